What follows belongs to an exercise in optimizing a design on an open flow for small area; a production flow would make more cautious choices. At most, simulation tests tie the RTL to the original design; equivalence was not proved. The runs stand in the order in which they began. Some may have run side by side, so a run need not build on the results above it, and the first need not be the original design. The series may have gaps, and a smaller design here may also do less where the tests do not look. Function not checked in run 3: the RTL went through the layout flow alone. The flow treats the clock pin as an ideal source, which a real chip does not have. Power is estimated from default activity; no workload was simulated.

--- design/flow/run.sh ---
#!/bin/bash
# synth_recipe.tcl (not shown) runs the flow's synth.tcl, then flattens the netlist and writes it again
# the make line also repeats each setting of config.mk as NAME=value (left out here)
make -C /OpenROAD-flow-scripts/flow DESIGN_CONFIG=/design/flow/config.mk WORK_HOME=/design/flow/orfs CLKGATE_MAP_FILE= SYNTH_SCRIPT=/design/flow/synth_recipe.tcl finish
--- design/flow/constraint.sdc ---
create_clock -name core_clock -period 10.0 [get_ports {clk}]
set_input_delay 2.0000 -clock core_clock [delete_from_list [all_inputs] [get_ports {clk}]]
set_output_delay 2.0000 -clock core_clock [all_outputs]
set_load 0.01 [all_outputs]
--- design/flow/design.v ---
`timescale 1ns / 1ps
module pb_pulse(
    input btn,
    input clk,
    input rst,
    output pbPulse);
 reg [1:0] btnState;
 assign pbPulse = btnState[0] & ~btnState[1];
 always @(posedge clk) begin
    if (rst)
       btnState <= 2'b00;
    else
       btnState <= {btnState[0], btn};
 end
endmodule
`timescale 1ns / 1ps
module signal_decoder(
    input [4:0]SW,
    input [3:0] BTN,
    input clk,
    input rst,
    output reg wu_jiao,
    output reg yi_yuan,
    output reg coin_out,
    output reg coca_cola,
    output reg oolong,
    output reg redtea,
    output reg inquire_coca_cola,
    output reg inquire_oolong,
    output reg inquire_redtea,
    output reg fill_up);
wire BTN0;
wire BTN1;
wire BTN2;
wire BTN3;
wire PBPULSE0;
wire PBPULSE1;
wire PBPULSE2;
wire PBPULSE3;
assign BTN0 = BTN[0];
assign BTN1 = BTN[1];
assign BTN2 = BTN[2];
assign BTN3 = BTN[3];
pb_pulse pp0(.btn(BTN0),
			 .clk(clk),
			 .rst(rst),
			 .pbPulse(PBPULSE0));
pb_pulse pp1(.btn(BTN1),
			 .clk(clk),
			 .rst(rst),
			 .pbPulse(PBPULSE1));
pb_pulse pp2(.btn(BTN2),
			 .clk(clk),
			 .rst(rst),
			 .pbPulse(PBPULSE2));
pb_pulse pp3(.btn(BTN3),
			 .clk(clk),
			 .rst(rst),
			 .pbPulse(PBPULSE3));
always@(*) begin	
	if(SW[0])
		wu_jiao = PBPULSE1;
	else
		wu_jiao = 1'b0;
end
always@(*) begin
	if(SW[0])
		yi_yuan = PBPULSE2;
	else
		yi_yuan = 1'b0;
end
always@(*) begin
	coin_out = PBPULSE3;
end
always@(*) begin
	if(SW[1])
		coca_cola = PBPULSE0;
	else
		coca_cola = 1'b0;
end
always@(*) begin
	if(SW[2])
		oolong = PBPULSE0;
	else
		oolong = 1'b0;
end
always@(*) begin
	if(SW[3])
		redtea = PBPULSE0;
	else
		redtea = 1'b0;
end
always@(*) begin
	if(SW[1])
		inquire_coca_cola = PBPULSE1;
	else
		inquire_coca_cola = 1'b0;
end
always@(*) begin
	if(SW[2])
		inquire_oolong = PBPULSE1;
	else
		inquire_oolong = 1'b0;
end
always@(*) begin
	if(SW[3])
		inquire_redtea = PBPULSE1;
	else
		inquire_redtea = 1'b0;
end
always@(*) begin
	if(SW[4])
		fill_up = PBPULSE0;
	else
		fill_up = 1'b0;
end
endmodule
`timescale 1ns / 1ps
module clk_div(
   input clk,
   input rst,
   input coin_out,
   output tick_50hz,
   output tick_1000hz);
reg [31:0] clk_50_cnt;
reg [14:0] clk_1000_cnt;
reg clk_50hz;
reg clk_1000hz;
assign tick_50hz = !coin_out && clk_50_cnt == 32'd799 && !clk_50hz;
assign tick_1000hz = !coin_out && clk_1000_cnt == 15'd4 && !clk_1000hz;
always@(posedge clk) begin
	if(rst || coin_out)
		clk_50_cnt <= 0;
	else if(clk_50_cnt == 32'd799)
		clk_50_cnt <= 0;
	else
		clk_50_cnt <= clk_50_cnt + 1; 
end
always@(posedge clk) begin
	if(rst || coin_out)
		clk_50hz <= 1'b0;
	else if(clk_50_cnt == 32'd799)
		clk_50hz <= ~clk_50hz;
	else
		clk_50hz <= clk_50hz;
end
always@(posedge clk) begin
	if(rst || coin_out)
		clk_1000_cnt <= 0;
	else if(clk_1000_cnt == 15'd4)
		clk_1000_cnt <= 0;
	else
		clk_1000_cnt <= clk_1000_cnt + 1;
end
always@(posedge clk) begin
	if(rst || coin_out)
		clk_1000hz <= 1'b0;
	else if(clk_1000_cnt == 15'd4)
		clk_1000hz <= ~clk_1000hz;
	else
		clk_1000hz <= clk_1000hz;
end
endmodule
`timescale 1ns / 1ps
module seg7_display(
	input [3:0] NUM,
    output reg[6:0] a_to_g);
always @(*) 
case(NUM)
0:a_to_g=7'b0000001;
1:a_to_g=7'b1001111;
2:a_to_g=7'b0010010;
3:a_to_g=7'b0000110;
4:a_to_g=7'b1001100;
5:a_to_g=7'b0100100;
6:a_to_g=7'b0100000;
7:a_to_g=7'b0001111;
8:a_to_g=7'b0000000;
9:a_to_g=7'b0000100;
'hA: a_to_g=7'b0001000;
'hB: a_to_g=7'b1100000;
'hC: a_to_g=7'b0110001;
'hD: a_to_g=7'b1000010;
'hE: a_to_g=7'b0110000;
'hF: a_to_g=7'b0111000;
default: a_to_g=7'b0000001; 
endcase 
endmodule
`timescale 1ns / 1ps
module control(
    input clk,
    input rst,
    input tick_50hz,
    input tick_1000hz,
    input coin_out,
    input fill_up,
    input wu_jiao,
    input yi_yuan,
    input coca_cola,
    input oolong,
    input redtea,
    input inquire_coca_cola,
    input inquire_oolong,
    input inquire_redtea,
    output reg[3:0] AN,
    output [6:0] a_to_g,
    output reg point);
reg [3:0] xiaoshu;
reg [3:0] ge;
reg [3:0] shi;
reg [3:0] bai;
wire [13:0]money;
reg dis_mode;
assign money = 14'd1000 * bai + 14'd100 * shi + 14'd10 * ge + 14'd1 * bai;
reg [2:0]coca_cola_cnt;
reg [2:0]oolong_cnt;
reg [2:0]redtea_cnt;
always@(posedge clk) begin
	if(rst || fill_up)
		coca_cola_cnt <= 3'd5;
	else if(coca_cola && money >= 14'd20 && coca_cola_cnt > 3'd0)
		coca_cola_cnt <= coca_cola_cnt - 1;
	else
		coca_cola_cnt <= coca_cola_cnt;
end
always@(posedge clk) begin
	if(rst || fill_up)
		oolong_cnt <= 3'd5;
	else if(oolong && money >= 14'd30 && oolong_cnt > 3'd0)
		oolong_cnt <= oolong_cnt - 1;
	else
		oolong_cnt <= oolong_cnt;
end
always@(posedge clk) begin
	if(rst || fill_up)
		redtea_cnt <= 3'd5;
	else if(redtea && money >= 14'd35 && redtea_cnt > 3'd0)
		redtea_cnt <= redtea_cnt - 1;
	else
		redtea_cnt <= redtea_cnt;
end
always@(posedge clk) begin
	if(rst || coin_out)
		xiaoshu <= 4'd0;
	else if(wu_jiao && xiaoshu == 4'd5)
		xiaoshu <= 4'd0;
	else if(wu_jiao && xiaoshu == 4'd0)
		xiaoshu <= 4'd5;
	else if(redtea) begin
		if(money >= 14'd35 && redtea_cnt > 3'd0) begin
			if(ge >= 4'd3 && xiaoshu == 4'd5)
				xiaoshu <= 4'd0;
			else if(xiaoshu != 4'd5)
				xiaoshu <= 4'd5;
		end
		else begin
		end
	end
	else
		xiaoshu <= xiaoshu;
end
always@(posedge clk) begin
	if(rst || coin_out)
		ge <= 4'd0;
	else if(ge == 4'd9 && yi_yuan)
		ge <= 4'd0;
	else if(ge == 4'd9 && xiaoshu == 4'd5 && wu_jiao)
		ge <= 4'd0;
	else if(xiaoshu == 4'd5 && wu_jiao)
		ge <= ge + 4'd1;
	else if(yi_yuan)
		ge <= ge + 4'd1;
	else if(coca_cola) begin
		if(money >= 14'd20 && coca_cola_cnt > 3'd0) begin
			if(ge >= 4'd2)
				ge <= ge - 4'd2;
			else 
				ge <= ge + 4'd8;
		end
		else begin
		end
	end
	else if(oolong) begin
		if(money >= 14'd30 && oolong_cnt > 3'd0) begin
			if(ge >= 4'd3)
				ge <= ge - 4'd3;
			else
				ge <= ge + 4'd7; 
		end
		else begin
		end
	end
	else if(redtea) begin
		if(money >= 14'd35) begin
			if(ge >= 4'd3 && xiaoshu == 4'd5)
				ge <= ge - 4'd3;
			else if(ge >= 4'd4 && xiaoshu == 4'd0)
				ge <= ge - 4'd4;
			else
				ge <= ge + 4'd6;
		end
		else begin
		end
	end
	else
		ge <= ge; 	
end
always@(posedge clk) begin
	if(rst || coin_out)
		shi <= 4'd0;
	else if(shi == 4'd9 && ge == 4'd9 && xiaoshu == 4'd5 && wu_jiao)
		shi <= 4'd0;
	else if(shi == 4'd9 && ge == 4'd9 && yi_yuan)
		shi <= 4'd0;
	else if(ge == 4'd9 && yi_yuan)
		shi <= shi + 4'd1;
	else if(ge == 4'd9 && xiaoshu == 4'd5 && wu_jiao)
		shi <= shi + 4'd1;
	else if(coca_cola) begin
		if(money >= 14'd20 && coca_cola_cnt > 3'd0) begin
			if(shi == 4'd0 && ge <= 4'd1)
				shi <= shi + 4'd9;
			else if(shi >= 4'd1 && ge <= 4'd1)
				shi <= shi - 4'd1;
			else
				shi <= shi;
		end
		else begin
		end
	end
	else if(oolong) begin
		if(money >= 14'd30 && oolong_cnt > 3'd0) begin
			if(shi == 4'd0 && ge <= 4'd2)
				shi <= shi + 4'd9;
			else if(shi >= 4'd1 && ge <= 4'd2)
				shi <= shi - 4'd1;
			else
				shi <= shi;
		end
		else begin
		end
	end
	else if(redtea)begin
		if(money >= 14'd35 && redtea_cnt > 3'd0) begin
			if(shi == 4'd0 && ge <= 4'd2)
				shi <= shi + 4'd9;
			else if(shi == 4'd0 && ge == 4'd3 && xiaoshu == 4'd0)
				shi <= shi + 4'd9;
			else if(shi >= 4'd1 && ge <= 4'd2)
				shi <= shi - 4'd1;
			else if(shi >= 4'd1 && ge == 4'd3 && xiaoshu == 4'd0)
				shi <= shi - 4'd1;
			else 
				shi <= shi;
		end
		else begin
		end
	end
	else
		shi <= shi;
end
always@(posedge clk) begin
	if(rst || coin_out)
		bai <= 4'd0;
	else if(shi == 4'd9 && ge == 4'd9 && xiaoshu == 4'd5 && wu_jiao)
		bai <= bai + 4'd1;
	else if(shi == 4'd9 && ge == 4'd9 && yi_yuan)
		bai <= bai + 4'd1;
	else if(bai == 4'd9 && shi == 4'd9 && ge == 4'd9 && xiaoshu == 4'd5 && wu_jiao)
		bai <= 4'd0;
	else if(bai == 4'd9 && shi == 4'd9 && ge == 4'd9 && yi_yuan)
		bai <= 4'd0;
	else if(coca_cola) begin
		if(money >= 14'd20 && coca_cola_cnt > 3'd0) begin
			if(shi == 4'd0 && ge <= 4'd1)
				bai <= bai - 4'd1;
			else
				bai <= bai;
		end
		else begin
		end
	end
	else if(oolong) begin
		if(money >= 14'd30 && oolong_cnt > 3'd0) begin
			if(shi == 4'd0 && ge <= 4'd2)
				bai <= bai - 4'd1;
			else
				bai <= bai; 
		end
		else begin
		end
	end
	else if(redtea) begin
		if(money >= 14'd35 && redtea_cnt > 3'd0) begin
			if(shi == 4'd0 && ge <= 4'd2)
				bai <= bai - 4'd1;
			else if(shi == 4'd0 && ge == 4'd3 && xiaoshu == 4'd0)
				bai <= bai - 4'd1;
			else
				bai <= bai;
		end
	end
	else
		bai <= bai;
end
reg [31:0]timer1;
always @(posedge clk)begin
	if(rst)
		dis_mode <= 1'b0;
	else if(redtea && redtea_cnt == 3'd0)
		dis_mode <= 1'b1;
	else if(oolong && oolong_cnt == 3'd0)
		dis_mode <= 1'b1;
	else if(coca_cola && coca_cola_cnt == 3'd0)
		dis_mode <= 1'b1;
	else if(dis_mode == 1'b1 && timer1 > 9'd0)
		dis_mode <= 1'b1;
	else
		dis_mode <= 1'b0;
end
always@(posedge clk) begin
	if(rst)
		timer1 <= 32'd0;
	else if(redtea && redtea_cnt == 3'd0)
		timer1 <= 32'd10000;
	else if(oolong && oolong_cnt == 3'd0)
		timer1 <= 32'd10000;
	else if(coca_cola && coca_cola_cnt == 3'd0)
		timer1 <= 32'd10000;
	else if(timer1 == 0)
		timer1 <= timer1;
	else
		timer1 <= timer1 - 1;
end
reg [31:0] timer2;
always@(posedge clk)begin
	if(rst)
		timer2 <= 32'd0;
	else if(coca_cola && money < 14'd20)
		timer2 <= 32'd10000;
	else if(oolong && money < 14'd30)
		timer2 <= 32'd10000;
	else if(redtea && money < 14'd35)
		timer2 <= 32'd10000;
	else if(timer2 == 0)
		timer2 <= timer2;
	else
		timer2 <= timer2 - 1;
end
reg [1:0] mode_flash;
always@(posedge clk)begin
	if(rst)
		mode_flash <= 2'd0;
	else if(coca_cola && money <= 14'd20)
		mode_flash <= 2'd1;
	else if(timer2 > 0 && mode_flash == 2'd1)
		mode_flash <= 2'd1;
	else if(oolong && money <= 14'd30)
		mode_flash <= 2'd2;
	else if(timer2 > 0 && mode_flash == 2'd2)
		mode_flash <= 2'd2;
	else if(redtea && money <= 14'd35)
		mode_flash <= 2'd3;
	else if(timer2 > 0 && mode_flash == 2'd3)
		mode_flash <= 2'd3;
	else
		mode_flash <= 2'd0; 
end
reg [31:0] timer3;
reg [1:0] mode_inquire;
always@(posedge clk)begin
	if(rst)
		timer3 <= 32'd0;
	else if(inquire_coca_cola)
		timer3 <= 32'd10000;
	else if(inquire_oolong)
		timer3 <= 32'd10000;
	else if(inquire_redtea)
		timer3 <= 32'd10000;
	else if(timer3 > 0)
		timer3 <= timer3 - 1;
	else
		timer3 <= 0;
end
always@(posedge clk)begin
	if(rst)
		mode_inquire <= 2'd0;
	else if(inquire_coca_cola)
		mode_inquire <= 2'd1;
	else if(timer3 > 0 && mode_inquire == 2'd1)
		mode_inquire <= 2'd1;
	else if(inquire_oolong)
		mode_inquire <= 2'd2;
	else if(timer3 > 0 && mode_inquire == 2'd2)
		mode_inquire <= 2'd2;
	else if(inquire_redtea)
		mode_inquire <= 2'd3;
	else if(timer3 >0 && mode_inquire == 2'd3)
		mode_inquire <= 2'd3;
	else
		mode_inquire <= 2'd0;
end
reg [1:0]select;
reg [3:0]NUM;
always @(posedge clk)
begin
	if(rst || coin_out)
		select <= 2'd0;
	else if(tick_1000hz)
		select <= select + 1;
end
reg [1:0] select_flash;
always @(posedge clk)
begin
	if(rst || coin_out)
		select_flash <= 2'd0;
	else if(tick_50hz)
		select_flash <= select_flash + 1;
end
always @(*) begin
	if(timer2 > 0) begin
		case(select_flash)
		2'b00:AN = 4'b1110;
		2'b01:AN = 4'b1101;
		2'b10:AN = 4'b1111;
		2'b11:AN = 4'b1111;
		endcase
	end
	else begin
		case(select)
		2'b00:AN = 4'b1110;
		2'b01:AN = 4'b1101;
		2'b10:AN = 4'b1011;
		2'b11:AN = 4'b0111;
		endcase
	end
end
always @(*)
case(select)
2'b01:point = 1'b0;
default:point = 1'b1;
endcase
always @(*) begin
	if(timer1 > 9'd0) begin
		case(select)
		4'b00:NUM = 4'hf;
		4'b01:NUM = 4'hf;
		4'b10:NUM = 4'hf;
		4'b11:NUM = 4'hf;
		endcase	
	end
	else if(timer2 > 9'd0 && mode_flash == 2'd1) begin
			case(select_flash)
			4'b00:NUM = 4'd0;
			4'b01:NUM = 4'd2;
			4'b10:NUM = 4'd0;
			4'b11:NUM = 4'd0;
			endcase
	end
	else if(timer2 > 9'd0 && mode_flash == 2'd2) begin
		case(select_flash)
		4'b00:NUM = 4'd0;
		4'b01:NUM = 4'd3;
		4'b10:NUM = 4'd0;
		4'b11:NUM = 4'd0;
		endcase
	end
	else if(timer2 > 9'd0 && mode_flash == 2'd3) begin
		case(select_flash)
		4'b00:NUM = 4'd5;
		4'b01:NUM = 4'd3;
		4'b10:NUM = 4'd0;
		4'b11:NUM = 4'd0;
		endcase
	end
	else if(timer3 > 9'd0 && mode_inquire == 2'd1) begin
		case(select)
		4'b00:NUM = 4'd0;
		4'b01:NUM = coca_cola_cnt;
		4'b10:NUM = 4'd0;
		4'b11:NUM = 4'd0;
		endcase
	end
	else if(timer3 > 9'd0 && mode_inquire == 2'd2) begin
		case(select)
		4'b00:NUM = 4'd0;
		4'b01:NUM = oolong_cnt;
		4'b10:NUM = 4'd0;
		4'b11:NUM = 4'd0;
		endcase
	end
	else if(timer3 > 9'd0 && mode_inquire == 2'd3) begin
		case(select)
		4'b00:NUM = 4'd0;
		4'b01:NUM = redtea_cnt;
		4'b10:NUM = 4'd0;
		4'b11:NUM = 4'd0;
		endcase
	end
	else begin
		case(select)
		4'b00:NUM = xiaoshu;
		4'b01:NUM = ge;
		4'b10:NUM = shi;
		4'b11:NUM = bai;
		endcase
	end
end
seg7_display seg_d(.NUM(NUM),
			.a_to_g(a_to_g));
endmodule
`timescale 1ns / 1ps
module VendingMachine_top(
    input [3:0] BTN,
    input [4:0]SW,
    input clk,
    input rst,
    output [3:0] AN,
    output [6:0] a_to_g,
    output point);
wire tick_50hz;
wire tick_1000hz;
wire wu_jiao;
wire yi_yuan;
wire coin_out;
wire coca_cola;
wire oolong;
wire redtea;
wire inquire_coca_cola;
wire inquire_oolong;
wire inquire_redtea;
wire fill_up;
signal_decoder s_d(.SW(SW),
				   .BTN(BTN),
				   .coin_out(coin_out),
				   .clk(clk),
				   .rst(rst),
				   .wu_jiao(wu_jiao),
				   .yi_yuan(yi_yuan),
				   .coca_cola(coca_cola),
				   .oolong(oolong),
				   .redtea(redtea),
				   .inquire_coca_cola(inquire_coca_cola),
				   .inquire_oolong(inquire_oolong),
				   .inquire_redtea(inquire_redtea),
				   .fill_up(fill_up));
clk_div c_d(.clk(clk),
			.rst(rst),
			.coin_out(coin_out),
			.tick_50hz(tick_50hz),
			.tick_1000hz(tick_1000hz));
control cl(.clk(clk),
		   .rst(rst),
		   .tick_50hz(tick_50hz),
		   .tick_1000hz(tick_1000hz),
		   .coin_out(coin_out),
		   .fill_up(fill_up),
		   .wu_jiao(wu_jiao),
		   .yi_yuan(yi_yuan),
		   .coca_cola(coca_cola),
		   .oolong(oolong),
		   .redtea(redtea),
		   .inquire_coca_cola(inquire_coca_cola),
		   .inquire_oolong(inquire_oolong),
		   .inquire_redtea(inquire_redtea),
		   .AN(AN),
		   .a_to_g(a_to_g),
		   .point(point));
endmodule
--- design/flow/config.mk ---
export PLATFORM = sky130hd
export DESIGN_NAME = VendingMachine_top
export DESIGN_NICKNAME = VendingMachine_top
export VERILOG_FILES = /design/flow/design.v
export SDC_FILE = /design/flow/constraint.sdc
export NUM_CORES = 4
export LEC_CHECK = 0
export CAP_MARGIN = 20
export CORE_MARGIN = 2
export CORE_UTILIZATION = 40
export SLEW_MARGIN = 20
==> impl_summary.log, run 1 <==
[metrics] average via count per standard cell: 5.26
[metrics] post-CTS sizing: 0
[metrics] static power due to leakage: 4.98 nW
[metrics] Nets: 1,462
[metrics] worst clock skew: 0.0155 ns
[metrics] width of the die: 172 um
[metrics] Power Internal: 2.42 mW
[metrics] buffers from clock root to sink, at most: 2
[metrics] area taken by flip-flops and latches: 3660 um2
[metrics] most instantiated flip-flop cell in the synthesis netlist: dfxtp_1
[metrics] slack of the worst reg-to-reg path: 3.73 ns
[metrics] weighted congestion reported at the end of routability-driven placement: 0.855
[metrics] register bit count reported by yosys: 183
[metrics] total track usage: 0.170
[metrics] Die Y: 172 um
[metrics] clock root buffer master: clkbuf_16
[metrics] Final Core Density: 0.447
[metrics] synth warn: 5
[metrics] number of levels in the clock H-tree: 4
[metrics] drt total wl: 24,300 um
[metrics] required time of the critical path: 8.00 ns
[metrics] element type at the critical path end: primary output
[metrics] ANT nets after route: 0
[metrics] core box area: 27,800 um2
[metrics] I/O Buffers: 22
[metrics] final period utilization: 0.659
[metrics] largest fanout of any net on the critical path: 11
[metrics] tightest slew margin relative to the limit: 0.332
[metrics] WL/cell: 14.1 um
[metrics] clock input transition at the sequential cells of the worst setup and hold paths: 0.08 ns
[metrics] vias in the first global route: 8,559
[metrics] Worst-Skew Late Latency: 0.44 ns
[metrics] power density over the cells: 363 nW/um2
[metrics] postcts setup bufs: 0
[metrics] gate count of the mapped netlist: 1,332
[metrics] unrepaired setup endpoints after global routing: false
[metrics] clock share of power: 0.152
[metrics] total area of multi-input combinational cells: 7160 um2
[metrics] post-synth net total: 1,457
[metrics] share of the yosys chip area belonging to registers: 0.324
[metrics] share of flip-flops with an asynchronous set or reset after synthesis: 0
[metrics] number of violations of the max-capacitance limit: 0
[metrics] Filler Cells Inserted: 2,761
[metrics] outcome: timing/DRC/antenna clean
[metrics] worst path arrival time: 4.59 ns
[metrics] DRC viols: 0
[metrics] Total Negative Setup Slacks: 0 ns
[metrics] final number of max-transition violations: 0
[metrics] path type of the worst setup path: reg2out
[metrics] # hold bufs at CTS: 0
[metrics] Max IR drop VDD: 0.173 mV
[metrics] Final HPWL DP: 17,900 um
[metrics] post-synthesis cell type count: 95
[metrics] switching power total: 2.09 mW
[metrics] Reg power frac: 0.254
[metrics] switching share of power: 0.464
[metrics] clock tree from TritonCTS: done
[metrics] most frequent cells in the layout: dfxtp_1 (183), nor2_1 (180), nand2_1 (103)
[metrics] Die Outline Area: 29,600 um2
[metrics] startpoint type of the worst setup path: flip-flop
[metrics] Area growth, synth to finish: 10.0%
[metrics] first-pass GRT wire length: 41,100 um
[metrics] worst-margin pin slew: 1.00 ns
[metrics] clock sink count: 183
[metrics] final global-route overflow total: 0
[metrics] DR iter-0 viols: 535
[metrics] DR vias: 9,086
[metrics] pin count of the biggest net entering global routing: 35
[metrics] Final Critical Period: 6.59 ns
[metrics] Final Hold Vio Count: 0
[metrics] initial standard-cell utilization of the core: 0.406
[metrics] netlist area before placement: 11,300 um2
[metrics] antenna cells: 0
[metrics] f_max: 152 MHz
[metrics] combinational fraction of design power: 0.594
[metrics] cts bufs inserted: 17
[metrics] number of primary I/O pins: 23
[metrics] Post-synth EDFFs: 0
[metrics] fraction of final layout cells sized beyond drive strength 1: 0.0593
[metrics] post-synthesis average cell area: 8.48 um2
[metrics] number of antenna violations at the first check in global routing: 0
[metrics] most common cell after layout, fill and taps aside: dfxtp_1
[metrics] first-pass detailed-route iteration total: 4
[metrics] worst hold-check path type: reg2reg
[metrics] num rows: 61
[metrics] PnR Total Power: 4.52 mW
[metrics] final setup violation count: 0
## cell usage after synthesis, drive strengths merged (27+ instances only)
| cell | n | area share |
|---|---|---|
| dfxtp | 183 | 0.32 |
| nor2 | 181 | 0.060 |
| nand2 | 105 | 0.035 |
| ha | 97 | 0.11 |
| a21oi | 82 | 0.037 |
| xnor2 | 73 | 0.057 |
| inv | 67 | 0.022 |
| xor2 | 57 | 0.044 |
| o21ai | 50 | 0.022 |
| nand3 | 49 | 0.023 |
| nor3 | 36 | 0.018 |
| nor4 | 30 | 0.018 |
| clkbuf | 28 | 0.011 |
| or3 | 27 | 0.016 |
## power groups by stage
stage	combinational, mW	clock (mW)	sequential (mW)
final	2.68	0.688	1.15
after global routing	3.04	0.736	1.18
after CTS	2.68	0.706	1.14
after detailed placement	2.65	0	1.16
after global placement	2.63	0	1.15
after floorplan	2.18	0	1.09
## metrics by stage
stage	hold WS [ns]	instance area [um2]	std cells	worst slack, ns
finish	0.466	12400	1728	3.41
floorplan	0.430	11300	1332	4.73
global placement	0.443	11800	1694	3.88
detailed placement	0.449	11800	1694	3.73
global route	0.490	12400	1728	3.01
CTS	0.468	12400	1726	3.37
## registers in the layout, summed over array words and instances (netlist names), 3 cells and up
signal and count:
c_d.clk_50_cnt 32, cl.timer1 32, cl.timer2 32, cl.timer3 32
c_d.clk_1000_cnt 15, cl.bai 4, cl.ge 4, cl.shi 4
cl.coca_cola_cnt 3, cl.oolong_cnt 3, cl.redtea_cnt 3
## final timing paths
check | endpoint | start | depth (start not counted)
worst max-delay path | a_to_g[3] | cl.timer2[4]$_SDFFE_PP0P_ | 13
worst min-delay path | c_d.clk_1000_cnt[0]$_SDFF_PP0_ | c_d.clk_1000_cnt[0]$_SDFF_PP0_ | 1
worst max register to register | cl.timer2[12]$_SDFFE_PP0P_ | cl.bai[1]$_SDFFE_PP0P_ | 19
worst min register to register | c_d.clk_1000_cnt[0]$_SDFF_PP0_ | c_d.clk_1000_cnt[0]$_SDFF_PP0_ | 1
## worst max-delay path, cell delays in order (launching register included)
cell,delay [ns]
dfxtp_1,0.35
or4_1,0.57
nor4_2,0.31
nand3_1,0.26
or2_1,0.46
nand2_1,0.21
o221ai_1,0.23
nor2_1,0.33
inv_1,0.12
ha_1,0.26
mux2_1,0.30
o22ai_1,0.14
a21oi_1,0.11
clkdlybuf4s50_1,0.51
## per-layer routing
layer,up-vias,GRT usage,part of all wire
met5,-,0,0
met2,107,0.281,0.46
met3,23,0.0279,0.028
met1,4280,0.232,0.50
met4,0,0.0442,0.012
li1,4676,-,-
## kinds of logic after synthesis
| kind of cell | share of synthesized area |
|---|---|
| simple gates | 0.245 |
| compound gates | 0.138 |
| flops | 0.324 |
| xor+xnor | 0.103 |
| fa+ha+maj | 0.138 |
| buf+inv | 0.0414 |
| mux | 0.0111 |
## area by class of cell
class,instances,area share
clock buffers,18,0.0345
clock inverters,14,0.0146
inverters,67,0.0202
multi-input cells,1042,0.576
flip-flops and latches,183,0.295
well taps,378,0.0381
repair buffers,26,0.0214
==> run 2: changes to the inputs <==
==> design/flow/design.v (replaced) <==
`timescale 1ns / 1ps
module VendingMachine_top(
    input [3:0] BTN,
    input [4:0] SW,
    input clk,
    input rst,
    output reg [3:0] AN,
    output reg [6:0] a_to_g,
    output point);
reg [3:0] s0, p;
always @(posedge clk) begin
	if (rst) begin
		s0 <= 4'd0;
		p  <= 4'd0;
	end else begin
		s0 <= BTN;
		p  <= BTN & ~s0;
	end
end
wire wj = p[1] & SW[0];
wire yy = p[2] & SW[0];
wire co = p[3];
wire cc = p[0] & SW[1];
wire ol = p[0] & SW[2];
wire rt = p[0] & SW[3];
wire fill = p[0] & SW[4];
wire iqc = p[1] & SW[1];
wire iqo = p[1] & SW[2];
wire iqr = p[1] & SW[3];
reg [2:0] c5;
reg c2;
reg [1:0] sel;
reg [5:0] u;
reg [1:0] sf;
wire e5 = (c5 == 3'd4);
always @(posedge clk) begin
	if (rst || co) begin
		c5 <= 3'd0;
		c2 <= 1'b0;
		sel <= 2'd0;
		u <= 6'd20;
		sf <= 2'd0;
	end else begin
		c5 <= e5 ? 3'd0 : c5 + 3'd1;
		if (e5) begin
			c2 <= ~c2;
			if (!c2)
				sel <= sel + 2'd1;
			if (c2 && sel == 2'd0) begin
				u <= (u == 6'd39) ? 6'd0 : u + 6'd1;
				if (u == 6'd39)
					sf <= sf + 2'd1;
			end
		end
	end
end
reg x;             
reg [3:0] ge, shi, bai;
reg [2:0] nc, no, nr;
wire hi   = (shi != 4'd0) || (bai != 4'd0);
wire ge2  = ge >= 4'd2;
wire ge3  = ge >= 4'd3;
wire ge4  = ge >= 4'd4;
wire m20  = hi || ge2;     
wire m30  = hi || ge3;     
wire m35  = hi || ge4;     
wire okc  = m20 && nc != 3'd0;
wire oko  = m30 && no != 3'd0;
wire okr  = m35 && nr != 3'd0;
wire ge9  = ge == 4'd9;
wire shi9 = shi == 4'd9;
wire inc  = yy || (x && wj);
wire dec_shi = cc ? (okc && ge <= 4'd1) :
               ol ? (oko && ge <= 4'd2) :
               rt ? (okr && (ge <= 4'd2 || (ge == 4'd3 && !x))) : 1'b0;
always @(posedge clk) begin
	if (rst || co)
		x <= 1'b0;
	else if (wj)
		x <= ~x;
	else if (rt && okr)
		x <= ~x || !ge3;
end
always @(posedge clk) begin
	if (rst || co)
		ge <= 4'd0;
	else if (inc)
		ge <= ge9 ? 4'd0 : ge + 4'd1;
	else if (cc) begin
		if (okc) ge <= ge2 ? ge - 4'd2 : ge + 4'd8;
	end else if (ol) begin
		if (oko) ge <= ge3 ? ge - 4'd3 : ge + 4'd7;
	end else if (rt) begin
		if (m35) begin
			if (ge3 && x) ge <= ge - 4'd3;
			else if (ge4 && !x) ge <= ge - 4'd4;
			else ge <= ge + 4'd6;
		end
	end
end
always @(posedge clk) begin
	if (rst || co)
		shi <= 4'd0;
	else if (inc && ge9)
		shi <= shi9 ? 4'd0 : shi + 4'd1;
	else if (dec_shi)
		shi <= (shi == 4'd0) ? 4'd9 : shi - 4'd1;
end
always @(posedge clk) begin
	if (rst || co)
		bai <= 4'd0;
	else if (inc && ge9 && shi9)
		bai <= bai + 4'd1;
	else if (dec_shi && shi == 4'd0)
		bai <= bai - 4'd1;
end
always @(posedge clk) begin
	if (rst || fill) begin
		nc <= 3'd5;
		no <= 3'd5;
		nr <= 3'd5;
	end else begin
		if (cc && okc) nc <= nc - 3'd1;
		if (ol && oko) no <= no - 3'd1;
		if (rt && okr) nr <= nr - 3'd1;
	end
end
reg [13:0] t1, t2, t3;
wire a1 = t1 != 14'd0;
wire a2 = t2 != 14'd0;
wire a3 = t3 != 14'd0;
wire ld1 = (cc && nc == 3'd0) || (ol && no == 3'd0) || (rt && nr == 3'd0);
wire ld2 = (cc && !m20) || (ol && !m30) || (rt && !m35);
wire ld3 = iqc || iqo || iqr;
always @(posedge clk) begin
	if (rst) t1 <= 14'd0;
	else if (ld1) t1 <= 14'd10000;
	else if (a1) t1 <= t1 - 14'd1;
end
always @(posedge clk) begin
	if (rst) t2 <= 14'd0;
	else if (ld2) t2 <= 14'd10000;
	else if (a2) t2 <= t2 - 14'd1;
end
always @(posedge clk) begin
	if (rst) t3 <= 14'd0;
	else if (ld3) t3 <= 14'd10000;
	else if (a3) t3 <= t3 - 14'd1;
end
wire le20 = !hi && ge <= 4'd2;
wire le30 = !hi && ge <= 4'd3;
reg [1:0] mf, mi;
always @(posedge clk) begin
	if (rst) mf <= 2'd0;
	else if (cc && le20) mf <= 2'd1;
	else if (a2 && mf == 2'd1) mf <= 2'd1;
	else if (ol && le30) mf <= 2'd2;
	else if (a2 && mf == 2'd2) mf <= 2'd2;
	else if (rt && le30) mf <= 2'd3;
	else if (a2 && mf == 2'd3) mf <= 2'd3;
	else mf <= 2'd0;
end
always @(posedge clk) begin
	if (rst) mi <= 2'd0;
	else if (iqc) mi <= 2'd1;
	else if (a3 && mi == 2'd1) mi <= 2'd1;
	else if (iqo) mi <= 2'd2;
	else if (a3 && mi == 2'd2) mi <= 2'd2;
	else if (iqr) mi <= 2'd3;
	else if (a3 && mi == 2'd3) mi <= 2'd3;
	else mi <= 2'd0;
end
assign point = ~(sel == 2'd1);
always @(*) begin
	if (a2)
		case (sf)
		2'd0: AN = 4'b1110;
		2'd1: AN = 4'b1101;
		default: AN = 4'b1111;
		endcase
	else
		case (sel)
		2'd0: AN = 4'b1110;
		2'd1: AN = 4'b1101;
		2'd2: AN = 4'b1011;
		default: AN = 4'b0111;
		endcase
end
reg [3:0] num;
always @(*) begin
	if (a1)
		num = 4'hf;
	else if (a2) begin
		if (sf == 2'd1) num = (mf == 2'd1) ? 4'd2 : 4'd3;
		else if (sf == 2'd0 && mf == 2'd3) num = 4'd5;
		else num = 4'd0;
	end else if (a3) begin
		if (sel == 2'd1) num = (mi == 2'd1) ? {1'b0, nc} : (mi == 2'd2) ? {1'b0, no} : {1'b0, nr};
		else num = 4'd0;
	end else
		case (sel)
		2'd0: num = x ? 4'd5 : 4'd0;
		2'd1: num = ge;
		2'd2: num = shi;
		default: num = bai;
		endcase
end
always @(*)
	case (num)
	4'h0: a_to_g = 7'b0000001;
	4'h1: a_to_g = 7'b1001111;
	4'h2: a_to_g = 7'b0010010;
	4'h3: a_to_g = 7'b0000110;
	4'h4: a_to_g = 7'b1001100;
	4'h5: a_to_g = 7'b0100100;
	4'h6: a_to_g = 7'b0100000;
	4'h7: a_to_g = 7'b0001111;
	4'h8: a_to_g = 7'b0000000;
	4'h9: a_to_g = 7'b0000100;
	4'hA: a_to_g = 7'b0001000;
	4'hB: a_to_g = 7'b1100000;
	4'hC: a_to_g = 7'b0110001;
	4'hD: a_to_g = 7'b1000010;
	4'hE: a_to_g = 7'b0110000;
	default: a_to_g = 7'b0111000;
	endcase
endmodule
==> run 2 against run 1 <==
Against the previous run:
- first-iteration DRC count down 30%
- maximum frequency up 6.8%
- synthesized area down 51%
- design area down 50%
- cell count down 50%
- still clean on timing, DRC and antenna
- largest power group unchanged
- non-clock buffer count down 3
- flip-flop and latch count down 93
- highest routed layer unchanged
- critical endpoint is now a_to_g[5]
==> impl_summary.log, run 2 <==
[metrics] power density over the cells: 259 nW/um2
[metrics] Worst R2R Path Depth: 9
[metrics] postcts setup bufs: 0
[metrics] drt total wl: 13,200 um
[metrics] worst clock skew: 0.00673 ns
[metrics] gate count of the mapped netlist: 678
[metrics] number of violations of the max-capacitance limit: 0
[metrics] num rows: 42
[metrics] leading post-synthesis cells by cell area: dfxtp_1 (33%), ha_1 (9.3%), xnor2_1 (6.0%)
[metrics] slack of the worst reg-to-reg path: 6.72 ns
[metrics] Filler Cells Inserted: 1,284
[metrics] largest fanout of any net on the critical path: 14
[metrics] top post-synthesis cells by count: dfxtp_1 (90), nor2_1 (82), nand2_1 (56)
[metrics] buffers from clock root to sink, at most: 2
[metrics] final global-route overflow total: 0
[metrics] Worst setup startpoint: t3[4]$_SDFFE_PP0P_
[metrics] Final HPWL DP: 9720 um
[metrics] Area growth, synth to finish: 11.7%
[metrics] number of primary I/O pins: 23
[metrics] first-pass detailed-route iteration total: 5
[metrics] share of the yosys chip area belonging to registers: 0.326
[metrics] number of levels in the clock H-tree: 3
[metrics] cts bufs inserted: 9
[metrics] final worst setup slack: 3.83 ns
[metrics] Worst Hold Depth: 1
[metrics] Worst-Skew Late Latency: 0.36 ns
[metrics] post-synthesis cell type count: 67
[metrics] path type of the worst setup path: reg2out
[metrics] Die Outline Area: 14,800 um2
[metrics] clock tree from TritonCTS: done
[metrics] cell type with the largest total area after synthesis: dfxtp_1
[metrics] final number of max-transition violations: 0
[metrics] average via count per standard cell: 5.52
[metrics] startpoint type of the worst setup path: flip-flop
[metrics] static power due to leakage: 2.39 nW
[metrics] # hold bufs at CTS: 0
[metrics] Final Hold Vio Count: 0
[metrics] DRC viols: 0
[metrics] clock root buffer master: clkbuf_16
[metrics] DR vias: 4,773
[metrics] core box area: 13,300 um2
[metrics] I/O Buffers: 22
[metrics] unrepaired setup endpoints after global routing: false
[metrics] clock input transition at the sequential cells of the worst setup and hold paths: 0.07 ns
[metrics] cell with the most instances after synthesis: dfxtp_1
[metrics] area fraction of the dominant cell type after synthesis: 0.326
[metrics] WL/cell: 15.2 um
[metrics] number of antenna violations at the first check in global routing: 0
[metrics] Die Y: 122 um
[metrics] final setup violation count: 0
[metrics] register bit count reported by yosys: 90
[metrics] element type at the critical path end: primary output
[metrics] post-CTS sizing: 0
[metrics] share of flip-flops with an asynchronous set or reset after synthesis: 0
[metrics] most common cell after layout, fill and taps aside: dfxtp_1
[metrics] DR iter-0 viols: 373
[metrics] width of the die: 122 um
[metrics] netlist area before placement: 5530 um2
[metrics] biggest registers after layout: t1 x14, t2 x14, t3 x14
[metrics] Nets: 736
[metrics] f_max: 162 MHz
[metrics] outcome: timing/DRC/antenna clean
[metrics] post-synth net total: 731
[metrics] ANT nets after route: 0
[metrics] post-synthesis average cell area: 8.15 um2
[metrics] first-pass GRT wire length: 22,300 um
[metrics] initial standard-cell utilization of the core: 0.414
[metrics] Post-synth EDFFs: 0
[metrics] antenna cells: 0
[metrics] clock sink count: 90
[metrics] total track usage: 0.187
[metrics] Worst Hold Launch: s0[1]$_SDFF_PP0_
[metrics] vias in the first global route: 4,635
[metrics] worst-margin pin slew: 0.879 ns
[metrics] weighted congestion reported at the end of routability-driven placement: 0.867
[metrics] synth warn: 1
[metrics] required time of the critical path: 8.00 ns
[metrics] final period utilization: 0.617
[metrics] startpoint of the worst-slack reg-to-reg timing path: ge[2]$_SDFFE_PP0P_
[metrics] worst path arrival time: 4.17 ns
[metrics] Total Negative Setup Slacks: 0 ns
[metrics] Final Critical Period: 6.17 ns
[metrics] Max IR drop VDD: 0.109 mV
[metrics] most instantiated flip-flop cell in the synthesis netlist: dfxtp_1
[metrics] Worst R2R End: bai[3]$_SDFFE_PP0P_
[metrics] fraction of final layout cells sized beyond drive strength 1: 0.0451
[metrics] pin count of the biggest net entering global routing: 31
[metrics] most frequent cells in the layout: dfxtp_1 (90), nor2_1 (82), nand2_1 (56)
[metrics] pre-CTS WS: 4.20 ns
[metrics] tightest slew margin relative to the limit: 0.412
[metrics] Hold Path Sink: p[1]$_SDFF_PP0_
[metrics] worst hold-check path type: reg2reg
run 2: changes by cell type after synthesis, sizes merged, moves of 16 or more:
cell,delta
nor3,-25
nor2,-98
inv,-28
xnor2,-35
ha,-56
dfxtp,-93
nor4,-18
a21oi,-30
nand3,-32
o21ai,-21
fa,-16
or3,-22
nand2,-49
xor2,-37
run 2: worst max-delay path by stage:
stage | endpoint | slack (ns) | cells after the start
floorplan | a_to_g[5] | 5.05 | 13
global placement | a_to_g[5] | 4.30 | 12
detailed placement | a_to_g[5] | 4.20 | 12
CTS | a_to_g[5] | 3.81 | 12
global route | a_to_g[5] | 3.61 | 14
finish | a_to_g[5] | 3.83 | 12
run 2: critical path, cell delays in order, from the launching register on:
cell and delay (ns):
dfxtp_1 0.35, or4_1 0.68, or4b_4 0.70, a221o_1 0.32, o311a_1 0.14, a21o_1 0.17, nand2_1 0.13, inv_1 0.12
ha_1 0.32, nor2_1 0.10, nand2_1 0.06, o311ai_1 0.12, clkdlybuf4s50_1 0.61
run 2: stage by stage:
stage	utilization	hold WS (ns)	instance area, um2	power, mW	cells
after global placement	0.438	0.372	5840	1.21	848
final	0.462	0.385	6170	1.60	864
after global routing	0.462	0.393	6170	1.72	864
after floorplan	-	0.367	5530	1.05	678
after detailed placement	0.438	0.377	5840	1.23	848
after CTS	0.462	0.387	6170	1.61	864
run 2: per-layer routing:
| layer | GRT usage | vias up | share of wire |
|---|---|---|---|
| met4 | 0.0740 | 0 | 0.017 |
| met2 | 0.309 | 94 | 0.48 |
| li1 | - | 2393 | - |
| met1 | 0.239 | 2272 | 0.47 |
| met5 | 0 | - | 0 |
| met3 | 0.0393 | 14 | 0.034 |
run 2: cell families (layout without fill, tap and decap cells):
group,Yosys count,count (layout),share of synthesized area
buffers and inverters,68,78,0.0498
adder cells (fa/ha/maj),42,42,0.0965
multiplexers,10,10,0.0186
AO/OA/AOI/OAI,153,153,0.184
AND/OR/NAND/NOR,257,257,0.233
flip-flops,90,90,0.326
XOR/XNOR,58,58,0.0919
run 2: layout make-up:
type	count	area, um2	share of cell area
Inverter	39	146	0.0237
Tap cell	176	220	0.0357
Timing Repair Buffer	23	228	0.0369
Sequential cell	90	1800	0.292
Clock inverter	7	103	0.0166
Multi-Input combinational cell	520	3450	0.559
Clock buffer	9	225	0.0365
run 2: where the power goes:
group | internal, mW | switching [mW] | total, mW
Clock | 0.221 | 0.151 | 0.372
Combinational | 0.326 | 0.395 | 0.721
Sequential | 0.434 | 0.0724 | 0.506
Total | 0.981 | 0.618 | 1.60
==> run 3: changes to the inputs <==
--- a/design/flow/design.v
+++ b/design/flow/design.v
@@ -125,27 +125,31 @@
 		if (rt && okr) nr <= nr - 3'd1;
 	end
 end
+localparam [13:0] TSTART = 14'h1d8a;
 reg [13:0] t1, t2, t3;
-wire a1 = t1 != 14'd0;
-wire a2 = t2 != 14'd0;
-wire a3 = t3 != 14'd0;
+wire z1 = t1[12:0] == 13'd0;
+wire z2 = t2[12:0] == 13'd0;
+wire z3 = t3[12:0] == 13'd0;
+wire a1 = !z1 || t1[13];
+wire a2 = !z2 || t2[13];
+wire a3 = !z3 || t3[13];
 wire ld1 = (cc && nc == 3'd0) || (ol && no == 3'd0) || (rt && nr == 3'd0);
 wire ld2 = (cc && !m20) || (ol && !m30) || (rt && !m35);
 wire ld3 = iqc || iqo || iqr;
 always @(posedge clk) begin
 	if (rst) t1 <= 14'd0;
-	else if (ld1) t1 <= 14'd10000;
-	else if (a1) t1 <= t1 - 14'd1;
+	else if (ld1) t1 <= TSTART;
+	else t1 <= {t1[12:0], (t1[13] ^ t1[0]) & !z1};
 end
 always @(posedge clk) begin
 	if (rst) t2 <= 14'd0;
-	else if (ld2) t2 <= 14'd10000;
-	else if (a2) t2 <= t2 - 14'd1;
+	else if (ld2) t2 <= TSTART;
+	else t2 <= {t2[12:0], (t2[13] ^ t2[0]) & !z2};
 end
 always @(posedge clk) begin
 	if (rst) t3 <= 14'd0;
-	else if (ld3) t3 <= 14'd10000;
-	else if (a3) t3 <= t3 - 14'd1;
+	else if (ld3) t3 <= TSTART;
+	else t3 <= {t3[12:0], (t3[13] ^ t3[0]) & !z3};
 end
 wire le20 = !hi && ge <= 4'd2;
 wire le30 = !hi && ge <= 4'd3;
==> design/flow/flow/run.sh (new file) <==
#!/bin/bash
# Own layout flow: standard ORFS steps, with an area-oriented synthesis
# (no adder extraction, ABC deepsyn + area mapping), minimum-size port
# buffers and a small clock tree without dummy loads.
set -euo pipefail
HERE=$(pwd)
export MY_ABC_SCRIPT=$HERE/flow/abc_area.script

# Synthesis: the standard script, with extract_fa and the ABC script swapped.
bash standard.sh SYNTH_SCRIPT=$HERE/flow/my_synth.tcl synth > synth.log 2>&1

# Rest of the flow.
bash standard.sh \
  BUFFER_PORTS_ARGS="-buffer_cell sky130_fd_sc_hd__buf_1" \
  CTS_ARGS="-buf_list sky130_fd_sc_hd__clkbuf_8 -root_buf sky130_fd_sc_hd__clkbuf_8 -sink_clustering_enable -sink_clustering_size 30 -sink_clustering_max_diameter 60 -dont_use_dummy_load -repair_clock_nets" \
  finish > layout.log 2>&1
==> design/flow/flow/abc_area.script (new file) <==
strash
&get -n
&st
&deepsyn -T 60
&nf -a
&put
topo
stime -c
==> design/flow/flow/my_synth.tcl (new file) <==
proc synth {args} { yosys synth -nofsm -noshare {*}$args }
proc extract_fa {args} { puts "own synthesis: extract_fa skipped" }
proc abc {args} {
  set i [lsearch -exact $args -script]
  if { $i >= 0 } { lset args [expr {$i + 1}] $::env(MY_ABC_SCRIPT) }
  puts "own synthesis: abc $args"
  yosys abc {*}$args
}
source $::env(SCRIPTS_DIR)/synth.tcl
# left out here: clear keep_hierarchy, flatten, clean up, hide names made inside functions, write 1_2_yosys.v
==> design/flow/standard.sh (new file) <==
#!/bin/bash
# synth_recipe.tcl (not shown) runs the flow's synth.tcl, then flattens the netlist and writes it again
# the make line also repeats each setting of config.mk as NAME=value (left out here)
make -C /OpenROAD-flow-scripts/flow DESIGN_CONFIG=/design/flow/config.mk WORK_HOME=/design/flow/orfs CLKGATE_MAP_FILE= SYNTH_SCRIPT=/design/flow/synth_recipe.tcl "${@:-finish}"
removed: design/flow/run.sh
==> run 3 against run 2 <==
Against the previous run:
- via count down 31%
- design area down 32%
- critical path depth down 2
- cell count down 29%
- clock skew up 0.028 ns
- synthesized area down 31%
- critical path type unchanged
- largest cell class unchanged
- largest power group is now sequential cells
- highest routed layer unchanged
==> impl_summary.log, run 3 <==
[metrics] outcome: timing/DRC/antenna clean
[metrics] share of flip-flops with an asynchronous set or reset after synthesis: 0
[metrics] Reg power frac: 0.584
[metrics] Total Negative Setup Slacks: 0 ns
[metrics] initial standard-cell utilization of the core: 0.413
[metrics] buffer and inverter count on the worst path: 1
[metrics] leading post-synthesis cells by cell area: dfxtp_1 (47%), nor2_1 (6.8%), a21oi_1 (4.7%)
[metrics] weighted congestion reported at the end of routability-driven placement: 0.889
[metrics] post-CTS sizing: 0
[metrics] WL/cell: 14.1 um
[metrics] Worst R2R End: shi[2]$_SDFFE_PP0P_
[metrics] Worst R2R Path Depth: 9
[metrics] Worst Hold Depth: 1
[metrics] top post-synthesis cells by count: dfxtp_1 (90), nor2_1 (69), a21oi_1 (36)
[metrics] largest fanout of any net on the critical path: 5
[metrics] total track usage: 0.175
[metrics] clock root buffer master: clkbuf_8
[metrics] cell with the most instances after synthesis: dfxtp_1
[metrics] switching share of power: 0.268
[metrics] final period utilization: 0.556
[metrics] num rows: 35
[metrics] fraction of final layout cells sized beyond drive strength 1: 0.0248
[metrics] biggest registers after layout: t1 x14, t2 x14, t3 x14
[metrics] antenna cells: 0
[metrics] startpoint type of the worst setup path: flip-flop
[metrics] cell area reported after detailed placement: 4100 um2
[metrics] Global Route met3 Usage: 0.0356
[metrics] path type of the worst setup path: reg2out
[metrics] delay contributed by the slowest stage of the critical path: 0.53 ns
[metrics] filler-free cell count of the finished design: 612
[metrics] Post-synth EDFFs: 0
[metrics] number of violations of the max-capacitance limit: 0
[metrics] ANT nets after route: 0
[metrics] static power due to leakage: 1.56 nW
[metrics] number of primary I/O pins: 23
[metrics] first-pass detailed-route iteration total: 7
[metrics] number of levels in the clock H-tree: 3
[metrics] Nets: 496
[metrics] share of the yosys chip area belonging to registers: 0.470
[metrics] Worst setup startpoint: t3[1]$_SDFF_PP0_
[metrics] Final Core Density: 0.455
[metrics] unrepaired setup endpoints after global routing: false
[metrics] post-synthesis cell type count: 52
[metrics] worst hold-check path type: reg2reg
[metrics] post-synth net total: 460
[metrics] combinational fraction of design power: 0.132
[metrics] Final Hold Vio Count: 0
[metrics] final setup violation count: 0
[metrics] met1 track demand over resource: 0.246
[metrics] gate count of the mapped netlist: 449
[metrics] pin count of the biggest net entering global routing: 37
[metrics] total instance count after detailed placement: 603
[metrics] Die Y: 102 um
[metrics] Power Internal: 0.486 mW
[metrics] worst clock skew: 0.0348 ns
[metrics] postcts setup bufs: 0
[metrics] cts bufs inserted: 9
[metrics] core box area: 9280 um2
[metrics] most common cell after layout, fill and taps aside: dfxtp_1
[metrics] Worst Hold Launch: s0[3]$_SDFF_PP0_
[metrics] first-pass GRT wire length: 14,400 um
[metrics] drt total wl: 8600 um
[metrics] fraction of met2 tracks used by global routing: 0.272
[metrics] Final Critical Period: 5.56 ns
[metrics] clock tree from TritonCTS: done
[metrics] width of the die: 102 um
[metrics] most frequent cells in the layout: dfxtp_1 (90), nor2_1 (69), a21oi_1 (36)
[metrics] netlist area before placement: 3830 um2
[metrics] Die Outline Area: 10,400 um2
[metrics] # hold bufs at CTS: 0
[metrics] DRC viols: 0
[metrics] cell-by-cell trace of the critical path: nor4_1 > and4_1 > nor4b_1 > a32oi_1 > and3_1 > or3_1 > a21boi_0 > o31ai_1 > a21oi_1 > buf_1
[metrics] worst-margin pin slew: 0.741 ns
[metrics] area taken by flip-flops and latches: 1800 um2
[metrics] worst path arrival time: 3.56 ns
[metrics] Filler Cells Inserted: 957
[metrics] vias in the first global route: 3,009
[metrics] most instantiated flip-flop cell in the synthesis netlist: dfxtp_1
[metrics] family with the most delay on the worst path: simple AND/OR/NAND/NOR gates
[metrics] buffers from clock root to sink, at most: 2
[metrics] synth warn: 1
[metrics] required time of the critical path: 8.00 ns
[metrics] Area growth, synth to finish: 10.2%
[metrics] post-synthesis average cell area: 8.54 um2
[metrics] clock share of power: 0.283
[metrics] clock sink count: 90
[metrics] Worst-Skew Late Latency: 0.35 ns
[metrics] DR iter-0 viols: 178
[metrics] final global-route overflow total: 0
[metrics] Top Usage Layer GRT: met2
[metrics] area fraction of the dominant cell type after synthesis: 0.470
[metrics] Max stage delay cell, worst path: nor4b_1
[metrics] DR vias: 3,306
[metrics] cell type with the largest total area after synthesis: dfxtp_1
[metrics] switching power total: 0.178 mW
[metrics] average via count per standard cell: 5.40
[metrics] clock input transition at the sequential cells of the worst setup and hold paths: 0.09 ns
[metrics] f_max: 180 MHz
[metrics] total non-filler cell area in the finished layout: 4230 um2
[metrics] Hold Path Sink: p[3]$_SDFF_PP0_
[metrics] element type at the critical path end: primary output
[metrics] power density over the cells: 157 nW/um2
[metrics] Max IR drop VDD: 0.0800 mV
[metrics] register bit count reported by yosys: 90
[metrics] tightest slew margin relative to the limit: 0.493
[metrics] slack of the worst reg-to-reg path: 6.72 ns
[metrics] final number of max-transition violations: 0
[metrics] total area of multi-input combinational cells: 1970 um2
[metrics] Final HPWL DP: 6300 um
[metrics] startpoint of the worst-slack reg-to-reg timing path: shi[3]$_SDFFE_PP0P_
[metrics] I/O Buffers: 22
[metrics] number of antenna violations at the first check in global routing: 0
-- run 3: cell count changes after synthesis, moves of 18 or more --
cell,before,now
xnor2_1,38,4
ha_1,41,0
nand2_1,56,31
clkinv_1,0,18
inv_1,38,0
and2_0,0,24
clkbuf_1,25,0
-- run 3: layout make-up --
class                           count  share of cell area
Tap cell                          129              0.0382
Sequential cell                    90               0.426
Clock buffer                        9              0.0293
Multi-Input combinational cell    341               0.465
Inverter                           18              0.0160
Timing Repair Buffer               25              0.0249
-- run 3: per-stage QoR --
step	setup WS, ns	hold WS, ns	power (mW)
floorplan	4.71	0.367	0.455
global placement	4.96	0.372	0.482
detailed placement	4.85	0.375	0.483
CTS	4.43	0.384	0.671
global route	4.11	0.399	0.699
finish	4.44	0.380	0.663
-- run 3: cells by family after synthesis --
| logic type | synth area share |
|---|---|
| xor+xnor | 0.0183 |
| mux | 0.00294 |
| buf+inv | 0.0176 |
| flops | 0.470 |
| simple gates | 0.267 |
| compound gates | 0.224 |
-- run 3: worst max path at each step --
stage / end / slack [ns] / cells after the start
after global routing: a_to_g[2] / 4.11 / 10
after CTS: a_to_g[2] / 4.43 / 10
final: a_to_g[2] / 4.44 / 10
after global placement: a_to_g[2] / 4.96 / 11
after floorplan: a_to_g[2] / 4.71 / 9
after detailed placement: a_to_g[2] / 4.85 / 10
-- run 3: layer usage --
metal / share of wire / wire length, um
met1: 0.49 / 4260
met2: 0.45 / 3860
met5: 0 / 0
met4: 0.0097 / 83
met3: 0.046 / 395
-- run 3: power by group through the flow --
stage,logic (mW),registers (mW),clock network [mW]
after global routing,0.0994,0.390,0.210
after detailed placement,0.0873,0.395,0
final,0.0877,0.387,0.188
after global placement,0.0866,0.395,0
after CTS,0.0877,0.387,0.196
after floorplan,0.0640,0.391,0
==> run 4: changes to the inputs <==
==> design/flow/design.v (replaced) <==
`timescale 1ns / 1ps
module VendingMachine_top(
    input [3:0] BTN,
    input [4:0] SW,
    input clk,
    input rst,
    output [3:0] AN,
    output [6:0] a_to_g,
    output point);
reg [3:0] s0, p;
always @(posedge clk) begin
	if (rst) begin
		s0 <= 4'd0;
		p  <= 4'd0;
	end else begin
		s0 <= BTN;
		p  <= BTN & ~s0;
	end
end
wire wj = p[1] & SW[0];
wire yy = p[2] & SW[0];
wire co = p[3];
wire cc = p[0] & SW[1];
wire ol = p[0] & SW[2];
wire rt = p[0] & SW[3];
wire fill = p[0] & SW[4];
wire iqc = p[1] & SW[1];
wire iqo = p[1] & SW[2];
wire iqr = p[1] & SW[3];
wire rc = rst | co;
reg [2:0] c5;
reg c2;
reg [1:0] sel;
reg [5:0] u;
reg [1:0] sf;
wire e5 = c5[2];                        
wire eu = e5 & c2 & (sel == 2'd0);      
wire [6:0] u1 = {1'b0, u} + 7'd1;
wire uw = u1[6];                        
always @(posedge clk) begin
	if (rc) begin
		c5 <= 3'd0;
		c2 <= 1'b0;
		sel <= 2'd0;
		u <= 6'd44;
		sf <= 2'd0;
	end else begin
		c5 <= {c5[1] & c5[0], c5[1] ^ c5[0], ~c5[0] & ~c5[2]};
		if (e5) begin
			c2 <= ~c2;
			if (!c2)
				sel <= sel + 2'd1;
		end
		if (eu) begin
			u <= {u1[5], u1[4] | uw, u1[3] | uw, u1[2:0]};
			if (uw)
				sf <= sf + 2'd1;
		end
	end
end
reg x;             
reg [3:0] ge, shi, bai;
reg [2:0] nc, no, nr;
wire shi0 = shi == 4'd0;
wire hi   = !shi0 || (bai != 4'd0);
wire ge2  = ge[3] | ge[2] | ge[1];
wire ge3  = ge[3] | ge[2] | (ge[1] & ge[0]);
wire ge4  = ge[3] | ge[2];
wire ge9  = ge[3] & ge[0];
wire shi9 = shi[3] & shi[0];
wire eq3  = !ge[3] & !ge[2] & ge[1] & ge[0];
wire m20  = hi || ge2;     
wire m30  = hi || ge3;     
wire m35  = hi || ge4;     
wire hc   = nc != 3'd0;
wire ho   = no != 3'd0;
wire hr   = nr != 3'd0;
wire okc  = m20 && hc;
wire oko  = m30 && ho;
wire okr  = m35 && hr;
wire inc  = yy || (x && wj);
wire dec_shi = cc ? (hi && hc && !ge2) :
               ol ? (hi && ho && !ge3) :
               rt ? (hi && hr && (!ge3 || (eq3 && !x))) : 1'b0;
always @(posedge clk) begin
	if (rc)
		x <= 1'b0;
	else if (wj)
		x <= ~x;
	else if (rt && okr)
		x <= ~x || !ge3;
end
wire [1:0] dsel = cc ? 2'd0 : ol ? 2'd1 : (x && ge3) ? 2'd1 : 2'd2;
wire [3:0] damt = {1'b0, dsel == 2'd2, dsel != 2'd2, dsel == 2'd1};
wire [4:0] gsub = {1'b0, ge} - {1'b0, damt};
wire [3:0] gdec = gsub[4] ? gsub[3:0] + 4'd10 : gsub[3:0];
wire gdo = cc ? okc : ol ? oko : rt ? m35 : 1'b0;
always @(posedge clk) begin
	if (rc)
		ge <= 4'd0;
	else if (inc)
		ge <= ge9 ? 4'd0 : ge + 4'd1;
	else if (gdo)
		ge <= gdec;
end
always @(posedge clk) begin
	if (rc)
		shi <= 4'd0;
	else if (inc && ge9)
		shi <= shi9 ? 4'd0 : shi + 4'd1;
	else if (dec_shi)
		shi <= shi0 ? 4'd9 : shi - 4'd1;
end
always @(posedge clk) begin
	if (rc)
		bai <= 4'd0;
	else if (inc && ge9 && shi9)
		bai <= bai + 4'd1;
	else if (dec_shi && shi0)
		bai <= bai - 4'd1;
end
always @(posedge clk) begin
	if (rst || fill) begin
		nc <= 3'd5;
		no <= 3'd5;
		nr <= 3'd5;
	end else begin
		if (cc && okc) nc <= nc - 3'd1;
		if (ol && oko) no <= no - 3'd1;
		if (rt && okr) nr <= nr - 3'd1;
	end
end
localparam [13:0] TSTART = 14'h1d8a;
reg [13:0] t1, t2, t3;
wire z1 = t1[12:0] == 13'd0;
wire z2 = t2[12:0] == 13'd0;
wire z3 = t3[12:0] == 13'd0;
wire a1 = !z1 || t1[13];
wire a2 = !z2 || t2[13];
wire a3 = !z3 || t3[13];
wire ld1 = (cc && !hc) || (ol && !ho) || (rt && !hr);
wire ld2 = (cc && !m20) || (ol && !m30) || (rt && !m35);
wire ld3 = iqc || iqo || iqr;
always @(posedge clk) begin
	if (rst) t1 <= 14'd0;
	else if (ld1) t1 <= TSTART;
	else t1 <= {t1[12:0], (t1[13] ^ t1[0]) & !z1};
end
always @(posedge clk) begin
	if (rst) t2 <= 14'd0;
	else if (ld2) t2 <= TSTART;
	else t2 <= {t2[12:0], (t2[13] ^ t2[0]) & !z2};
end
always @(posedge clk) begin
	if (rst) t3 <= 14'd0;
	else if (ld3) t3 <= TSTART;
	else t3 <= {t3[12:0], (t3[13] ^ t3[0]) & !z3};
end
wire le20 = !hi && !ge3;                 
wire le30 = !hi && !ge4;                 
reg [1:0] mf, mi;
always @(posedge clk) begin
	if (cc && le20) mf <= 2'd1;
	else if (a2 && mf == 2'd1) mf <= 2'd1;
	else if (ol && le30) mf <= 2'd2;
	else if (a2 && mf == 2'd2) mf <= 2'd2;
	else if (rt && le30) mf <= 2'd3;
	else if (a2) mf <= mf;
	else mf <= 2'd3;
end
always @(posedge clk) begin
	if (iqc) mi <= 2'd1;
	else if (a3 && mi == 2'd1) mi <= 2'd1;
	else if (iqo) mi <= 2'd2;
	else if (a3 && mi == 2'd2) mi <= 2'd2;
	else if (iqr) mi <= 2'd3;
	else if (a3) mi <= mi;
	else mi <= 2'd3;
end
assign point = ~(sel == 2'd1);
assign AN = a2 ? {2'b11, sf != 2'd1, sf != 2'd0} : ~(4'd1 << sel);
reg [3:0] num;
always @(*) begin
	if (a1)
		num = 4'hf;
	else if (a2) begin
		if (sf == 2'd1) num = (mf == 2'd1) ? 4'd2 : 4'd3;
		else if (sf == 2'd0 && mf == 2'd3) num = 4'd5;
		else num = 4'd0;
	end else if (a3) begin
		if (sel == 2'd1) num = {1'b0, mi[1] ? (mi[0] ? nr : no) : nc};
		else num = 4'd0;
	end else
		case (sel)
		2'd0: num = {1'b0, x, 1'b0, x};
		2'd1: num = ge;
		2'd2: num = shi;
		default: num = bai;
		endcase
end
reg [6:0] seg;
always @(*)
	case (num)
	4'h0: seg = 7'b0000001;
	4'h1: seg = 7'b1001111;
	4'h2: seg = 7'b0010010;
	4'h3: seg = 7'b0000110;
	4'h4: seg = 7'b1001100;
	4'h5: seg = 7'b0100100;
	4'h6: seg = 7'b0100000;
	4'h7: seg = 7'b0001111;
	4'h8: seg = 7'b0000000;
	4'h9: seg = 7'b0000100;
	4'hA: seg = 7'b0001000;
	4'hB: seg = 7'b1100000;
	4'hC: seg = 7'b0110001;
	4'hD: seg = 7'b1000010;
	4'hE: seg = 7'b0110000;
	default: seg = 7'b0111000;
	endcase
assign a_to_g = seg;
endmodule
==> run 4 against run 3 <==
Against the previous run:
- total power is 6.3% higher
- worst setup slack got worse by 0.48 ns
- non-clock buffer count fell by 1
- largest power group unchanged
- cell count is 0.49% lower
- design area is 0.41% lower
==> impl_summary.log, run 4 <==
[metrics] Final HPWL DP: 6230 um
[metrics] Worst-Skew Late Latency: 0.37 ns
[metrics] Total Negative Setup Slacks: 0 ns
[metrics] number of primary I/O pins: 23
[metrics] Worst R2R Path Depth: 9
[metrics] final setup violation count: 0
[metrics] width of the die: 102 um
[metrics] num rows: 35
[metrics] f_max: 165 MHz
[metrics] biggest registers after layout: t1 x14, t2 x14, t3 x14
[metrics] gate count of the mapped netlist: 447
[metrics] fraction of final layout cells sized beyond drive strength 1: 0.0229
[metrics] Final Hold Vio Count: 0
[metrics] Hold Path Sink: p[3]$_SDFF_PP0_
[metrics] most frequent cells in the layout: dfxtp_1 (90), nor2_1 (46), a21oi_1 (44)
[metrics] Most common cell on crit path: nor4_1
[metrics] vias in the first global route: 3,123
[metrics] Max IR drop VDD: 0.0645 mV
[metrics] DR vias: 3,266
[metrics] first-pass GRT wire length: 14,200 um
[metrics] register bit count reported by yosys: 90
[metrics] Final Core Density: 0.455
[metrics] pin count of the biggest net entering global routing: 33
[metrics] Filler Cells Inserted: 956
[metrics] DRC viols: 0
[metrics] worst-margin pin slew: 0.842 ns
[metrics] post-synthesis average cell area: 8.56 um2
[metrics] total track usage: 0.175
[metrics] post-CTS sizing: 0
[metrics] weighted congestion reported at the end of routability-driven placement: 0.856
[metrics] I/O Buffers: 22
[metrics] Area growth, synth to finish: 10.0%
[metrics] post-synthesis cell type count: 47
[metrics] number of violations of the max-capacitance limit: 0
[metrics] clock tree from TritonCTS: done
[metrics] cell with the most instances after synthesis: dfxtp_1
[metrics] share of flip-flops with an asynchronous set or reset after synthesis: 0
[metrics] outcome: timing/DRC/antenna clean
[metrics] cell-by-cell trace of the critical path: nor4_1 > nand4_1 > nor4_1 > a32oi_1 > a211oi_1 > a311oi_1 > a311o_1 > o211ai_1 > o211a_1 > buf_1
[metrics] worst path arrival time: 4.04 ns
[metrics] WL/cell: 13.9 um
[metrics] drt total wl: 8460 um
[metrics] clock root buffer master: clkbuf_8
[metrics] final period utilization: 0.604
[metrics] clock sink count: 90
[metrics] Worst Hold Launch: s0[3]$_SDFF_PP0_
[metrics] core box area: 9240 um2
[metrics] netlist area before placement: 3820 um2
[metrics] antenna cells: 0
[metrics] buffers from clock root to sink, at most: 2
[metrics] area fraction of the dominant cell type after synthesis: 0.471
[metrics] path type of the worst setup path: reg2out
[metrics] Post-synth EDFFs: 0
[metrics] # hold bufs at CTS: 0
[metrics] Worst Hold Depth: 1
[metrics] first-pass detailed-route iteration total: 4
[metrics] DR iter-0 viols: 172
[metrics] delay contributed by the slowest stage of the critical path: 0.73 ns
[metrics] static power due to leakage: 1.54 nW
[metrics] final global-route overflow total: 0
[metrics] worst clock skew: 0.0257 ns
[metrics] unrepaired setup endpoints after global routing: false
[metrics] Worst R2R End: ge[3]$_SDFFE_PP0P_
[metrics] largest fanout of any net on the critical path: 6
[metrics] Die Outline Area: 10,400 um2
[metrics] cts bufs inserted: 9
[metrics] share of the yosys chip area belonging to registers: 0.471
[metrics] number of levels in the clock H-tree: 3
[metrics] postcts setup bufs: 0
[metrics] top post-synthesis cells by count: dfxtp_1 (90), nor2_1 (46), a21oi_1 (44)
[metrics] ANT nets after route: 0
[metrics] initial standard-cell utilization of the core: 0.414
[metrics] tightest slew margin relative to the limit: 0.437
[metrics] Die Y: 102 um
[metrics] startpoint of the worst-slack reg-to-reg timing path: shi[1]$_SDFFE_PP0P_
[metrics] final number of max-transition violations: 0
[metrics] element type at the critical path end: primary output
[metrics] Nets: 493
[metrics] most common cell after layout, fill and taps aside: dfxtp_1
[metrics] hold slack: 0.388 ns
[metrics] Max stage delay cell, worst path: nor4_1
[metrics] slack of the worst reg-to-reg path: 6.93 ns
[metrics] synth warn: 1
[metrics] required time of the critical path: 8.00 ns
[metrics] average via count per standard cell: 5.36
[metrics] Final Critical Period: 6.04 ns
[metrics] Worst setup startpoint: t3[3]$_SDFF_PP0_
[metrics] clock input transition at the sequential cells of the worst setup and hold paths: 0.08 ns
[metrics] post-synth net total: 458
[metrics] number of antenna violations at the first check in global routing: 0
[metrics] startpoint type of the worst setup path: flip-flop
[metrics] most instantiated flip-flop cell in the synthesis netlist: dfxtp_1
[metrics] leading post-synthesis cells by cell area: dfxtp_1 (47%), a21oi_1 (5.8%), nor2_1 (4.5%)
[metrics] cell type with the largest total area after synthesis: dfxtp_1
[metrics] worst hold-check path type: reg2reg
[metrics] power density over the cells: 167 nW/um2
==> run 4: cell type report <==
class	instances	area, um2	share of cell area
tap	129	161	0.0384
sequential	90	1800	0.428
clock buffer	9	124	0.0294
inverter	27	101	0.0241
timing repair buffer	24	97.6	0.0232
multi-input combinational	330	1920	0.457
==> run 4: worst max-delay path by stage <==
stage,to,slack [ns],depth (start not counted)
final,a_to_g[4],3.96,10
after global routing,a_to_g[4],3.60,10
after CTS,a_to_g[4],3.97,10
after detailed placement,a_to_g[4],4.38,10
after global placement,a_to_g[4],4.61,10
after floorplan,a_to_g[4],5.02,9
==> run 4: per-layer routing <==
layer	global-route usage	part of all wire	vias to the layer above
met4	0.0863	0.012	0
met3	0.0345	0.038	10
met1	0.221	0.49	1508
met5	0	0	-
met2	0.284	0.46	52
li1	-	-	1696
==> run 4: stage by stage <==
stage                     cells  power [mW]  cell area, um2  setup slack [ns]
after global routing        609       0.745            4210              3.60
after CTS                   609       0.712            4210              3.97
after detailed placement    600       0.521            4080              4.38
after floorplan             447       0.482            3820              5.02
final                       609       0.705            4210              3.96
after global placement      600       0.518            4080              4.61
==> run 4: logic make-up (layout without fill, tap and decap cells) <==
kind of cell	count (synthesis)	in the layout	synth area share
compound gates	132	132	0.227
simple gates	190	190	0.256
buf+inv	27	60	0.0265
mux	1	1	0.00262
fa+ha+maj	1	1	0.00262
xor+xnor	6	6	0.0137
flops	90	90	0.471
==> run 4: where the power goes <==
part / internal (mW) / leakage (nW) / switching (mW) / total, mW
sequential: 0.374 / 0.732 / 0.0162 / 0.390
clock: 0.0807 / 0.0647 / 0.111 / 0.191
combinational: 0.0473 / 0.740 / 0.0761 / 0.123
==> run 4: critical path, delay by kind of cell, from the launching register on <==
family / cells / cell delay, ns
compound gates: 6 / 1.82
buf+inv: 1 / 0.15
flops: 1 / 0.31
simple gates: 3 / 1.39
==> run 5: changes to the inputs <==
==> design/flow/flow/run.sh (replaced) <==
#!/bin/bash
# Own layout flow: the standard ORFS steps (standard.sh), with
#  - an area-oriented synthesis: the standard synthesis script with Yosys's
#    extract_fa skipped and ABC run as &deepsyn + area-oriented &nf for
#    several seeds, keeping the smallest netlist (flow/my_synth.tcl);
#    registers come out as in the standard synthesis;
#  - minimum-size port buffers (buf_1) instead of clkdlybuf4s50_1;
#  - a clock tree of clkbuf_8 cells without dummy loads (the denser
#    placement of config.mk keeps its wires short).
# Each step's full output goes to a log file in this folder.
set -euo pipefail
HERE=$(pwd)
export MY_ABC_DIR=$HERE/abc
export MY_ABC_SEEDS="1 2 3 4 5 6 7 8"
export MY_ABC_TIME=20
mkdir -p "$MY_ABC_DIR"

bash standard.sh SYNTH_SCRIPT=$HERE/flow/my_synth.tcl synth > synth.log 2>&1

bash standard.sh \
  BUFFER_PORTS_ARGS="-buffer_cell sky130_fd_sc_hd__buf_1" \
  CTS_ARGS="-buf_list sky130_fd_sc_hd__clkbuf_8 -root_buf sky130_fd_sc_hd__clkbuf_8 -sink_clustering_enable -dont_use_dummy_load -repair_clock_nets" \
  finish > layout.log 2>&1
==> design/flow/flow/my_synth.tcl (replaced) <==
# Standard synthesis script (synth_recipe.tcl), with two changes for area:
# Yosys's extract_fa is skipped, and ABC maps with an area script
# (&deepsyn, then area-oriented &nf) run for several random seeds, keeping
# the smallest result. Registers are untouched (ABC only maps logic).
proc synth {args} { yosys synth -nofsm -noshare {*}$args }
proc extract_fa {args} { puts "own synthesis: extract_fa skipped" }
proc abc {args} {
  set i [lsearch -exact $args -script]
  set lib [lindex $args [expr {[lsearch -exact $args -liberty] + 1}]]
  yosys design -save pre_abc
  set best 1e18
  set bestseed -1
  foreach seed $::env(MY_ABC_SEEDS) {
    yosys design -load pre_abc
    set path $::env(MY_ABC_DIR)/abc_seed$seed.script
    set f [open $path w]
    puts $f "strash\n&get -n\n&st\n&deepsyn -T $::env(MY_ABC_TIME) -S $seed\n&nf -a\n&put\ntopo\nstime -c"
    close $f
    lset args [expr {$i + 1}] $path
    yosys abc {*}$args
    set s [tee -q -s result.string stat -liberty $lib]
    regexp {Chip area for module[^:]*: ([0-9.]+)} $s -> area
    puts "own synthesis: seed $seed area $area"
    if { $area < $best } {
      set best $area
      set bestseed $seed
      yosys design -save best_abc
    }
  }
  yosys design -load best_abc
  puts "own synthesis: kept seed $bestseed area $best"
}
source $::env(SCRIPTS_DIR)/synth.tcl
# left out here: clear keep_hierarchy, flatten, clean up, hide names made inside functions, write 1_2_yosys.v
--- a/design/flow/config.mk
+++ b/design/flow/config.mk
@@ -7,5 +7,6 @@
 export LEC_CHECK = 0
 export CAP_MARGIN = 20
 export CORE_MARGIN = 2
-export CORE_UTILIZATION = 40
+export CORE_UTILIZATION = 70
+export PLACE_DENSITY = 0.8
 export SLEW_MARGIN = 20
removed: design/flow/flow/abc_area.script
==> run 5 against run 4 <==
Against the previous run:
- sequential share of layout area is 1.7 points higher
- largest cell class unchanged
- clock skew is 0.0077 ns lower
- clock-buffer cell count stayed put
- register-to-register slack better by 0.31 ns
- synthesized area is 2.1% lower
==> impl_summary.log, run 5 <==
[metrics] outcome: timing/DRC/antenna clean
[metrics] synth warn: 1
[metrics] largest fanout of any net on the critical path: 10
[metrics] startpoint of the worst-slack reg-to-reg timing path: ge[1]$_SDFFE_PP0P_
[metrics] post-synthesis average cell area: 8.37 um2
[metrics] average via count per standard cell: 6.01
[metrics] biggest registers after layout: t1 x14, t2 x14, t3 x14
[metrics] vias in the first global route: 3,191
[metrics] Final Critical Period: 5.70 ns
[metrics] final number of max-transition violations: 0
[metrics] Die Y: 77.1 um
[metrics] Nets: 492
[metrics] buffers from clock root to sink, at most: 2
[metrics] delay contributed by the slowest stage of the critical path: 0.65 ns
[metrics] ANT nets after route: 0
[metrics] first-pass GRT wire length: 14,000 um
[metrics] f_max: 175 MHz
[metrics] cell with the most instances after synthesis: dfxtp_1
[metrics] Filler Cells Inserted: 377
[metrics] final worst setup slack: 4.30 ns
[metrics] tightest slew margin relative to the limit: 0.462
[metrics] hold slack: 0.392 ns
[metrics] cell type with the largest total area after synthesis: dfxtp_1
[metrics] pin count of the biggest net entering global routing: 35
[metrics] Worst-Skew Late Latency: 0.35 ns
[metrics] post-synth net total: 458
[metrics] worst hold-check path type: reg2reg
[metrics] first-pass detailed-route iteration total: 7
[metrics] number of primary I/O pins: 23
[metrics] static power due to leakage: 1.55 nW
[metrics] most instantiated flip-flop cell in the synthesis netlist: dfxtp_1
[metrics] final setup violation count: 0
[metrics] Worst Hold Depth: 1
[metrics] register bit count reported by yosys: 90
[metrics] number of violations of the max-capacitance limit: 0
[metrics] DR iter-0 viols: 223
[metrics] area fraction of the dominant cell type after synthesis: 0.481
[metrics] cts bufs inserted: 9
[metrics] element type at the critical path end: primary output
[metrics] slack of the worst reg-to-reg path: 7.24 ns
[metrics] Final Core Density: 0.787
[metrics] width of the die: 77.1 um
[metrics] Post-synth EDFFs: 0
[metrics] Area growth, synth to finish: 8.05%
[metrics] Final Hold Vio Count: 0
[metrics] gate count of the mapped netlist: 447
[metrics] clock sink count: 90
[metrics] top post-synthesis cells by count: dfxtp_1 (90), nor2_1 (75), nand2_1 (37)
[metrics] most frequent cells in the layout: dfxtp_1 (90), nor2_1 (75), nand2_1 (37)
[metrics] clock tree from TritonCTS: done
[metrics] total track usage: 0.290
[metrics] pre-CTS WS: 4.75 ns
[metrics] antenna cells: 0
[metrics] cell-by-cell trace of the critical path: nor2b_1 > clkinv_1 > nor3_1 > nand3b_1 > o2111ai_1 > xor2_1 > o32ai_1 > o22ai_1 > a211oi_1 > buf_1
[metrics] Worst R2R Path Depth: 9
[metrics] share of flip-flops with an asynchronous set or reset after synthesis: 0
[metrics] DR vias: 3,298
[metrics] Max IR drop VDD: 0.137 mV
[metrics] I/O Buffers: 22
[metrics] WL/cell: 14.6 um
[metrics] core box area: 5140 um2
[metrics] fraction of final layout cells sized beyond drive strength 1: 0.0209
[metrics] num rows: 26
[metrics] netlist area before placement: 3740 um2
[metrics] weighted congestion reported at the end of routability-driven placement: 0.920
[metrics] path type of the worst setup path: reg2out
[metrics] worst path arrival time: 3.70 ns
[metrics] Worst Hold Launch: s0[0]$_SDFF_PP0_
[metrics] power density over the cells: 190 nW/um2
[metrics] final period utilization: 0.570
[metrics] most common cell after layout, fill and taps aside: dfxtp_1
[metrics] final global-route overflow total: 0
[metrics] worst-margin pin slew: 0.800 ns
[metrics] required time of the critical path: 8.00 ns
[metrics] drt total wl: 8040 um
[metrics] Total Negative Setup Slacks: 0 ns
[metrics] Hold Path Sink: p[0]$_SDFF_PP0_
[metrics] share of the yosys chip area belonging to registers: 0.481
[metrics] Final HPWL DP: 5870 um
[metrics] Max stage delay cell, worst path: nor3_1
[metrics] number of antenna violations at the first check in global routing: 0
[metrics] post-CTS sizing: 0
[metrics] Die Outline Area: 5950 um2
[metrics] clock input transition at the sequential cells of the worst setup and hold paths: 0.08 ns
[metrics] # hold bufs at CTS: 0
[metrics] Worst R2R End: bai[3]$_SDFFE_PP0P_
[metrics] clock root buffer master: clkbuf_8
[metrics] startpoint type of the worst setup path: flip-flop
[metrics] worst clock skew: 0.0180 ns
[metrics] number of levels in the clock H-tree: 3
[metrics] postcts setup bufs: 0
[metrics] leading post-synthesis cells by cell area: dfxtp_1 (48%), nor2_1 (7.5%), a21oi_1 (4.3%)
[metrics] post-synthesis cell type count: 46
[metrics] unrepaired setup endpoints after global routing: false
[metrics] DRC viols: 0
[metrics] initial standard-cell utilization of the core: 0.728
-- run 5: final cells by class --
| type | count | area, um2 | share of cell area |
|---|---|---|---|
| well taps | 70 | 87.6 | 0.0217 |
| inverters | 22 | 82.6 | 0.0204 |
| repair buffers | 23 | 90.1 | 0.0223 |
| clock buffers | 9 | 124 | 0.0306 |
| multi-input cells | 335 | 1860 | 0.460 |
| flip-flops and latches | 90 | 1800 | 0.445 |
-- run 5: worst max-delay path by stage --
stage,start,cells past startpoint,to
floorplan,sel[0]$_SDFFE_PP0P_,9,a_to_g[2]
CTS,sel[0]$_SDFFE_PP0P_,10,a_to_g[2]
global route,sel[0]$_SDFFE_PP0P_,10,a_to_g[4]
finish,sel[0]$_SDFFE_PP0P_,10,a_to_g[2]
detailed placement,sel[0]$_SDFFE_PP0P_,10,a_to_g[2]
global placement,sel[0]$_SDFFE_PP0P_,10,a_to_g[2]
-- run 5: where the power goes --
part | total (mW) | leakage (nW) | switching, mW | internal (mW)
clock | 0.188 | 0.0647 | 0.107 | 0.0807
combinational | 0.185 | 0.755 | 0.115 | 0.0698
sequential | 0.396 | 0.732 | 0.0176 | 0.378
total | 0.769 | 1.55 | 0.240 | 0.529
-- run 5: kinds of logic after synthesis --
kind of cell / after synthesis / synth area share
simple gates: 224 / 0.296
mux: 1 / 0.00301
fa+ha+maj: 1 / 0.00267
compound gates: 97 / 0.166
flops: 90 / 0.481
buf+inv: 22 / 0.0221
xor+xnor: 12 / 0.0281
-- run 5: worst max-delay path, delay by kind of cell, from the launching register on --
kind            cells  cell delay, ns
flops               1            0.48
compound gates      4            1.11
xor+xnor            1            0.19
buf+inv             2            0.39
simple gates        3            1.20
-- run 5: layer usage --
metal  GRT usage  vias up  part of all wire
li1            -     1638                 -
met1       0.339     1521              0.42
met2       0.505      109              0.49
met3      0.0682       30             0.054
met4       0.125        0             0.032
met5           0        -                 0
-- run 5: stage by stage --
step	total power, mW	instances	instance area (um2)
floorplan	0.533	447	3740
global placement	0.579	540	3920
detailed placement	0.585	540	3920
CTS	0.765	549	4050
global route	0.804	549	4050
finish	0.769	549	4050
==> run 6: changes to the inputs <==
==> design/flow/flow/run.sh (replaced) <==
#!/bin/bash
# Own layout flow: the standard ORFS steps (standard.sh), with
#  - an area-oriented synthesis: the standard synthesis script with Yosys's
#    extract_fa skipped and ABC run as &deepsyn + the area mapper amap for
#    several seeds, keeping the smallest netlist (flow/my_synth.tcl);
#    registers come out as in the standard synthesis;
#  - minimum-size port buffers (buf_1) instead of clkdlybuf4s50_1;
#  - CTS's clock tree without dummy loads, its leaf buffers then sized
#    down to what keeps the register clock slew at most 105 ps
#    (flow/post_cts.tcl).
# Each step's full output goes to a log file in this folder.
set -euo pipefail
HERE=$(pwd)
export MY_ABC_DIR=$HERE/abc
export MY_ABC_SEEDS="1 2 3 4 5 6 7 8"
export MY_ABC_TIME=20
mkdir -p "$MY_ABC_DIR"

bash standard.sh SYNTH_SCRIPT=$HERE/flow/my_synth.tcl synth > synth.log 2>&1

export MY_CLK_PORT=clk
export MY_CLK_ROOT_CELL=sky130_fd_sc_hd__clkbuf_8
export MY_CLK_LEAF_CELLS="sky130_fd_sc_hd__clkbuf_2 sky130_fd_sc_hd__clkbuf_4 sky130_fd_sc_hd__clkbuf_8 sky130_fd_sc_hd__clkbuf_16"
export MY_CLK_SLEW_NS=0.105
bash standard.sh \
  BUFFER_PORTS_ARGS="-buffer_cell sky130_fd_sc_hd__buf_1" \
  CTS_ARGS="-buf_list sky130_fd_sc_hd__clkbuf_8 -root_buf sky130_fd_sc_hd__clkbuf_8 -sink_clustering_enable -dont_use_dummy_load" \
  POST_CTS_TCL=$HERE/flow/post_cts.tcl \
  finish > layout.log 2>&1
--- a/design/flow/flow/my_synth.tcl
+++ b/design/flow/flow/my_synth.tcl
@@ -1,6 +1,6 @@
 # Standard synthesis script (synth_recipe.tcl), with two changes for area:
 # Yosys's extract_fa is skipped, and ABC maps with an area script
-# (&deepsyn, then area-oriented &nf) run for several random seeds, keeping
+# (&deepsyn, then the area mapper amap) run for several random seeds, keeping
 # the smallest result. Registers are untouched (ABC only maps logic).
 proc synth {args} { yosys synth -nofsm -noshare {*}$args }
 proc extract_fa {args} { puts "own synthesis: extract_fa skipped" }
@@ -14,7 +14,7 @@
     yosys design -load pre_abc
     set path $::env(MY_ABC_DIR)/abc_seed$seed.script
     set f [open $path w]
-    puts $f "strash\n&get -n\n&st\n&deepsyn -T $::env(MY_ABC_TIME) -S $seed\n&nf -a\n&put\ntopo\nstime -c"
+    puts $f "strash\n&get -n\n&st\n&deepsyn -T $::env(MY_ABC_TIME) -S $seed\n&dch -f\n&put\namap\ntopo\nstime -c"
     close $f
     lset args [expr {$i + 1}] $path
     yosys abc {*}$args
==> design/flow/flow/post_cts.tcl (new file) <==
# Resize the clock buffers that CTS built (a root buffer and leaf buffers
# of at most 15 registers each). Every leaf starts at the smallest size in
# MY_CLK_LEAF_CELLS and is stepped up until the estimated slew at each of
# its register clock pins is at most MY_CLK_SLEW_NS. The tree's shape and
# every register's path (two buffers) are unchanged.
set block [ord::get_db_block]
set db [ord::get_db]
set sizes $::env(MY_CLK_LEAF_CELLS)
set target $::env(MY_CLK_SLEW_NS)
proc out_net { inst } {
  foreach it [$inst getITerms] {
    if { [$it getIoType] == "OUTPUT" } { return [$it getNet] }
  }
  return ""
}
set root [$block findInst "clkbuf_0_$::env(MY_CLK_PORT)"]
$root swapMaster [$db findMaster $::env(MY_CLK_ROOT_CELL)]
set leaves {}
foreach it [[out_net $root] getITerms] {
  set inst [$it getInst]
  if { $inst == $root } { continue }
  if { [string match "sky130_fd_sc_hd__clkbuf_*" [[$inst getMaster] getName]] } {
    lappend leaves $inst
    set level([$inst getName]) 0
    $inst swapMaster [$db findMaster [lindex $sizes 0]]
  }
}
set_propagated_clock [all_clocks]
for { set iter 0 } { $iter < [llength $sizes] } { incr iter } {
  estimate_parasitics -placement
  set changed 0
  foreach inst $leaves {
    set name [$inst getName]
    set mx 0
    foreach p [get_pins -of_objects [get_nets [[out_net $inst] getName]] -filter "direction==input"] {
      set s [get_property $p slew_max]
      if { $s > $mx } { set mx $s }
    }
    puts "post_cts: iter $iter leaf $name [[$inst getMaster] getName] max slew $mx"
    if { $mx > $target && $level($name) < [llength $sizes] - 1 } {
      incr level($name)
      $inst swapMaster [$db findMaster [lindex $sizes $level($name)]]
      set changed 1
    }
  }
  if { !$changed } { break }
}
set_placement_padding -global -left 0 -right 0
detailed_placement
estimate_parasitics -placement
repair_timing -hold
detailed_placement
check_placement -verbose
report_clock_skew
==> run 6 against run 5 <==
Against the previous run:
- highest routed layer unchanged
- clock power is about 10% lower
- global-route usage is 1.3 points lower
- total power is 28% higher
- critical endpoint unchanged
- utilization is 1.5 points lower
- still clean on timing, DRC and antenna
- critical path depth is 6 higher
- maximum frequency is 15% lower
==> impl_summary.log, run 6 <==
[metrics] antenna cells: 0
[metrics] worst hold-check path type: reg2reg
[metrics] Post-synth EDFFs: 0
[metrics] DRC viols: 0
[metrics] power density over the cells: 251 nW/um2
[metrics] combinational fraction of design power: 0.384
[metrics] unrepaired setup endpoints after global routing: false
[metrics] path type of the worst setup path: reg2out
[metrics] cell area reported after detailed placement: 3820 um2
[metrics] initial standard-cell utilization of the core: 0.718
[metrics] I/O Buffers: 22
[metrics] largest fanout of any net on the critical path: 7
[metrics] cell type with the largest total area after synthesis: dfxtp_1
[metrics] Max stage delay cell, worst path: a2111oi_0
[metrics] cell-by-cell trace of the critical path: nor4_1 > nand4_1 > nor2_1 > clkinv_1 > nand2_1 > nor2_1 > a2111oi_0 > clkinv_1 > nor2_1 > nor2_1 > or3_1 > o21ai_0 > o32ai_1 > a32o_1 > nor2_1 > buf_1
[metrics] pin count of the biggest net entering global routing: 35
[metrics] Total Negative Setup Slacks: 0 ns
[metrics] number of antenna violations at the first check in global routing: 0
[metrics] Nets: 512
[metrics] startpoint of the worst-slack reg-to-reg timing path: shi[2]$_SDFFE_PP0P_
[metrics] total non-filler cell area in the finished layout: 3920 um2
[metrics] f_max: 150 MHz
[metrics] Worst Hold Launch: s0[2]$_SDFF_PP0_
[metrics] worst-margin pin slew: 1.09 ns
[metrics] first-pass GRT wire length: 13,000 um
[metrics] startpoint type of the worst setup path: flip-flop
[metrics] DR iter-0 viols: 241
[metrics] simple-gate portion of the synthesized area: 0.285
[metrics] outcome: timing/DRC/antenna clean
[metrics] worst clock skew: 0.0312 ns
[metrics] tightest slew margin relative to the limit: 0.254
[metrics] adder-cell share of the synthesized area: 0
[metrics] switching power total: 0.390 mW
[metrics] Die Outline Area: 5800 um2
[metrics] xor and xnor area share after synthesis: 0
[metrics] Die Y: 76.1 um
[metrics] number of violations of the max-capacitance limit: 0
[metrics] most frequent cells in the layout: nor2_1 (123), dfxtp_1 (90), clkinv_1 (54)
[metrics] biggest registers after layout: t1 x14, t2 x14, t3 x14
[metrics] most instantiated flip-flop cell in the synthesis netlist: dfxtp_1
[metrics] worst path arrival time: 4.69 ns
[metrics] Final HPWL DP: 5760 um
[metrics] synth warn: 1
[metrics] Worst setup startpoint: t2[8]$_SDFF_PP0_
[metrics] register bit count reported by yosys: 90
[metrics] fraction of final layout cells sized beyond drive strength 1: 0.0200
[metrics] switching share of power: 0.396
[metrics] leading post-synthesis cells by cell area: dfxtp_1 (49%), nor2_1 (13%), clkinv_1 (5.6%)
[metrics] Final Hold Vio Count: 0
[metrics] Worst-Skew Late Latency: 0.36 ns
[metrics] gate count of the mapped netlist: 467
[metrics] ANT nets after route: 0
[metrics] clock sink count: 90
[metrics] delay contributed by the slowest stage of the critical path: 0.95 ns
[metrics] required time of the critical path: 8.00 ns
[metrics] static power due to leakage: 1.46 nW
[metrics] buffer and inverter count on the worst path: 3
[metrics] clock input transition at the sequential cells of the worst setup and hold paths: 0.10 ns
[metrics] combinational family with the most area after synthesis: simple AND/OR/NAND/NOR gates
[metrics] clock share of power: 0.172
[metrics] cell with the most instances after synthesis: nor2_1
[metrics] WL/cell: 13.5 um
[metrics] final period utilization: 0.669
[metrics] Reg power frac: 0.444
[metrics] family with the most delay on the worst path: simple AND/OR/NAND/NOR gates
[metrics] top post-synthesis cells by count: nor2_1 (123), dfxtp_1 (90), clkinv_1 (54)
[metrics] core box area: 5070 um2
[metrics] weighted congestion reported at the end of routability-driven placement: 0.866
[metrics] netlist area before placement: 3640 um2
[metrics] complex-gate fraction of the synthesized area: 0.165
[metrics] number of primary I/O pins: 23
[metrics] Power Internal: 0.595 mW
[metrics] DR vias: 3,313
[metrics] post-synthesis cell type count: 34
[metrics] share of synthesized area spent on multiplexers: 0
[metrics] post-synthesis average cell area: 7.80 um2
[metrics] Max IR drop VDD: 0.132 mV
[metrics] share of the yosys chip area belonging to registers: 0.495
[metrics] num rows: 26
[metrics] first-pass detailed-route iteration total: 5
[metrics] most common cell after layout, fill and taps aside: nor2_1
[metrics] Final Critical Period: 6.69 ns
[metrics] average via count per standard cell: 5.82
[metrics] vias in the first global route: 3,010
[metrics] area fraction of the dominant cell type after synthesis: 0.495
[metrics] final number of max-transition violations: 0
[metrics] clock tree from TritonCTS: done
[metrics] Area growth, synth to finish: 7.59%
[metrics] post-synth net total: 478
[metrics] share of flip-flops with an asynchronous set or reset after synthesis: 0
[metrics] final setup violation count: 0
[metrics] Most common cell on crit path: nor2_1
[metrics] final global-route overflow total: 0
[metrics] width of the die: 76.1 um
[metrics] element type at the critical path end: primary output
[metrics] drt total wl: 7690 um
[metrics] total track usage: 0.277
[run 6: changes by cell type in the layout (fill, tap and decap cells not counted), moves of 6 or more]
cell	delta
a21oi_1	-20
and2_0	-21
clkinv_1	+32
nand2_1	-6
nand4_1	-6
nor2_1	+48
nor2b_1	+11
nor3_1	+6
o21ai_0	+12
xnor2_1	-6
xor2_1	-6
[run 6: stage by stage]
step	instances	setup WS [ns]	util	total power, mW	hold WS (ns)
2_1_floorplan	467	4.30	-	0.713	0.367
3_3_place_gp	560	4.10	0.753	0.797	0.370
3_5_place_dp	560	3.82	0.753	0.814	0.373
5_1_grt	569	2.93	0.772	1.05	0.358
6_report	569	3.31	0.772	0.985	0.353
[run 6: path summary, 6_finish.rpt]
kind	end	cells past startpoint	slack, ns
setup / recovery	a_to_g[2]	16	3.31
hold / removal	p[2]$_SDFF_PP0_	1	0.35
setup reg to reg	bai[3]$_SDFFE_PP0P_	14	6.66
hold reg to reg	p[2]$_SDFF_PP0_	1	0.35
[run 6: power by group through the flow]
stage / Combinational, mW / Clock (mW) / Sequential (mW)
finish: 0.378 / 0.169 / 0.438
floorplan: 0.280 / 0 / 0.433
global placement: 0.357 / 0 / 0.440
global route: 0.422 / 0.183 / 0.442
detailed placement: 0.370 / 0 / 0.444
[run 6: metal layers]
metal	share of wire	track usage
met5	0	0
met4	0.025	0.122
met3	0.059	0.0486
met2	0.47	0.469
met1	0.45	0.350
[run 6: cell type report]
type / count / area, um2
Clock buffer: 9 / 98.8
Timing Repair Buffer: 23 / 90.1
Inverter: 54 / 203
Tap cell: 70 / 87.6
Fill cell: 374 / 1150
Multi-Input combinational cell: 323 / 1640
Sequential cell: 90 / 1800
[run 6: logic make-up after synthesis]
kind of cell           count (synthesis)
buffers and inverters                 54
flip-flops                            90
AND/OR/NAND/NOR                      232
AO/OA/AOI/OAI                         91
==> run 7: changes to the inputs <==
--- a/design/flow/flow/run.sh
+++ b/design/flow/flow/run.sh
@@ -13,7 +13,7 @@
 HERE=$(pwd)
 export MY_ABC_DIR=$HERE/abc
 export MY_ABC_SEEDS="1 2 3 4 5 6 7 8"
-export MY_ABC_TIME=20
+export MY_ABC_TIME=30
 mkdir -p "$MY_ABC_DIR"
 
 bash standard.sh SYNTH_SCRIPT=$HERE/flow/my_synth.tcl synth > synth.log 2>&1
--- a/design/flow/flow/my_synth.tcl
+++ b/design/flow/flow/my_synth.tcl
@@ -14,7 +14,7 @@
     yosys design -load pre_abc
     set path $::env(MY_ABC_DIR)/abc_seed$seed.script
     set f [open $path w]
-    puts $f "strash\n&get -n\n&st\n&deepsyn -T $::env(MY_ABC_TIME) -S $seed\n&dch -f\n&put\namap\ntopo\nstime -c"
+    puts $f "strash\n&get -n\n&st\n&deepsyn -T $::env(MY_ABC_TIME) -S $seed\n&dch -f\n&put\namap -F 4\ntopo\nstime -c"
     close $f
     lset args [expr {$i + 1}] $path
     yosys abc {*}$args
==> run 7 against run 6 <==
Against the previous run:
- still clean on timing, DRC and antenna
- combinational power grew 4%
- clock skew rose by 0.0024 ns
- clock power is essentially flat
- synthesized area shrank 1.1%
- first-iteration DRC count grew 5.0%
- critical path depth is 1 lower
- utilization shrank 0.17 points
- register-to-register slack improved by 0.34 ns
- flip-flop and latch count is the same
- via count is 0.24% higher
- largest power group unchanged
==> impl_summary.log, run 7 <==
[metrics] power density over the cells: 257 nW/um2
[metrics] share of synthesized area spent on multiplexers: 0
[metrics] gate count of the mapped netlist: 458
[metrics] adder-cell share of the synthesized area: 0
[metrics] leading post-synthesis cells by cell area: dfxtp_1 (50%), nor2_1 (13%), clkinv_1 (5.6%)
[metrics] Die Outline Area: 5740 um2
[metrics] Max stage delay cell, worst path: nor2_1
[metrics] worst-margin pin slew: 0.832 ns
[metrics] share of flip-flops with an asynchronous set or reset after synthesis: 0
[metrics] PnR Total Power: 0.998 mW
[metrics] total non-filler cell area in the finished layout: 3890 um2
[metrics] average via count per standard cell: 5.93
[metrics] combinational family with the most area after synthesis: simple AND/OR/NAND/NOR gates
[metrics] Die Y: 75.8 um
[metrics] worst hold-check path type: reg2reg
[metrics] worst path arrival time: 4.15 ns
[metrics] drt total wl: 7750 um
[metrics] filler-free cell count of the finished design: 560
[metrics] total instance count after detailed placement: 551
[metrics] largest fanout of any net on the critical path: 7
[metrics] required time of the critical path: 8.00 ns
[metrics] startpoint of the worst-slack reg-to-reg timing path: shi[3]$_SDFFE_PP0P_
[metrics] Worst Hold Depth: 1
[metrics] final global-route overflow total: 0
[metrics] final number of max-transition violations: 0
[metrics] Area growth, synth to finish: 7.85%
[metrics] initial standard-cell utilization of the core: 0.715
[metrics] synth warn: 1
[metrics] cell type with the largest total area after synthesis: dfxtp_1
[metrics] startpoint type of the worst setup path: flip-flop
[metrics] Total Negative Setup Slacks: 0 ns
[metrics] simple-gate portion of the synthesized area: 0.274
[metrics] Final Hold Vio Count: 0
[metrics] vias in the first global route: 2,882
[metrics] number of antenna violations at the first check in global routing: 0
[metrics] number of primary I/O pins: 23
[metrics] I/O Buffers: 22
[metrics] number of violations of the max-capacitance limit: 0
[metrics] register bit count reported by yosys: 90
[metrics] element type at the critical path end: primary output
[metrics] area taken by flip-flops and latches: 1800 um2
[metrics] Final Critical Period: 6.15 ns
[metrics] static power due to leakage: 1.39 nW
[metrics] worst clock skew: 0.0335 ns
[metrics] delay contributed by the slowest stage of the critical path: 0.40 ns
[metrics] first-pass GRT wire length: 12,200 um
[metrics] top post-synthesis cells by count: nor2_1 (124), dfxtp_1 (90), clkinv_1 (54)
[metrics] total area of multi-input combinational cells: 1600 um2
[metrics] post-synth net total: 469
[metrics] Worst R2R Path Depth: 16
[metrics] total track usage: 0.280
[metrics] Hold Path Sink: p[3]$_SDFF_PP0_
[metrics] complex-gate fraction of the synthesized area: 0.170
[metrics] DR iter-0 viols: 253
[metrics] clock input transition at the sequential cells of the worst setup and hold paths: 0.08 ns
[metrics] Worst R2R End: bai[3]$_SDFFE_PP0P_
[metrics] outcome: timing/DRC/antenna clean
[metrics] f_max: 163 MHz
[metrics] family with the most delay on the worst path: simple AND/OR/NAND/NOR gates
[metrics] area fraction of the dominant cell type after synthesis: 0.500
[metrics] tightest slew margin relative to the limit: 0.439
[metrics] xor and xnor area share after synthesis: 0
[metrics] final setup violation count: 0
[metrics] path type of the worst setup path: reg2out
[metrics] Post-synth EDFFs: 0
[metrics] width of the die: 75.8 um
[metrics] biggest registers after layout: t1 x14, t2 x14, t3 x14
[metrics] Max IR drop VDD: 0.157 mV
[metrics] cell with the most instances after synthesis: nor2_1
[metrics] Worst Hold Launch: s0[3]$_SDFF_PP0_
[metrics] DRC viols: 0
[metrics] most instantiated flip-flop cell in the synthesis netlist: dfxtp_1
[metrics] unrepaired setup endpoints after global routing: false
[metrics] Worst-Skew Late Latency: 0.36 ns
[metrics] Most common cell on crit path: nor2_1
[metrics] Final HPWL DP: 5750 um
[metrics] buffer and inverter count on the worst path: 3
[metrics] Filler Cells Inserted: 394
[metrics] first-pass detailed-route iteration total: 5
[metrics] share of the yosys chip area belonging to registers: 0.500
[metrics] clock tree from TritonCTS: done
[metrics] pin count of the biggest net entering global routing: 35
[metrics] fraction of final layout cells sized beyond drive strength 1: 0.0204
[metrics] most frequent cells in the layout: nor2_1 (124), dfxtp_1 (90), clkinv_1 (54)
[metrics] WL/cell: 13.8 um
[metrics] cell area reported after detailed placement: 3780 um2
[metrics] DR vias: 3,321
[metrics] most common cell after layout, fill and taps aside: nor2_1
[metrics] ANT nets after route: 0
[metrics] core box area: 5040 um2
[metrics] clock sink count: 90
[metrics] hold slack: 0.386 ns
[metrics] antenna cells: 0
[metrics] netlist area before placement: 3600 um2
[metrics] num rows: 26
[metrics] post-synthesis cell type count: 35
[metrics] Nets: 503
[metrics] cell-by-cell trace of the critical path: nor4_1 > nand4_1 > nor2_1 > clkinv_1 > nor2_1 > nand3_1 > o221ai_1 > clkinv_1 > nor2_1 > nor2_1 > o31ai_1 > o22ai_1 > a32o_1 > nor2_1 > buf_1
[metrics] slack of the worst reg-to-reg path: 7.00 ns
[metrics] weighted congestion reported at the end of routability-driven placement: 0.913
[metrics] post-synthesis average cell area: 7.87 um2
[metrics] final period utilization: 0.615
[run 7: cell count changes in the layout (fill, tap and decap cells not counted), moves of 5 or more]
cell      change
nand2_1       -9
a21oi_1       +7
a211oi_1      -6
a31oi_1       -5
o221ai_1      +5
[run 7: through the flow]
stage | worst slack, ns | utilization
2_1_floorplan | 4.71 | -
3_3_place_gp | 4.69 | 0.750
3_5_place_dp | 4.37 | 0.750
5_1_grt | 3.42 | 0.771
6_report | 3.85 | 0.771
[run 7: worst register-to-register path, stage by stage (launching register included)]
cell and delay, ns:
dfxtp_1 0.40, clkinv_1 0.14, nand4_1 0.13, nor4b_1 0.09, nand2_1 0.14, nand3_1 0.17, nor2_1 0.21, a21oi_1 0.09
nor4_1 0.42, clkinv_1 0.18, nor2_1 0.20, o22ai_1 0.13, clkinv_1 0.07, o221ai_1 0.14, nor2_1 0.15, o21ai_0 0.10
a21oi_1 0.15
[run 7: metal layers]
layer / vias to the layer above / track usage / part of all wire
li1: 1645 / - / -
met1: 1528 / 0.348 / 0.44
met2: 112 / 0.464 / 0.47
met3: 36 / 0.0582 / 0.050
met4: 0 / 0.135 / 0.033
met5: - / 0 / 0
[run 7: logic make-up after synthesis]
| group | Yosys count |
|---|---|
| AND/OR/NAND/NOR | 222 |
| AO/OA/AOI/OAI | 92 |
| flip-flops | 90 |
| buffers and inverters | 54 |
[run 7: final cells by class]
| type | instances | area share |
|---|---|---|
| inverter | 54 | 0.0522 |
| sequential | 90 | 0.464 |
| multi-input combinational | 314 | 0.411 |
| clock buffer | 9 | 0.0270 |
| timing repair buffer | 23 | 0.0232 |
| tap | 70 | 0.0225 |
[run 7: report_power, final]
group	internal (mW)	switching (mW)
sequential	0.402	0.0320
clock	0.0681	0.104
combinational	0.133	0.259
total	0.603	0.395
[run 7: worst max-delay path by stage]
stage	startpoint	endpoint	slack, ns	depth (start not counted)
2_1_floorplan	t2[8]$_SDFF_PP0_	a_to_g[2]	4.71	14
3_3_place_gp	t2[8]$_SDFF_PP0_	a_to_g[2]	4.69	15
3_5_place_dp	t2[8]$_SDFF_PP0_	a_to_g[2]	4.37	15
5_1_grt	t2[12]$_SDFF_PP0_	a_to_g[2]	3.42	15
6_report	t2[12]$_SDFF_PP0_	a_to_g[2]	3.85	15
==> run 8: changes to the inputs <==
--- a/design/flow/flow/run.sh
+++ b/design/flow/flow/run.sh
@@ -2,8 +2,8 @@
 # Own layout flow: the standard ORFS steps (standard.sh), with
 #  - an area-oriented synthesis: the standard synthesis script with Yosys's
 #    extract_fa skipped and ABC run as &deepsyn + the area mapper amap for
-#    several seeds, keeping the smallest netlist (flow/my_synth.tcl);
-#    registers come out as in the standard synthesis;
+#    12 seeds (4 at a time), keeping the smallest netlist
+#    (flow/my_synth.tcl); registers come out as in the standard synthesis;
 #  - minimum-size port buffers (buf_1) instead of clkdlybuf4s50_1;
 #  - CTS's clock tree without dummy loads, its leaf buffers then sized
 #    down to what keeps the register clock slew at most 105 ps
@@ -12,8 +12,9 @@
 set -euo pipefail
 HERE=$(pwd)
 export MY_ABC_DIR=$HERE/abc
-export MY_ABC_SEEDS="1 2 3 4 5 6 7 8"
-export MY_ABC_TIME=30
+export MY_ABC_SEEDS="1 2 3 4 5 6 7 8 9 10 11 12"
+export MY_ABC_TIME=40
+export MY_ABC_PAR=4
 mkdir -p "$MY_ABC_DIR"
 
 bash standard.sh SYNTH_SCRIPT=$HERE/flow/my_synth.tcl synth > synth.log 2>&1
==> design/flow/flow/my_synth.tcl (replaced) <==
# Standard synthesis script (synth_recipe.tcl), with two changes for area:
# Yosys's extract_fa is skipped, and ABC maps with an area script
# (&deepsyn, then the area mapper amap). The ABC runs for several random
# seeds go in parallel on the same extracted logic; the smallest mapped
# netlist is then read back through Yosys's abc pass. Registers are
# untouched (ABC only maps the logic between them).
proc synth {args} { yosys synth -nofsm -noshare {*}$args }
proc extract_fa {args} { puts "own synthesis: extract_fa skipped" }
proc abc {args} {
  set dir $::env(MY_ABC_DIR)
  set i [lsearch -exact $args -script]
  set abcbin [file join [file dirname [info nameofexecutable]] yosys-abc]
  if { ![file executable $abcbin] } { set abcbin yosys-abc }
  yosys design -save pre_abc
  # 1. Let the abc pass write out the logic (input.blif) and its script.
  set f [open $dir/dump.script w]
  puts $f "strash"
  close $f
  lset args [expr {$i + 1}] $dir/dump.script
  file mkdir $dir/dump
  set old [pwd]
  cd $dir/dump
  yosys abc -nocleanup {*}$args
  cd $old
  set tmp [lindex [glob -directory $dir/dump -type d _tmp_yosys-abc-*] 0]
  set hdr {}
  set f [open $tmp/abc.script r]
  foreach line [split [read $f] "\n"] {
    if { [regexp {^(read_lib|read_constr) } $line] } { lappend hdr $line }
  }
  close $f
  yosys design -load pre_abc
  # 2. Map with each seed, in parallel batches.
  set jobs {}
  foreach seed $::env(MY_ABC_SEEDS) {
    set f [open $dir/seed$seed.script w]
    puts $f "read_blif $tmp/input.blif"
    foreach line $hdr { puts $f $line }
    puts $f "strash\n&get -n\n&st\n&deepsyn -T $::env(MY_ABC_TIME) -S $seed\n&dch -f\n&put\namap -F 4\ntopo\nwrite_blif $dir/seed$seed.blif\nstime"
    close $f
    lappend jobs "$abcbin -f $dir/seed$seed.script > $dir/seed$seed.log 2>&1"
  }
  set par $::env(MY_ABC_PAR)
  for { set k 0 } { $k < [llength $jobs] } { incr k $par } {
    set batch [lrange $jobs $k [expr {$k + $par - 1}]]
    exec sh -c "[join $batch { & }] & wait"
  }
  # 3. Keep the smallest.
  set best 1e18
  set bestseed -1
  foreach seed $::env(MY_ABC_SEEDS) {
    set f [open $dir/seed$seed.log r]
    set log [read $f]
    close $f
    if { [regexp {Area =\s*([0-9.]+)} [regsub -all {\x1b\[[0-9;]*m} $log ""] -> area] && [file exists $dir/seed$seed.blif] } {
      puts "own synthesis: seed $seed area $area"
      if { $area < $best } {
        set best $area
        set bestseed $seed
      }
    }
  }
  if { $bestseed < 0 } { error "own synthesis: no ABC run finished" }
  puts "own synthesis: kept seed $bestseed (logic area $best)"
  # 4. Read the chosen netlist back through the abc pass.
  set f [open $dir/final.script w]
  puts $f "read_blif $dir/seed$bestseed.blif"
  close $f
  lset args [expr {$i + 1}] $dir/final.script
  yosys abc {*}$args
}
source $::env(SCRIPTS_DIR)/synth.tcl
# left out here: clear keep_hierarchy, flatten, clean up, hide names made inside functions, write 1_2_yosys.v
==> run 8 against run 7 <==
Against the previous run:
- maximum frequency unchanged
- worst setup slack unchanged
- flip-flop and latch count unchanged
- critical path type unchanged
- highest routed layer unchanged
==> impl_summary.log, run 8 <==
[metrics] most instantiated flip-flop cell in the synthesis netlist: dfxtp_1
[metrics] first-pass GRT wire length: 12,200 um
[metrics] combinational fraction of design power: 0.393
[metrics] most frequent cells in the layout: nor2_1 (124), dfxtp_1 (90), clkinv_1 (54)
[metrics] gate count of the mapped netlist: 458
[metrics] width of the die: 75.8 um
[metrics] DR iter-0 viols: 253
[metrics] antenna cells: 0
[metrics] number of antenna violations at the first check in global routing: 0
[metrics] post-synthesis average cell area: 7.87 um2
[metrics] post-synth net total: 469
[metrics] num rows: 26
[metrics] initial standard-cell utilization of the core: 0.715
[metrics] cell type with the largest total area after synthesis: dfxtp_1
[metrics] startpoint type of the worst setup path: flip-flop
[metrics] top post-synthesis cells by count: nor2_1 (124), dfxtp_1 (90), clkinv_1 (54)
[metrics] Power Internal: 0.603 mW
[metrics] total track usage: 0.280
[metrics] drt total wl: 7750 um
[metrics] required time of the critical path: 8.00 ns
[metrics] element type at the critical path end: primary output
[metrics] leading post-synthesis cells by cell area: dfxtp_1 (50%), nor2_1 (13%), clkinv_1 (5.6%)
[metrics] outcome: timing/DRC/antenna clean
[metrics] Die Y: 75.8 um
[metrics] Max IR drop VDD: 0.157 mV
[metrics] share of the yosys chip area belonging to registers: 0.500
[metrics] WL/cell: 13.8 um
[metrics] static power due to leakage: 1.39 nW
[metrics] vias in the first global route: 2,882
[metrics] Post-synth EDFFs: 0
[metrics] worst hold-check path type: reg2reg
[metrics] share of flip-flops with an asynchronous set or reset after synthesis: 0
[metrics] post-synthesis cell type count: 35
[metrics] netlist area before placement: 3600 um2
[metrics] Nets: 503
[metrics] DR vias: 3,321
[metrics] fraction of final layout cells sized beyond drive strength 1: 0.0204
[metrics] path type of the worst setup path: reg2out
[metrics] Worst Hold Depth: 1
[metrics] Worst-Skew Late Latency: 0.36 ns
[metrics] f_max: 163 MHz
[metrics] Reg power frac: 0.435
[metrics] Worst R2R Path Depth: 16
[metrics] synth warn: 1
[metrics] Final HPWL DP: 5750 um
[metrics] Final Hold Vio Count: 0
[metrics] pin count of the biggest net entering global routing: 35
[metrics] switching power total: 0.395 mW
[metrics] worst-margin pin slew: 0.832 ns
[metrics] Final Critical Period: 6.15 ns
[metrics] power density over the cells: 257 nW/um2
[metrics] final setup violation count: 0
[metrics] clock tree from TritonCTS: done
[metrics] cell with the most instances after synthesis: nor2_1
[metrics] register bit count reported by yosys: 90
[metrics] hold slack: 0.386 ns
[metrics] clock sink count: 90
[metrics] area fraction of the dominant cell type after synthesis: 0.500
[metrics] ANT nets after route: 0
[metrics] Die Outline Area: 5740 um2
[metrics] final period utilization: 0.615
[metrics] weighted congestion reported at the end of routability-driven placement: 0.913
[metrics] clock input transition at the sequential cells of the worst setup and hold paths: 0.08 ns
[metrics] core box area: 5040 um2
[metrics] switching share of power: 0.396
[metrics] biggest registers after layout: t1 x14, t2 x14, t3 x14
[metrics] number of primary I/O pins: 23
[metrics] number of violations of the max-capacitance limit: 0
[metrics] final number of max-transition violations: 0
[metrics] I/O Buffers: 22
[metrics] final global-route overflow total: 0
[metrics] largest fanout of any net on the critical path: 7
[metrics] tightest slew margin relative to the limit: 0.439
[metrics] average via count per standard cell: 5.93
[metrics] most common cell after layout, fill and taps aside: nor2_1
[metrics] clock share of power: 0.172
[metrics] Total Negative Setup Slacks: 0 ns
[metrics] unrepaired setup endpoints after global routing: false
[metrics] DRC viols: 0
[metrics] worst path arrival time: 4.15 ns
[metrics] Area growth, synth to finish: 7.85%
[metrics] worst clock skew: 0.0335 ns
[metrics] first-pass detailed-route iteration total: 5
[run 8: cell counts after synthesis]
No cell type changed its count.
[run 8: per-layer routing]
| metal | share of wire | GRT usage |
|---|---|---|
| met5 | 0 | 0 |
| met4 | 0.033 | 0.135 |
| met3 | 0.050 | 0.0582 |
| met2 | 0.47 | 0.464 |
| met1 | 0.44 | 0.348 |
[run 8: final timing paths]
kind | start | to | slack, ns
worst min register to register | s0[3]$_SDFF_PP0_ | p[3]$_SDFF_PP0_ | 0.39
worst max register to register | shi[3]$_SDFFE_PP0P_ | bai[3]$_SDFFE_PP0P_ | 7.00
worst min-delay path | s0[3]$_SDFF_PP0_ | p[3]$_SDFF_PP0_ | 0.39
worst max-delay path | t2[12]$_SDFF_PP0_ | a_to_g[2] | 3.85
[run 8: cell type report]
cell class | count | area, um2
Timing Repair Buffer | 23 | 90.1
Fill cell | 394 | 1160
Multi-Input combinational cell | 314 | 1600
Clock buffer | 9 | 105
Sequential cell | 90 | 1800
Tap cell | 70 | 87.6
Inverter | 54 | 203
[run 8: per-stage QoR]
stage | cell area, um2 | std cells | setup WS [ns] | utilization | power, mW
floorplan | 3600 | 458 | 4.71 | - | 0.723
global placement | 3780 | 551 | 4.69 | 0.750 | 0.809
detailed placement | 3780 | 551 | 4.37 | 0.750 | 0.824
global route | 3890 | 560 | 3.42 | 0.771 | 1.07
finish | 3890 | 560 | 3.85 | 0.771 | 0.998
[run 8: critical path: stages (launching register included)]
cell and delay, ns:
dfxtp_1 0.32, nor4_1 0.29, nand4_1 0.16, nor2_1 0.40, clkinv_1 0.19, nor2_1 0.31
nand3_1 0.20, o221ai_1 0.33, clkinv_1 0.21, nor2_1 0.23, nor2_1 0.09, o31ai_1 0.31
o22ai_1 0.17, a32o_1 0.33, nor2_1 0.09, buf_1 0.15
[run 8: cell families after synthesis]
group | share of synthesized area
buf+inv | 0.0562
flops | 0.500
simple gates | 0.274
compound gates | 0.170
[run 8: power by group through the flow]
stage | combinational [mW] | clock, mW | sequential (mW)
after floorplan | 0.290 | 0 | 0.433
after global placement | 0.371 | 0 | 0.438
after detailed placement | 0.383 | 0 | 0.441
after global routing | 0.444 | 0.188 | 0.439
final | 0.393 | 0.172 | 0.434
==> run 9: changes to the inputs <==
--- a/design/flow/flow/run.sh
+++ b/design/flow/flow/run.sh
@@ -5,9 +5,9 @@
 #    12 seeds (4 at a time), keeping the smallest netlist
 #    (flow/my_synth.tcl); registers come out as in the standard synthesis;
 #  - minimum-size port buffers (buf_1) instead of clkdlybuf4s50_1;
-#  - CTS's clock tree without dummy loads, its leaf buffers then sized
-#    down to what keeps the register clock slew at most 105 ps
-#    (flow/post_cts.tcl).
+#  - CTS's clock tree without dummy loads, its leaves then evened out,
+#    centred on their registers and sized down to what keeps the
+#    estimated register clock slew at most 114 ps (flow/post_cts.tcl).
 # Each step's full output goes to a log file in this folder.
 set -euo pipefail
 HERE=$(pwd)
@@ -22,7 +22,7 @@
 export MY_CLK_PORT=clk
 export MY_CLK_ROOT_CELL=sky130_fd_sc_hd__clkbuf_8
 export MY_CLK_LEAF_CELLS="sky130_fd_sc_hd__clkbuf_2 sky130_fd_sc_hd__clkbuf_4 sky130_fd_sc_hd__clkbuf_8 sky130_fd_sc_hd__clkbuf_16"
-export MY_CLK_SLEW_NS=0.105
+export MY_CLK_SLEW_NS=0.114
 bash standard.sh \
   BUFFER_PORTS_ARGS="-buffer_cell sky130_fd_sc_hd__buf_1" \
   CTS_ARGS="-buf_list sky130_fd_sc_hd__clkbuf_8 -root_buf sky130_fd_sc_hd__clkbuf_8 -sink_clustering_enable -dont_use_dummy_load" \
==> design/flow/flow/post_cts.tcl (replaced) <==
# Rework the clock tree that CTS built (a root buffer and leaf buffers of
# at most 15 registers each), keeping its shape (every register is clocked
# through exactly two buffers):
#  1. even out the leaves: registers move from leaves above
#     ceil(registers / leaves) to the nearest leaf below it;
#  2. move each leaf buffer to the centre of its registers;
#  3. size each leaf to the smallest of MY_CLK_LEAF_CELLS that keeps the
#     estimated slew at its register clock pins at most MY_CLK_SLEW_NS.
set block [ord::get_db_block]
set db [ord::get_db]
set sizes $::env(MY_CLK_LEAF_CELLS)
set target $::env(MY_CLK_SLEW_NS)
proc out_net { inst } {
  foreach it [$inst getITerms] {
    if { [$it getIoType] == "OUTPUT" } { return [$it getNet] }
  }
  return ""
}
proc sinks_of { inst } {
  set l {}
  foreach it [[out_net $inst] getITerms] {
    if { [$it getInst] != $inst } { lappend l $it }
  }
  return $l
}
proc center { inst } {
  set b [$inst getBBox]
  return [list [expr {([$b xMin] + [$b xMax]) / 2}] [expr {([$b yMin] + [$b yMax]) / 2}]]
}
proc dist { a b } {
  return [expr {abs([lindex $a 0] - [lindex $b 0]) + abs([lindex $a 1] - [lindex $b 1])}]
}
set root [$block findInst "clkbuf_0_$::env(MY_CLK_PORT)"]
$root swapMaster [$db findMaster $::env(MY_CLK_ROOT_CELL)]
set leaves {}
foreach it [[out_net $root] getITerms] {
  set inst [$it getInst]
  if { $inst == $root } { continue }
  if { [string match "sky130_fd_sc_hd__clkbuf_*" [[$inst getMaster] getName]] } {
    lappend leaves $inst
  }
}
set nsinks 0
foreach l $leaves { incr nsinks [llength [sinks_of $l]] }
set cap [expr {($nsinks + [llength $leaves] - 1) / [llength $leaves]}]
puts "post_cts: [llength $leaves] leaves, $nsinks registers, at most $cap per leaf"
# 1. even out
for { set guard 0 } { $guard < 200 } { incr guard } {
  set moved 0
  foreach l $leaves {
    set s [sinks_of $l]
    if { [llength $s] <= $cap } { continue }
    # the register of this leaf that is closest to another leaf with room
    set best ""
    set bestd 1e18
    foreach it $s {
      set p [center [$it getInst]]
      foreach m $leaves {
        if { $m == $l || [llength [sinks_of $m]] >= $cap } { continue }
        set d [expr {[dist $p [center $m]] - [dist $p [center $l]]}]
        if { $d < $bestd } {
          set bestd $d
          set best [list $it $m]
        }
      }
    }
    if { $best == "" } { continue }
    set it [lindex $best 0]
    $it disconnect
    $it connect [out_net [lindex $best 1]]
    set moved 1
  }
  if { !$moved } { break }
}
# 2. centre the leaves on their registers
foreach l $leaves {
  set sx 0
  set sy 0
  set s [sinks_of $l]
  foreach it $s {
    set p [center [$it getInst]]
    set sx [expr {$sx + [lindex $p 0]}]
    set sy [expr {$sy + [lindex $p 1]}]
  }
  set n [llength $s]
  if { $n > 0 } {
    $l setLocation [expr {$sx / $n}] [expr {$sy / $n}]
  }
}
# 3. size the leaves
foreach l $leaves {
  set level([$l getName]) 0
  $l swapMaster [$db findMaster [lindex $sizes 0]]
}
set_placement_padding -global -left 0 -right 0
detailed_placement
set_propagated_clock [all_clocks]
for { set iter 0 } { $iter < [llength $sizes] } { incr iter } {
  estimate_parasitics -placement
  set changed 0
  foreach inst $leaves {
    set name [$inst getName]
    set mx 0
    foreach p [get_pins -of_objects [get_nets [[out_net $inst] getName]] -filter "direction==input"] {
      set s [get_property $p slew_max]
      if { $s > $mx } { set mx $s }
    }
    puts "post_cts: iter $iter leaf $name [[$inst getMaster] getName] fanout [llength [sinks_of $inst]] max slew $mx"
    if { $mx > $target && $level($name) < [llength $sizes] - 1 } {
      incr level($name)
      $inst swapMaster [$db findMaster [lindex $sizes $level($name)]]
      set changed 1
    }
  }
  if { !$changed } { break }
  detailed_placement
}
estimate_parasitics -placement
repair_timing -hold
detailed_placement
check_placement -verbose
report_clock_skew
==> run 9 against run 8 <==
Against the previous run:
- clock skew increased by 0.0028 ns
- worst setup slack worse by 0.098 ns
- clock-buffer cell count unchanged
- combinational power barely moved
- sequential share of layout area is the same
- clock power up 3%
- non-clock buffer count unchanged
- utilization did not move
- critical endpoint unchanged
==> impl_summary.log, run 9 <==
[metrics] worst-margin pin slew: 0.817 ns
[metrics] DRC viols: 0
[metrics] number of logic stages on the critical path including buffering: 15
[metrics] initial standard-cell utilization of the core: 0.715
[metrics] final period utilization: 0.625
[metrics] clock input transition at the sequential cells of the worst setup and hold paths: 0.11 ns
[metrics] DR iter-0 viols: 245
[metrics] I/O Buffers: 22
[metrics] startpoint type of the worst setup path: flip-flop
[metrics] element type at the critical path end: primary output
[metrics] WL/cell: 14.4 um
[metrics] most common cell after layout, fill and taps aside: nor2_1
[metrics] Worst-Skew Late Latency: 0.37 ns
[metrics] width of the die: 75.8 um
[metrics] total track usage: 0.290
[metrics] cell type with the largest total area after synthesis: dfxtp_1
[metrics] register bit count reported by yosys: 90
[metrics] most instantiated flip-flop cell in the synthesis netlist: dfxtp_1
[metrics] pre-CTS WS: 4.37 ns
[metrics] Post-synth EDFFs: 0
[metrics] gate count of the mapped netlist: 458
[metrics] final worst setup slack: 3.75 ns
[metrics] tightest slew margin relative to the limit: 0.450
[metrics] drt total wl: 8090 um
[metrics] Worst R2R Path Depth: 16
[metrics] total non-filler cell area in the finished layout: 3890 um2
[metrics] post-synthesis average cell area: 7.87 um2
[metrics] synth warn: 1
[metrics] top post-synthesis cells by count: nor2_1 (124), dfxtp_1 (90), clkinv_1 (54)
[metrics] Final HPWL DP: 5750 um
[metrics] Max IR drop VDD: 0.149 mV
[metrics] DR vias: 3,329
[metrics] share of the yosys chip area belonging to registers: 0.500
[metrics] post-synthesis cell type count: 35
[metrics] Total Negative Setup Slacks: 0 ns
[metrics] total area of multi-input combinational cells: 1600 um2
[metrics] power density over the cells: 259 nW/um2
[metrics] area fraction of the dominant cell type after synthesis: 0.500
[metrics] Nets: 503
[metrics] fraction of met2 tracks used by global routing: 0.480
[metrics] antenna cells: 0
[metrics] post-synth net total: 469
[metrics] static power due to leakage: 1.39 nW
[metrics] share of flip-flops with an asynchronous set or reset after synthesis: 0
[metrics] Max stage delay cell, worst path: nor2_1
[metrics] core box area: 5040 um2
[metrics] number of antenna violations at the first check in global routing: 0
[metrics] cell with the most instances after synthesis: nor2_1
[metrics] Filler Cells Inserted: 382
[metrics] buffer and inverter count on the worst path: 3
[metrics] clock tree from TritonCTS: done
[metrics] total instance count after detailed placement: 551
[metrics] final number of max-transition violations: 0
[metrics] final setup violation count: 0
[metrics] number of violations of the max-capacitance limit: 0
[metrics] fraction of final layout cells sized beyond drive strength 1: 0.0204
[metrics] unrepaired setup endpoints after global routing: false
[metrics] vias in the first global route: 2,916
[metrics] netlist area before placement: 3600 um2
[metrics] outcome: timing/DRC/antenna clean
[metrics] path type of the worst setup path: reg2out
[metrics] Final Core Density: 0.771
[metrics] Global Route met3 Usage: 0.0569
[metrics] number of primary I/O pins: 23
[metrics] f_max: 160 MHz
[metrics] worst hold-check path type: reg2reg
[metrics] worst path arrival time: 4.25 ns
[metrics] biggest registers after layout: t1 x14, t2 x14, t3 x14
[metrics] required time of the critical path: 8.00 ns
[metrics] average via count per standard cell: 5.94
[metrics] weighted congestion reported at the end of routability-driven placement: 0.913
[metrics] cell-by-cell trace of the critical path: nor4_1 > nand4_1 > nor2_1 > clkinv_1 > nor2_1 > nand3_1 > o221ai_1 > clkinv_1 > nor2_1 > nor2_1 > o31ai_1 > o22ai_1 > a32o_1 > nor2_1 > buf_1
[metrics] worst clock skew: 0.0364 ns
[metrics] first-pass GRT wire length: 12,600 um
[metrics] filler-free cell count of the finished design: 560
[metrics] first-pass detailed-route iteration total: 6
[metrics] Die Outline Area: 5740 um2
[metrics] Most common cell on crit path: nor2_1
[metrics] Worst Hold Depth: 1
[metrics] pin count of the biggest net entering global routing: 35
[metrics] num rows: 26
[metrics] Die Y: 75.8 um
[metrics] family with the most delay on the worst path: simple AND/OR/NAND/NOR gates
[metrics] final global-route overflow total: 0
[metrics] ANT nets after route: 0
[metrics] leading post-synthesis cells by cell area: dfxtp_1 (50%), nor2_1 (13%), clkinv_1 (5.6%)
[metrics] clock sink count: 90
[metrics] Final Hold Vio Count: 0
[metrics] met1 track demand over resource: 0.356
[metrics] Area growth, synth to finish: 7.85%
[metrics] cell area reported after detailed placement: 3780 um2
[metrics] most frequent cells in the layout: nor2_1 (124), dfxtp_1 (90), clkinv_1 (54)
[metrics] area taken by flip-flops and latches: 1800 um2
[metrics] largest fanout of any net on the critical path: 7
[metrics] delay contributed by the slowest stage of the critical path: 0.40 ns
[metrics] Top Usage Layer GRT: met2
[metrics] Final Critical Period: 6.25 ns
[run 9: layer usage]
| layer | vias up | wire length, um |
|---|---|---|
| met5 | - | 0 |
| met4 | 0 | 253 |
| met3 | 37 | 452 |
| met2 | 130 | 3820 |
| met1 | 1517 | 3570 |
| li1 | 1645 | - |
[run 9: logic make-up after synthesis]
| kind of cell | count (synthesis) | share of synthesized area |
|---|---|---|
| buf+inv | 54 | 0.0562 |
| simple gates | 222 | 0.274 |
| compound gates | 92 | 0.170 |
| flops | 90 | 0.500 |
[run 9: area by class of cell]
type | instances | share of cell area
multi-input cells | 314 | 0.411
flip-flops and latches | 90 | 0.464
inverters | 54 | 0.0522
repair buffers | 23 | 0.0232
well taps | 70 | 0.0225
clock buffers | 9 | 0.0270
[run 9: where the power goes]
group          internal (mW)  leakage (nW)  total (mW)  switching, mW
combinational          0.133         0.603       0.396          0.263
sequential             0.402         0.732       0.434         0.0320
clock                 0.0681        0.0569       0.178          0.110
total                  0.603          1.39        1.01          0.405
[run 9: path summary, 6_finish.rpt]
path,startpoint,to,slack [ns]
setup / recovery,t2[8]$_SDFF_PP0_,a_to_g[2],3.75
setup reg to reg,shi[1]$_SDFFE_PP0P_,bai[3]$_SDFFE_PP0P_,7.00
hold / removal,s0[3]$_SDFF_PP0_,p[3]$_SDFF_PP0_,0.39
hold reg to reg,s0[3]$_SDFF_PP0_,p[3]$_SDFF_PP0_,0.39
[run 9: worst reg2reg max path, stage by stage (launching register included)]
cell and delay, ns:
dfxtp_1 0.41, clkinv_1 0.12, nand4_1 0.13, nor4b_1 0.09
nand2_1 0.14, nand3_1 0.17, nor2_1 0.21, a21oi_1 0.09
nor4_1 0.44, clkinv_1 0.20, nor2_1 0.20, o22ai_1 0.12
clkinv_1 0.07, o221ai_1 0.15, nor2_1 0.16, o21ai_0 0.09
a21oi_1 0.15
[run 9: stage by stage]
step                hold slack [ns]  power, mW
floorplan                     0.367      0.723
global placement              0.371      0.809
detailed placement            0.373      0.824
global route                  0.403       1.07
finish                        0.387       1.01
==> run 10: changes to the inputs <==
--- a/design/flow/flow/run.sh
+++ b/design/flow/flow/run.sh
@@ -5,9 +5,9 @@
 #    12 seeds (4 at a time), keeping the smallest netlist
 #    (flow/my_synth.tcl); registers come out as in the standard synthesis;
 #  - minimum-size port buffers (buf_1) instead of clkdlybuf4s50_1;
-#  - CTS's clock tree without dummy loads, its leaves then evened out,
-#    centred on their registers and sized down to what keeps the
-#    estimated register clock slew at most 114 ps (flow/post_cts.tcl).
+#  - CTS's clock tree without dummy loads, its leaf buffers then sized
+#    down to what keeps the register clock slew at most 105 ps
+#    (flow/post_cts.tcl).
 # Each step's full output goes to a log file in this folder.
 set -euo pipefail
 HERE=$(pwd)
@@ -22,7 +22,7 @@
 export MY_CLK_PORT=clk
 export MY_CLK_ROOT_CELL=sky130_fd_sc_hd__clkbuf_8
 export MY_CLK_LEAF_CELLS="sky130_fd_sc_hd__clkbuf_2 sky130_fd_sc_hd__clkbuf_4 sky130_fd_sc_hd__clkbuf_8 sky130_fd_sc_hd__clkbuf_16"
-export MY_CLK_SLEW_NS=0.114
+export MY_CLK_SLEW_NS=0.105
 bash standard.sh \
   BUFFER_PORTS_ARGS="-buffer_cell sky130_fd_sc_hd__buf_1" \
   CTS_ARGS="-buf_list sky130_fd_sc_hd__clkbuf_8 -root_buf sky130_fd_sc_hd__clkbuf_8 -sink_clustering_enable -dont_use_dummy_load" \
==> design/flow/flow/post_cts.tcl (replaced) <==
# Resize the clock buffers that CTS built (a root buffer and leaf buffers
# of at most 15 registers each). Every leaf starts at the smallest size in
# MY_CLK_LEAF_CELLS and is stepped up until the estimated slew at each of
# its register clock pins is at most MY_CLK_SLEW_NS. The tree's shape and
# every register's path (two buffers) are unchanged.
set block [ord::get_db_block]
set db [ord::get_db]
set sizes $::env(MY_CLK_LEAF_CELLS)
set target $::env(MY_CLK_SLEW_NS)
proc out_net { inst } {
  foreach it [$inst getITerms] {
    if { [$it getIoType] == "OUTPUT" } { return [$it getNet] }
  }
  return ""
}
set root [$block findInst "clkbuf_0_$::env(MY_CLK_PORT)"]
$root swapMaster [$db findMaster $::env(MY_CLK_ROOT_CELL)]
set leaves {}
foreach it [[out_net $root] getITerms] {
  set inst [$it getInst]
  if { $inst == $root } { continue }
  if { [string match "sky130_fd_sc_hd__clkbuf_*" [[$inst getMaster] getName]] } {
    lappend leaves $inst
    set level([$inst getName]) 0
    $inst swapMaster [$db findMaster [lindex $sizes 0]]
  }
}
set_propagated_clock [all_clocks]
for { set iter 0 } { $iter < [llength $sizes] } { incr iter } {
  estimate_parasitics -placement
  set changed 0
  foreach inst $leaves {
    set name [$inst getName]
    set mx 0
    foreach p [get_pins -of_objects [get_nets [[out_net $inst] getName]] -filter "direction==input"] {
      set s [get_property $p slew_max]
      if { $s > $mx } { set mx $s }
    }
    puts "post_cts: iter $iter leaf $name [[$inst getMaster] getName] max slew $mx"
    if { $mx > $target && $level($name) < [llength $sizes] - 1 } {
      incr level($name)
      $inst swapMaster [$db findMaster [lindex $sizes $level($name)]]
      set changed 1
    }
  }
  if { !$changed } { break }
}
set_placement_padding -global -left 0 -right 0
detailed_placement
estimate_parasitics -placement
repair_timing -hold
detailed_placement
check_placement -verbose
report_clock_skew
--- a/design/flow/config.mk
+++ b/design/flow/config.mk
@@ -7,6 +7,6 @@
 export LEC_CHECK = 0
 export CAP_MARGIN = 20
 export CORE_MARGIN = 2
-export CORE_UTILIZATION = 70
-export PLACE_DENSITY = 0.8
+export CORE_UTILIZATION = 60
+export PLACE_DENSITY = 0.7
 export SLEW_MARGIN = 20
==> run 10 against run 9 <==
Against the previous run:
- still clean on timing, DRC and antenna
- design area increased by 0.32%
- combinational power decreased by 2%
- sequential power about the same
- largest power group unchanged
==> impl_summary.log, run 10 <==
[metrics] simple-gate portion of the synthesized area: 0.274
[metrics] leading post-synthesis cells by cell area: dfxtp_1 (50%), nor2_1 (13%), clkinv_1 (5.6%)
[metrics] Max IR drop VDD: 0.141 mV
[metrics] DR vias: 3,225
[metrics] outcome: timing/DRC/antenna clean
[metrics] register bit count reported by yosys: 90
[metrics] Die Outline Area: 6640 um2
[metrics] Most common cell on crit path: nor2_1
[metrics] share of the yosys chip area belonging to registers: 0.500
[metrics] WL/cell: 13.5 um
[metrics] post-synthesis cell type count: 35
[metrics] netlist area before placement: 3600 um2
[metrics] Nets: 503
[metrics] complex-gate fraction of the synthesized area: 0.170
[metrics] cell-by-cell trace of the critical path: nor4_1 > nand4_1 > nor2_1 > clkinv_1 > nor2_1 > nand3_1 > o221ai_1 > clkinv_1 > nor2_1 > nor2_1 > o31ai_1 > o22ai_1 > a32o_1 > nor2_1 > buf_1
[metrics] share of flip-flops with an asynchronous set or reset after synthesis: 0
[metrics] Final HPWL DP: 5830 um
[metrics] I/O Buffers: 22
[metrics] delay contributed by the slowest stage of the critical path: 0.42 ns
[metrics] area fraction of the dominant cell type after synthesis: 0.500
[metrics] Filler Cells Inserted: 511
[metrics] Post-synth EDFFs: 0
[metrics] average via count per standard cell: 5.71
[metrics] buffer and inverter count on the worst path: 3
[metrics] Worst Hold Depth: 1
[metrics] family with the most delay on the worst path: simple AND/OR/NAND/NOR gates
[metrics] DRC viols: 0
[metrics] most frequent cells in the layout: nor2_1 (124), dfxtp_1 (90), clkinv_1 (54)
[metrics] clock sink count: 90
[metrics] path type of the worst setup path: reg2out
[metrics] Worst-Skew Late Latency: 0.35 ns
[metrics] top post-synthesis cells by count: nor2_1 (124), dfxtp_1 (90), clkinv_1 (54)
[metrics] Total Negative Setup Slacks: 0 ns
[metrics] post-synth net total: 469
[metrics] tightest slew margin relative to the limit: 0.406
[metrics] most common cell after layout, fill and taps aside: nor2_1
[metrics] weighted congestion reported at the end of routability-driven placement: 0.899
[metrics] worst clock skew: 0.0282 ns
[metrics] static power due to leakage: 1.40 nW
[metrics] f_max: 166 MHz
[metrics] number of violations of the max-capacitance limit: 0
[metrics] drt total wl: 7620 um
[metrics] combinational family with the most area after synthesis: simple AND/OR/NAND/NOR gates
[metrics] width of the die: 81.5 um
[metrics] most instantiated flip-flop cell in the synthesis netlist: dfxtp_1
[metrics] element type at the critical path end: primary output
[metrics] first-pass GRT wire length: 12,500 um
[metrics] cell with the most instances after synthesis: nor2_1
[metrics] final setup violation count: 0
[metrics] worst hold-check path type: reg2reg
[metrics] final number of max-transition violations: 0
[metrics] antenna cells: 0
[metrics] synth warn: 1
[metrics] total track usage: 0.244
[metrics] worst path arrival time: 4.02 ns
[metrics] adder-cell share of the synthesized area: 0
[metrics] pin count of the biggest net entering global routing: 35
[metrics] total area of multi-input combinational cells: 1600 um2
[metrics] number of primary I/O pins: 23
[metrics] required time of the critical path: 8.00 ns
[metrics] core box area: 5850 um2
[metrics] Final Critical Period: 6.02 ns
[metrics] DR iter-0 viols: 183
[metrics] share of synthesized area spent on multiplexers: 0
[metrics] num rows: 28
[metrics] startpoint type of the worst setup path: flip-flop
[metrics] area taken by flip-flops and latches: 1800 um2
[metrics] Max stage delay cell, worst path: o221ai_1
[metrics] first-pass detailed-route iteration total: 8
[metrics] final global-route overflow total: 0
[metrics] Die Y: 81.5 um
[metrics] Final Core Density: 0.666
[metrics] unrepaired setup endpoints after global routing: false
[metrics] xor and xnor area share after synthesis: 0
[metrics] cell type with the largest total area after synthesis: dfxtp_1
[metrics] power density over the cells: 257 nW/um2
[metrics] final period utilization: 0.602
[metrics] Worst R2R Path Depth: 16
[metrics] gate count of the mapped netlist: 458
[metrics] initial standard-cell utilization of the core: 0.616
[metrics] biggest registers after layout: t1 x14, t2 x14, t3 x14
[metrics] fraction of final layout cells sized beyond drive strength 1: 0.0204
[metrics] number of antenna violations at the first check in global routing: 0
[metrics] number of logic stages on the critical path including buffering: 15
[metrics] largest fanout of any net on the critical path: 7
[metrics] vias in the first global route: 2,949
[metrics] Area growth, synth to finish: 8.19%
[metrics] Final Hold Vio Count: 0
[metrics] clock input transition at the sequential cells of the worst setup and hold paths: 0.09 ns
[metrics] worst-margin pin slew: 0.882 ns
[metrics] ANT nets after route: 0
[metrics] post-synthesis average cell area: 7.87 um2
[metrics] clock tree from TritonCTS: done
run 10: cell families after synthesis:
kind of cell           after synthesis
flip-flops                          90
AO/OA/AOI/OAI                       92
AND/OR/NAND/NOR                    222
buffers and inverters               54
run 10: report_power, final:
| part | switching, mW | total (mW) | internal (mW) | leakage, nW |
|---|---|---|---|---|
| registers | 0.0310 | 0.433 | 0.402 | 0.732 |
| clock network | 0.106 | 0.178 | 0.0724 | 0.0595 |
| logic | 0.256 | 0.390 | 0.133 | 0.603 |
run 10: area by class of cell:
class,count,area share
sequential,90,0.462
multi-input combinational,314,0.410
inverter,54,0.0520
clock buffer,9,0.0286
tap,75,0.0241
timing repair buffer,23,0.0231
run 10: through the flow:
stage / setup slack, ns / cells / hold WS (ns) / total power, mW / cell area [um2]
6_report: 3.98 / 565 / 0.367 / 1.00 / 3900
3_5_place_dp: 4.46 / 556 / 0.378 / 0.823 / 3790
5_1_grt: 3.53 / 565 / 0.388 / 1.08 / 3900
2_1_floorplan: 4.71 / 458 / 0.367 / 0.723 / 3600
3_3_place_gp: 4.67 / 556 / 0.369 / 0.813 / 3790
run 10: path summary, 6_finish.rpt:
check | startpoint | end | slack (ns)
worst max-delay path | t2[8]$_SDFF_PP0_ | a_to_g[2] | 3.98
worst min-delay path | s0[2]$_SDFF_PP0_ | p[2]$_SDFF_PP0_ | 0.37
worst max register to register | shi[0]$_SDFFE_PP0P_ | bai[3]$_SDFFE_PP0P_ | 6.88
worst min register to register | s0[2]$_SDFF_PP0_ | p[2]$_SDFF_PP0_ | 0.37
run 10: metal layers:
| layer | track usage | up-vias | wire [um] |
|---|---|---|---|
| met5 | 0 | - | 0 |
| li1 | - | 1641 | - |
| met4 | 0.100 | 0 | 108 |
| met3 | 0.0440 | 13 | 415 |
| met2 | 0.430 | 95 | 3630 |
| met1 | 0.293 | 1476 | 3470 |
==> run 11: changes to the inputs <==
--- a/design/flow/config.mk
+++ b/design/flow/config.mk
@@ -7,6 +7,6 @@
 export LEC_CHECK = 0
 export CAP_MARGIN = 20
 export CORE_MARGIN = 2
-export CORE_UTILIZATION = 60
-export PLACE_DENSITY = 0.7
+export CORE_UTILIZATION = 78
+export PLACE_DENSITY = 0.86
 export SLEW_MARGIN = 20
==> run 11 against run 10 <==
Against the previous run:
- still clean on timing, DRC and antenna
- sequential power rose by 1%
- wire length rose by 15%
- via count rose by 8.2%
- first-iteration DRC count rose by 130%
- combinational power rose by 5.4%
- cell count fell by 4.1%
- die area fell by 22%
- maximum frequency fell by 3.7%
- critical path depth did not move
- hold slack improved by 0.026 ns
- worst setup slack got worse by 0.23 ns
==> impl_summary.log, run 11 <==
[metrics] outcome: timing/DRC/antenna clean
[metrics] clock share of power: 0.170
[metrics] final global-route overflow total: 0
[metrics] Filler Cells Inserted: 235
[metrics] DR iter-0 viols: 425
[metrics] Most common cell on crit path: nor2_1
[metrics] num rows: 24
[metrics] pin count of the biggest net entering global routing: 35
[metrics] Final Hold Vio Count: 0
[metrics] DR vias: 3,491
[metrics] gate count of the mapped netlist: 458
[metrics] average via count per standard cell: 6.44
[metrics] Worst setup startpoint: t2[10]$_SDFF_PP0_
[metrics] biggest registers after layout: t1 x14, t2 x14, t3 x14
[metrics] total track usage: 0.367
[metrics] element type at the critical path end: primary output
[metrics] combinational fraction of design power: 0.401
[metrics] drt total wl: 8790 um
[metrics] cell-by-cell trace of the critical path: nor4_1 > nand4_1 > nor2_1 > clkinv_1 > nor2_1 > nand3_1 > o221ai_1 > clkinv_1 > nor2_1 > nor2_1 > o31ai_1 > o22ai_1 > a32o_1 > nor2_1 > buf_1
[metrics] cell with the most instances after synthesis: nor2_1
[metrics] initial standard-cell utilization of the core: 0.816
[metrics] total instance count after detailed placement: 533
[metrics] post-synthesis average cell area: 7.87 um2
[metrics] worst clock skew: 0.0325 ns
[metrics] number of violations of the max-capacitance limit: 0
[metrics] switching share of power: 0.410
[metrics] Die Outline Area: 5180 um2
[metrics] DRC viols: 0
[metrics] PnR Total Power: 1.02 mW
[metrics] static power due to leakage: 1.39 nW
[metrics] number of primary I/O pins: 23
[metrics] width of the die: 72.0 um
[metrics] Area growth, synth to finish: 7.22%
[metrics] Worst-Skew Late Latency: 0.36 ns
[metrics] core box area: 4410 um2
[metrics] final worst setup slack: 3.75 ns
[metrics] top post-synthesis cells by count: nor2_1 (124), dfxtp_1 (90), clkinv_1 (54)
[metrics] clock input transition at the sequential cells of the worst setup and hold paths: 0.10 ns
[metrics] share of flip-flops with an asynchronous set or reset after synthesis: 0
[metrics] slack of the worst reg-to-reg path: 6.84 ns
[metrics] tightest slew margin relative to the limit: 0.433
[metrics] Worst R2R Path Depth: 16
[metrics] post-synthesis cell type count: 35
[metrics] Max IR drop VDD: 0.222 mV
[metrics] worst hold-check path type: reg2reg
[metrics] family with the most delay on the worst path: simple AND/OR/NAND/NOR gates
[metrics] most instantiated flip-flop cell in the synthesis netlist: dfxtp_1
[metrics] weighted congestion reported at the end of routability-driven placement: 0.966
[metrics] startpoint type of the worst setup path: flip-flop
[metrics] unrepaired setup endpoints after global routing: false
[metrics] worst-margin pin slew: 0.841 ns
[metrics] first-pass detailed-route iteration total: 6
[metrics] final setup violation count: 0
[metrics] clock sink count: 90
[metrics] most frequent cells in the layout: nor2_1 (124), dfxtp_1 (90), clkinv_1 (54)
[metrics] most common cell after layout, fill and taps aside: nor2_1
[metrics] worst path arrival time: 4.25 ns
[metrics] required time of the critical path: 8.00 ns
[metrics] Final HPWL DP: 6060 um
[metrics] Max stage delay cell, worst path: nor2_1
[metrics] Total Negative Setup Slacks: 0 ns
[metrics] number of antenna violations at the first check in global routing: 0
[metrics] antenna cells: 0
[metrics] synth warn: 1
[metrics] largest fanout of any net on the critical path: 7
[metrics] Die Y: 72.0 um
[metrics] Reg power frac: 0.429
[metrics] ANT nets after route: 0
[metrics] Critical path destination: a_to_g[2]
[metrics] filler-free cell count of the finished design: 542
[metrics] switching power total: 0.420 mW
[metrics] area fraction of the dominant cell type after synthesis: 0.500
[metrics] total non-filler cell area in the finished layout: 3860 um2
[metrics] Final Critical Period: 6.25 ns
[metrics] Nets: 503
[metrics] Post-synth EDFFs: 0
[metrics] vias in the first global route: 3,306
[metrics] f_max: 160 MHz
[metrics] WL/cell: 16.2 um
[metrics] post-synth net total: 469
[metrics] buffer and inverter count on the worst path: 3
[metrics] I/O Buffers: 22
[metrics] hold slack: 0.393 ns
[metrics] fraction of final layout cells sized beyond drive strength 1: 0.0204
[metrics] Final Core Density: 0.875
[metrics] cell type with the largest total area after synthesis: dfxtp_1
[metrics] register bit count reported by yosys: 90
[metrics] startpoint of the worst-slack reg-to-reg timing path: shi[0]$_SDFFE_PP0P_
[metrics] leading post-synthesis cells by cell area: dfxtp_1 (50%), nor2_1 (13%), clkinv_1 (5.6%)
[metrics] clock tree from TritonCTS: done
[metrics] delay contributed by the slowest stage of the critical path: 0.46 ns
[metrics] final period utilization: 0.625
[metrics] first-pass GRT wire length: 14,800 um
[metrics] netlist area before placement: 3600 um2
[metrics] share of the yosys chip area belonging to registers: 0.500
[metrics] final number of max-transition violations: 0
[metrics] Power Internal: 0.604 mW
[metrics] power density over the cells: 265 nW/um2
[metrics] cell area reported after detailed placement: 3760 um2
[metrics] pre-CTS WS: 4.31 ns
[metrics] path type of the worst setup path: reg2out
[metrics] Worst R2R End: bai[3]$_SDFFE_PP0P_
[metrics] number of logic stages on the critical path including buffering: 15
## run 11: worst min path at each step
stage / from / endpoint / slack, ns / cells past startpoint
5_1_grt: s0[1]$_SDFF_PP0_ / p[1]$_SDFF_PP0_ / 0.40 / 1
2_1_floorplan: s0[0]$_SDFF_PP0_ / p[0]$_SDFF_PP0_ / 0.37 / 1
3_3_place_gp: s0[3]$_SDFF_PP0_ / p[3]$_SDFF_PP0_ / 0.37 / 1
3_5_place_dp: s0[3]$_SDFF_PP0_ / p[3]$_SDFF_PP0_ / 0.38 / 1
6_report: s0[1]$_SDFF_PP0_ / p[1]$_SDFF_PP0_ / 0.39 / 1
## run 11: cell type report
| class | count | area [um2] | share of cell area |
|---|---|---|---|
| clock buffer | 9 | 105 | 0.0272 |
| timing repair buffer | 23 | 90.1 | 0.0233 |
| inverter | 54 | 203 | 0.0525 |
| sequential | 90 | 1800 | 0.466 |
| tap | 52 | 65.1 | 0.0168 |
| multi-input combinational | 314 | 1600 | 0.414 |
## run 11: power groups by stage
stage	Clock [mW]	Combinational (mW)	Sequential, mW
detailed placement	0	0.390	0.442
global placement	0	0.372	0.438
floorplan	0	0.290	0.433
global route	0.190	0.458	0.442
finish	0.174	0.411	0.439
## run 11: kinds of logic after synthesis
| logic type | after synthesis | share of synthesized area |
|---|---|---|
| AND/OR/NAND/NOR | 222 | 0.274 |
| AO/OA/AOI/OAI | 92 | 0.170 |
| flip-flops | 90 | 0.500 |
| buffers and inverters | 54 | 0.0562 |
## run 11: layer usage
metal	up-vias	track usage	routed length, um
met2	203	0.613	4130
met3	57	0.110	714
met4	0	0.161	356
met5	-	0	0
met1	1587	0.440	3580
li1	1644	-	-
==> run 12: changes to the inputs <==
--- a/design/flow/flow/my_synth.tcl
+++ b/design/flow/flow/my_synth.tcl
@@ -36,7 +36,7 @@
     set f [open $dir/seed$seed.script w]
     puts $f "read_blif $tmp/input.blif"
     foreach line $hdr { puts $f $line }
-    puts $f "strash\n&get -n\n&st\n&deepsyn -T $::env(MY_ABC_TIME) -S $seed\n&dch -f\n&put\namap -F 4\ntopo\nwrite_blif $dir/seed$seed.blif\nstime"
+    puts $f "strash\n&get -n\n&st\n&deepsyn -T $::env(MY_ABC_TIME) -S $seed\n&dch -f\n&put\namap -F 4 -A 16\ntopo\nwrite_blif $dir/seed$seed.blif\nstime"
     close $f
     lappend jobs "$abcbin -f $dir/seed$seed.script > $dir/seed$seed.log 2>&1"
   }
--- a/design/flow/config.mk
+++ b/design/flow/config.mk
@@ -7,6 +7,6 @@
 export LEC_CHECK = 0
 export CAP_MARGIN = 20
 export CORE_MARGIN = 2
-export CORE_UTILIZATION = 78
-export PLACE_DENSITY = 0.86
+export CORE_UTILIZATION = 70
+export PLACE_DENSITY = 0.8
 export SLEW_MARGIN = 20
==> run 12 against run 11 <==
Against the previous run:
- clock-buffer cell count unchanged
- clock power about the same
- flip-flop and latch count unchanged
- critical path type unchanged
- global-route usage decreased by 8.3 points
- non-clock buffer count did not move
- wire length fell by 11%
==> impl_summary.log, run 12 <==
[metrics] outcome: timing/DRC/antenna clean
[metrics] number of antenna violations at the first check in global routing: 0
[metrics] path type of the worst setup path: reg2out
[metrics] f_max: 165 MHz
[metrics] post-synthesis average cell area: 7.89 um2
[metrics] startpoint type of the worst setup path: flip-flop
[metrics] Max IR drop VDD: 0.144 mV
[metrics] first-pass GRT wire length: 12,100 um
[metrics] Final HPWL DP: 5890 um
[metrics] Filler Cells Inserted: 385
[metrics] DR vias: 3,301
[metrics] gate count of the mapped netlist: 456
[metrics] Worst-Skew Late Latency: 0.36 ns
[metrics] post-synthesis cell type count: 35
[metrics] cell-by-cell trace of the critical path: nor4_1 > nand4_1 > nor2_1 > clkinv_1 > nor2_1 > nand3_1 > o221ai_1 > nand2_1 > o21ai_0 > nand4_1 > o31ai_1 > o22ai_1 > a32o_1 > nor2_1 > buf_1
[metrics] final global-route overflow total: 0
[metrics] initial standard-cell utilization of the core: 0.713
[metrics] delay contributed by the slowest stage of the critical path: 0.47 ns
[metrics] family with the most delay on the worst path: simple AND/OR/NAND/NOR gates
[metrics] leading post-synthesis cells by cell area: dfxtp_1 (50%), nor2_1 (13%), clkinv_1 (5.5%)
[metrics] Post-synth EDFFs: 0
[metrics] weighted congestion reported at the end of routability-driven placement: 0.923
[metrics] total track usage: 0.284
[metrics] DR iter-0 viols: 371
[metrics] fraction of final layout cells sized beyond drive strength 1: 0.0205
[metrics] most frequent cells in the layout: nor2_1 (122), dfxtp_1 (90), clkinv_1 (53)
[metrics] total non-filler cell area in the finished layout: 3880 um2
[metrics] final number of max-transition violations: 0
[metrics] post-synth net total: 467
[metrics] clock sink count: 90
[metrics] total area of multi-input combinational cells: 1600 um2
[metrics] static power due to leakage: 1.39 nW
[metrics] top post-synthesis cells by count: nor2_1 (122), dfxtp_1 (90), clkinv_1 (53)
[metrics] ANT nets after route: 0
[metrics] core box area: 5040 um2
[metrics] synth warn: 1
[metrics] clock tree from TritonCTS: done
[metrics] share of the yosys chip area belonging to registers: 0.501
[metrics] power density over the cells: 257 nW/um2
[metrics] drt total wl: 7780 um
[metrics] area fraction of the dominant cell type after synthesis: 0.501
[metrics] width of the die: 75.7 um
[metrics] vias in the first global route: 2,822
[metrics] tightest slew margin relative to the limit: 0.366
[metrics] most common cell after layout, fill and taps aside: nor2_1
[metrics] Max stage delay cell, worst path: nor2_1
[metrics] Final Core Density: 0.769
[metrics] Final Hold Vio Count: 0
[metrics] largest fanout of any net on the critical path: 7
[metrics] final worst setup slack: 3.93 ns
[metrics] Most common cell on crit path: nor2_1
[metrics] WL/cell: 13.9 um
[metrics] antenna cells: 0
[metrics] pin count of the biggest net entering global routing: 35
[metrics] average via count per standard cell: 5.92
[metrics] Die Outline Area: 5730 um2
[metrics] biggest registers after layout: t1 x14, t2 x14, t3 x14
[metrics] DRC viols: 0
[metrics] buffer and inverter count on the worst path: 2
[metrics] required time of the critical path: 8.00 ns
[metrics] most instantiated flip-flop cell in the synthesis netlist: dfxtp_1
[metrics] area taken by flip-flops and latches: 1800 um2
[metrics] unrepaired setup endpoints after global routing: false
[metrics] PnR Total Power: 0.998 mW
[metrics] cell with the most instances after synthesis: nor2_1
[metrics] pre-CTS WS: 4.43 ns
[metrics] final setup violation count: 0
[metrics] final period utilization: 0.607
[metrics] cell type with the largest total area after synthesis: dfxtp_1
[metrics] cell area reported after detailed placement: 3770 um2
[metrics] Die Y: 75.7 um
[metrics] Total Negative Setup Slacks: 0 ns
[metrics] worst-margin pin slew: 0.941 ns
[metrics] num rows: 26
[metrics] I/O Buffers: 22
[metrics] worst clock skew: 0.0281 ns
[metrics] Nets: 501
[metrics] number of violations of the max-capacitance limit: 0
[metrics] worst path arrival time: 4.07 ns
[metrics] worst hold-check path type: reg2reg
[metrics] Final Critical Period: 6.07 ns
[metrics] register bit count reported by yosys: 90
[metrics] clock input transition at the sequential cells of the worst setup and hold paths: 0.09 ns
[metrics] element type at the critical path end: primary output
[metrics] number of primary I/O pins: 23
[metrics] first-pass detailed-route iteration total: 5
[metrics] Area growth, synth to finish: 7.86%
[metrics] netlist area before placement: 3600 um2
[metrics] share of flip-flops with an asynchronous set or reset after synthesis: 0
run 12: cell types whose count changed after synthesis, sizes merged:
cell and delta:
clkinv -1, o22ai +1, o221ai -1, nor2 -2, a211oi +1
run 12: cell type report:
cell class / count / area share
Clock buffer: 9 / 0.0271
Inverter: 53 / 0.0513
Multi-Input combinational cell: 313 / 0.411
Sequential cell: 90 / 0.464
Tap cell: 70 / 0.0226
Timing Repair Buffer: 23 / 0.0232
run 12: through the flow:
step / instances / hold slack, ns
3_5_place_dp: 549 / 0.381
2_1_floorplan: 456 / 0.367
3_3_place_gp: 549 / 0.371
6_report: 558 / 0.393
5_1_grt: 558 / 0.404
run 12: routing by layer:
metal | up-vias | global-route usage | wire length (um) | part of all wire
li1 | 1647 | - | - | -
met1 | 1509 | 0.360 | 3420 | 0.44
met2 | 128 | 0.467 | 3680 | 0.47
met3 | 17 | 0.0569 | 531 | 0.068
met4 | 0 | 0.131 | 151 | 0.019
met5 | - | 0 | 0 | 0
run 12: path summary, 6_finish.rpt:
kind	endpoint	from	slack, ns	cells past startpoint
setup / recovery	a_to_g[2]	t2[10]$_SDFF_PP0_	3.93	15
hold / removal	p[3]$_SDFF_PP0_	s0[3]$_SDFF_PP0_	0.39	1
setup reg to reg	bai[3]$_SDFFE_PP0P_	shi[3]$_SDFFE_PP0P_	6.74	16
hold reg to reg	p[3]$_SDFF_PP0_	s0[3]$_SDFF_PP0_	0.39	1
run 12: cells by family (layout without fill, tap and decap cells):
family | Yosys count | count (layout) | share of synthesized area
simple gates | 220 | 220 | 0.272
compound gates | 93 | 93 | 0.172
flops | 90 | 90 | 0.501
buf+inv | 53 | 85 | 0.0553
run 12: worst reg2reg max path: stages, from the launching register on:
cell and delay [ns]:
dfxtp_1 0.41, clkinv_1 0.14, nand4_1 0.13, nor4b_1 0.10
nand2_1 0.14, nand3_1 0.21, nor2_1 0.29, a21oi_1 0.10
nor4_1 0.54, clkinv_1 0.19, nor2_1 0.20, o22ai_1 0.12
clkinv_1 0.08, o221ai_1 0.16, nor2_1 0.16, o21ai_0 0.09
a21oi_1 0.13
run 12: report_power, final:
| part | internal (mW) | switching, mW | total, mW |
|---|---|---|---|
| registers | 0.402 | 0.0311 | 0.433 |
| logic | 0.132 | 0.261 | 0.393 |
| clock network | 0.0681 | 0.104 | 0.172 |
| total | 0.602 | 0.396 | 0.998 |
==> run 13: changes to the inputs <==
--- a/design/flow/flow/run.sh
+++ b/design/flow/flow/run.sh
@@ -5,7 +5,8 @@
 #    12 seeds (4 at a time), keeping the smallest netlist
 #    (flow/my_synth.tcl); registers come out as in the standard synthesis;
 #  - minimum-size port buffers (buf_1) instead of clkdlybuf4s50_1;
-#  - CTS's clock tree without dummy loads, its leaf buffers then sized
+#  - CTS's clock tree without dummy loads, with a clkbuf_4 root; its leaf
+#    buffers are then sized
 #    down to what keeps the register clock slew at most 105 ps
 #    (flow/post_cts.tcl).
 # Each step's full output goes to a log file in this folder.
@@ -20,7 +21,7 @@
 bash standard.sh SYNTH_SCRIPT=$HERE/flow/my_synth.tcl synth > synth.log 2>&1
 
 export MY_CLK_PORT=clk
-export MY_CLK_ROOT_CELL=sky130_fd_sc_hd__clkbuf_8
+export MY_CLK_ROOT_CELL=sky130_fd_sc_hd__clkbuf_4
 export MY_CLK_LEAF_CELLS="sky130_fd_sc_hd__clkbuf_2 sky130_fd_sc_hd__clkbuf_4 sky130_fd_sc_hd__clkbuf_8 sky130_fd_sc_hd__clkbuf_16"
 export MY_CLK_SLEW_NS=0.105
 bash standard.sh \
==> run 13 against run 12 <==
Against the previous run:
- cell count did not move
- hold slack hardly changed
- highest routed layer unchanged
- largest cell class unchanged
- clock power decreased by 3%
- critical endpoint unchanged
- worst setup slack got worse by 0.10 ns
- register-to-register slack about the same
- clock-buffer cell count is the same
- flip-flop and latch count is the same
==> impl_summary.log, run 13 <==
[metrics] DRC viols: 0
[metrics] register bit count reported by yosys: 90
[metrics] delay contributed by the slowest stage of the critical path: 0.48 ns
[metrics] antenna cells: 0
[metrics] slack of the worst reg-to-reg path: 6.74 ns
[metrics] startpoint type of the worst setup path: flip-flop
[metrics] first-pass GRT wire length: 12,100 um
[metrics] fraction of met2 tracks used by global routing: 0.467
[metrics] post-synthesis average cell area: 7.89 um2
[metrics] family with the most delay on the worst path: simple AND/OR/NAND/NOR gates
[metrics] pre-CTS WS: 4.43 ns
[metrics] unrepaired setup endpoints after global routing: false
[metrics] drt total wl: 7820 um
[metrics] total non-filler cell area in the finished layout: 3870 um2
[metrics] synth warn: 1
[metrics] Nets: 501
[metrics] Filler Cells Inserted: 386
[metrics] Final HPWL DP: 5890 um
[metrics] Global Route met3 Usage: 0.0569
[metrics] vias in the first global route: 2,822
[metrics] f_max: 162 MHz
[metrics] Worst R2R End: bai[3]$_SDFFE_PP0P_
[metrics] switching power total: 0.400 mW
[metrics] post-synth net total: 467
[metrics] most frequent cells in the layout: nor2_1 (122), dfxtp_1 (90), clkinv_1 (53)
[metrics] area fraction of the dominant cell type after synthesis: 0.501
[metrics] final period utilization: 0.617
[metrics] total area of multi-input combinational cells: 1600 um2
[metrics] initial standard-cell utilization of the core: 0.713
[metrics] final worst setup slack: 3.83 ns
[metrics] switching share of power: 0.401
[metrics] Worst Hold Depth: 1
[metrics] first-pass detailed-route iteration total: 6
[metrics] average via count per standard cell: 5.96
[metrics] clock sink count: 90
[metrics] I/O Buffers: 22
[metrics] worst-margin pin slew: 0.934 ns
[metrics] clock input transition at the sequential cells of the worst setup and hold paths: 0.09 ns
[metrics] Power Internal: 0.597 mW
[metrics] final global-route overflow total: 0
[metrics] met1 track demand over resource: 0.360
[metrics] combinational fraction of design power: 0.398
[metrics] width of the die: 75.7 um
[metrics] share of the yosys chip area belonging to registers: 0.501
[metrics] Worst-Skew Late Latency: 0.43 ns
[metrics] biggest registers after layout: t1 x14, t2 x14, t3 x14
[metrics] Worst R2R Path Depth: 16
[metrics] WL/cell: 14.0 um
[metrics] Most common cell on crit path: nor2_1
[metrics] weighted congestion reported at the end of routability-driven placement: 0.923
[metrics] hold slack: 0.393 ns
[metrics] startpoint of the worst-slack reg-to-reg timing path: shi[3]$_SDFFE_PP0P_
[metrics] number of antenna violations at the first check in global routing: 0
[metrics] power density over the cells: 257 nW/um2
[metrics] most common cell after layout, fill and taps aside: nor2_1
[metrics] final setup violation count: 0
[metrics] tightest slew margin relative to the limit: 0.371
[metrics] Worst Hold Launch: s0[3]$_SDFF_PP0_
[metrics] area taken by flip-flops and latches: 1800 um2
[metrics] most instantiated flip-flop cell in the synthesis netlist: dfxtp_1
[metrics] final number of max-transition violations: 0
[metrics] Die Outline Area: 5730 um2
[metrics] outcome: timing/DRC/antenna clean
[metrics] number of violations of the max-capacitance limit: 0
[metrics] largest fanout of any net on the critical path: 7
[metrics] number of primary I/O pins: 23
[metrics] clock tree from TritonCTS: done
[metrics] post-synthesis cell type count: 35
[metrics] pin count of the biggest net entering global routing: 35
[metrics] fraction of final layout cells sized beyond drive strength 1: 0.0205
[metrics] worst hold-check path type: reg2reg
[metrics] DR vias: 3,324
[metrics] Top Usage Layer GRT: met2
[metrics] PnR Total Power: 0.996 mW
[metrics] clock share of power: 0.167
[metrics] Die Y: 75.7 um
[metrics] share of flip-flops with an asynchronous set or reset after synthesis: 0
[metrics] Max stage delay cell, worst path: nor2_1
[metrics] Post-synth EDFFs: 0
[metrics] ANT nets after route: 0
[metrics] cell-by-cell trace of the critical path: nor4_1 > nand4_1 > nor2_1 > clkinv_1 > nor2_1 > nand3_1 > o221ai_1 > nand2_1 > o21ai_0 > nand4_1 > o31ai_1 > o22ai_1 > a32o_1 > nor2_1 > buf_1
[metrics] Area growth, synth to finish: 7.69%
[metrics] top post-synthesis cells by count: nor2_1 (122), dfxtp_1 (90), clkinv_1 (53)
[metrics] DR iter-0 viols: 360
[metrics] Final Critical Period: 6.17 ns
[metrics] core box area: 5040 um2
[metrics] worst clock skew: 0.0260 ns
[metrics] buffer and inverter count on the worst path: 2
[metrics] cell area reported after detailed placement: 3770 um2
[metrics] element type at the critical path end: primary output
[metrics] Reg power frac: 0.434
[metrics] leading post-synthesis cells by cell area: dfxtp_1 (50%), nor2_1 (13%), clkinv_1 (5.5%)
[metrics] gate count of the mapped netlist: 456
[metrics] netlist area before placement: 3600 um2
[metrics] worst path arrival time: 4.17 ns
[metrics] num rows: 26
[metrics] cell type with the largest total area after synthesis: dfxtp_1
[metrics] Max IR drop VDD: 0.144 mV
[metrics] required time of the critical path: 8.00 ns
[metrics] cell with the most instances after synthesis: nor2_1
[metrics] Hold Path Sink: p[3]$_SDFF_PP0_
[metrics] Final Hold Vio Count: 0
[metrics] Total Negative Setup Slacks: 0 ns
[metrics] static power due to leakage: 1.39 nW
[metrics] total track usage: 0.284
[metrics] path type of the worst setup path: reg2out
run 13: cell count changes in the layout (fill, tap and decap cells not counted):
cell / delta
clkbuf_4: +1
clkbuf_8: -1
run 13: worst max-delay path by stage:
stage | startpoint | end | slack (ns) | cells past startpoint
6_report | t2[10]$_SDFF_PP0_ | a_to_g[2] | 3.83 | 15
5_1_grt | t2[10]$_SDFF_PP0_ | a_to_g[2] | 3.49 | 15
3_5_place_dp | t2[10]$_SDFF_PP0_ | a_to_g[2] | 4.43 | 15
3_3_place_gp | t2[8]$_SDFF_PP0_ | a_to_g[2] | 4.75 | 15
2_1_floorplan | t2[8]$_SDFF_PP0_ | a_to_g[2] | 4.82 | 14
run 13: kinds of logic (layout without fill, tap and decap cells):
group / after synthesis / after routing / share of synthesized area
compound gates: 93 / 93 / 0.172
buf+inv: 53 / 85 / 0.0553
flops: 90 / 90 / 0.501
simple gates: 220 / 220 / 0.272
run 13: area by class of cell:
class	count	area share
repair buffers	23	0.0233
inverters	53	0.0514
flip-flops and latches	90	0.465
clock buffers	9	0.0255
multi-input cells	313	0.412
well taps	70	0.0226
run 13: per-stage QoR:
step / utilization / cells
final: 0.768 / 558
after floorplan: - / 456
after global placement: 0.749 / 549
after detailed placement: 0.749 / 549
after global routing: 0.768 / 558
run 13: power groups by stage:
stage / combinational (mW) / clock, mW / sequential [mW]
floorplan: 0.286 / 0 / 0.433
global placement: 0.370 / 0 / 0.438
detailed placement: 0.382 / 0 / 0.441
global route: 0.440 / 0.182 / 0.438
finish: 0.397 / 0.167 / 0.433
run 13: metal layers:
metal	routed length [um]	vias to the layer above	share of wire
met1	3480	1529	0.44
met3	490	17	0.063
met4	145	0	0.019
met5	0	-	0
li1	-	1644	-
met2	3710	134	0.47
==> run 14: changes to the inputs <==
--- a/design/flow/config.mk
+++ b/design/flow/config.mk
@@ -8,5 +8,6 @@
 export CAP_MARGIN = 20
 export CORE_MARGIN = 2
 export CORE_UTILIZATION = 70
+export GPL_TIMING_DRIVEN = 0
 export PLACE_DENSITY = 0.8
 export SLEW_MARGIN = 20
==> run 14 against run 13 <==
Against the previous run:
- register-to-register slack improved by 0.09 ns
- first-iteration DRC count shrank 31%
- largest power group unchanged
- maximum frequency up 0.11%
- design area stayed put
- global-route usage is 1.6 points lower
- critical endpoint unchanged
- clock power rose by 5%
- combinational power down 3%
- critical path depth is the same
==> impl_summary.log, run 14 <==
[metrics] outcome: timing/DRC/antenna clean
[metrics] Filler Cells Inserted: 375
[metrics] number of primary I/O pins: 23
[metrics] Die Y: 75.7 um
[metrics] DRC viols: 0
[metrics] Worst-Skew Late Latency: 0.44 ns
[metrics] total non-filler cell area in the finished layout: 3870 um2
[metrics] number of antenna violations at the first check in global routing: 0
[metrics] worst hold-check path type: reg2reg
[metrics] WL/cell: 13.6 um
[metrics] clock tree from TritonCTS: done
[metrics] cell type with the largest total area after synthesis: dfxtp_1
[metrics] startpoint type of the worst setup path: flip-flop
[metrics] drt total wl: 7580 um
[metrics] gate count of the mapped netlist: 456
[metrics] Area growth, synth to finish: 7.69%
[metrics] DR vias: 3,275
[metrics] vias in the first global route: 2,662
[metrics] worst-margin pin slew: 0.940 ns
[metrics] final global-route overflow total: 0
[metrics] Hold Path Sink: p[3]$_SDFF_PP0_
[metrics] slack of the worst reg-to-reg path: 6.83 ns
[metrics] Max IR drop VDD: 0.184 mV
[metrics] synth warn: 1
[metrics] Final Critical Period: 6.16 ns
[metrics] Final Hold Vio Count: 0
[metrics] pin count of the biggest net entering global routing: 35
[metrics] area fraction of the dominant cell type after synthesis: 0.501
[metrics] Final HPWL DP: 5570 um
[metrics] first-pass detailed-route iteration total: 5
[metrics] weighted congestion reported at the end of routability-driven placement: 0.939
[metrics] most instantiated flip-flop cell in the synthesis netlist: dfxtp_1
[metrics] startpoint of the worst-slack reg-to-reg timing path: shi[1]$_SDFFE_PP0P_
[metrics] first-pass GRT wire length: 11,500 um
[metrics] Post-synth EDFFs: 0
[metrics] biggest registers after layout: t1 x14, t2 x14, t3 x14
[metrics] largest fanout of any net on the critical path: 7
[metrics] tightest slew margin relative to the limit: 0.367
[metrics] fraction of final layout cells sized beyond drive strength 1: 0.0205
[metrics] number of violations of the max-capacitance limit: 0
[metrics] required time of the critical path: 8.00 ns
[metrics] final setup violation count: 0
[metrics] PnR Total Power: 0.996 mW
[metrics] share of flip-flops with an asynchronous set or reset after synthesis: 0
[metrics] netlist area before placement: 3600 um2
[metrics] final period utilization: 0.616
[metrics] power density over the cells: 257 nW/um2
[metrics] path type of the worst setup path: reg2out
[metrics] Worst R2R Path Depth: 16
[metrics] Final Core Density: 0.768
[metrics] worst path arrival time: 4.16 ns
[metrics] num rows: 26
[metrics] cell area reported after detailed placement: 3770 um2
[metrics] core box area: 5040 um2
[metrics] Die Outline Area: 5730 um2
[metrics] f_max: 162 MHz
[metrics] I/O Buffers: 22
[metrics] clock input transition at the sequential cells of the worst setup and hold paths: 0.09 ns
[metrics] antenna cells: 0
[metrics] most frequent cells in the layout: nor2_1 (122), dfxtp_1 (90), clkinv_1 (53)
[metrics] final number of max-transition violations: 0
[metrics] top post-synthesis cells by count: nor2_1 (122), dfxtp_1 (90), clkinv_1 (53)
[metrics] worst clock skew: 0.0322 ns
[metrics] static power due to leakage: 1.39 nW
[metrics] Worst R2R End: bai[3]$_SDFFE_PP0P_
[metrics] Nets: 500
[metrics] Worst Hold Launch: s0[3]$_SDFF_PP0_
[metrics] Total Negative Setup Slacks: 0 ns
[metrics] post-synthesis cell type count: 35
[metrics] total area of multi-input combinational cells: 1600 um2
[metrics] clock sink count: 90
[metrics] Worst Hold Depth: 1
[metrics] unrepaired setup endpoints after global routing: false
[metrics] ANT nets after route: 0
[metrics] leading post-synthesis cells by cell area: dfxtp_1 (50%), nor2_1 (13%), clkinv_1 (5.5%)
[metrics] total track usage: 0.268
[metrics] width of the die: 75.7 um
[metrics] area taken by flip-flops and latches: 1800 um2
[metrics] register bit count reported by yosys: 90
[metrics] post-synthesis average cell area: 7.89 um2
[metrics] share of the yosys chip area belonging to registers: 0.501
[metrics] most common cell after layout, fill and taps aside: nor2_1
[metrics] cell with the most instances after synthesis: nor2_1
[metrics] DR iter-0 viols: 248
[metrics] element type at the critical path end: primary output
[metrics] post-synth net total: 467
[metrics] initial standard-cell utilization of the core: 0.713
[metrics] Worst setup startpoint: t2[10]$_SDFF_PP0_
[metrics] average via count per standard cell: 5.88
-- run 14: worst max path at each step --
stage	to	slack, ns	depth (start not counted)
floorplan	a_to_g[2]	4.82	14
global placement	a_to_g[2]	4.45	15
detailed placement	a_to_g[2]	4.37	15
global route	a_to_g[2]	3.36	15
finish	a_to_g[2]	3.84	15
-- run 14: stage by stage --
step	cells	setup slack (ns)	hold slack (ns)
3_5_place_dp	548	4.37	0.376
2_1_floorplan	456	4.82	0.367
5_1_grt	557	3.36	0.406
3_3_place_gp	548	4.45	0.370
6_report	557	3.84	0.388
-- run 14: worst max-delay path: stages (launching register included) --
cell      delay [ns]
dfxtp_1         0.33
nor4_1          0.29
nand4_1         0.17
nor2_1          0.48
clkinv_1        0.25
nor2_1          0.31
nand3_1         0.18
o221ai_1        0.43
nand2_1         0.17
o21ai_0         0.17
nand4_1         0.16
o31ai_1         0.13
o22ai_1         0.14
a32o_1          0.29
nor2_1          0.08
buf_1           0.15
-- run 14: cell families after synthesis --
family,count (synthesis),synth area share
AND/OR/NAND/NOR,220,0.272
buffers and inverters,53,0.0553
AO/OA/AOI/OAI,93,0.172
flip-flops,90,0.501
-- run 14: final cells by class --
type / count / area share
multi-input cells: 313 / 0.412
inverters: 53 / 0.0514
repair buffers: 22 / 0.0216
well taps: 70 / 0.0226
flip-flops and latches: 90 / 0.465
clock buffers: 9 / 0.0271
-- run 14: report_power, final --
part	internal, mW	total (mW)	switching [mW]
clock	0.0671	0.175	0.108
sequential	0.402	0.434	0.0322
combinational	0.132	0.387	0.255
total	0.601	0.996	0.395
-- run 14: metal layers --
layer	track usage	part of all wire	vias to the layer above
li1	-	-	1644
met5	0	0	-
met2	0.435	0.46	104
met1	0.351	0.46	1509
met4	0.111	0.020	0
met3	0.0529	0.055	18

## what the ideal ports hide
The flow's constraints put no driver on any port. The routed layouts listed below were extracted and timed again, unchanged, in two steps.
Step 1 sets driving cells, clkbuf_16 on the clock port and buf_2 on the other inputs (assumed; they add their load-dependent delay and slew).
Step 2 moves the port delays by t, midway between the first and last clock arrival at a register: inputs arrive t later, outputs are due t later. That takes back most of the time a late clock gives input paths.
a / b / c = no drivers / after step 1 / after step 2; a / b = the first two.
run | shift t [ns] | slack for setup (ns) | latest minus earliest clock arrival (ns) | slew at the worst register clock pin (ns) | worst slew at a driven data input, ns
run 1 | 0.478 | 3.406 / 3.360 / 3.728 | 0.019 / 0.019 | 0.08 / 0.08 | 0.07
run 2 | 0.394 | 3.827 / 3.785 / 4.179 | 0.006 / 0.007 | 0.07 / 0.07 | 0.03
run 3 | 0.365 | 4.436 / 4.405 / 4.771 | 0.035 / 0.035 | 0.09 / 0.09 | 0.03
run 4 | 0.386 | 3.956 / 3.924 / 4.310 | 0.026 / 0.026 | 0.09 / 0.09 | 0.04
run 5 | 0.370 | 4.301 / 4.271 / 4.641 | 0.018 / 0.018 | 0.08 / 0.08 | 0.03
run 6 | 0.379 | 3.315 / 3.284 / 3.663 | 0.031 / 0.031 | 0.11 / 0.11 | 0.03
run 7 | 0.374 | 3.853 / 3.824 / 4.198 | 0.034 / 0.034 | 0.11 / 0.11 | 0.04
run 8 | 0.374 | 3.853 / 3.824 / 4.198 | 0.034 / 0.034 | 0.11 / 0.11 | 0.04
run 9 | 0.386 | 3.755 / 3.726 / 4.111 | 0.037 / 0.037 | 0.11 / 0.11 | 0.04
run 10 | 0.363 | 3.985 / 3.956 / 4.319 | 0.028 / 0.029 | 0.10 / 0.10 | 0.04
run 11 | 0.376 | 3.754 / 3.726 / 4.101 | 0.033 / 0.033 | 0.10 / 0.10 | 0.04
run 12 | 0.379 | 3.935 / 3.904 / 4.283 | 0.029 / 0.029 | 0.10 / 0.10 | 0.04
run 13 | 0.451 | 3.833 / 3.804 / 4.255 | 0.027 / 0.026 | 0.10 / 0.10 | 0.04
run 14 | 0.456 | 3.840 / 3.812 / 4.268 | 0.033 / 0.032 | 0.10 / 0.10 | 0.04
After both steps setup and hold are still met in every run listed.
